This is an optimization exercise on Yosys and OpenROAD, whose aim is small area, a short achievable clock period and few clock cycles per item, not a production implementation.
Where RTL was checked, it was by simulation tests only, not by an equivalence proof against the original.
Runs are listed by start time; runs that overlapped did not see each other's results, and the first one shown may already differ from the original design.
The series may have gaps, and a smaller design here may also do less where the tests do not look.
The RTL of runs 1 to 7, 11 to 13, 17, 20, 21, 24 and 25 was laid out without a check of its function.
Power is estimated from default activity; no workload was simulated.

==> design/flow/design.v <==
module fa_padd #(parameter W = 8)
  (input [W-1:0] x, input [W-1:0] y, input ci, output [W-1:0] s, output co);
   localparam L = $clog2(W);
   wire [W-1:0] p0 = x ^ y;
   reg  [W-1:0] g, p;
   integer      l, i;
   always @* begin
      g = x & y;
      p = p0;
      g[0] = g[0] | (p[0] & ci);
      for (l = 0; l < L; l = l + 1)
        for (i = 0; i < W; i = i + 1)
          if (i[l]) begin
             g[i] = g[i] | (p[i] & g[((i >> l) << l) - 1]);
             p[i] = p[i] & p[((i >> l) << l) - 1];
          end
   end
   assign s  = p0 ^ {g[W-2:0], ci};
   assign co = g[W-1];
endmodule
module float_add_module
  (
   input         clk,
   input         rstn,
   input  [31:0] a,
   input  [31:0] b,
   output [31:0] result,
   input         start_sig,
   output [3:0]  done_sig
   );
   wire        sa = a[31];
   wire        sb = b[31];
   wire [7:0]  ea = a[30:23];
   wire [7:0]  eb = b[30:23];
   wire [22:0] fa = a[22:0];
   wire [22:0] fb = b[22:0];
   wire [7:0]  dab, dba;
   wire        cab, cba;
   fa_padd #(8) u_dab (.x(ea), .y(~eb), .ci(1'b1), .s(dab), .co(cab));
   fa_padd #(8) u_dba (.x(eb), .y(~ea), .ci(1'b1), .s(dba), .co(cba));
   wire        swe  = ~cab;                 
   wire        eeq  = cab & cba;            
   wire [7:0]  d    = swe ? dba : dab;
   wire [22:0] fdum;
   wire        cf;
   fa_padd #(23) u_fc (.x(fa), .y(~fb), .ci(1'b1), .s(fdum), .co(cf));
   wire        swap = swe | (eeq & ~cf);
   wire        sx = swap ? sb : sa;
   wire        sy = swap ? sa : sb;
   wire [22:0] fx = swap ? fb : fa;
   wire [22:0] fy = swap ? fa : fb;
   wire [7:0]  ex = swe ? eb : ea;
   wire [23:0] sigy = {1'b1, fy};
   wire        dbig = |d[7:5];
   wire [25:0] s0 = {sigy, 2'b00};
   wire [25:0] s1 = d[0] ? {1'b0,  s0[25:1]}  : s0;
   wire [25:0] s2 = d[1] ? {2'b0,  s1[25:2]}  : s1;
   wire [25:0] s3 = d[2] ? {4'b0,  s2[25:4]}  : s2;
   wire [25:0] s4 = d[3] ? {8'b0,  s3[25:8]}  : s3;
   wire [25:0] s5 = d[4] ? {16'b0, s4[25:16]} : s4;
   wire [25:0] yw = dbig ? 26'd0 : s5;
   reg         sticky;
   integer     j;
   always @* begin
      sticky = 1'b0;
      for (j = 0; j < 24; j = j + 1)
        if (sigy[j] && ({1'b0, d} >= j + 3) && ({1'b0, d} <= j + 23))
          sticky = 1'b1;
   end
   wire        quirk = sy & (d >= 8'd47);
   wire        op = sx ^ sy;
   wire [26:0] xw = {2'b01, fx, 2'b00};
   wire [26:0] xa = quirk ? 27'd0 : xw;
   wire [26:0] yv = ({1'b0, yw} ^ {27{op & ~quirk}}) | ({27{quirk}} & ~xw);
   wire [26:0] m;
   wire        mco;
   fa_padd #(27) u_add (.x(xa), .y(yv), .ci((op & ~sticky) | quirk), .s(m), .co(mco));
   reg  [26:0] rm;
   reg  [7:0]  rex;
   reg         rs;
   reg         busy;
   always @(posedge clk) begin
      rm  <= m;
      rex <= ex;
      rs  <= sx ^ quirk;
   end
   always @(posedge clk)
     if (!rstn)
       busy <= 1'b0;
     else
       busy <= start_sig & ~busy;
   wire [31:0] mz  = {rm, 5'b11111};
   wire        z16 = ~|mz[31:16];
   wire [15:0] q16 = z16 ? mz[15:0] : mz[31:16];
   wire        z8  = ~|q16[15:8];
   wire [7:0]  q8  = z8 ? q16[7:0] : q16[15:8];
   wire        z4  = ~|q8[7:4];
   wire [3:0]  q4  = z4 ? q8[3:0] : q8[7:4];
   wire        z2  = ~|q4[3:2];
   wire [1:0]  q2  = z2 ? q4[1:0] : q4[3:2];
   wire        z1  = ~q2[1];
   wire [4:0]  lz  = {z16, z8, z4, z2, z1};
   wire [26:0] n4 = z16 ? {rm[10:0], 16'd0} : rm;
   wire [26:0] n3 = z8  ? {n4[18:0], 8'd0} : n4;
   wire [26:0] n2 = z4  ? {n3[22:0], 4'd0} : n3;
   wire [26:0] n1 = z2  ? {n2[24:0], 2'd0} : n2;
   wire [26:0] n0 = z1  ? {n1[25:0], 1'b0} : n1;
   wire [8:0]  eq1   = {1'b0, rex} + 9'd1;
   wire        mzero = ~|rm[26:2];          
   wire [9:0]  en;
   wire        enc;
   fa_padd #(10) u_en (.x({1'b0, eq1}), .y(~{5'd0, lz}), .ci(1'b1), .s(en), .co(enc));  
   wire [22:0] frac;
   wire        fco;
   fa_padd #(23) u_rnd (.x(n0[25:3]), .y(23'd0), .ci(n0[2]), .s(frac), .co(fco));
   wire over  = ~mzero & (en[9:8] == 2'b01);
   wire under = ~mzero & (en[9:8] == 2'b11);
   wire zero  = mzero;
   assign result   = (over | under | zero) ? 32'h3F800000 : {rs, en[7:0], frac};
   assign done_sig = {over, under, zero, busy};
endmodule
==> design/flow/run.sh <==
#!/bin/bash
# synth_recipe.tcl (not shown) runs the flow's synth.tcl, then flattens the netlist and writes it again
# the make line also repeats each setting of config.mk as NAME=value (left out here)
make -C /OpenROAD-flow-scripts/flow DESIGN_CONFIG=/design/flow/config.mk WORK_HOME=/design/flow/orfs CLKGATE_MAP_FILE= SYNTH_SCRIPT=/design/flow/synth_recipe.tcl finish
==> design/flow/config.mk <==
export PLATFORM = sky130hd
export DESIGN_NAME = float_add_module
export DESIGN_NICKNAME = float_add_module
export VERILOG_FILES = /design/flow/design.v
export SDC_FILE = /design/flow/constraint.sdc
export NUM_CORES = 4
export LEC_CHECK = 0
export ABC_AREA = 1
export CAP_MARGIN = 20
export CORE_MARGIN = 2
export CORE_UTILIZATION = 40
export SLEW_MARGIN = 20
==> design/flow/constraint.sdc <==
create_clock -name core_clock -period 10.0 [get_ports {clk}]
set_input_delay 2.0000 -clock core_clock [delete_from_list [all_inputs] [get_ports {clk}]]
set_output_delay 2.0000 -clock core_clock [all_outputs]
set_load 0.01 [all_outputs]
==> results of run 1 <==
state kept, by name (all words and copies together) (netlist names):
signal	flops
rm	27
rex	8
busy	1
rs	1
final cells by class:
cell class	instances	share of cell area [%]
multi-input cells	1351	68.5
repair buffers	125	11.3
inverters	226	8.08
flip-flops and latches	37	7.03
well taps	285	3.39
clock buffers	5	1.19
clock inverters	3	0.439
through the flow:
step	hold WS [ns]	total power, mW	instance area (um^2)
detailed placement	0.406	2.69	10400
floorplan	0.391	1.93	9220
global route	0.435	3.20	10500
global placement	0.397	2.70	10400
CTS	0.418	2.89	10500
finish	0.414	2.89	10500
layout by cell type (no fill, tap or decap), types with 3 or more instances in the layout:
cell type and instances:
nor2_4 7, nand2_4 5, a21o_1 3, clkdlybuf4s50_1 102, nand3_2 4, o31ai_1 5, nand4_1 18, dfxtp_1 37
nand2_1 523, nor2_1 107, o21bai_1 5, nand2_2 11, ha_1 75, fa_1 13, a21oi_1 67, a31oi_1 4
o211ai_1 8, or2_2 11, o2111ai_1 4, clkbuf_16 5, nand3_1 266, inv_1 222, o21ai_0 116, o21ai_2 4
nor3_1 16, xnor2_1 15, nor2_2 8, o21ai_1 12, xor2_1 26, buf_4 23
cell families after synthesis:
logic type | Yosys count | share of synthesized area, %
mux | 1 | 0.109
xor+xnor | 41 | 3.89
compound gates | 239 | 14.4
fa+ha+maj | 88 | 13.0
flops | 37 | 8.03
buf+inv | 303 | 13.8
simple gates | 982 | 46.8
metal layers:
| metal | global-route usage [%] | vias up |
|---|---|---|
| met4 | 10.3 | 0 |
| met3 | 2.08 | 79 |
| met2 | 51.5 | 404 |
| met5 | 0 | - |
| li1 | - | 5597 |
| met1 | 34.6 | 4933 |
where the power goes:
part           internal (mW)  leakage [nW]  switching [mW]  total [mW]
logic                  0.907          5.33            1.54        2.45
clock network          0.118        0.0800          0.0692       0.187
registers              0.218         0.312          0.0373       0.255
total                   1.24          5.72            1.65        2.89
final timing paths:
kind,startpoint,endpoint,slack [ns],cells after the start
max,rm[14],result[28],1.40,33
min,busy,busy,0.41,1
min reg2reg,busy,busy,0.41,1
max reg2reg,busy,busy,9.53,1
==> summary.txt, run 1 <==
===========================================================================================
Leakage power summed over all cells                                                 5.72 nW
Cell mode on critical path                                                            inv_1
Total I/O pin count                                                                     103
Total routing usage reported by global routing                                        28.2%
Clock slew at the register clock pins of the worst setup and hold paths             0.06 ns
Largest net degree at the start of global routing                                        48
Power per unit of standard cell area                                            275 nW/um^2
Bufs and invs on worst path                                                              10
First-pass GRT wire length                                                         54300 um
Final count of pins violating max slew                                                    0
Initial antenna violation count                                                           1
Post-Synthesis Cell Area                                                          9220 um^2
Fraction of synthesized cell area taken by the top area cell type                     21.3%
Number of setup buffers added after CTS                                                   0
Worst Path Class, Setup                                                        flip-flop to output pin
Maximum buffer depth of the clock tree                                                    2
Worst-path fanout max                                                                    36
Fmax achieved                                                                       116 MHz
Metal1 wirelength                                                                  14500 um
Min Tclk post-route                                                                 8.60 ns
Via count of the first global-routing pass                                            10300
Endpoint type of the worst setup path                                            output pin
GP Congestion                                                                          1.02
Number of hold buffers added after cts                                                    0
Antenna diode count                                                                       0
Final routed wirelength across all metal layers                                    34500 um
Wire length on met2                                                                16900 um
Leading register cell type out of synthesis                                         dfxtp_1
Transition time at the pin with the least slew margin                              0.860 ns
Top routing layer in use                                                               met4
Area occupied by multi-input gates                                                7220 um^2
Top-count cell post-synth                                                           nand2_1
HPWL Detailed                                                                      28900 um
TritonCTS clock tree                                                                    yes
CP peak stage delay                                                                 0.57 ns
TritonRoute pass-1 iters                                                                  6
Layout cells sized above 1                                                            5.15%
Antenna Nets Post-Route                                                                   0
Number of nets in the synthesized netlist                                              1846
Number of endpoints with negative hold slack in the final report                          0
Total clock sinks                                                                        37
Number of buffers added by the clock tree synthesis step                                  5
Required time of the critical path                                                  8.00 ns
Met3 WL post-DR                                                                     1830 um
Number of instances in the synthesized netlist                                         1691
Core ar.                                                                         22600 um^2
Cell with the biggest individual delay on the critical path                    clkdlybuf4s50_1
Cell type contributing the most total cell area after synthesis                     nand2_1
Post-Synthesis Mean Instance Area                                                 5.45 um^2
Number of core rows                                                                      55
Gr ovfl total                                                                             0
Worst-case setup slack after placement                                              1.20 ns
Number of gates resized after cts                                                         0
Leading post-synthesis cells by instance count                                 524 x nand2_1, 266 x nand3_1, 222 x inv_1
Synth top area cells                                                           nand2_1 21%, nand3_1 14%, ha_1 10%
Worst ir drop on vdd                                                             0.000198 V
Overall die area                                                                 24300 um^2
Count of cell types in the netlist                                                       50
Ratio of routed vias to standard cells                                                 5.42
Filler cell count                                                                      2512
Post-Route Utilization                                                                46.5%
Drt wl/cell                                                                         17.0 um
Sum of negative setup slack                                                            0 ns
Count of yosys warnings during synthesis                                                  5
Cell at the root of the clock tree                                                clkbuf_16
Placed Cells                                                                           2024
Later-pin clock latency in the skew report                                          0.29 ns
Hold Crit Class                                                                flip-flop to flip-flop
Relative area change from synthesis to final layout                                   14.2%
Vias                                                                                  11000
Count of buffers from port buffering                                                    102
Relative slew margins                                                                 42.1%
Status                                                                         finished clean
Number of design-rule violations left by the first detailed-router iteration            971
EDFF count, synth                                                                         0
Final clock period utilization by the worst path                                      86.0%
NumNets Final                                                                          1901
Arrival @ worst endpoint                                                            6.60 ns
Fraction of registers with async set or reset after synthesis                            0%
Sequential standard cell area                                                      741 um^2
Proportion of synthesized chip area in sequential cells                               8.03%
Die height                                                                           156 um
Setup repair after global routing missed its margin                                      no
#FFs+latches synth                                                                       37
Horizontal die dimension                                                             156 um
Fin cells                                                                              2032
Starting density of the core                                                          40.7%
Worst path top cell family by delay                                            buffers and inverters
# H-tree levels                                                                           2
Clock tree skew after final layout                                                     0 ns
Number of max-capacitance violations reported                                             0
Element type at the critical path start                                           flip-flop
Number of remaining DRC errors                                                            0
Count of endpoints failing setup in the final report                                      0
Worst Setup Slack, final                                                            1.40 ns
===========================================================================================
==> run 2, diff against run 1 <==
--- a/design/flow/config.mk
+++ b/design/flow/config.mk
@@ -8,5 +8,5 @@
 export ABC_AREA = 1
 export CAP_MARGIN = 20
 export CORE_MARGIN = 2
-export CORE_UTILIZATION = 40
+export CORE_UTILIZATION = 65
 export SLEW_MARGIN = 20
==> run 2 against run 1 <==
Total power down 1.1%. Still clean. Routed wire length is 8.6% lower. Die area down 38%. Critical endpoint is now rm[25]. Largest cell class unchanged. First-iteration DRC count grew 58%. Non-clock buffer count shrank 6.
==> summary.txt, run 2 <==
===========================================================================================
Worst-path fanout max                                                                    20   -44%
Number of setup buffers added after CTS                                                   0   unchanged
Total clock sinks                                                                        37   unchanged
Via count of the first global-routing pass                                            10100   -1.9%
Power per unit of standard cell area                                            276 nW/um^2   +0.60%
Count of buffers from port buffering                                                    102   unchanged
Cell with the biggest individual delay on the critical path                           inv_1
Relative area change from synthesis to final layout                                   12.3%
Total routing usage reported by global routing                                        41.1%   +13 points
Required time of the critical path                                                 10.21 ns   +2.21 ns
Leakage power summed over all cells                                                 5.70 nW   -0.43%
Hold_ws                                                                            0.409 ns   -0.00568 ns
Starting density of the core                                                          66.5%   +26 points
Count of cell types in the netlist                                                       50   unchanged
GP Congestion                                                                          1.17   +14%
NumNets Final                                                                          1895   -0.32%
Area occupied by multi-input gates                                                7220 um^2   unchanged
Number of hold buffers added after cts                                                    0   unchanged
TritonCTS clock tree                                                                    yes
Min Tclk post-route                                                                 9.15 ns   +0.552 ns
Layout cells sized above 1                                                            4.82%   -0.33 points
Post-Route Utilization                                                                74.6%   +28 points
Relative slew margins                                                                 41.3%   -0.81 points
Element type at the critical path start                                        primary input
Number of instances in the synthesized netlist                                         1691   unchanged
Proportion of synthesized chip area in sequential cells                               8.03%   unchanged
Total power draw                                                                    2.86 mW   -1.1%
Leading register cell type out of synthesis                                         dfxtp_1
Status                                                                         finished clean
Number of design-rule violations left by the first detailed-router iteration           1531   +58%
TritonRoute pass-1 iters                                                                  9   +3
Top-count cell post-synth                                                           nand2_1
Later-pin clock latency in the skew report                                          0.29 ns   about the same
HPWL Detailed                                                                      25500 um   -12%
Leading cell type in the layout, fill and taps excluded                             nand2_1
Number of nets in the synthesized netlist                                              1846   unchanged
Placed Cells                                                                           1913   -5.5%
Overall die area                                                                 15200 um^2   -38%
Post-route standard cell area excluding fillers                                  10400 um^2   -1.7%
Clock slew at the register clock pins of the worst setup and hold paths             0.06 ns   about the same
Vias                                                                                  11500   +4.7%
Total I/O pin count                                                                     103   unchanged
Final clock period utilization by the worst path                                      91.5%   +5.5 points
Setup repair after global routing missed its margin                                      no
Clock tree skew after final layout                                                     0 ns   unchanged
EDFF count, synth                                                                         0   unchanged
Number of buffers added by the clock tree synthesis step                                  5   unchanged
Arrival @ worst endpoint                                                            9.35 ns   +2.75 ns
Worst-case setup slack after placement                                             0.881 ns   -0.323 ns
Sum of negative setup slack                                                            0 ns   unchanged
Initial antenna violation count                                                           0   -1
CP peak stage delay                                                                 0.47 ns   -0.10 ns
Horizontal die dimension                                                             123 um   -21%
Count of endpoints failing setup in the final report                                      0   unchanged
Synth top area cells                                                           nand2_1 21%, nand3_1 14%, ha_1 10%
Leading post-synthesis cells by instance count                                 524 x nand2_1, 266 x nand3_1, 222 x inv_1
Die height                                                                           123 um   -21%
Antenna diode count                                                                       0   unchanged
Highest-count cells in the layout ignoring fill and taps                       523 x nand2_1, 266 x nand3_1, 222 x inv_1
Fraction of registers with async set or reset after synthesis                            0%   unchanged
Drt wl/cell                                                                         16.4 um   -3.3%
Registers with the most flip-flops                                             rm: 27 flops, rex: 8 flops
Cell at the root of the clock tree                                                clkbuf_16
Number of max-capacitance violations reported                                             0   unchanged
Worst Path Class, Setup                                                        primary input to flip-flop
Worst Setup Slack, final                                                           0.852 ns   -0.552 ns
Final routed wirelength across all metal layers                                    31500 um   -8.6%
Post-Synthesis Cell Area                                                          9220 um^2   unchanged
Number of remaining DRC errors                                                            0   unchanged
Worst ir drop on vdd                                                             0.000219 V   +11%
Core ar.                                                                         13900 um^2   -39%
First-pass GRT wire length                                                         49300 um   -9.2%
Fraction of synthesized cell area taken by the top area cell type                     21.3%   unchanged
# H-tree levels                                                                           2   unchanged
Hold Crit Class                                                                flip-flop to flip-flop
Number of endpoints with negative hold slack in the final report                          0   unchanged
Final count of pins violating max slew                                                    0   unchanged
#FFs+latches synth                                                                       37   unchanged
Total placed instance area                                                       10200 um^2   -1.7%
Ratio of routed vias to standard cells                                                 6.00   +11%
Largest net degree at the start of global routing                                        48   unchanged
Max reg flops                                                                            27   unchanged
Gr ovfl total                                                                             0   unchanged
Cell mode on critical path                                                          nand2_1
Filler cell count                                                                      1262   -50%
Endpoint type of the worst setup path                                             flip-flop
Count of yosys warnings during synthesis                                                  5   unchanged
Sequential standard cell area                                                      741 um^2   unchanged
Transition time at the pin with the least slew margin                              0.880 ns   +0.0202 ns
Cell type contributing the most total cell area after synthesis                     nand2_1
Post-Synthesis Mean Instance Area                                                 5.45 um^2   unchanged
Maximum buffer depth of the clock tree                                                    2   unchanged
Fmax achieved                                                                       109 MHz   -6.0%
Antenna Nets Post-Route                                                                   0   unchanged
Number of core rows                                                                      43   -22%
Register bank with the most flops                                                        rm
Number of gates resized after cts                                                         0   unchanged
Fin cells                                                                              1921   -5.5%
===========================================================================================
[run 2: changes by cell type in the layout (fill, tap and decap cells not counted)]
| cell | delta |
|---|---|
| clkinvlp_4 | -1 |
| inv_6 | +1 |
| clkinv_2 | +1 |
| buf_4 | -6 |
| clkinv_4 | -1 |
[run 2: kinds of logic after synthesis]
group | synth area share, %
buffers and inverters | 13.8
multiplexers | 0.109
flip-flops | 8.03
adder cells (fa/ha/maj) | 13.0
AO/OA/AOI/OAI | 14.4
XOR/XNOR | 3.89
AND/OR/NAND/NOR | 46.8
[run 2: power breakdown]
group | leakage, nW | internal, mW | switching [mW]
Sequential | 0.312 | 0.218 | 0.0346
Clock | 0.0842 | 0.118 | 0.0668
Combinational | 5.30 | 0.900 | 1.53
[run 2: final cells by class]
cell class	instances	share of cell area (%)
inverters	226	8.22
repair buffers	119	11.1
multi-input cells	1351	69.7
clock inverters	3	0.423
clock buffers	5	1.21
well taps	180	2.17
flip-flops and latches	37	7.15
[run 2: path summary, 6_finish.rpt]
kind                            start      to  slack, ns  depth (start not counted)
worst min register to register   busy    busy       0.41                          1
worst max register to register   busy    busy       9.53                          1
worst max-delay path            a[23]  rm[25]       0.85                         43
worst min-delay path             busy    busy       0.41                          1
[run 2: critical path, delay by kind of cell]
| kind | cells | cell delay [ns] |
|---|---|---|
| XOR/XNOR | 1 | 0.17 |
| buffers and inverters | 8 | 1.96 |
| AND/OR/NAND/NOR | 24 | 2.88 |
| adder cells (fa/ha/maj) | 3 | 0.76 |
| AO/OA/AOI/OAI | 7 | 1.59 |
[run 2: metal layers]
layer | vias up | track usage [%] | wire length (um) | part of all wire [%]
met4 | 0 | 20.9 | 1680 | 5.3
met3 | 141 | 11.8 | 3720 | 12
met2 | 719 | 65.2 | 14100 | 45
li1 | 5584 | - | - | -
met5 | - | 0 | 0 | 0
met1 | 5088 | 50.6 | 12000 | 38
==> run 3, diff against run 2 <==
==> design/flow/flow/run.sh (new file) <==
#!/bin/bash
# The standard layout, except that the port buffers are plain buffers
# (sky130_fd_sc_hd__buf_2) instead of the delay cells buffer_ports picks by
# default; the sizing steps of the flow then resize them as usual.
set -euo pipefail
cd "$(dirname "$0")/.."
bash standard.sh "BUFFER_PORTS_ARGS=-buffer_cell sky130_fd_sc_hd__buf_2" finish > flow_make.log 2>&1
==> design/flow/standard.sh (new file) <==
#!/bin/bash
# synth_recipe.tcl (not shown) runs the flow's synth.tcl, then flattens the netlist and writes it again
# the make line also repeats each setting of config.mk as NAME=value (left out here)
make -C /OpenROAD-flow-scripts/flow DESIGN_CONFIG=/design/flow/config.mk WORK_HOME=/design/flow/orfs CLKGATE_MAP_FILE= SYNTH_SCRIPT=/design/flow/synth_recipe.tcl "${@:-finish}"
--- a/design/flow/config.mk
+++ b/design/flow/config.mk
@@ -8,5 +8,5 @@
 export ABC_AREA = 1
 export CAP_MARGIN = 20
 export CORE_MARGIN = 2
-export CORE_UTILIZATION = 65
+export CORE_UTILIZATION = 40
 export SLEW_MARGIN = 20
removed: design/flow/run.sh
==> run 3 against run 2 <==
Still clean. Total power down 4.5%. Routed wire length is 7.1% higher. First-iteration DRC count down 48%. Global-route usage is 13 points lower. Critical endpoint unchanged. Largest power group unchanged.
==> summary.txt, run 3 <==
===========================================================================================
First-pass GRT wire length                                                         53600 um   +8.7%
Final clock period utilization by the worst path                                      85.8%   -5.7 points
Synth top area cells                                                           nand2_1 21%, nand3_1 14%, ha_1 10%
Total routing usage reported by global routing                                        27.7%   -13 points
Net switching power                                                                 1.63 mW   about the same
Cell mode on critical path                                                          nand2_1
Fin cells                                                                              2027   +5.5%
Min Tclk post-route                                                                 8.58 ns   -0.569 ns
Number of max-capacitance violations reported                                             0   unchanged
Fraction of synthesized cell area taken by the top area cell type                     21.3%   unchanged
Number of core rows                                                                      55   +28%
Post-route standard cell area excluding fillers                                  10000 um^2   -3.3%
Endpoint type of the worst setup path                                             flip-flop
#FFs+latches synth                                                                       37   unchanged
Transition time at the pin with the least slew margin                               1.03 ns   +0.147 ns
Antenna Nets Post-Route                                                                   0   unchanged
Arrival @ worst endpoint                                                            8.76 ns   -0.59 ns
Clock tree skew after final layout                                                     0 ns   unchanged
Required time of the critical path                                                 10.18 ns   -0.03 ns
CP peak stage delay                                                                 0.60 ns   +0.13 ns
Highest-count cells in the layout ignoring fill and taps                       523 x nand2_1, 266 x nand3_1, 222 x inv_1
Clock share of power                                                                   7.6%   +1.1 points
Leading cell type in the layout, fill and taps excluded                             nand2_1
Number of buffers added by the clock tree synthesis step                                  5   unchanged
Combinational share of power                                                          83.2%   -1.5 points
Worst path top cell family by delay                                            compound AO/OA/AOI/OAI gates
EDFF count, synth                                                                         0   unchanged
Bufs and invs on worst path                                                               6   -2
Initial antenna violation count                                                           1   +1
Count of endpoints failing setup in the final report                                      0   unchanged
Number of setup buffers added after CTS                                                   0   unchanged
Sum of negative setup slack                                                            0 ns   unchanged
Worst-path fanout max                                                                    18   -10%
Hold Crit Class                                                                flip-flop to flip-flop
Clock slew at the register clock pins of the worst setup and hold paths             0.06 ns   about the same
TritonCTS clock tree                                                                    yes
Fmax achieved                                                                       117 MHz   +6.6%
Sequential fraction of design power                                                    9.2%   +0.4 points
Vias                                                                                  11000   -4.6%
Proportion of synthesized chip area in sequential cells                               8.03%   unchanged
Antenna diode count                                                                       0   unchanged
Crit Reg-Reg Startpoint                                                                busy
Core ar.                                                                         22600 um^2   +63%
Post-Synthesis Cell Area                                                          9220 um^2   unchanged
Count of cell types in the netlist                                                       50   unchanged
Later-pin clock latency in the skew report                                          0.29 ns   about the same
Launching instance or port of the critical path                                       a[23]
Worst Setup Slack, final                                                            1.42 ns   +0.569 ns
Layout cells sized above 1                                                            10.7%   +5.9 points
Number of design-rule violations left by the first detailed-router iteration            796   -48%
Number of endpoints with negative hold slack in the final report                          0   unchanged
Placed Cells                                                                           2019   +5.5%
Drt wl/cell                                                                         16.6 um   +1.5%
Filler cell count                                                                      2534   +100%
Horizontal die dimension                                                             156 um   +27%
Critical Path Stages                                                                     43   unchanged
Registers with the most flip-flops                                             rm: 27 flops, rex: 8 flops
Cell type contributing the most total cell area after synthesis                     nand2_1
Number of nets in the synthesized netlist                                              1846   unchanged
Register bank with the most flops                                                        rm
Worst Path Class, Setup                                                        primary input to flip-flop
Internal Pwr Total                                                                  1.11 mW   -11%
Number of remaining DRC errors                                                            0   unchanged
Post-Synthesis Mean Instance Area                                                 5.45 um^2   unchanged
Worst R2R Setup Slack                                                               9.53 ns   about the same
Final routed wirelength across all metal layers                                    33700 um   +7.1%
Total power draw                                                                    2.73 mW   -4.5%
Leading post-synthesis cells by instance count                                 524 x nand2_1, 266 x nand3_1, 222 x inv_1
Number of instances in the synthesized netlist                                         1691   unchanged
Power per unit of standard cell area                                            273 nW/um^2   -1.2%
Relative area change from synthesis to final layout                                   8.50%
Final count of pins violating max slew                                                    0   unchanged
Worst reg2reg path endpoint                                                            busy
Starting density of the core                                                          40.7%   -26 points
Leakage power summed over all cells                                                 5.72 nW   +0.51%
Via count of the first global-routing pass                                            10200   +0.71%
Number of hold buffers added after cts                                                    0   unchanged
Fraction of registers with async set or reset after synthesis                            0%   unchanged
Switch share                                                                          59.6%   +2.7 points
Worst-case setup slack after placement                                              1.23 ns   +0.354 ns
Die height                                                                           156 um   +27%
Relative slew margins                                                                 31.5%   -9.8 points
Total placed instance area                                                        9810 um^2   -3.6%
Count of yosys warnings during synthesis                                                  5   unchanged
Total I/O pin count                                                                     103   unchanged
Number of gates resized after cts                                                         0   unchanged
Cell at the root of the clock tree                                                clkbuf_16
GP Congestion                                                                          1.01   -13%
Worst setup path endpoint                                                            rm[25]
Ratio of routed vias to standard cells                                                 5.43   -9.6%
Count of buffers from port buffering                                                    102   unchanged
Status                                                                         finished clean
HPWL Detailed                                                                      28100 um   +10%
NumNets Final                                                                          1896   +0.053%
TritonRoute pass-1 iters                                                                  8   -1
Overall die area                                                                 24300 um^2   +60%
Total clock sinks                                                                        37   unchanged
Top-count cell post-synth                                                           nand2_1
Cell with the biggest individual delay on the critical path                         o21ai_2
Worst ir drop on vdd                                                             0.000147 V   -33%
Maximum buffer depth of the clock tree                                                    2   unchanged
Element type at the critical path start                                        primary input
Largest net degree at the start of global routing                                        52   +8.3%
# H-tree levels                                                                           2   unchanged
Gr ovfl total                                                                             0   unchanged
Leading register cell type out of synthesis                                         dfxtp_1
Max reg flops                                                                            27   unchanged
Setup repair after global routing missed its margin                                      no
Number of cells traversed by the worst register-to-register path                          1   unchanged
===========================================================================================
run 3: cell counts after synthesis:
Identical to the previous run, type by type.
run 3: worst min-delay path by stage:
stage	start	endpoint	slack [ns]	depth (start not counted)
final	busy	busy	0.41	1
after global placement	busy	busy	0.40	1
after detailed placement	busy	busy	0.40	1
after global routing	busy	busy	0.43	1
after floorplan	busy	busy	0.39	1
after CTS	busy	busy	0.41	1
run 3: metrics by stage:
step | hold slack [ns] | util (%)
final | 0.406 | 44.2
after global routing | 0.427 | 44.2
after CTS | 0.414 | 44.2
after detailed placement | 0.405 | 43.3
after global placement | 0.396 | 43.3
after floorplan | 0.391 | -
run 3: routing by layer:
layer | wire length, um | vias to the layer above | GRT usage, % | share of wire [%]
met5 | 0 | - | 0 | 0
met4 | 920 | 0 | 8.52 | 2.7
met3 | 1540 | 48 | 1.58 | 4.6
met2 | 16600 | 350 | 49.6 | 49
met1 | 14700 | 5025 | 35.6 | 43
li1 | - | 5574 | - | -
run 3: layout make-up:
type / instances / area, um^2 / area share (%)
flip-flops and latches: 37 / 741 / 7.40
well taps: 285 / 357 / 3.56
inverters: 226 / 851 / 8.50
clock buffers: 5 / 125 / 1.25
clock inverters: 3 / 68.8 / 0.688
repair buffers: 120 / 646 / 6.45
multi-input cells: 1351 / 7220 / 72.1
run 3: cells by family (layout without fill, tap and decap cells):
logic type | count (synthesis) | count (layout) | synth area share, %
fa+ha+maj | 88 | 88 | 13.0
compound gates | 239 | 239 | 14.4
simple gates | 982 | 982 | 46.8
mux | 1 | 1 | 0.109
xor+xnor | 41 | 41 | 3.89
flops | 37 | 37 | 8.03
buf+inv | 303 | 354 | 13.8
run 3: power groups by stage:
stage                     Sequential [mW]  Combinational [mW]  Clock [mW]
final                               0.251                2.27       0.208
after CTS                           0.252                2.27       0.212
after floorplan                     0.242                1.68           0
after global placement              0.255                2.25           0
after detailed placement            0.255                2.26           0
after global routing                0.257                2.56       0.218
==> run 4, diff against run 3 <==
==> design/flow/run.sh (new file) <==
#!/bin/bash
# synth_recipe.tcl (not shown) runs the flow's synth.tcl, then flattens the netlist and writes it again
# the make line also repeats each setting of config.mk as NAME=value (left out here)
make -C /OpenROAD-flow-scripts/flow DESIGN_CONFIG=/design/flow/config.mk WORK_HOME=/design/flow/orfs CLKGATE_MAP_FILE= SYNTH_SCRIPT=/design/flow/synth_recipe.tcl finish
--- a/design/flow/config.mk
+++ b/design/flow/config.mk
@@ -9,4 +9,5 @@
 export CAP_MARGIN = 20
 export CORE_MARGIN = 2
 export CORE_UTILIZATION = 40
+export SETUP_SLACK_MARGIN = 2
 export SLEW_MARGIN = 20
removed: design/flow/flow/run.sh
removed: design/flow/standard.sh
==> run 4 against run 3 <==
Still clean. Register-to-register slack hardly changed. Non-clock buffer count is 35 higher. Core utilization is 6.2 points higher. Setup slack better by 0.93 ns. Synthesized cell count stayed put. Design area is 14% higher. Sequential cell count stayed put. Critical path type unchanged. Critical endpoint unchanged.
==> summary.txt, run 4 <==
===========================================================================================
Total clock sinks                                                                        37   unchanged
Fraction of synthesized cell area taken by the top area cell type                     21.3%   unchanged
EDFF count, synth                                                                         0   unchanged
Required time of the critical path                                                 10.22 ns   +0.04 ns
Largest net degree at the start of global routing                                        48   -7.7%
TritonRoute pass-1 iters                                                                  6   -2
Clock tree skew after final layout                                                     0 ns   unchanged
#FFs+latches synth                                                                       37   unchanged
Leading post-synthesis cells by instance count                                 524 x nand2_1, 266 x nand3_1, 222 x inv_1
Max reg flops                                                                            27   unchanged
Vias                                                                                  11400   +3.7%
Antenna Nets Post-Route                                                                   0   unchanged
Worst ir drop on vdd                                                             0.000199 V   +35%
Ratio of routed vias to standard cells                                                 5.51   +1.6%
Number of instances in the synthesized netlist                                         1691   unchanged
Clock slew at the register clock pins of the worst setup and hold paths             0.06 ns   about the same
Core ar.                                                                         22600 um^2   unchanged
Cell mode on critical path                                                          nand2_1
Fraction of registers with async set or reset after synthesis                            0%   unchanged
Min Tclk post-route                                                                 7.65 ns   -0.932 ns
Transition time at the pin with the least slew margin                              0.888 ns   -0.139 ns
Total I/O pin count                                                                     103   unchanged
GP Congestion                                                                          1.02   +0.65%
Cell type contributing the most total cell area after synthesis                     nand2_1
Number of endpoints with negative hold slack in the final report                          0   unchanged
Hold_ws                                                                            0.413 ns   +0.00785 ns
NumNets Final                                                                          1938   +2.2%
Leakage power summed over all cells                                                 6.01 nW   +5.0%
Drt wl/cell                                                                         17.7 um   +6.2%
Layout cells sized above 1                                                            10.9%   +0.14 points
Highest-count cells in the layout ignoring fill and taps                       501 x nand2_1, 259 x nand3_1, 212 x inv_1
Arrival @ worst endpoint                                                            7.86 ns   -0.90 ns
Relative area change from synthesis to final layout                                   23.8%
Count of endpoints failing setup in the final report                                      0   unchanged
Later-pin clock latency in the skew report                                          0.29 ns   about the same
Leading register cell type out of synthesis                                         dfxtp_1
Number of remaining DRC errors                                                            0   unchanged
Number of design-rule violations left by the first detailed-router iteration           1017   +28%
Setup repair after global routing missed its margin                                     yes
Overall die area                                                                 24300 um^2   unchanged
Hold Crit Class                                                                flip-flop to flip-flop
Element type at the critical path start                                        primary input
Final clock period utilization by the worst path                                      76.5%   -9.3 points
Number of core rows                                                                      55   unchanged
# H-tree levels                                                                           2   unchanged
Worst-path fanout max                                                                    20   +2
Endpoint type of the worst setup path                                             flip-flop
Horizontal die dimension                                                             156 um   unchanged
Post-Route Utilization                                                                50.5%   +6.2 points
Post-Synthesis Cell Area                                                          9220 um^2   unchanged
Leading cell type in the layout, fill and taps excluded                             nand2_1
Synth top area cells                                                           nand2_1 21%, nand3_1 14%, ha_1 10%
Starting density of the core                                                          40.7%   unchanged
Cell with the biggest individual delay on the critical path                    clkdlybuf4s50_1
Number of nets in the synthesized netlist                                              1846   unchanged
CP peak stage delay                                                                 0.44 ns   -0.16 ns
HPWL Detailed                                                                      28900 um   +2.7%
TritonCTS clock tree                                                                    yes
Cell at the root of the clock tree                                                clkbuf_16
Maximum buffer depth of the clock tree                                                    2   unchanged
Final count of pins violating max slew                                                    0   unchanged
Number of max-capacitance violations reported                                             0   unchanged
Post-Synthesis Mean Instance Area                                                 5.45 um^2   unchanged
Total power draw                                                                    3.07 mW   +12%
Power per unit of standard cell area                                            269 nW/um^2   -1.4%
Count of buffers from port buffering                                                    102   unchanged
Final routed wirelength across all metal layers                                    36600 um   +8.4%
Status                                                                         finished clean
Total routing usage reported by global routing                                        28.6%   +0.90 points
Initial antenna violation count                                                           1   unchanged
Relative slew margins                                                                 40.2%   +8.6 points
Proportion of synthesized chip area in sequential cells                               8.03%   unchanged
Worst Path Class, Setup                                                        primary input to flip-flop
Registers with the most flip-flops                                             rm: 27 flops, rex: 8 flops
Register bank with the most flops                                                        rm
Count of yosys warnings during synthesis                                                  5   unchanged
Gr ovfl total                                                                             0   unchanged
Via count of the first global-routing pass                                            10400   +2.1%
Top-count cell post-synth                                                           nand2_1
Die height                                                                           156 um   unchanged
Fmax achieved                                                                       131 MHz   +12%
Number of buffers added by the clock tree synthesis step                                  5   unchanged
Sum of negative setup slack                                                            0 ns   unchanged
First-pass GRT wire length                                                         55100 um   +2.7%
Count of cell types in the netlist                                                       50   unchanged
===========================================================================================
==> run 4: through the flow <==
stage	cell area (um^2)	setup WS [ns]	instances
floorplan	9220	3.07	1691
CTS	10600	2.01	2037
global placement	10400	1.19	2024
detailed placement	10400	1.20	2024
finish	11400	2.35	2070
global route	11400	1.88	2070
==> run 4: worst paths after layout <==
check             startpoint     end  slack (ns)  cells past startpoint
setup / recovery       a[23]  rm[25]        2.35                     45
hold / removal          busy    busy        0.41                      1
setup reg to reg        busy    busy        9.53                      1
hold reg to reg         busy    busy        0.41                      1
==> run 4: layer usage <==
layer / vias up / routed length (um) / GRT usage, %
met4: 0 / 1340 / 10.4
met1: 5182 / 15100 / 35.1
met3: 84 / 1990 / 1.78
met2: 469 / 18100 / 52.4
met5: - / 0 / 0
li1: 5674 / - / -
==> run 4: where the power goes <==
part	switching, mW	internal, mW
Sequential	0.0378	0.219
Clock	0.0677	0.118
Combinational	1.63	1.00
Total	1.73	1.34
==> run 4: repair_timing <==
item / in CTS / in global routing
endpoints found under the hold margin: 0 / 0
hold buffers: 0 / 0
setup buffers: 2 / 23
gates cloned: 3 / 9
gates resized for setup: 24 / 112
endpoints found under the setup margin: 36 / 50
pin swaps: 2 / 14
==> run 4: final cells by class <==
class                      instances  area, um^2
antenna                            1        2.50
clock buffer                       5         125
fill                            2429       11200
timing repair inverter             5        32.5
clock inverter                     3        46.3
multi-input combinational       1353        7590
inverter                         226         870
sequential                        37         743
timing repair buffer             155        1660
tap                              285         357
==> run 4: critical path: cells and delay by family <==
family | cells | cell delay, ns
buffers and inverters | 8 | 1.27
adders and majority gates | 4 | 0.93
and+or+nand+nor | 22 | 1.92
AOI/OAI and AO/OA | 10 | 1.60
xor gates and xnor gates | 1 | 0.12
==> run 4: logic make-up after synthesis <==
group / Yosys count / synth area share (%)
flops: 37 / 8.03
compound gates: 239 / 14.4
fa+ha+maj: 88 / 13.0
xor+xnor: 41 / 3.89
mux: 1 / 0.109
simple gates: 982 / 46.8
buf+inv: 303 / 13.8
==> run 5, diff against run 4 <==
--- a/design/flow/design.v
+++ b/design/flow/design.v
@@ -41,10 +41,7 @@
    wire        swe  = ~cab;                 
    wire        eeq  = cab & cba;            
    wire [7:0]  d    = swe ? dba : dab;
-   wire [22:0] fdum;
-   wire        cf;
-   fa_padd #(23) u_fc (.x(fa), .y(~fb), .ci(1'b1), .s(fdum), .co(cf));
-   wire        swap = swe | (eeq & ~cf);
+   wire        swap = swe | (eeq & (fa < fb));
    wire        sx = swap ? sb : sa;
    wire        sy = swap ? sa : sb;
    wire [22:0] fx = swap ? fb : fa;
@@ -59,22 +56,20 @@
    wire [25:0] s4 = d[3] ? {8'b0,  s3[25:8]}  : s3;
    wire [25:0] s5 = d[4] ? {16'b0, s4[25:16]} : s4;
    wire [25:0] yw = dbig ? 26'd0 : s5;
-   reg         sticky;
-   integer     j;
-   always @* begin
-      sticky = 1'b0;
-      for (j = 0; j < 24; j = j + 1)
-        if (sigy[j] && ({1'b0, d} >= j + 3) && ({1'b0, d} <= j + 23))
-          sticky = 1'b1;
-   end
+   wire [4:0]  dm2   = d[4:0] - 5'd2;
+   wire [22:0] smask = (d[4:0] < 5'd3) ? 23'd0 : ~(23'h7fffff << dm2);
+   wire [22:0] sfy   = fy & smask & {21'h1fffff, ~(d[4:0] == 5'd25), ~(d[4:0] >= 5'd24)};
+   wire        dlo   = (d[7:5] == 3'd0) & (d[4:0] <= 5'd25);
+   wire        dmid  = ~dlo & (d <= 8'd46);
+   wire        sticky = dmid | (dlo & |sfy);
    wire        quirk = sy & (d >= 8'd47);
    wire        op = sx ^ sy;
-   wire [26:0] xw = {2'b01, fx, 2'b00};
-   wire [26:0] xa = quirk ? 27'd0 : xw;
-   wire [26:0] yv = ({1'b0, yw} ^ {27{op & ~quirk}}) | ({27{quirk}} & ~xw);
+   wire        opy = op & ~quirk;
+   wire [26:0] xw = {2'b01, fx, 2'b00} ^ {27{quirk}};
+   wire [26:0] yv = {1'b0, yw} ^ {27{opy}};
    wire [26:0] m;
    wire        mco;
-   fa_padd #(27) u_add (.x(xa), .y(yv), .ci((op & ~sticky) | quirk), .s(m), .co(mco));
+   fa_padd #(27) u_add (.x(xw), .y(yv), .ci((opy & ~sticky) | quirk), .s(m), .co(mco));
    reg  [26:0] rm;
    reg  [7:0]  rex;
    reg         rs;
==> design/flow/flow/run.sh (new file) <==
#!/bin/bash
# The standard layout (standard.sh), with two changes:
#  * ADDER_MAP_FILE is empty, so synthesis does not extract full and half
#    adder cells; ABC maps the adders' prefix networks as ordinary logic
#  * the port buffers are plain buffers (sky130_fd_sc_hd__buf_2) instead of
#    the delay cells buffer_ports picks by default
# All of make's output goes to flow_make.log here; ORFS keeps its own
# per-step logs under orfs/logs.
set -euo pipefail
cd "$(dirname "$0")/.."
bash standard.sh "ADDER_MAP_FILE=" \
  "BUFFER_PORTS_ARGS=-buffer_cell sky130_fd_sc_hd__buf_2" finish > flow_make.log 2>&1
==> design/flow/standard.sh (new file) <==
#!/bin/bash
# synth_recipe.tcl (not shown) runs the flow's synth.tcl, then flattens the netlist and writes it again
# the make line also repeats each setting of config.mk as NAME=value (left out here)
make -C /OpenROAD-flow-scripts/flow DESIGN_CONFIG=/design/flow/config.mk WORK_HOME=/design/flow/orfs CLKGATE_MAP_FILE= SYNTH_SCRIPT=/design/flow/synth_recipe.tcl "${@:-finish}"
--- a/design/flow/config.mk
+++ b/design/flow/config.mk
@@ -9,5 +9,4 @@
 export CAP_MARGIN = 20
 export CORE_MARGIN = 2
 export CORE_UTILIZATION = 40
-export SETUP_SLACK_MARGIN = 2
 export SLEW_MARGIN = 20
removed: design/flow/run.sh
==> run 5 against run 4 <==
Still clean on timing, DRC and antenna. Synthesized area is 0.64% lower. Global-route usage is 5.8 points lower. Clock skew stayed put. Sequential power is 3% lower. Core utilization is 7.2 points lower. Register-to-register slack hardly changed. Via count is 4.5% lower. Cell count is 2.8% higher. Design area is 15% lower. Synthesized cell count is 6.4% higher. Largest cell class unchanged. Largest power group unchanged.
==> summary.txt, run 5 <==
===========================================================================================
Sum of negative setup slack                                                            0 ns   unchanged
HPWL Detailed                                                                      22900 um   -21%
Crit Reg-Reg Startpoint                                                                busy
Max reg flops                                                                            27   unchanged
Worst-path fanout max                                                                    38   +90%
Leading post-synthesis cells by instance count                                 644 x nand2_1, 254 x nand3_1, 197 x inv_1
Cell with the biggest individual delay on the critical path                         a21oi_4
Core ar.                                                                         22600 um^2   -0.30%
Worst R2R Setup Slack                                                               9.54 ns   about the same
Transition time at the pin with the least slew margin                              0.862 ns   -0.0264 ns
Top-count cell post-synth                                                           nand2_1
Leading register cell type out of synthesis                                         dfxtp_1
Proportion of synthesized chip area in sequential cells                               8.08%   +0.052 points
Number of gates resized after cts                                                         0   -100%
Global-route layer with the greatest usage                                             met2
Clock tree skew after final layout                                                     0 ns   unchanged
Via count of the first global-routing pass                                             9922   -4.7%
Post-route standard cell area excluding fillers                                   9750 um^2   -15%
Number of instances in the synthesized netlist                                         1800   +6.4%
Hold Crit Class                                                                flip-flop to flip-flop
Later-pin clock latency in the skew report                                          0.28 ns   about the same
Initial antenna violation count                                                           0   -1
NumNets Final                                                                          1908   -1.5%
Count of cell types in the netlist                                                       51   +2.0%
Count of endpoints failing setup in the final report                                      0   unchanged
Antenna diode count                                                                       0   -1
Maximum buffer depth of the clock tree                                                    2   unchanged
Die height                                                                           155 um   -0.31%
Count of buffers from port buffering                                                    102   unchanged
Number of remaining DRC errors                                                            0   unchanged
Number of max-capacitance violations reported                                             0   unchanged
Bufs and invs on worst path                                                               6   -2
Hold path start                                                                        busy
Hold_ws                                                                            0.400 ns   -0.0129 ns
GP Congestion                                                                         0.962   -5.8%
Drt wl/cell                                                                         12.9 um   -27%
Launching instance or port of the critical path                                      rm[23]
Post-Synthesis Cell Area                                                          9170 um^2   -0.64%
Fraction of registers with async set or reset after synthesis                            0%   unchanged
Ratio of routed vias to standard cells                                                 5.12   -7.1%
Total routing usage reported by global routing                                        22.7%   -5.8 points
Relative slew margins                                                                 42.0%   +1.9 points
Register bank with the most flops                                                        rm
Cell type contributing the most total cell area after synthesis                     nand2_1
Endpoint type of the worst setup path                                            output pin
Post-Synthesis Mean Instance Area                                                 5.09 um^2   -6.7%
Count of yosys warnings during synthesis                                                  5   unchanged
Largest net degree at the start of global routing                                        79   +65%
Total clock sinks                                                                        37   unchanged
Total placed instance area                                                        9560 um^2   -7.7%
First-pass GRT wire length                                                         46300 um   -16%
TritonCTS clock tree                                                                    yes
Registers with the most flip-flops                                             rm: 27 flops, rex: 8 flops
Number of setup buffers added after CTS                                                   0   -2
Status                                                                         finished clean
Gr ovfl total                                                                             0   unchanged
Leakage power summed over all cells                                                 5.51 nW   -8.2%
Synth top area cells                                                           nand2_1 26%, nand3_1 14%, dfxtp_1 8.1%
CP peak stage delay                                                                 0.48 ns   +0.04 ns
Number of hold buffers added after cts                                                    0   unchanged
Worst Setup Slack, final                                                            2.61 ns   +0.253 ns
Relative area change from synthesis to final layout                                   6.40%
Arrival @ worst endpoint                                                            5.39 ns   -2.47 ns
Global-route met3 utilization                                                         1.31%   -0.47 points
Number of nets in the synthesized netlist                                              1867   +1.1%
# H-tree levels                                                                           2   unchanged
Leading cell type in the layout, fill and taps excluded                             nand2_1
Starting density of the core                                                          40.6%   -0.14 points
Number of endpoints with negative hold slack in the final report                          0   unchanged
Number of buffers added by the clock tree synthesis step                                  5   unchanged
Hold Path Cell Cnt                                                                        1   unchanged
Final routed wirelength across all metal layers                                    27400 um   -25%
Required time of the critical path                                                  8.00 ns   -2.22 ns
Setup repair after global routing missed its margin                                      no
Worst Path Class, Setup                                                        flip-flop to output pin
Layout cells sized above 1                                                            13.8%   +3.0 points
Worst path top cell family by delay                                            simple AND/OR/NAND/NOR gates
Met2 track utilization from global routing                                            41.5%   -11 points
Filler cell count                                                                      2609   +7.4%
Final count of pins violating max slew                                                    0   unchanged
Worst ir drop on vdd                                                             0.000136 V   -31%
Vias                                                                                  10900   -4.5%
Antenna Nets Post-Route                                                                   0   unchanged
Highest-count cells in the layout ignoring fill and taps                       644 x nand2_1, 254 x nand3_1, 197 x inv_1
EDFF count, synth                                                                         0   unchanged
Horizontal die dimension                                                             155 um   -0.31%
Power per unit of standard cell area                                            270 nW/um^2   +0.12%
Total I/O pin count                                                                     103   unchanged
Fraction of synthesized cell area taken by the top area cell type                     26.4%   +5.1 points
Cell mode on critical path                                                          nand2_1
#FFs+latches synth                                                                       37   unchanged
Element type at the critical path start                                           flip-flop
Clock slew at the register clock pins of the worst setup and hold paths             0.06 ns   about the same
Final clock period utilization by the worst path                                      73.9%   -2.5 points
TritonRoute pass-1 iters                                                                  7   +1
Critical Path Stages                                                                     30   -33%
Number of core rows                                                                      55   unchanged
Overall die area                                                                 24100 um^2   -0.62%
Number of design-rule violations left by the first detailed-router iteration            697   -31%
Min Tclk post-route                                                                 7.39 ns   -0.253 ns
Number of cells traversed by the worst register-to-register path                          1   unchanged
Met1 usage                                                                            28.0%   -7.1 points
Worst-case setup slack after placement                                              2.91 ns   +1.71 ns
Fmax achieved                                                                       135 MHz   +3.4%
Cell at the root of the clock tree                                                clkbuf_16
===========================================================================================
-- run 5: cell count changes in the layout (fill, tap and decap cells not counted), moves of 19 or more --
| cell | delta |
|---|---|
| a21oi_1 | -30 |
| buf_2 | +101 |
| buf_4 | -27 |
| clkdlybuf4s50_1 | -99 |
| ha_1 | -74 |
| inv_2 | +29 |
| nand2_1 | +143 |
| nand2_2 | +19 |
| nor2_1 | +46 |
| xor2_1 | +23 |
-- run 5: cells by family (layout without fill, tap and decap cells) --
| family | count (synthesis) | after routing | synth area share (%) |
|---|---|---|---|
| xor+xnor | 68 | 68 | 6.58 |
| flops | 37 | 37 | 8.08 |
| compound gates | 190 | 190 | 11.9 |
| buf+inv | 308 | 350 | 15.1 |
| simple gates | 1197 | 1197 | 58.4 |
-- run 5: area by class of cell --
cell class	count	area, um^2	area share, %
Multi-Input combinational cell	1455	7040	72.2
Inverter	236	888	9.11
Timing Repair Buffer	106	548	5.62
Clock buffer	6	139	1.42
Sequential cell	37	741	7.60
Tap cell	285	357	3.66
Clock inverter	2	37.5	0.385
-- run 5: where the power goes --
group          switching, mW  internal [mW]
sequential            0.0347          0.215
combinational           1.47          0.729
clock                 0.0555          0.124
total                   1.56           1.07
-- run 5: layer usage --
layer  vias to the layer above  wire length, um  share of wire [%]
li1                       5773                -                  -
met4                         0             1010                3.7
met1                      4730            12100                 44
met3                        72             1190                4.3
met5                         -                0                  0
met2                       315            13100                 48
-- run 5: final timing paths --
kind / end
worst max-delay path: result[17]
worst min-delay path: busy
worst max register to register: busy
worst min register to register: busy
-- run 5: metrics by stage --
stage	power, mW	utilization [%]	cells
after global placement	2.43	42.4	2118
after global routing	2.97	43.2	2127
after CTS	2.63	43.1	2126
after floorplan	1.98	-	1800
final	2.63	43.2	2127
after detailed placement	2.45	42.4	2118
==> run 6, diff against run 5 <==
--- a/design/flow/config.mk
+++ b/design/flow/config.mk
@@ -8,5 +8,5 @@
 export ABC_AREA = 1
 export CAP_MARGIN = 20
 export CORE_MARGIN = 2
-export CORE_UTILIZATION = 40
+export CORE_UTILIZATION = 55
 export SLEW_MARGIN = 20
==> run 6 against run 5 <==
Synthesized cell count is the same. Die area shrank 27%. Still clean. Clock skew is the same. Core utilization grew 15 points. Critical path type unchanged. Highest routed layer unchanged. Design area shrank 1.3%.
==> summary.txt, run 6 <==
===========================================================================================
NumNets Final                                                                          1908   unchanged
Registers with the most flip-flops                                             rm: 27 flops, rex: 8 flops
Cell with the biggest individual delay on the critical path                          nor2_4
Area occupied by multi-input gates                                                7040 um^2   unchanged
Count of buffers from port buffering                                                    102   unchanged
Filler cell count                                                                      1772   -32%
Power per unit of standard cell area                                            268 nW/um^2   -0.48%
Total power draw                                                                    2.58 mW   -1.8%
Hold Crit Class                                                                flip-flop to flip-flop
Post-Synthesis Mean Instance Area                                                 5.09 um^2   unchanged
Max reg flops                                                                            27   unchanged
Status                                                                         finished clean
CP peak stage delay                                                                 0.48 ns   about the same
Setup repair after global routing missed its margin                                      no
Vias                                                                                  10800   -0.55%
Global-route layer with the greatest usage                                             met2
Count of yosys warnings during synthesis                                                  5   unchanged
Arrival @ worst endpoint                                                            5.41 ns   +0.02 ns
Number of setup buffers added after CTS                                                   0   unchanged
Clock slew at the register clock pins of the worst setup and hold paths             0.05 ns   about the same
Final routed wirelength across all metal layers                                    26300 um   -4.1%
GP Congestion                                                                          1.01   +5.5%
#FFs+latches synth                                                                       37   unchanged
Hold Path Cell Cnt                                                                        1   unchanged
Total clock sinks                                                                        37   unchanged
Final count of pins violating max slew                                                    0   unchanged
Number of gates resized after cts                                                         0   unchanged
Required time of the critical path                                                  8.00 ns   about the same
Die height                                                                           133 um   -14%
Number of instances in the synthesized netlist                                         1800   unchanged
Cell at the root of the clock tree                                                clkbuf_16
Element type at the critical path start                                           flip-flop
Leading cell type in the layout, fill and taps excluded                             nand2_1
Synth top area cells                                                           nand2_1 26%, nand3_1 14%, dfxtp_1 8.1%
Met2 track utilization from global routing                                            53.5%   +12 points
Ratio of routed vias to standard cells                                                 5.25   +2.6%
Count of cell types in the netlist                                                       51   unchanged
Number of cells traversed by the worst register-to-register path                          1   unchanged
Post-route standard cell area excluding fillers                                   9620 um^2   -1.3%
Number of design-rule violations left by the first detailed-router iteration            750   +7.6%
Clock tree skew after final layout                                                     0 ns   unchanged
Later-pin clock latency in the skew report                                          0.28 ns   about the same
Leakage power summed over all cells                                                 5.49 nW   -0.37%
Final clock period utilization by the worst path                                      74.1%   +0.19 points
Drt wl/cell                                                                         12.8 um   -1.1%
Leading post-synthesis cells by instance count                                 644 x nand2_1, 254 x nand3_1, 197 x inv_1
Number of buffers added by the clock tree synthesis step                                  5   unchanged
Maximum buffer depth of the clock tree                                                    2   unchanged
Worst-case setup slack after placement                                              2.88 ns   -0.0353 ns
HPWL Detailed                                                                      21800 um   -4.7%
Via count of the first global-routing pass                                             9456   -4.7%
Count of endpoints failing setup in the final report                                      0   unchanged
Total routing usage reported by global routing                                        29.2%   +6.5 points
Layout cells sized above 1                                                            13.7%   -0.16 points
Top-count cell post-synth                                                           nand2_1
Placed Cells                                                                           2054   -3.0%
Worst-path fanout max                                                                    38   unchanged
Global-route met3 utilization                                                         1.99%   +0.68 points
Number of max-capacitance violations reported                                             0   unchanged
Sequential standard cell area                                                      741 um^2   unchanged
EDFF count, synth                                                                         0   unchanged
Fmax achieved                                                                       135 MHz   -0.25%
TritonRoute pass-1 iters                                                                  6   -1
Cell mode on critical path                                                          nand2_1
Number of remaining DRC errors                                                            0   unchanged
# H-tree levels                                                                           2   unchanged
Fraction of registers with async set or reset after synthesis                            0%   unchanged
Proportion of synthesized chip area in sequential cells                               8.08%   unchanged
Overall die area                                                                 17700 um^2   -27%
Antenna Nets Post-Route                                                                   0   unchanged
Number of nets in the synthesized netlist                                              1867   unchanged
Core ar.                                                                         16400 um^2   -27%
Fraction of synthesized cell area taken by the top area cell type                     26.4%   unchanged
Number of endpoints with negative hold slack in the final report                          0   unchanged
Cell type contributing the most total cell area after synthesis                     nand2_1
Min Tclk post-route                                                                 7.41 ns   +0.0186 ns
Highest-count cells in the layout ignoring fill and taps                       644 x nand2_1, 254 x nand3_1, 197 x inv_1
Number of core rows                                                                      47   -15%
Total placed instance area                                                        9490 um^2   -0.77%
Met1 usage                                                                            35.3%   +7.3 points
TritonCTS clock tree                                                                    yes
Largest net degree at the start of global routing                                        79   unchanged
Fin cells                                                                              2062   -3.1%
Horizontal die dimension                                                             133 um   -14%
Sum of negative setup slack                                                            0 ns   unchanged
Worst Setup Slack, final                                                            2.59 ns   -0.0186 ns
Gr ovfl total                                                                             0   unchanged
Worst Path Class, Setup                                                        flip-flop to output pin
Worst ir drop on vdd                                                             0.000163 V   +19%
Relative area change from synthesis to final layout                                   5.00%
Post-Synthesis Cell Area                                                          9170 um^2   unchanged
Endpoint type of the worst setup path                                            output pin
Number of hold buffers added after cts                                                    0   unchanged
Initial antenna violation count                                                           0   unchanged
Critical Path Stages                                                                     31   +3.3%
Relative slew margins                                                                 36.0%   -6.0 points
Bufs and invs on worst path                                                               7   +1
Post-Route Utilization                                                                58.7%   +15 points
Antenna diode count                                                                       0   unchanged
Transition time at the pin with the least slew margin                              0.951 ns   +0.0887 ns
Starting density of the core                                                          55.9%   +15 points
Hold_ws                                                                            0.399 ns   -0.00131 ns
Total I/O pin count                                                                     103   unchanged
Worst path top cell family by delay                                            simple AND/OR/NAND/NOR gates
Register bank with the most flops                                                        rm
First-pass GRT wire length                                                         43400 um   -6.4%
Leading register cell type out of synthesis                                         dfxtp_1
===========================================================================================
## run 6: cell counts after synthesis
No cell type changed its count.
## run 6: cell type report
cell class / count / area share [%]
tap: 220 / 2.86
inverter: 236 / 9.23
multi-input combinational: 1455 / 73.2
timing repair buffer: 106 / 5.62
clock buffer: 8 / 1.42
sequential: 37 / 7.70
## run 6: per-layer routing
layer  vias to the layer above  wire [um]
li1                       5794          -
met1                      4672      11400
met2                       296      12600
met3                        68       1200
met4                         0       1050
met5                         -          0
## run 6: kinds of logic (layout without fill, tap and decap cells)
group,Yosys count,after routing,share of synthesized area [%]
flops,37,37,8.08
simple gates,1197,1197,58.4
compound gates,190,190,11.9
buf+inv,308,350,15.1
xor+xnor,68,68,6.58
## run 6: path summary, 6_finish.rpt
kind                            startpoint          to  slack [ns]
worst min-delay path                  busy        busy        0.40
worst min register to register        busy        busy        0.40
worst max-delay path                rm[23]  result[29]        2.59
worst max register to register        busy        busy        9.54
## run 6: power by group
group | total, mW | switching [mW] | internal [mW]
Sequential | 0.250 | 0.0349 | 0.215
Clock | 0.146 | 0.0538 | 0.0925
Combinational | 2.18 | 1.46 | 0.729
==> run 7, diff against run 6 <==
--- a/design/flow/config.mk
+++ b/design/flow/config.mk
@@ -8,5 +8,6 @@
 export ABC_AREA = 1
 export CAP_MARGIN = 20
 export CORE_MARGIN = 2
-export CORE_UTILIZATION = 55
+export CORE_UTILIZATION = 40
+export SETUP_SLACK_MARGIN = 1.5
 export SLEW_MARGIN = 20
==> run 7 against run 6 <==
Design area increased by 1.3%. Register-to-register slack about the same. Count of clock-buffer cells in the layout shrank 2. First-iteration DRC count shrank 7.1%. Via count rose by 0.55%. Sequential share of layout area decreased by 0.10 points. Largest cell class unchanged. Core utilization shrank 15 points. Setup slack gained 0.019 ns. Global-route usage down 6.5 points. Synthesized cell count unchanged. Sequential cell count is the same. Highest routed layer unchanged.
==> summary.txt, run 7 <==
===========================================================================================
Endpoint type of the worst setup path                                            output pin
Later-pin clock latency in the skew report                                          0.28 ns   about the same
Antenna Nets Post-Route                                                                   0   unchanged
EDFF count, synth                                                                         0   unchanged
CP peak stage delay                                                                 0.48 ns   about the same
Registers with the most flip-flops                                             rm: 27 flops, rex: 8 flops
Leading post-synthesis cells by instance count                                 644 x nand2_1, 254 x nand3_1, 197 x inv_1
Total routing usage reported by global routing                                        22.7%   -6.5 points
First-pass GRT wire length                                                         46300 um   +6.8%
Number of instances in the synthesized netlist                                         1800   unchanged
Count of yosys warnings during synthesis                                                  5   unchanged
Status                                                                         finished clean
Arrival @ worst endpoint                                                            5.39 ns   -0.02 ns
Number of gates resized after cts                                                         0   unchanged
Total power draw                                                                    2.63 mW   +1.8%
Transition time at the pin with the least slew margin                              0.862 ns   -0.0887 ns
Cell mode on critical path                                                          nand2_1
TritonRoute pass-1 iters                                                                  7   +1
Count of buffers from port buffering                                                    102   unchanged
Fraction of synthesized cell area taken by the top area cell type                     26.4%   unchanged
Cell with the biggest individual delay on the critical path                         a21oi_4
Cell type contributing the most total cell area after synthesis                     nand2_1
Initial antenna violation count                                                           0   unchanged
Relative slew margins                                                                 42.0%   +6.0 points
GP Congestion                                                                         0.962   -5.2%
Relative area change from synthesis to final layout                                   6.40%
Post-Synthesis Cell Area                                                          9170 um^2   unchanged
Highest-count cells in the layout ignoring fill and taps                       644 x nand2_1, 254 x nand3_1, 197 x inv_1
Via count of the first global-routing pass                                             9922   +4.9%
Post-Route Utilization                                                                43.2%   -15 points
Cell at the root of the clock tree                                                clkbuf_16
Filler cell count                                                                      2609   +47%
Leakage power summed over all cells                                                 5.51 nW   +0.37%
Post-Synthesis Mean Instance Area                                                 5.09 um^2   unchanged
Fmax achieved                                                                       135 MHz   +0.25%
Final routed wirelength across all metal layers                                    27400 um   +4.3%
Synth top area cells                                                           nand2_1 26%, nand3_1 14%, dfxtp_1 8.1%
Min Tclk post-route                                                                 7.39 ns   -0.0186 ns
Drt wl/cell                                                                         12.9 um   +1.1%
HPWL Detailed                                                                      22900 um   +4.9%
Horizontal die dimension                                                             155 um   +17%
Number of design-rule violations left by the first detailed-router iteration            697   -7.1%
Power per unit of standard cell area                                            270 nW/um^2   +0.48%
Number of cells traversed by the worst register-to-register path                          1   unchanged
Element type at the critical path start                                           flip-flop
Clock slew at the register clock pins of the worst setup and hold paths             0.06 ns   about the same
Worst-case setup slack after placement                                              2.91 ns   +0.0353 ns
TritonCTS clock tree                                                                    yes
Starting density of the core                                                          40.6%   -15 points
Total clock sinks                                                                        37   unchanged
Maximum buffer depth of the clock tree                                                    2   unchanged
Worst-path fanout max                                                                    38   unchanged
Max reg flops                                                                            27   unchanged
Core ar.                                                                         22600 um^2   +38%
NumNets Final                                                                          1908   unchanged
Top-count cell post-synth                                                           nand2_1
Required time of the critical path                                                  8.00 ns   about the same
Final clock period utilization by the worst path                                      73.9%   -0.19 points
Setup repair after global routing missed its margin                                      no
Proportion of synthesized chip area in sequential cells                               8.08%   unchanged
Vias                                                                                  10900   +0.55%
Overall die area                                                                 24100 um^2   +36%
Number of setup buffers added after CTS                                                   0   unchanged
Largest net degree at the start of global routing                                        79   unchanged
Gr ovfl total                                                                             0   unchanged
Register bank with the most flops                                                        rm
Number of core rows                                                                      55   +17%
Fraction of registers with async set or reset after synthesis                            0%   unchanged
Sum of negative setup slack                                                            0 ns   unchanged
Leading cell type in the layout, fill and taps excluded                             nand2_1
Count of cell types in the netlist                                                       51   unchanged
#FFs+latches synth                                                                       37   unchanged
Final count of pins violating max slew                                                    0   unchanged
Die height                                                                           155 um   +17%
Number of endpoints with negative hold slack in the final report                          0   unchanged
Worst ir drop on vdd                                                             0.000136 V   -16%
Number of remaining DRC errors                                                            0   unchanged
Worst Setup Slack, final                                                            2.61 ns   +0.0186 ns
Hold Crit Class                                                                flip-flop to flip-flop
Hold Path Cell Cnt                                                                        1   unchanged
Worst Path Class, Setup                                                        flip-flop to output pin
# H-tree levels                                                                           2   unchanged
Antenna diode count                                                                       0   unchanged
Number of nets in the synthesized netlist                                              1867   unchanged
Number of max-capacitance violations reported                                             0   unchanged
Leading register cell type out of synthesis                                         dfxtp_1
Layout cells sized above 1                                                            13.8%   +0.16 points
Total I/O pin count                                                                     103   unchanged
Number of hold buffers added after cts                                                    0   unchanged
Hold_ws                                                                            0.400 ns   +0.00131 ns
Count of endpoints failing setup in the final report                                      0   unchanged
Number of buffers added by the clock tree synthesis step                                  5   unchanged
Clock tree skew after final layout                                                     0 ns   unchanged
Ratio of routed vias to standard cells                                                 5.12   -2.5%
===========================================================================================
run 7: cell types whose count changed in the layout (fill, tap and decap cells not counted), sizes merged:
cell	previous run	this run
clkinvlp	0	1
clkbuf	8	6
bufinv	0	1
run 7: per-layer routing:
metal	part of all wire, %	routed length, um	up-vias	GRT usage [%]
met5	0	0	-	0
met4	3.7	1010	0	8.69
met3	4.3	1190	72	1.31
met2	48	13100	315	41.5
met1	44	12100	4730	28.0
li1	-	-	5773	-
run 7: critical path, delay by kind of cell, from the launching register on:
kind            cells  cell delay, ns
compound gates      3            0.83
flops               1            0.36
buf+inv             6            1.26
simple gates       21            2.63
run 7: cells by family (layout without fill, tap and decap cells):
group                     after synthesis  in the layout  synth area share (%)
and+or+nand+nor                      1197           1197                  58.4
xor gates and xnor gates               68             68                  6.58
DFF                                    37             37                  8.08
buffers and inverters                 308            350                  15.1
AOI/OAI and AO/OA                     190            190                  11.9
run 7: power breakdown:
group | switching (mW) | internal [mW] | total, mW
sequential | 0.0347 | 0.215 | 0.250
clock | 0.0555 | 0.124 | 0.180
combinational | 1.47 | 0.729 | 2.20
run 7: layout make-up:
type | count | area (um^2) | share of cell area [%]
Multi-Input combinational cell | 1455 | 7040 | 72.2
Inverter | 236 | 888 | 9.11
Sequential cell | 37 | 741 | 7.60
Timing Repair Buffer | 106 | 548 | 5.62
Tap cell | 285 | 357 | 3.66
Clock buffer | 6 | 139 | 1.42
Clock inverter | 2 | 37.5 | 0.385
run 7: final timing paths:
kind / slack [ns] / start / endpoint
setup reg to reg: 9.54 / busy / busy
hold / removal: 0.40 / busy / busy
setup / recovery: 2.61 / rm[23] / result[17]
hold reg to reg: 0.40 / busy / busy
run 7: metrics by stage:
step / area (um^2) / cells
final: 9750 / 2127
after global routing: 9750 / 2127
after CTS: 9740 / 2126
after detailed placement: 9560 / 2118
after global placement: 9560 / 2118
after floorplan: 9170 / 1800
==> run 8, diff against run 7 <==
--- a/design/flow/design.v
+++ b/design/flow/design.v
@@ -1,6 +1,5 @@
 module fa_padd #(parameter W = 8)
   (input [W-1:0] x, input [W-1:0] y, input ci, output [W-1:0] s, output co);
-   localparam L = $clog2(W);
    wire [W-1:0] p0 = x ^ y;
    reg  [W-1:0] g, p;
    integer      l, i;
@@ -8,7 +7,7 @@
       g = x & y;
       p = p0;
       g[0] = g[0] | (p[0] & ci);
-      for (l = 0; l < L; l = l + 1)
+      for (l = 0; (1 << l) < W; l = l + 1)
         for (i = 0; i < W; i = i + 1)
           if (i[l]) begin
              g[i] = g[i] | (p[i] & g[((i >> l) << l) - 1]);
--- a/design/flow/config.mk
+++ b/design/flow/config.mk
@@ -9,5 +9,4 @@
 export CAP_MARGIN = 20
 export CORE_MARGIN = 2
 export CORE_UTILIZATION = 40
-export SETUP_SLACK_MARGIN = 1.5
 export SLEW_MARGIN = 20
==> run 8 against run 7 <==
Combinational power is essentially flat. Design area is the same. Sequential share of layout area is the same. Critical endpoint unchanged. Largest power group unchanged. Sequential cell count is the same. Total power is the same. Hold slack is the same. Register-to-register slack is essentially flat. Non-clock buffer count is the same. Setup slack is the same. Largest cell class unchanged. Clock power is essentially flat. Still clean on timing, DRC and antenna. First-iteration DRC count is the same.
==> summary.txt, run 8 <==
===========================================================================================
Fmax achieved                                                                       135 MHz   unchanged
Count of cell types in the netlist                                                       51   unchanged
Via count of the first global-routing pass                                             9922   unchanged
Antenna diode count                                                                       0   unchanged
# H-tree levels                                                                           2   unchanged
Total routing usage reported by global routing                                        22.7%   unchanged
Die height                                                                           155 um   unchanged
Post-Synthesis Mean Instance Area                                                 5.09 um^2   unchanged
Worst path top cell family by delay                                            simple AND/OR/NAND/NOR gates
Number of buffers added by the clock tree synthesis step                                  5   unchanged
Max reg flops                                                                            27   unchanged
Internal Pwr Total                                                                  1.07 mW   unchanged
Number of max-capacitance violations reported                                             0   unchanged
Fraction of synthesized cell area taken by the top area cell type                     26.4%   unchanged
Overall die area                                                                 24100 um^2   unchanged
Core ar.                                                                         22600 um^2   unchanged
Final clock period utilization by the worst path                                      73.9%   unchanged
Switch share                                                                          59.3%   unchanged
Fraction of registers with async set or reset after synthesis                            0%   unchanged
First-pass GRT wire length                                                         46300 um   unchanged
Number of setup buffers added after CTS                                                   0   unchanged
Later-pin clock latency in the skew report                                          0.28 ns   about the same
Total clock sinks                                                                        37   unchanged
Count of endpoints failing setup in the final report                                      0   unchanged
Top-count cell post-synth                                                           nand2_1
Antenna Nets Post-Route                                                                   0   unchanged
Number of nets in the synthesized netlist                                              1867   unchanged
EDFF count, synth                                                                         0   unchanged
Starting density of the core                                                          40.6%   unchanged
Worst ir drop on vdd                                                             0.000136 V   unchanged
Worst-path fanout max                                                                    38   unchanged
Gr ovfl total                                                                             0   unchanged
Registers with the most flip-flops                                             rm: 27 flops, rex: 8 flops
Number of remaining DRC errors                                                            0   unchanged
Vias                                                                                  10900   unchanged
Sum of negative setup slack                                                            0 ns   unchanged
HPWL Detailed                                                                      22900 um   unchanged
Worst Path Class, Setup                                                        flip-flop to output pin
Ratio of routed vias to standard cells                                                 5.12   unchanged
CP peak stage delay                                                                 0.48 ns   about the same
Synth top area cells                                                           nand2_1 26%, nand3_1 14%, dfxtp_1 8.1%
Final routed wirelength across all metal layers                                    27400 um   unchanged
Hold Crit Class                                                                flip-flop to flip-flop
Number of hold buffers added after cts                                                    0   unchanged
Bufs and invs on worst path                                                               6   unchanged
Hold_ws                                                                            0.400 ns   unchanged
#FFs+latches synth                                                                       37   unchanged
Count of buffers from port buffering                                                    102   unchanged
Horizontal die dimension                                                             155 um   unchanged
Highest-count cells in the layout ignoring fill and taps                       644 x nand2_1, 254 x nand3_1, 197 x inv_1
Clock tree skew after final layout                                                     0 ns   unchanged
Initial antenna violation count                                                           0   unchanged
Relative slew margins                                                                 42.0%   unchanged
Register bank with the most flops                                                        rm
Largest net degree at the start of global routing                                        79   unchanged
Cell at the root of the clock tree                                                clkbuf_16
Leading register cell type out of synthesis                                         dfxtp_1
TritonRoute pass-1 iters                                                                  7   unchanged
Count of yosys warnings during synthesis                                                  5   unchanged
Number of design-rule violations left by the first detailed-router iteration            697   unchanged
Power per unit of standard cell area                                            270 nW/um^2   unchanged
Maximum buffer depth of the clock tree                                                    2   unchanged
Leading post-synthesis cells by instance count                                 644 x nand2_1, 254 x nand3_1, 197 x inv_1
Cell mode on critical path                                                          nand2_1
Net switching power                                                                 1.56 mW   unchanged
Element type at the critical path start                                           flip-flop
Layout cells sized above 1                                                            13.8%   unchanged
Clock share of power                                                                   6.8%   about the same
Number of instances in the synthesized netlist                                         1800   unchanged
Combinational share of power                                                          83.7%   about the same
Setup repair after global routing missed its margin                                      no
NumNets Final                                                                          1908   unchanged
Clock slew at the register clock pins of the worst setup and hold paths             0.06 ns   about the same
Leading cell type in the layout, fill and taps excluded                             nand2_1
Status                                                                         finished clean
Post-Synthesis Cell Area                                                          9170 um^2   unchanged
Endpoint type of the worst setup path                                            output pin
Arrival @ worst endpoint                                                            5.39 ns   about the same
TritonCTS clock tree                                                                    yes
Total power draw                                                                    2.63 mW   unchanged
Cell with the biggest individual delay on the critical path                         a21oi_4
Leakage power summed over all cells                                                 5.51 nW   unchanged
Drt wl/cell                                                                         12.9 um   unchanged
Cell type contributing the most total cell area after synthesis                     nand2_1
Relative area change from synthesis to final layout                                   6.40%   unchanged
Proportion of synthesized chip area in sequential cells                               8.08%   unchanged
Total I/O pin count                                                                     103   unchanged
Final count of pins violating max slew                                                    0   unchanged
Min Tclk post-route                                                                 7.39 ns   unchanged
Number of gates resized after cts                                                         0   unchanged
Sequential fraction of design power                                                    9.5%   about the same
Transition time at the pin with the least slew margin                              0.862 ns   unchanged
GP Congestion                                                                         0.962   unchanged
Required time of the critical path                                                  8.00 ns   about the same
Number of endpoints with negative hold slack in the final report                          0   unchanged
Number of core rows                                                                      55   unchanged
===========================================================================================
==> run 8: cell counts after synthesis <==
No cell type changed its count.
==> run 8: power by group through the flow <==
stage | clock network [mW] | registers (mW) | logic (mW)
after global placement | 0 | 0.251 | 2.17
after global routing | 0.188 | 0.257 | 2.53
after detailed placement | 0 | 0.254 | 2.19
after CTS | 0.183 | 0.251 | 2.20
after floorplan | 0 | 0.238 | 1.74
final | 0.180 | 0.250 | 2.20
==> run 8: worst paths after layout <==
path / start / endpoint / slack [ns] / cells after the start
worst max-delay path: rm[23] / result[17] / 2.61 / 30
worst min register to register: busy / busy / 0.40 / 1
worst max register to register: busy / busy / 9.54 / 1
worst min-delay path: busy / busy / 0.40 / 1
==> run 8: cell families (layout without fill, tap and decap cells) <==
kind of cell / count (synthesis) / count (layout) / share of synthesized area, %
buffers and inverters: 308 / 350 / 15.1
XOR/XNOR: 68 / 68 / 6.58
AO/OA/AOI/OAI: 190 / 190 / 11.9
AND/OR/NAND/NOR: 1197 / 1197 / 58.4
flip-flops: 37 / 37 / 8.08
==> run 8: per-stage QoR <==
step,area (um^2),cells,utilization (%),setup slack (ns)
floorplan,9170,1800,-,4.79
global placement,9560,2118,42.4,3.03
detailed placement,9560,2118,42.4,2.91
CTS,9740,2126,43.1,2.61
global route,9750,2127,43.2,1.89
finish,9750,2127,43.2,2.61
==> run 8: metal layers <==
metal	global-route usage (%)	up-vias	wire length [um]
met3	1.31	72	1190
met4	8.69	0	1010
met1	28.0	4730	12100
met5	0	-	0
li1	-	5773	-
met2	41.5	315	13100
==> run 8: cell type report <==
cell class / count / area [um^2]
flip-flops and latches: 37 / 741
clock buffers: 6 / 139
multi-input cells: 1455 / 7040
well taps: 285 / 357
clock inverters: 2 / 37.5
fillers: 2609 / 12800
inverters: 236 / 888
repair buffers: 106 / 548
Testbench counts for the RTL of run 8, summed over its fixed seeds: cycles 4,096, items 2,048.
==> run 9, diff against run 8 <==
--- a/design/flow/config.mk
+++ b/design/flow/config.mk
@@ -9,4 +9,5 @@
 export CAP_MARGIN = 20
 export CORE_MARGIN = 2
 export CORE_UTILIZATION = 40
+export SETUP_SLACK_MARGIN = 4
 export SLEW_MARGIN = 20
==> run 9 against run 8 <==
Clock power is essentially flat. Critical endpoint is now result[10]. Sequential power grew 5%. Total power grew 29%. Non-clock buffer count grew 87. Die area is the same. Routed wire length grew 19%. Critical path type unchanged. Critical path depth grew 2.
==> summary.txt, run 9 <==
===========================================================================================
Sequential fraction of design power                                                    7.7%   -1.8 points
Count of endpoints failing setup in the final report                                      0   unchanged
Status                                                                         finished clean
Transition time at the pin with the least slew margin                              0.954 ns   +0.0926 ns
Later-pin clock latency in the skew report                                          0.28 ns   about the same
Synthesized-area fraction occupied by and/or/nand/nor cells                           58.4%   unchanged
Final clock period utilization by the worst path                                      61.0%   -13 points
Cell mode on critical path                                                          nand2_2
Register bank with the most flops                                                        rm
Post-Synthesis Mean Instance Area                                                 5.09 um^2   unchanged
Worst ir drop on vdd                                                             0.000186 V   +36%
Relative area change from synthesis to final layout                                   27.1%
Total routing usage reported by global routing                                        25.3%   +2.5 points
Final count of pins violating max slew                                                    0   unchanged
Leading cell type in the layout, fill and taps excluded                             nand2_1
Hold path start                                                                        busy
Number of hold buffers added after cts                                                    0   unchanged
Gr ovfl total                                                                             0   unchanged
Endpoint type of the worst setup path                                            output pin
Setup repair after global routing missed its margin                                     yes
CP peak stage delay                                                                 0.35 ns   -0.13 ns
Post-Synthesis Cell Area                                                          9170 um^2   unchanged
Vias                                                                                  11900   +9.1%
HPWL Detailed                                                                      22900 um   unchanged
Total placed instance area                                                        9560 um^2   unchanged
Leading register cell type out of synthesis                                         dfxtp_1
# H-tree levels                                                                           2   unchanged
Number of remaining DRC errors                                                            0   unchanged
Max reg flops                                                                            27   unchanged
Net switching power                                                                 1.91 mW   +23%
Sum of negative setup slack                                                            0 ns   unchanged
Adder and majority gate portion of the synthesized area                                  0%   unchanged
Post-route standard cell area excluding fillers                                  11700 um^2   +19%
Crit Reg-Reg Startpoint                                                                busy
XOR/XNOR share of the synthesized area                                                6.58%   unchanged
Number of max-capacitance violations reported                                             0   unchanged
Cell at the root of the clock tree                                                clkbuf_16
#FFs+latches synth                                                                       37   unchanged
Count of yosys warnings during synthesis                                                  5   unchanged
Required time of the critical path                                                  8.00 ns   about the same
Drt wl/cell                                                                         14.6 um   +13%
Combinational share of power                                                          87.0%   +3.3 points
Antenna Nets Post-Route                                                                   0   unchanged
Die height                                                                           155 um   unchanged
Sequential standard cell area                                                      757 um^2   +2.2%
Total I/O pin count                                                                     103   unchanged
Synth top area cells                                                           nand2_1 26%, nand3_1 14%, dfxtp_1 8.1%
Number of buffers added by the clock tree synthesis step                                  5   unchanged
Total clock sinks                                                                        37   unchanged
Fraction of synthesized cell area taken by the top area cell type                     26.4%   unchanged
Arrival @ worst endpoint                                                            4.10 ns   -1.29 ns
GP Congestion                                                                         0.962   unchanged
Initial antenna violation count                                                           0   unchanged
Core ar.                                                                         22600 um^2   unchanged
Internal Pwr Total                                                                  1.48 mW   +39%
Overall die area                                                                 24100 um^2   unchanged
Worst Path Class, Setup                                                        flip-flop to output pin
Largest net degree at the start of global routing                                        40   -49%
Total power draw                                                                    3.39 mW   +29%
Number of design-rule violations left by the first detailed-router iteration            923   +32%
Number of instances in the synthesized netlist                                         1800   unchanged
Clock slew at the register clock pins of the worst setup and hold paths             0.05 ns   about the same
Count of cell types in the netlist                                                       51   unchanged
Bufs and invs on worst path                                                               9   +3
Registers with the most flip-flops                                             rm: 27 flops, rex: 8 flops
Worst-case setup slack after placement                                              2.91 ns   unchanged
Element type at the critical path start                                           flip-flop
Number of core rows                                                                      55   unchanged
Hold Crit Class                                                                flip-flop to flip-flop
Worst Setup Slack, final                                                            3.90 ns   +1.29 ns
Ratio of routed vias to standard cells                                                 5.32   +3.9%
Proportion of synthesized chip area in sequential cells                               8.08%   unchanged
Area occupied by multi-input gates                                                7870 um^2   +12%
Clock tree skew after final layout                                                     0 ns   unchanged
Final routed wirelength across all metal layers                                    32700 um   +19%
Min Tclk post-route                                                                 6.10 ns   -1.29 ns
Count of buffers from port buffering                                                    102   unchanged
Cell with the biggest individual delay on the critical path                         dfxtp_4
Switch share                                                                          56.3%   -3.0 points
First-pass GRT wire length                                                         51000 um   +10%
Number of endpoints with negative hold slack in the final report                          0   unchanged
Area fraction in compound gates after synthesis                                       11.9%   unchanged
TritonRoute pass-1 iters                                                                  6   -1
Cell type contributing the most total cell area after synthesis                     nand2_1
Number of nets in the synthesized netlist                                              1867   unchanged
EDFF count, synth                                                                         0   unchanged
Hold_ws                                                                            0.400 ns   -0.000220 ns
Horizontal die dimension                                                             155 um   unchanged
Fraction of registers with async set or reset after synthesis                            0%   unchanged
Highest-count cells in the layout ignoring fill and taps                       611 x nand2_1, 247 x nand3_1, 193 x inv_1
Filler cell count                                                                      2336   -10%
Clock share of power                                                                   5.3%   -1.5 points
Starting density of the core                                                          40.6%   unchanged
Via count of the first global-routing pass                                            10800   +9.1%
Leakage power summed over all cells                                                 6.32 nW   +15%
Relative slew margins                                                                 35.8%   -6.2 points
Power per unit of standard cell area                                            291 nW/um^2   +8.0%
Worst path top cell family by delay                                            simple AND/OR/NAND/NOR gates
Launching instance or port of the critical path                                      rm[23]
NumNets Final                                                                          2014   +5.6%
Maximum buffer depth of the clock tree                                                    2   unchanged
Worst-path fanout max                                                                     6   -84%
Antenna diode count                                                                       0   unchanged
Layout cells sized above 1                                                            24.1%   +10 points
Fraction of synthesized area in multiplexers                                             0%   unchanged
Leading post-synthesis cells by instance count                                 644 x nand2_1, 254 x nand3_1, 197 x inv_1
TritonCTS clock tree                                                                    yes
Fmax achieved                                                                       164 MHz   +21%
Top-count cell post-synth                                                           nand2_1
Main combinational cell family by area after synthesis                         simple AND/OR/NAND/NOR gates
===========================================================================================
run 9: cell counts after synthesis:
Identical to the previous run, type by type.
run 9: layer usage:
layer / track usage (%) / vias up / share of wire (%) / routed length (um)
met5: 0 / - / 0 / 0
met4: 12.8 / 0 / 5.8 / 1900
met3: 1.25 / 127 / 5.1 / 1670
met2: 46.4 / 474 / 50 / 16200
met1: 29.8 / 5251 / 40 / 12900
li1: - / 6026 / - / -
run 9: power groups by stage:
stage / Combinational, mW / Clock [mW] / Sequential [mW]
final: 2.95 / 0.179 / 0.262
after global routing: 3.27 / 0.188 / 0.270
after CTS: 2.62 / 0.183 / 0.256
after detailed placement: 2.19 / 0 / 0.254
after global placement: 2.17 / 0 / 0.251
after floorplan: 1.74 / 0 / 0.238
run 9: cells by family after synthesis:
family,count (synthesis)
simple gates,1197
buf+inv,308
compound gates,190
xor+xnor,68
flops,37
run 9: final timing paths:
path / endpoint / slack [ns] / cells past startpoint
min: busy / 0.40 / 1
max reg2reg: busy / 9.54 / 1
min reg2reg: busy / 0.40 / 1
max: result[10] / 3.90 / 32
run 9: timing repair:
action                     4_1_cts  5_1_grt
pin swaps                       27       50
buffers inserted                55       29
setup endpoints to repair       53       52
gates cloned                    15        8
gates resized for setup        130      131
run 9: final cells by class:
cell class	count	area share, %
Multi-Input combinational cell	1472	67.5
Sequential cell	37	6.50
Timing Repair Buffer	193	12.7
Tap cell	285	3.06
Timing Repair inverter	2	0.129
Inverter	236	8.55
Clock inverter	2	0.322
Clock buffer	6	1.19
run 9: metrics by stage:
stage               std cells  utilization (%)
floorplan                1800                -
global placement         2118             42.4
detailed placement       2118             42.4
CTS                      2196             48.3
global route             2233             51.6
finish                   2233             51.6
==> run 10, diff against run 9 <==
--- a/design/flow/design.v
+++ b/design/flow/design.v
@@ -7,11 +7,16 @@
       g = x & y;
       p = p0;
       g[0] = g[0] | (p[0] & ci);
-      for (l = 0; (1 << l) < W; l = l + 1)
-        for (i = 0; i < W; i = i + 1)
-          if (i[l]) begin
-             g[i] = g[i] | (p[i] & g[((i >> l) << l) - 1]);
-             p[i] = p[i] & p[((i >> l) << l) - 1];
+      for (l = 1; (1 << (l - 1)) < W; l = l + 1)
+        for (i = (1 << l) - 1; i < W; i = i + (1 << l)) begin
+           g[i] = g[i] | (p[i] & g[i - (1 << (l - 1))]);
+           p[i] = p[i] & p[i - (1 << (l - 1))];
+        end
+      for (l = 8; l > 0; l = l - 1)
+        if ((1 << l) <= 2 * W)
+          for (i = (1 << l) + (1 << (l - 1)) - 1; i < W; i = i + (1 << l)) begin
+             g[i] = g[i] | (p[i] & g[i - (1 << (l - 1))]);
+             p[i] = p[i] & p[i - (1 << (l - 1))];
           end
    end
    assign s  = p0 ^ {g[W-2:0], ci};
--- a/design/flow/config.mk
+++ b/design/flow/config.mk
@@ -9,5 +9,4 @@
 export CAP_MARGIN = 20
 export CORE_MARGIN = 2
 export CORE_UTILIZATION = 40
-export SETUP_SLACK_MARGIN = 4
 export SLEW_MARGIN = 20
==> run 10 against run 9 <==
Highest routed layer unchanged. Still clean. Synthesized area decreased by 4.4%. Die area decreased by 4.3%. Sequential share of layout area is 1.4 points higher. Cell count shrank 9.6%. Largest cell class unchanged. Hold slack improved by 0.0017 ns. Global-route usage down 3.3 points.
==> summary.txt, run 10 <==
===========================================================================================
Proportion of synthesized chip area in sequential cells                               8.46%   +0.38 points
GP Congestion                                                                         0.959   -0.24%
Clock tree skew after final layout                                                     0 ns   unchanged
Worst Path Class, Setup                                                        flip-flop to output pin
CP peak stage delay                                                                 0.32 ns   -0.03 ns
Final count of pins violating max slew                                                    0   unchanged
EDFF count, synth                                                                         0   unchanged
Antenna diode count                                                                       0   unchanged
Worst ir drop on vdd                                                             0.000101 V   -46%
Core ar.                                                                         21700 um^2   -3.9%
Starting density of the core                                                          40.4%   -0.22 points
Hold_ws                                                                            0.402 ns   +0.00166 ns
Post-route standard cell area excluding fillers                                   9410 um^2   -19%
Sequential fraction of design power                                                    9.8%   +2.1 points
Hold Crit Class                                                                flip-flop to flip-flop
Clock slew at the register clock pins of the worst setup and hold paths             0.05 ns   about the same
Cell type contributing the most total cell area after synthesis                     nand2_1
Number of remaining DRC errors                                                            0   unchanged
Adder and majority gate portion of the synthesized area                                  0%   unchanged
Clock share of power                                                                   7.6%   +2.3 points
Worst path top cell family by delay                                            simple AND/OR/NAND/NOR gates
TritonRoute pass-1 iters                                                                  5   -1
Max reg flops                                                                            27   unchanged
Leading cell type in the layout, fill and taps excluded                             nand2_1
Number of max-capacitance violations reported                                             0   unchanged
Power per unit of standard cell area                                            277 nW/um^2   -4.7%
Total power draw                                                                    2.61 mW   -23%
Internal Pwr Total                                                                  1.11 mW   -25%
Number of gates resized after cts                                                         0   -100%
XOR/XNOR share of the synthesized area                                                8.27%   +1.7 points
Fmax achieved                                                                       140 MHz   -15%
Antenna Nets Post-Route                                                                   0   unchanged
Count of cell types in the netlist                                                       53   +3.9%
Leading post-synthesis cells by instance count                                 600 x nand2_1, 214 x nand3_1, 172 x inv_1
Largest net degree at the start of global routing                                        78   +95%
Number of instances in the synthesized netlist                                         1690   -6.1%
Element type at the critical path start                                           flip-flop
Total routing usage reported by global routing                                        22.0%   -3.3 points
Number of buffers added by the clock tree synthesis step                                  5   unchanged
Highest-count cells in the layout ignoring fill and taps                       600 x nand2_1, 214 x nand3_1, 172 x inv_1
Final clock period utilization by the worst path                                      71.6%   +11 points
Count of endpoints failing setup in the final report                                      0   unchanged
Synth top area cells                                                           nand2_1 26%, nand3_1 12%, dfxtp_1 8.5%
Status                                                                         finished clean
Cell with the biggest individual delay on the critical path                         nand2_2
Arrival @ worst endpoint                                                            5.16 ns   +1.06 ns
Relative area change from synthesis to final layout                                   7.44%
Switch share                                                                          57.5%   +1.2 points
Register bank with the most flops                                                        rm
NumNets Final                                                                          1805   -10%
Cell at the root of the clock tree                                                clkbuf_16
Number of design-rule violations left by the first detailed-router iteration            574   -38%
Sum of negative setup slack                                                            0 ns   unchanged
Synthesized-area fraction occupied by and/or/nand/nor cells                           56.6%   -1.7 points
Horizontal die dimension                                                             152 um   -2.2%
Fraction of synthesized area in multiplexers                                             0%   unchanged
Total I/O pin count                                                                     103   unchanged
Combinational share of power                                                          82.6%   -4.4 points
Drt wl/cell                                                                         13.0 um   -11%
Bufs and invs on worst path                                                               4   -5
Post-Synthesis Cell Area                                                          8760 um^2   -4.4%
Main combinational cell family by area after synthesis                         simple AND/OR/NAND/NOR gates
Worst-path fanout max                                                                    35   +29
Post-Route Utilization                                                                43.4%   -8.2 points
Top-count cell post-synth                                                           nand2_1
Overall die area                                                                 23100 um^2   -4.3%
Leading register cell type out of synthesis                                         dfxtp_1
Area fraction in compound gates after synthesis                                       12.7%   +0.78 points
Fraction of synthesized cell area taken by the top area cell type                     25.7%   -0.66 points
Initial antenna violation count                                                           0   unchanged
First-pass GRT wire length                                                         43200 um   -15%
Required time of the critical path                                                  8.00 ns   about the same
Count of buffers from port buffering                                                    102   unchanged
Count of yosys warnings during synthesis                                                  5   unchanged
HPWL Detailed                                                                      22100 um   -3.3%
Total placed instance area                                                        9220 um^2   -3.6%
Post-Synthesis Mean Instance Area                                                 5.18 um^2   +1.8%
Registers with the most flip-flops                                             rm: 27 flops, rex: 8 flops
Die height                                                                           152 um   -2.2%
Gr ovfl total                                                                             0   unchanged
#FFs+latches synth                                                                       37   unchanged
Number of hold buffers added after cts                                                    0   unchanged
Number of setup buffers added after CTS                                                   0   -100%
Via count of the first global-routing pass                                             8980   -17%
Fraction of registers with async set or reset after synthesis                            0%   unchanged
Final routed wirelength across all metal layers                                    26200 um   -20%
Min Tclk post-route                                                                 7.16 ns   +1.06 ns
Setup repair after global routing missed its margin                                      no
Vias                                                                                  10100   -15%
# H-tree levels                                                                           2   unchanged
Ratio of routed vias to standard cells                                                 5.03   -5.5%
Net switching power                                                                 1.50 mW   -21%
Total clock sinks                                                                        37   unchanged
Transition time at the pin with the least slew margin                              0.721 ns   -0.234 ns
Endpoint type of the worst setup path                                            output pin
Number of core rows                                                                      54   -1.8%
TritonCTS clock tree                                                                    yes
Number of endpoints with negative hold slack in the final report                          0   unchanged
Number of nets in the synthesized netlist                                              1757   -5.9%
Later-pin clock latency in the skew report                                          0.28 ns   about the same
Layout cells sized above 1                                                            14.5%   -9.6 points
Relative slew margins                                                                 51.9%   +16 points
Maximum buffer depth of the clock tree                                                    2   unchanged
Leakage power summed over all cells                                                 5.35 nW   -15%
===========================================================================================
[run 10: cell count changes after synthesis, moves of 11 or more]
cell / before / now
nand3_2: 15 / 4
o21ai_1: 17 / 46
nand2_1: 644 / 600
inv_1: 197 / 172
nand3_1: 254 / 214
nand2_2: 45 / 26
[run 10: metal layers]
| layer | vias up | part of all wire [%] | track usage [%] |
|---|---|---|---|
| li1 | 5452 | - | - |
| met1 | 4383 | 46 | 28.6 |
| met2 | 257 | 47 | 38.2 |
| met3 | 54 | 2.9 | 0.456 |
| met4 | 0 | 3.6 | 9.26 |
| met5 | - | 0 | 0 |
[run 10: worst paths after layout]
path | from | slack, ns | endpoint | cells after the start
setup / recovery | rm[23] | 2.84 | result[21] | 25
hold / removal | busy | 0.40 | busy | 1
setup reg to reg | busy | 9.54 | busy | 1
hold reg to reg | busy | 0.40 | busy | 1
[run 10: power by group through the flow]
stage | Combinational, mW | Clock, mW | Sequential, mW
6_report | 2.16 | 0.199 | 0.255
5_1_grt | 2.45 | 0.212 | 0.262
4_1_cts | 2.16 | 0.204 | 0.255
3_5_place_dp | 2.16 | 0 | 0.259
3_3_place_gp | 2.15 | 0 | 0.257
2_1_floorplan | 1.71 | 0 | 0.246
[run 10: area by class of cell]
class / instances / area [um^2]
Timing Repair Buffer: 103 / 518
Inverter: 214 / 811
Tap cell: 280 / 350
Clock inverter: 3 / 68.8
Multi-Input combinational cell: 1377 / 6800
Clock buffer: 5 / 125
Fill cell: 2450 / 12300
Sequential cell: 37 / 741
[run 10: kinds of logic (layout without fill, tap and decap cells)]
kind of cell / after synthesis / count (layout)
DFF: 37 / 37
and+or+nand+nor: 1097 / 1097
buffers and inverters: 276 / 325
AOI/OAI and AO/OA: 199 / 199
xor gates and xnor gates: 81 / 81
[run 10: per-stage QoR]
step           instances  worst slack, ns
2_1_floorplan       1690             4.71
3_5_place_dp        2011             3.09
6_report            2019             2.84
4_1_cts             2019             2.78
3_3_place_gp        2011             3.25
5_1_grt             2019             2.23
Testbench counts for the RTL of run 10, summed over its fixed seeds: cycles 4,096, items 2,048.
==> run 11, diff against run 10 <==
--- a/design/flow/design.v
+++ b/design/flow/design.v
@@ -74,38 +74,36 @@
    wire [26:0] m;
    wire        mco;
    fa_padd #(27) u_add (.x(xw), .y(yv), .ci((opy & ~sticky) | quirk), .s(m), .co(mco));
+   wire        mz16 = ~|m[26:11];
+   wire [26:0] m16  = mz16 ? {m[10:0], 16'd0} : m;
    reg  [26:0] rm;
+   reg         rz16;
    reg  [7:0]  rex;
    reg         rs;
    reg         busy;
    always @(posedge clk) begin
-      rm  <= m;
-      rex <= ex;
-      rs  <= sx ^ quirk;
+      rm   <= m16;
+      rz16 <= mz16;
+      rex  <= ex;
+      rs   <= sx ^ quirk;
    end
    always @(posedge clk)
      if (!rstn)
        busy <= 1'b0;
      else
        busy <= start_sig & ~busy;
-   wire [31:0] mz  = {rm, 5'b11111};
-   wire        z16 = ~|mz[31:16];
-   wire [15:0] q16 = z16 ? mz[15:0] : mz[31:16];
-   wire        z8  = ~|q16[15:8];
-   wire [7:0]  q8  = z8 ? q16[7:0] : q16[15:8];
-   wire        z4  = ~|q8[7:4];
-   wire [3:0]  q4  = z4 ? q8[3:0] : q8[7:4];
-   wire        z2  = ~|q4[3:2];
-   wire [1:0]  q2  = z2 ? q4[1:0] : q4[3:2];
-   wire        z1  = ~q2[1];
+   wire        z16 = rz16;
+   wire        z8  = ~|rm[26:19];
+   wire [26:0] n3  = z8 ? {rm[18:0], 8'd0} : rm;
+   wire        z4  = ~|n3[26:23];
+   wire [26:0] n2  = z4 ? {n3[22:0], 4'd0} : n3;
+   wire        z2  = ~|n2[26:25];
+   wire [26:0] n1  = z2 ? {n2[24:0], 2'd0} : n2;
+   wire        z1  = ~n1[26];
+   wire [26:0] n0  = z1 ? {n1[25:0], 1'b0} : n1;
    wire [4:0]  lz  = {z16, z8, z4, z2, z1};
-   wire [26:0] n4 = z16 ? {rm[10:0], 16'd0} : rm;
-   wire [26:0] n3 = z8  ? {n4[18:0], 8'd0} : n4;
-   wire [26:0] n2 = z4  ? {n3[22:0], 4'd0} : n3;
-   wire [26:0] n1 = z2  ? {n2[24:0], 2'd0} : n2;
-   wire [26:0] n0 = z1  ? {n1[25:0], 1'b0} : n1;
    wire [8:0]  eq1   = {1'b0, rex} + 9'd1;
-   wire        mzero = ~|rm[26:2];          
+   wire        mzero = rz16 ? ~|rm[26:18] : 1'b0;    
    wire [9:0]  en;
    wire        enc;
    fa_padd #(10) u_en (.x({1'b0, eq1}), .y(~{5'd0, lz}), .ci(1'b1), .s(en), .co(enc));  
==> run 11 against run 10 <==
Largest power group unchanged. Highest routed layer unchanged. Critical path depth rose by 4. Total power shrank 6.8%. Sequential power barely moved. Non-clock buffer count increased by 3.
==> summary.txt, run 11 <==
===========================================================================================
Overall die area                                                                 23500 um^2   +1.8%
Number of design-rule violations left by the first detailed-router iteration            837   +46%
Arrival @ worst endpoint                                                            6.01 ns   +0.85 ns
Worst-case setup slack after placement                                              1.98 ns   -1.12 ns
Min Tclk post-route                                                                 8.01 ns   +0.847 ns
Leading post-synthesis cells by instance count                                 629 x nand2_1, 254 x nand3_1, 205 x inv_1
Antenna Nets Post-Route                                                                   0   unchanged
Count of buffers from port buffering                                                    102   unchanged
Leakage power summed over all cells                                                 5.48 nW   +2.4%
Worst ir drop on vdd                                                             0.000101 V   -0.29%
HPWL Detailed                                                                      22700 um   +2.5%
Relative area change from synthesis to final layout                                   7.03%
Worst-path fanout max                                                                    34   -2.9%
Hold Path Cell Cnt                                                                        1   unchanged
Leading register cell type out of synthesis                                         dfxtp_1
#FFs+latches synth                                                                       38   +2.7%
Relative slew margins                                                                 32.4%   -20 points
Number of buffers added by the clock tree synthesis step                                  5   unchanged
Via count of the first global-routing pass                                             9459   +5.3%
Largest net degree at the start of global routing                                        54   -31%
TritonRoute pass-1 iters                                                                  8   +3
Number of gates resized after cts                                                         0   unchanged
Die height                                                                           153 um   +0.89%
Filler cell count                                                                      2498   +2.0%
Number of instances in the synthesized netlist                                         1749   +3.5%
Number of cells traversed by the worst register-to-register path                          1   unchanged
Gr ovfl total                                                                             0   unchanged
Later-pin clock latency in the skew report                                          0.28 ns   about the same
Register bank with the most flops                                                        rm
Number of core rows                                                                      54   unchanged
Status                                                                         finished clean
First-pass GRT wire length                                                         45700 um   +5.6%
Maximum buffer depth of the clock tree                                                    2   unchanged
Number of max-capacitance violations reported                                             0   unchanged
Count of yosys warnings during synthesis                                                  5   unchanged
Number of setup buffers added after CTS                                                   0   unchanged
TritonCTS clock tree                                                                    yes
Max reg flops                                                                            27   unchanged
Fmax achieved                                                                       125 MHz   -11%
CP peak stage delay                                                                 0.63 ns   +0.31 ns
Synth top area cells                                                           nand2_1 26%, nand3_1 14%, inv_1 8.6%
Setup repair after global routing missed its margin                                      no
Drt wl/cell                                                                         13.2 um   +1.9%
Proportion of synthesized chip area in sequential cells                               8.53%   +0.071 points
Endpoint type of the worst setup path                                            output pin
Highest-count cells in the layout ignoring fill and taps                       629 x nand2_1, 254 x nand3_1, 205 x inv_1
Hold Crit Class                                                                flip-flop to flip-flop
Total power draw                                                                    2.43 mW   -6.8%
Number of hold buffers added after cts                                                    0   unchanged
Count of endpoints failing setup in the final report                                      0   unchanged
Cell at the root of the clock tree                                                clkbuf_16
Final routed wirelength across all metal layers                                    27500 um   +4.7%
Layout cells sized above 1                                                            12.5%   -2.0 points
GP Congestion                                                                         0.952   -0.77%
Power per unit of standard cell area                                            255 nW/um^2   -8.2%
Core ar.                                                                         21800 um^2   +0.62%
Cell mode on critical path                                                          nand2_2
Sum of negative setup slack                                                            0 ns   unchanged
Count of cell types in the netlist                                                       55   +3.8%
Transition time at the pin with the least slew margin                               1.01 ns   +0.292 ns
Worst path top cell family by delay                                            simple AND/OR/NAND/NOR gates
NumNets Final                                                                          1860   +3.0%
Starting density of the core                                                          40.9%   +0.49 points
Number of remaining DRC errors                                                            0   unchanged
Final clock period utilization by the worst path                                      80.1%   +8.5 points
Element type at the critical path start                                           flip-flop
Top-count cell post-synth                                                           nand2_1
Post-Synthesis Mean Instance Area                                                 5.10 um^2   -1.6%
Required time of the critical path                                                  8.00 ns   about the same
Vias                                                                                  10600   +4.8%
Initial antenna violation count                                                           0   unchanged
Post-Synthesis Cell Area                                                          8920 um^2   +1.8%
Fraction of synthesized cell area taken by the top area cell type                     26.5%   +0.76 points
Cell type contributing the most total cell area after synthesis                     nand2_1
Ratio of routed vias to standard cells                                                 5.13   +2.1%
Antenna diode count                                                                       0   unchanged
EDFF count, synth                                                                         0   unchanged
Critical Path Stages                                                                     29   +16%
Total I/O pin count                                                                     103   unchanged
Registers with the most flip-flops                                             rm: 27 flops, rex: 8 flops
Worst Setup Slack, final                                                            1.99 ns   -0.847 ns
Bufs and invs on worst path                                                               4   unchanged
Cell with the biggest individual delay on the critical path                         nand2_1
Number of nets in the synthesized netlist                                              1816   +3.4%
Number of endpoints with negative hold slack in the final report                          0   unchanged
Leading cell type in the layout, fill and taps excluded                             nand2_1
Clock tree skew after final layout                                                     0 ns   unchanged
Horizontal die dimension                                                             153 um   +0.89%
Worst Path Class, Setup                                                        flip-flop to output pin
Clock slew at the register clock pins of the worst setup and hold paths             0.06 ns   about the same
Fraction of registers with async set or reset after synthesis                            0%   unchanged
# H-tree levels                                                                           2   unchanged
Total clock sinks                                                                        38   +2.7%
Final count of pins violating max slew                                                    0   unchanged
Total routing usage reported by global routing                                        23.0%   +1.1 points
===========================================================================================
[run 11: cell count changes after synthesis, moves of 7 or more]
cell and delta:
a21oi_1 +9, clkbuf_1 +9, inv_1 +33, inv_2 -24
nand2_1 +29, nand2_2 +8, nand2_4 -7, nand3_1 +40
nor2_1 -19, o21ai_0 +33, o21ai_1 -33, xnor2_1 -13
xor2_1 -9
[run 11: kinds of logic (layout without fill, tap and decap cells)]
kind of cell | count (synthesis) | in the layout | share of synthesized area [%]
simple gates | 1150 | 1150 | 57.8
buf+inv | 293 | 338 | 14.7
compound gates | 204 | 204 | 12.5
xor+xnor | 59 | 59 | 5.96
flops | 38 | 38 | 8.53
mux | 5 | 5 | 0.561
[run 11: path summary, 6_finish.rpt]
kind	start	endpoint	slack [ns]
max	rm[19]	result[19]	1.99
min	busy	busy	0.40
max reg2reg	busy	busy	9.54
min reg2reg	busy	busy	0.40
[run 11: final cells by class]
class	instances	area [um^2]	share of cell area, %
multi-input cells	1418	6860	71.8
inverters	224	846	8.86
clock buffers	5	125	1.31
clock inverters	3	68.8	0.721
flip-flops and latches	38	761	7.97
well taps	280	350	3.67
repair buffers	106	541	5.66
[run 11: stage by stage]
stage / cells / utilization, % / hold WS (ns) / cell area (um^2)
floorplan: 1749 / - / 0.391 / 8920
global placement: 2066 / 42.9 / 0.393 / 9350
finish: 2074 / 43.7 / 0.405 / 9550
global route: 2074 / 43.7 / 0.439 / 9550
detailed placement: 2066 / 42.9 / 0.402 / 9350
CTS: 2074 / 43.7 / 0.410 / 9550
[run 11: per-layer routing]
| layer | share of wire (%) | global-route usage (%) |
|---|---|---|
| met1 | 46 | 30.8 |
| met2 | 45 | 38.9 |
| met3 | 5.7 | 1.50 |
| met4 | 3.9 | 8.56 |
| met5 | 0 | 0 |
[run 11: power breakdown]
| group | switching, mW | internal [mW] |
|---|---|---|
| Combinational | 1.33 | 0.648 |
| Sequential | 0.0346 | 0.221 |
| Clock | 0.0590 | 0.143 |
| Total | 1.42 | 1.01 |
==> run 12, diff against run 11 <==
--- a/design/flow/design.v
+++ b/design/flow/design.v
@@ -74,42 +74,57 @@
    wire [26:0] m;
    wire        mco;
    fa_padd #(27) u_add (.x(xw), .y(yv), .ci((opy & ~sticky) | quirk), .s(m), .co(mco));
-   wire        mz16 = ~|m[26:11];
-   wire [26:0] m16  = mz16 ? {m[10:0], 16'd0} : m;
    reg  [26:0] rm;
-   reg         rz16;
    reg  [7:0]  rex;
    reg         rs;
    reg         busy;
    always @(posedge clk) begin
-      rm   <= m16;
-      rz16 <= mz16;
-      rex  <= ex;
-      rs   <= sx ^ quirk;
+      rm  <= m;
+      rex <= ex;
+      rs  <= sx ^ quirk;
    end
    always @(posedge clk)
      if (!rstn)
        busy <= 1'b0;
      else
        busy <= start_sig & ~busy;
-   wire        z16 = rz16;
-   wire        z8  = ~|rm[26:19];
-   wire [26:0] n3  = z8 ? {rm[18:0], 8'd0} : rm;
-   wire        z4  = ~|n3[26:23];
-   wire [26:0] n2  = z4 ? {n3[22:0], 4'd0} : n3;
-   wire        z2  = ~|n2[26:25];
-   wire [26:0] n1  = z2 ? {n2[24:0], 2'd0} : n2;
-   wire        z1  = ~n1[26];
-   wire [26:0] n0  = z1 ? {n1[25:0], 1'b0} : n1;
-   wire [4:0]  lz  = {z16, z8, z4, z2, z1};
+   wire        lbig = ~|rm[26:24];          
+   wire [23:0] fr  = rm[26] ? rm[25:2] : rm[25] ? rm[24:1] : rm[23:0];
+   wire [22:0] frnd;
+   wire        fco;
+   fa_padd #(23) u_rnd (.x(fr[23:1]), .y(23'd0), .ci(fr[0]), .s(frnd), .co(fco));
+   wire [31:0] mz  = {rm[23:0], 8'hff};
+   wire [15:0] o2;                           
+   genvar      gi;
+   generate
+      for (gi = 0; gi < 16; gi = gi + 1) begin : g_o2
+         assign o2[gi] = mz[2*gi+1] | mz[2*gi];
+      end
+   endgenerate
+   wire [7:0]  o4 = {o2[15] | o2[14], o2[13] | o2[12], o2[11] | o2[10], o2[9] | o2[8],
+                     o2[7] | o2[6], o2[5] | o2[4], o2[3] | o2[2], o2[1] | o2[0]};
+   wire [3:0]  o8 = {o4[7] | o4[6], o4[5] | o4[4], o4[3] | o4[2], o4[1] | o4[0]};
+   wire        z16 = ~(o8[3] | o8[2]);
+   wire        z8  = z16 ? ~o8[1] : ~o8[3];
+   wire [1:0]  i4  = {z16, z8};
+   wire        z4  = ~o4[{~i4, 1'b1}];
+   wire [2:0]  i2  = {z16, z8, z4};
+   wire        z2  = ~o2[{~i2, 1'b1}];
+   wire [3:0]  i1  = {z16, z8, z4, z2};
+   wire        z1  = ~mz[{~i1, 1'b1}];
+   wire [4:0]  lzn = {z16, z8, z4, z2, z1};   
+   wire [23:0] n4 = z16 ? {rm[7:0], 16'd0} : rm[23:0];
+   wire [23:0] n3 = z8  ? {n4[15:0], 8'd0} : n4;
+   wire [23:0] n2 = z4  ? {n3[19:0], 4'd0} : n3;
+   wire [23:0] n1 = z2  ? {n2[21:0], 2'd0} : n2;
+   wire [22:0] n0 = z1  ? n1[21:0] << 1 : n1[22:0];
+   wire [22:0] frac = lbig ? n0 : frnd;
+   wire [4:0]  lz   = lbig ? lzn + 5'd3 : {3'd0, ~rm[26] & ~rm[25], ~rm[26] & rm[25]};
    wire [8:0]  eq1   = {1'b0, rex} + 9'd1;
-   wire        mzero = rz16 ? ~|rm[26:18] : 1'b0;    
+   wire        mzero = ~|rm[26:2];          
    wire [9:0]  en;
    wire        enc;
    fa_padd #(10) u_en (.x({1'b0, eq1}), .y(~{5'd0, lz}), .ci(1'b1), .s(en), .co(enc));  
-   wire [22:0] frac;
-   wire        fco;
-   fa_padd #(23) u_rnd (.x(n0[25:3]), .y(23'd0), .ci(n0[2]), .s(frac), .co(fco));
    wire over  = ~mzero & (en[9:8] == 2'b01);
    wire under = ~mzero & (en[9:8] == 2'b11);
    wire zero  = mzero;
==> run 12 against run 11 <==
Count of clock-buffer cells in the layout up 1. Core utilization grew 0.23 points. Maximum frequency is 0.93% higher. Synthesized area up 0.38%. Via count increased by 1.5%. Global-route usage grew 1.4 points. Total power up 6.8%. Sequential power increased by 21%. Sequential cell count decreased by 1. Critical path type unchanged. Setup slack better by 0.074 ns. Routed wire length is 8.1% higher.
==> summary.txt, run 12 <==
===========================================================================================
Power per unit of standard cell area                                            270 nW/um^2   +5.9%
Fraction of synthesized cell area taken by the top area cell type                     25.6%   -0.90 points
Worst setup path endpoint                                                        result[22]
Count of endpoints failing setup in the final report                                      0   unchanged
Hold path start                                                                        busy
Ratio of routed vias to standard cells                                                 5.14   +0.28%
Launching instance or port of the critical path                                      rm[23]
Fraction of synthesized area in multiplexers                                         0.447%   -0.11 points
Number of gates resized after cts                                                         0   unchanged
Cell at the root of the clock tree                                                clkbuf_16
Top routing layer in use                                                               met4
Worst Path Class, Setup                                                        flip-flop to output pin
Hold Crit Class                                                                flip-flop to flip-flop
Relative slew margins                                                                 41.1%   +8.8 points
Number of max-capacitance violations reported                                             0   unchanged
Layout cells sized above 1                                                            11.2%   -1.3 points
Overall die area                                                                 23600 um^2   +0.37%
Count of yosys warnings during synthesis                                                  5   unchanged
TritonCTS clock tree                                                                    yes
Final routed wirelength across all metal layers                                    29700 um   +8.1%
Hold_ws                                                                            0.404 ns   -0.000615 ns
Sum of negative setup slack                                                            0 ns   unchanged
Max reg flops                                                                            27   unchanged
Fraction of registers with async set or reset after synthesis                            0%   unchanged
Main combinational cell family by area after synthesis                         simple AND/OR/NAND/NOR gates
Antenna Nets Post-Route                                                                   0   unchanged
Core ar.                                                                         21900 um^2   +0.31%
Total clock sinks                                                                        37   -2.6%
Drt wl/cell                                                                         14.1 um   +6.8%
Horizontal die dimension                                                             154 um   +0.18%
Area fraction in compound gates after synthesis                                       16.2%   +3.7 points
Register bank with the most flops                                                        rm
Total I/O pin count                                                                     103   unchanged
Metal1 wirelength                                                                  13500 um   +7.5%
GP Congestion                                                                         0.941   -1.2%
Initial antenna violation count                                                           0   unchanged
Number of design-rule violations left by the first detailed-router iteration            701   -16%
Final count of pins violating max slew                                                    0   unchanged
Proportion of synthesized chip area in sequential cells                               8.27%   -0.26 points
Number of cells traversed by the worst register-to-register path                          1   unchanged
Post-Synthesis Mean Instance Area                                                 5.04 um^2   -1.1%
Number of core rows                                                                      54   unchanged
Final clock period utilization by the worst path                                      79.4%   -0.74 points
Synthesized-area fraction occupied by and/or/nand/nor cells                           53.7%   -4.1 points
Later-pin clock latency in the skew report                                          0.28 ns   about the same
Worst reg2reg path endpoint                                                            busy
Leading post-synthesis cells by instance count                                 610 x nand2_1, 229 x nand3_1, 190 x inv_1, 190 x nor2_1, 117 x o21ai_0
Post-route standard cell area excluding fillers                                   9630 um^2   +0.83%
Clock tree skew after final layout                                                     0 ns   unchanged
Setup repair after global routing missed its margin                                      no
Starting density of the core                                                          40.9%   about the same
Top-count cell post-synth                                                           nand2_1
Leakage power summed over all cells                                                 5.27 nW   -3.8%
Highest-count cells in the layout ignoring fill and taps                       610 x nand2_1, 229 x nand3_1, 190 x inv_1, 190 x nor2_1, 117 x o21ai_0
Gr ovfl total                                                                             0   unchanged
Vias                                                                                  10800   +1.5%
Cell type contributing the most total cell area after synthesis                     nand2_1
Wire length on met2                                                                13900 um   +14%
Worst ir drop on vdd                                                             0.000110 V   +8.9%
Clock slew at the register clock pins of the worst setup and hold paths             0.05 ns   about the same
Worst R2R Setup Slack                                                               9.54 ns   about the same
Number of buffers added by the clock tree synthesis step                                  5   unchanged
Count of buffers from port buffering                                                    102   unchanged
Total power draw                                                                    2.60 mW   +6.8%
Leading cell type in the layout, fill and taps excluded                             nand2_1
HPWL Detailed                                                                      24600 um   +8.3%
Fmax achieved                                                                       126 MHz   +0.93%
Cell with the biggest individual delay on the critical path                          nor2_1
TritonRoute pass-1 iters                                                                  6   -2
Element type at the critical path start                                           flip-flop
Antenna diode count                                                                       0   unchanged
NumNets Final                                                                          1886   +1.4%
Met3 WL post-DR                                                                      999 um   -36%
Transition time at the pin with the least slew margin                              0.882 ns   -0.131 ns
Min Tclk post-route                                                                 7.94 ns   -0.0738 ns
Via count of the first global-routing pass                                             9700   +2.5%
Status                                                                         finished clean
First-pass GRT wire length                                                         48300 um   +5.8%
Crit Reg-Reg Startpoint                                                                busy
Total placed instance area                                                        9450 um^2   +1.0%
Number of hold buffers added after cts                                                    0   unchanged
CP peak stage delay                                                                 0.69 ns   +0.06 ns
Required time of the critical path                                                  8.00 ns   about the same
Count of cell types in the netlist                                                       48   -13%
Number of setup buffers added after CTS                                                   0   unchanged
Synth top area cells                                                           nand2_1 26%, nand3_1 13%, dfxtp_1 8.3%
Number of nets in the synthesized netlist                                              1843   +1.5%
Die height                                                                           154 um   +0.18%
# H-tree levels                                                                           2   unchanged
Worst-path fanout max                                                                    32   -5.9%
Leading register cell type out of synthesis                                         dfxtp_1
Largest net degree at the start of global routing                                        78   +44%
Number of remaining DRC errors                                                            0   unchanged
Arrival @ worst endpoint                                                            5.94 ns   -0.07 ns
XOR/XNOR share of the synthesized area                                                7.91%   +1.9 points
Endpoint type of the worst setup path                                            output pin
Total routing usage reported by global routing                                        24.4%   +1.4 points
Cell mode on critical path                                                          nand2_1
Number of endpoints with negative hold slack in the final report                          0   unchanged
#FFs+latches synth                                                                       37   -2.6%
Adder and majority gate portion of the synthesized area                                  0%   unchanged
Number of instances in the synthesized netlist                                         1776   +1.5%
EDFF count, synth                                                                         0   unchanged
Post-Synthesis Cell Area                                                          8950 um^2   +0.38%
Relative area change from synthesis to final layout                                   7.50%
Registers with the most flip-flops                                             rm: 27 flops, rex: 8 flops
Maximum buffer depth of the clock tree                                                    2   unchanged
===========================================================================================
==> run 12: how the worst min path moves through the flow <==
stage / to / cells after the start
detailed placement: busy / 1
floorplan: busy / 1
finish: busy / 1
global placement: busy / 1
global route: busy / 1
CTS: busy / 1
==> run 12: final cells by class <==
type                            instances  area (um^2)
Timing Repair Buffer                  108          556
Tap cell                              280          350
Clock buffer                            6          139
Fill cell                            2539        12300
Sequential cell                        37          741
Clock inverter                          2         37.5
Inverter                              212          796
Multi-Input combinational cell       1455         7010
==> run 12: worst max-delay path: cells and delay by family, from the launching register on <==
kind	cells	cell delay, ns
buf+inv	5	1.20
simple gates	22	3.78
flops	1	0.33
compound gates	2	0.31
==> run 12: logic make-up (layout without fill, tap and decap cells) <==
kind of cell,count (synthesis),in the layout
flops,37,37
mux,4,4
xor+xnor,80,80
buf+inv,284,328
simple gates,1120,1120
compound gates,251,251
==> run 12: routing by layer <==
layer  up-vias  GRT usage (%)
li1       5775              -
met1      4664           31.6
met2       289           42.5
met3        73           1.07
met4         0           9.87
met5         -              0
==> run 12: stage by stage <==
step | instances | setup slack (ns) | util [%]
4_1_cts | 2100 | 2.11 | 44.0
3_3_place_gp | 2092 | 2.55 | 43.2
6_report | 2100 | 2.06 | 44.0
3_5_place_dp | 2092 | 2.41 | 43.2
5_1_grt | 2100 | 1.44 | 44.0
2_1_floorplan | 1776 | 4.62 | -
==> run 12: where the power goes <==
| group | internal (mW) | total [mW] | switching, mW |
|---|---|---|---|
| combinational | 0.732 | 2.11 | 1.38 |
| clock | 0.124 | 0.180 | 0.0559 |
| sequential | 0.220 | 0.308 | 0.0879 |
| total | 1.08 | 2.60 | 1.52 |
==> run 13, diff against run 12 <==
--- a/design/flow/design.v
+++ b/design/flow/design.v
@@ -122,11 +122,10 @@
    wire [4:0]  lz   = lbig ? lzn + 5'd3 : {3'd0, ~rm[26] & ~rm[25], ~rm[26] & rm[25]};
    wire [8:0]  eq1   = {1'b0, rex} + 9'd1;
    wire        mzero = ~|rm[26:2];          
-   wire [9:0]  en;
-   wire        enc;
-   fa_padd #(10) u_en (.x({1'b0, eq1}), .y(~{5'd0, lz}), .ci(1'b1), .s(en), .co(enc));  
-   wire over  = ~mzero & (en[9:8] == 2'b01);
-   wire under = ~mzero & (en[9:8] == 2'b11);
+   wire [7:0]  en    = eq1[7:0] - {3'd0, lz};                    
+   wire [22:0] umask = ~(23'h7fffff >> (rex[4:0] + 5'd1));     
+   wire over  = rm[26] & (&rex);
+   wire under = ~mzero & ~rm[26] & (rex < 8'd23) & ~|(rm[25:3] & umask);
    wire zero  = mzero;
    assign result   = (over | under | zero) ? 32'h3F800000 : {rs, en[7:0], frac};
    assign done_sig = {over, under, zero, busy};
==> run 13 against run 12 <==
Synthesized area rose by 3.2%. First-iteration DRC count rose by 55%. Non-clock buffer count is 2 higher. Combinational power grew 4%. Routed wire length up 11%. Clock power about the same. Global-route usage increased by 2.5 points. Design area rose by 3.6%. Critical endpoint is now result[27]. Largest cell class unchanged.
==> summary.txt, run 13 <==
===========================================================================================
# H-tree levels                                                                           2   unchanged
Endpoint type of the worst setup path                                            output pin
Worst-path fanout max                                                                    36   +13%
Post-route standard cell area excluding fillers                                   9970 um^2   +3.6%
Number of max-capacitance violations reported                                             0   unchanged
Number of design-rule violations left by the first detailed-router iteration           1089   +55%
Switch share                                                                          60.2%   +1.6 points
Hold Crit Class                                                                flip-flop to flip-flop
Post-Synthesis Cell Area                                                          9240 um^2   +3.2%
Final routed wirelength across all metal layers                                    32900 um   +11%
Total clock sinks                                                                        37   unchanged
Post-Synthesis Mean Instance Area                                                 5.09 um^2   +1.1%
Count of buffers from port buffering                                                    102   unchanged
Number of setup buffers added after CTS                                                   0   unchanged
Number of buffers added by the clock tree synthesis step                                  5   unchanged
Top-count cell post-synth                                                           nand2_1
Registers with the most flip-flops                                             rm: 27 flops, rex: 8 flops
Fraction of registers with async set or reset after synthesis                            0%   unchanged
EDFF count, synth                                                                         0   unchanged
Antenna Nets Post-Route                                                                   0   unchanged
Gr ovfl total                                                                             0   unchanged
Relative slew margins                                                                 36.0%   -5.2 points
Count of cell types in the netlist                                                       58   +21%
Starting density of the core                                                          40.8%   -0.10 points
Clock tree skew after final layout                                                     0 ns   unchanged
Overall die area                                                                 24300 um^2   +3.1%
Final count of pins violating max slew                                                    0   unchanged
Layout cells sized above 1                                                            11.7%   +0.56 points
Sum of negative setup slack                                                            0 ns   unchanged
Status                                                                         finished clean
TritonCTS clock tree                                                                    yes
HPWL Detailed                                                                      26900 um   +9.6%
Core ar.                                                                         22600 um^2   +3.4%
Antenna diode count                                                                       0   unchanged
Number of remaining DRC errors                                                            0   unchanged
Highest-count cells in the layout ignoring fill and taps                       565 x nand2_1, 229 x nand3_1, 208 x inv_1
Number of instances in the synthesized netlist                                         1813   +2.1%
Drt wl/cell                                                                         15.3 um   +8.4%
Internal Pwr Total                                                                  1.07 mW   -0.83%
Cell at the root of the clock tree                                                clkbuf_16
Number of core rows                                                                      55   +1.9%
TritonRoute pass-1 iters                                                                  6   unchanged
Total routing usage reported by global routing                                        26.8%   +2.5 points
Min Tclk post-route                                                                 8.02 ns   +0.0802 ns
Worst Setup Slack, final                                                            1.98 ns   -0.0802 ns
Clock slew at the register clock pins of the worst setup and hold paths             0.06 ns   about the same
Die height                                                                           156 um   +1.5%
Maximum buffer depth of the clock tree                                                    2   unchanged
Count of yosys warnings during synthesis                                                  4   -1
Number of nets in the synthesized netlist                                              1880   +2.0%
Combinational share of power                                                          81.5%   +0.3 points
Number of endpoints with negative hold slack in the final report                          0   unchanged
Number of hold buffers added after cts                                                    0   unchanged
Leading post-synthesis cells by instance count                                 565 x nand2_1, 229 x nand3_1, 208 x inv_1
Element type at the critical path start                                           flip-flop
CP peak stage delay                                                                 0.60 ns   -0.09 ns
Vias                                                                                  11700   +8.6%
Later-pin clock latency in the skew report                                          0.29 ns   about the same
Number of gates resized after cts                                                         0   unchanged
Sequential fraction of design power                                                   11.7%   about the same
Arrival @ worst endpoint                                                            6.02 ns   +0.08 ns
Largest net degree at the start of global routing                                        80   +2.6%
Via count of the first global-routing pass                                            10500   +8.6%
Total I/O pin count                                                                     103   unchanged
Register bank with the most flops                                                        rm
Total placed instance area                                                        9800 um^2   +3.7%
Synth top area cells                                                           nand2_1 23%, nand3_1 12%, inv_1 8.5%
Initial antenna violation count                                                           0   unchanged
Horizontal die dimension                                                             156 um   +1.5%
Fmax achieved                                                                       125 MHz   -1.0%
Ratio of routed vias to standard cells                                                 5.46   +6.2%
#FFs+latches synth                                                                       37   unchanged
Required time of the critical path                                                  8.00 ns   about the same
Transition time at the pin with the least slew margin                              0.957 ns   +0.0753 ns
Cell with the biggest individual delay on the critical path                         nand2_1
Proportion of synthesized chip area in sequential cells                               8.02%   -0.25 points
Power per unit of standard cell area                                            269 nW/um^2   -0.35%
Max reg flops                                                                            27   unchanged
Worst-case setup slack after placement                                              2.42 ns   +0.0109 ns
Fraction of synthesized cell area taken by the top area cell type                     23.0%   -2.6 points
Cell type contributing the most total cell area after synthesis                     nand2_1
First-pass GRT wire length                                                         53500 um   +11%
NumNets Final                                                                          1927   +2.2%
Cell mode on critical path                                                          nand2_1
Setup repair after global routing missed its margin                                      no
Relative area change from synthesis to final layout                                   7.94%
Leading cell type in the layout, fill and taps excluded                             nand2_1
Leakage power summed over all cells                                                 5.36 nW   +1.6%
Final clock period utilization by the worst path                                      80.2%   +0.80 points
Worst ir drop on vdd                                                             0.000102 V   -6.9%
Net switching power                                                                 1.61 mW   +6.1%
Clock share of power                                                                   6.8%   about the same
Count of endpoints failing setup in the final report                                      0   unchanged
Leading register cell type out of synthesis                                         dfxtp_1
Worst Path Class, Setup                                                        flip-flop to output pin
GP Congestion                                                                         0.986   +4.8%
===========================================================================================
[run 13: cell types whose count changed after synthesis, sizes merged, moves of 8 or more]
cell   before  now
nor3        2   27
a21oi      56   87
nor2      207  186
inv       211  237
xnor2      27   18
buf        39   31
nand2     640  594
o22ai      13   24
[run 13: through the flow]
stage / utilization, % / hold WS [ns] / std cells / total power [mW]
after global placement: 43.3 / 0.391 / 2138 / 2.48
after CTS: 44.0 / 0.405 / 2146 / 2.66
after global routing: 44.0 / 0.421 / 2146 / 2.96
after floorplan: - / 0.391 / 1813 / 1.89
final: 44.0 / 0.403 / 2146 / 2.68
after detailed placement: 43.3 / 0.396 / 2138 / 2.47
[run 13: final cells by class]
| class | count | area (um^2) |
|---|---|---|
| Tap cell | 285 | 357 |
| Sequential cell | 37 | 741 |
| Fill cell | 2589 | 12700 |
| Timing Repair Buffer | 110 | 571 |
| Multi-Input combinational cell | 1469 | 7240 |
| Clock buffer | 6 | 129 |
| Inverter | 237 | 895 |
| Clock inverter | 2 | 38.8 |
[run 13: cells by family (layout without fill, tap and decap cells)]
| group | after synthesis | after routing | share of synthesized area, % |
|---|---|---|---|
| AOI/OAI and AO/OA | 298 | 298 | 18.5 |
| xor gates and xnor gates | 72 | 72 | 6.99 |
| buffers and inverters | 307 | 355 | 13.7 |
| DFF | 37 | 37 | 8.02 |
| muxes | 11 | 11 | 1.19 |
| and+or+nand+nor | 1088 | 1088 | 51.6 |
[run 13: worst max-delay path: cells and delay by family, from the launching register on]
| family | cells | cell delay, ns |
|---|---|---|
| buffers and inverters | 6 | 1.49 |
| xor gates and xnor gates | 1 | 0.14 |
| AOI/OAI and AO/OA | 2 | 0.39 |
| DFF | 1 | 0.35 |
| and+or+nand+nor | 22 | 3.30 |
[run 13: final timing paths]
path / slack (ns) / cells after the start / end / from
worst min register to register: 0.40 / 1 / busy / busy
worst max-delay path: 1.98 / 31 / result[27] / rm[7]
worst min-delay path: 0.40 / 1 / busy / busy
worst max register to register: 9.54 / 1 / busy / busy
[run 13: power by group through the flow]
stage	Clock [mW]	Sequential [mW]	Combinational, mW
after floorplan	0	0.272	1.62
after global placement	0	0.313	2.17
after detailed placement	0	0.313	2.16
after CTS	0.184	0.310	2.17
after global routing	0.190	0.321	2.45
final	0.181	0.314	2.19
[run 13: layer usage]
| metal | wire length, um | part of all wire [%] | global-route usage (%) | vias to the layer above |
|---|---|---|---|---|
| met4 | 1180 | 3.6 | 9.04 | 0 |
| met2 | 15300 | 47 | 47.0 | 435 |
| met5 | 0 | 0 | 0 | - |
| met1 | 14600 | 44 | 35.0 | 5223 |
| li1 | - | - | - | 5992 |
| met3 | 1810 | 5.5 | 1.69 | 75 |
==> run 14, diff against run 13 <==
==> design/flow/design.v: back to that of run 10 <==
==> design/flow/flow/run.sh (replaced) <==
#!/bin/bash
# The standard layout (standard.sh), with three changes:
#  * synthesis runs flow/synth_abc.tcl: the standard flow's own synthesis script, except
#    that ABC maps with flow/abc.script (delay-targeted mapping with area
#    recovery) instead of ORFS's abc_area.script
#  * ADDER_MAP_FILE is empty, so synthesis does not extract full and half
#    adder cells; ABC maps the adders' prefix networks as ordinary logic
#  * the port buffers are plain buffers (sky130_fd_sc_hd__buf_2) instead of
#    the delay cells buffer_ports picks by default
# All of make's output goes to flow_make.log here; ORFS keeps its own
# per-step logs under orfs/logs.
set -euo pipefail
cd "$(dirname "$0")/.."
W=$(pwd)
export MY_ABC_SCRIPT="$W/flow/abc.script"
export FLOW_SYNTH_TCL="$W/synth_recipe.tcl"
bash standard.sh "ADDER_MAP_FILE=" \
  "BUFFER_PORTS_ARGS=-buffer_cell sky130_fd_sc_hd__buf_2" \
  "SYNTH_SCRIPT=$W/flow/synth_abc.tcl" finish > flow_make.log 2>&1
==> design/flow/flow/abc.script (new file) <==
strash
dch
map -D 3500
topo
stime -c
buffer -c
upsize -c
dnsize -c
==> design/flow/flow/synth_abc.tcl (new file) <==
# The standard flow's synthesis script (synth_recipe.tcl, which runs ORFS's synth.tcl) with
# one change: ABC maps the logic with flow/abc.script, a delay-targeted
# mapping with area recovery, instead of ORFS's own abc_area.script.
# Registers are not touched by ABC (no -dff), so they keep their names.
proc abc {args} {
  set i [lsearch -exact $args -script]
  if {$i >= 0} { lset args [expr {$i + 1}] $::env(MY_ABC_SCRIPT) }
  yosys abc {*}$args
}
source $::env(FLOW_SYNTH_TCL)
==> run 14 against run 13 <==
Total power shrank 3.9%. Non-clock buffer count increased by 1. Hold slack got worse by 0.00084 ns. Combinational power shrank 4%. Cell count is 22% lower. Core utilization up 0.73 points. Maximum frequency is 6.6% lower. Largest cell class unchanged. Highest routed layer unchanged.
==> summary.txt, run 14 <==
===========================================================================================
Antenna Nets Post-Route                                                                   0   unchanged
Clock tree skew after final layout                                                     0 ns   unchanged
First-pass GRT wire length                                                         38000 um   -29%
Proportion of synthesized chip area in sequential cells                               9.71%   +1.7 points
Number of buffers added by the clock tree synthesis step                                  5   unchanged
Cell at the root of the clock tree                                                clkbuf_16
Largest net degree at the start of global routing                                        47   -41%
Maximum buffer depth of the clock tree                                                    2   unchanged
Endpoint type of the worst setup path                                            output pin
Gr ovfl total                                                                             0   unchanged
Antenna diode count                                                                       0   unchanged
Leakage power summed over all cells                                                 4.03 nW   -25%
Number of max-capacitance violations reported                                             0   unchanged
Final routed wirelength across all metal layers                                    23300 um   -29%
Clock slew at the register clock pins of the worst setup and hold paths             0.06 ns   about the same
Drt wl/cell                                                                         13.9 um   -9.0%
Hold Crit Class                                                                flip-flop to flip-flop
Worst Setup Slack, final                                                            1.42 ns   -0.564 ns
Die height                                                                           142 um   -8.9%
Setup repair after global routing missed its margin                                      no
Overall die area                                                                 20200 um^2   -17%
Worst Path Class, Setup                                                        flip-flop to output pin
Highest-count cells in the layout ignoring fill and taps                       304 x nand2_1, 195 x nor2_1, 177 x inv_1
Core ar.                                                                         18700 um^2   -17%
Leading cell type in the layout, fill and taps excluded                             nand2_1
Leading post-synthesis cells by instance count                                 304 x nand2_1, 195 x nor2_1, 177 x inv_1
Relative area change from synthesis to final layout                                   9.79%
TritonCTS clock tree                                                                    yes
Register bank with the most flops                                                        rm
Number of hold buffers added after cts                                                    0   unchanged
NumNets Final                                                                          1504   -22%
CP peak stage delay                                                                 0.69 ns   +0.09 ns
GP Congestion                                                                         0.947   -3.9%
Number of setup buffers added after CTS                                                   0   unchanged
Later-pin clock latency in the skew report                                          0.28 ns   about the same
Cell with the biggest individual delay on the critical path                          nor2_2
Worst-case setup slack after placement                                              1.74 ns   -0.684 ns
Worst ir drop on vdd                                                             0.000111 V   +8.8%
Fraction of registers with async set or reset after synthesis                            0%   unchanged
Synth top area cells                                                           nand2_1 15%, o21ai_0 10%, dfxtp_1 9.7%
Fmax achieved                                                                       117 MHz   -6.6%
Ratio of routed vias to standard cells                                                 5.20   -4.8%
Layout cells sized above 1                                                            14.5%   +2.8 points
Power per unit of standard cell area                                            308 nW/um^2   +14%
Count of endpoints failing setup in the final report                                      0   unchanged
Count of cell types in the netlist                                                       76   +31%
Transition time at the pin with the least slew margin                              0.995 ns   +0.0379 ns
Number of remaining DRC errors                                                            0   unchanged
Number of design-rule violations left by the first detailed-router iteration            786   -28%
Post-Synthesis Cell Area                                                          7630 um^2   -17%
Starting density of the core                                                          40.8%   about the same
Max reg flops                                                                            27   unchanged
TritonRoute pass-1 iters                                                                  6   unchanged
Number of nets in the synthesized netlist                                              1439   -23%
Sum of negative setup slack                                                            0 ns   unchanged
Top-count cell post-synth                                                           nand2_1
Fraction of synthesized cell area taken by the top area cell type                     15.0%   -8.0 points
Total I/O pin count                                                                     103   unchanged
Status                                                                         finished clean
Count of buffers from port buffering                                                    102   unchanged
Number of core rows                                                                      50   -9.1%
Worst-path fanout max                                                                    33   -8.3%
Leading register cell type out of synthesis                                         dfxtp_1
Min Tclk post-route                                                                 8.58 ns   +0.564 ns
Number of gates resized after cts                                                         0   unchanged
Relative slew margins                                                                 33.5%   -2.5 points
Cell mode on critical path                                                          nand2_1
Total clock sinks                                                                        37   unchanged
Initial antenna violation count                                                           0   unchanged
HPWL Detailed                                                                      19400 um   -28%
Final clock period utilization by the worst path                                      85.8%   +5.6 points
Vias                                                                                   8693   -26%
Total routing usage reported by global routing                                        22.9%   -4.0 points
#FFs+latches synth                                                                       37   unchanged
EDFF count, synth                                                                         0   unchanged
Arrival @ worst endpoint                                                            6.58 ns   +0.56 ns
Horizontal die dimension                                                             142 um   -8.9%
Element type at the critical path start                                           flip-flop
Registers with the most flip-flops                                             rm: 27 flops, rex: 8 flops
Required time of the critical path                                                  8.00 ns   about the same
Post-Synthesis Mean Instance Area                                                 5.56 um^2   +9.1%
Number of endpoints with negative hold slack in the final report                          0   unchanged
Via count of the first global-routing pass                                             7833   -26%
Final count of pins violating max slew                                                    0   unchanged
# H-tree levels                                                                           2   unchanged
Cell type contributing the most total cell area after synthesis                     nand2_1
Count of yosys warnings during synthesis                                                  5   +1
Number of instances in the synthesized netlist                                         1372   -24%
===========================================================================================
## run 14: cell count changes after synthesis, moves of 20 or more
cell / before / now
nand2_1: 565 / 304
nand3_1: 229 / 23
o21ai_0: 116 / 155
inv_1: 208 / 177
xnor2_1: 18 / 46
nor2_1: 171 / 195
nand4_1: 26 / 6
## run 14: final timing paths
kind                             start   endpoint  slack, ns  depth (start not counted)
worst max-delay path            rm[13]  result[7]       1.42                         31
worst min-delay path              busy       busy       0.40                          1
worst max register to register    busy       busy       9.54                          1
worst min register to register    busy       busy       0.40                          1
## run 14: layout make-up
cell class	count	area, um^2
inverters	188	706
well taps	234	293
fillers	2057	10300
repair buffers	111	578
flip-flops and latches	37	741
clock buffers	5	125
clock inverters	3	68.8
multi-input cells	1094	5860
## run 14: kinds of logic (layout without fill, tap and decap cells)
group,Yosys count,count (layout),share of synthesized area [%]
xor+xnor,88,88,10.4
flops,37,37,9.71
simple gates,637,637,36.8
mux,10,10,1.31
buf+inv,241,307,13.4
compound gates,359,359,28.4
## run 14: per-stage QoR
stage,std cells,power [mW],hold slack (ns),cell area (um^2),util (%)
5_1_grt,1672,2.87,0.436,8370,44.8
2_1_floorplan,1372,1.87,0.391,7630,-
3_3_place_gp,1664,2.35,0.394,8180,43.7
6_report,1672,2.58,0.402,8370,44.8
3_5_place_dp,1664,2.36,0.397,8180,43.7
4_1_cts,1672,2.57,0.405,8370,44.8
## run 14: power by group
group	internal, mW	switching [mW]
Sequential	0.223	0.0474
Clock	0.144	0.0599
Combinational	0.763	1.34
## run 14: per-layer routing
metal	GRT usage, %	vias up	part of all wire (%)	wire length (um)
met4	5.42	0	1.8	420
met3	1.14	32	4.4	1040
li1	-	4596	-	-
met2	40.2	269	46	10800
met5	0	-	0	0
met1	30.8	3796	48	11100
## run 14: critical path, delay by kind of cell (launching register included)
kind | cells | cell delay [ns]
simple gates | 17 | 3.30
buf+inv | 6 | 1.30
flops | 1 | 0.33
compound gates | 8 | 1.35
Testbench counts for the RTL of run 14, summed over its fixed seeds: cycles 4,096, items 2,048.
==> run 15, diff against run 14 <==
--- a/design/flow/config.mk
+++ b/design/flow/config.mk
@@ -9,4 +9,5 @@
 export CAP_MARGIN = 20
 export CORE_MARGIN = 2
 export CORE_UTILIZATION = 40
+export SETUP_SLACK_MARGIN = 3.5
 export SLEW_MARGIN = 20
==> run 15 against run 14 <==
Sequential cell count stayed put. Die area unchanged. Hold slack about the same. Total power up 42%. Routed wire length is 30% higher. Sequential share of layout area fell by 2.6 points. Via count rose by 17%. First-iteration DRC count up 30%. Global-route usage is 3.7 points higher. Maximum frequency is 19% higher. Register-to-register slack about the same. Highest routed layer unchanged.
==> summary.txt, run 15 <==
===========================================================================================
Transition time at the pin with the least slew margin                              0.996 ns   +0.000724 ns
Endpoint type of the worst setup path                                            output pin
Largest net degree at the start of global routing                                        29   -38%
NumNets Final                                                                          1719   +14%
Fmax achieved                                                                       139 MHz   +19%
Leading register cell type out of synthesis                                         dfxtp_1
Antenna Nets Post-Route                                                                   0   unchanged
Count of yosys warnings during synthesis                                                  5   unchanged
Required time of the critical path                                                  8.00 ns   about the same
Number of nets in the synthesized netlist                                              1439   unchanged
Maximum buffer depth of the clock tree                                                    2   unchanged
Top-count cell post-synth                                                           nand2_1
Hold_ws                                                                            0.402 ns   +0.000303 ns
Number of max-capacitance violations reported                                             0   unchanged
Number of hold buffers added after cts                                                    0   unchanged
Combinational share of power                                                          86.6%   +5.0 points
Die height                                                                           142 um   unchanged
TritonRoute pass-1 iters                                                                  5   -1
EDFF count, synth                                                                         0   unchanged
Initial antenna violation count                                                           0   unchanged
Main combinational cell family by area after synthesis                         simple AND/OR/NAND/NOR gates
Area fraction in compound gates after synthesis                                       28.4%   unchanged
Number of instances in the synthesized netlist                                         1372   unchanged
Number of core rows                                                                      50   unchanged
Total routing usage reported by global routing                                        26.6%   +3.7 points
Min Tclk post-route                                                                 7.18 ns   -1.40 ns
Final routed wirelength across all metal layers                                    30300 um   +30%
Internal Pwr Total                                                                  1.73 mW   +53%
Cell at the root of the clock tree                                                clkbuf_16
Layout cells sized above 1                                                            40.4%   +26 points
Status                                                                         finished clean
Fraction of synthesized area in multiplexers                                          1.31%   unchanged
HPWL Detailed                                                                      19400 um   unchanged
Post-Route Utilization                                                                63.8%   +19 points
Via count of the first global-routing pass                                             8916   +14%
Cell type contributing the most total cell area after synthesis                     nand2_1
Highest-count cells in the layout ignoring fill and taps                       272 x nand2_1, 160 x inv_1, 158 x buf_4
Proportion of synthesized chip area in sequential cells                               9.71%   unchanged
Synth top area cells                                                           nand2_1 15%, o21ai_0 10%, dfxtp_1 9.7%
Fraction of synthesized cell area taken by the top area cell type                     15.0%   unchanged
Bufs and invs on worst path                                                               5   -1
Relative slew margins                                                                 33.5%   about the same
Total clock sinks                                                                        37   unchanged
Post-Synthesis Mean Instance Area                                                 5.56 um^2   unchanged
Horizontal die dimension                                                             142 um   unchanged
Count of endpoints failing setup in the final report                                      0   unchanged
# H-tree levels                                                                           2   unchanged
Later-pin clock latency in the skew report                                          0.28 ns   about the same
Number of endpoints with negative hold slack in the final report                          0   unchanged
Post-route standard cell area excluding fillers                                  11900 um^2   +43%
Register bank with the most flops                                                        rm
GP Congestion                                                                         0.947   unchanged
Leading post-synthesis cells by instance count                                 304 x nand2_1, 195 x nor2_1, 177 x inv_1
Ratio of routed vias to standard cells                                                 5.41   +4.0%
Max reg flops                                                                            27   unchanged
Clock share of power                                                                   5.6%   -2.3 points
CP peak stage delay                                                                 0.32 ns   -0.37 ns
Number of design-rule violations left by the first detailed-router iteration           1021   +30%
Adder and majority gate portion of the synthesized area                                  0%   unchanged
Number of remaining DRC errors                                                            0   unchanged
First-pass GRT wire length                                                         43800 um   +15%
#FFs+latches synth                                                                       37   unchanged
Leakage power summed over all cells                                                 5.50 nW   +37%
Setup repair after global routing missed its margin                                     yes
Leading cell type in the layout, fill and taps excluded                             nand2_1
Worst-path fanout max                                                                     6   -82%
Clock slew at the register clock pins of the worst setup and hold paths             0.06 ns   about the same
Relative area change from synthesis to final layout                                   56.6%
Vias                                                                                  10200   +17%
Count of buffers from port buffering                                                    102   unchanged
Worst path top cell family by delay                                            simple AND/OR/NAND/NOR gates
XOR/XNOR share of the synthesized area                                                10.4%   unchanged
Count of cell types in the netlist                                                       76   unchanged
Hold Crit Class                                                                flip-flop to flip-flop
Number of buffers added by the clock tree synthesis step                                  5   unchanged
Fraction of registers with async set or reset after synthesis                            0%   unchanged
Worst Path Class, Setup                                                        flip-flop to output pin
Sum of negative setup slack                                                            0 ns   unchanged
Starting density of the core                                                          40.8%   unchanged
Net switching power                                                                 1.93 mW   +33%
Total placed instance area                                                        8180 um^2   unchanged
Drt wl/cell                                                                         16.1 um   +15%
Core ar.                                                                         18700 um^2   unchanged
Synthesized-area fraction occupied by and/or/nand/nor cells                           36.8%   unchanged
Gr ovfl total                                                                             0   unchanged
Final count of pins violating max slew                                                    0   unchanged
Sequential fraction of design power                                                    7.8%   -2.7 points
Arrival @ worst endpoint                                                            5.18 ns   -1.40 ns
Antenna diode count                                                                       0   unchanged
Power per unit of standard cell area                                            306 nW/um^2   -0.58%
Post-Synthesis Cell Area                                                          7630 um^2   unchanged
Cell with the biggest individual delay on the critical path                         dfxtp_2
Worst ir drop on vdd                                                             0.000139 V   +25%
Final clock period utilization by the worst path                                      71.8%   -14 points
Overall die area                                                                 20200 um^2   unchanged
Registers with the most flip-flops                                             rm: 27 flops, rex: 8 flops
Element type at the critical path start                                           flip-flop
Clock tree skew after final layout                                                     0 ns   unchanged
TritonCTS clock tree                                                                    yes
Total I/O pin count                                                                     103   unchanged
Switch share                                                                          52.8%   -3.4 points
Cell mode on critical path                                                           nor2_4
===========================================================================================
-- run 15: cell counts after synthesis --
Identical to the previous run, type by type.
-- run 15: repair_timing --
item,CTS,global route
resized for setup,185,296
endpoints found under the setup margin,60,54
pin swaps,70,143
cloned,12,7
setup buffers,91,105
-- run 15: area by class of cell --
cell class | instances | area (um^2)
repair buffers | 316 | 2640
fillers | 1650 | 6760
well taps | 234 | 293
multi-input cells | 1103 | 7310
clock inverters | 3 | 68.8
clock buffers | 5 | 125
inverters | 188 | 751
flip-flops and latches | 37 | 747
repair inverters | 1 | 7.51
-- run 15: worst paths after layout --
path	depth (start not counted)	startpoint	to	slack, ns
max	31	rm[19]	result[22]	2.82
min	1	busy	busy	0.40
max reg2reg	1	busy	busy	9.54
min reg2reg	1	busy	busy	0.40
-- run 15: routing by layer --
metal	global-route usage (%)	wire (um)	vias up
met4	9.68	1290	0
met3	1.78	1680	106
met1	33.8	12500	4614
met5	0	0	-
li1	-	-	5042
met2	47.2	14900	444
-- run 15: power by group through the flow --
stage               logic, mW  clock network [mW]  registers [mW]
detailed placement       2.09                   0           0.273
floorplan                1.62                   0           0.252
global route             3.43               0.214           0.290
CTS                      2.54               0.207           0.274
global placement         2.08                   0           0.273
finish                   3.16               0.206           0.285
-- run 15: cell families (layout without fill, tap and decap cells) --
family	count (synthesis)	count (layout)
AOI/OAI and AO/OA	359	364
buffers and inverters	241	513
muxes	10	10
and+or+nand+nor	637	641
DFF	37	37
xor gates and xnor gates	88	88
-- run 15: through the flow --
stage	setup slack (ns)	cells	power [mW]
global placement	1.85	1664	2.35
floorplan	3.75	1372	1.87
CTS	2.81	1775	3.02
global route	2.53	1887	3.94
finish	2.82	1887	3.65
detailed placement	1.74	1664	2.36
==> run 16, diff against run 15 <==
==> design/flow/flow/run.sh (replaced) <==
#!/bin/bash
# The standard layout (standard.sh), with two changes:
#  * ADDER_MAP_FILE is empty, so synthesis does not extract full and half
#    adder cells; ABC maps the adders' prefix networks as ordinary logic
#  * the port buffers are plain buffers (sky130_fd_sc_hd__buf_2) instead of
#    the delay cells buffer_ports picks by default
# All of make's output goes to flow_make.log here; ORFS keeps its own
# per-step logs under orfs/logs.
set -euo pipefail
cd "$(dirname "$0")/.."
bash standard.sh "ADDER_MAP_FILE=" \
  "BUFFER_PORTS_ARGS=-buffer_cell sky130_fd_sc_hd__buf_2" finish > flow_make.log 2>&1
--- a/design/flow/config.mk
+++ b/design/flow/config.mk
@@ -9,5 +9,5 @@
 export CAP_MARGIN = 20
 export CORE_MARGIN = 2
 export CORE_UTILIZATION = 40
-export SETUP_SLACK_MARGIN = 3.5
+export SETUP_SLACK_MARGIN = 3.0
 export SLEW_MARGIN = 20
removed: design/flow/flow/abc.script
removed: design/flow/flow/synth_abc.tcl
==> run 16 against run 15 <==
Still clean. Sequential share of layout area increased by 1.4 points. Register-to-register slack about the same. Critical path depth decreased by 5. First-iteration DRC count decreased by 38%. Critical endpoint is now result[20]. Largest power group unchanged.
==> summary.txt, run 16 <==
===========================================================================================
Fraction of registers with async set or reset after synthesis                            0%   unchanged
Setup repair after global routing missed its margin                                      no
Number of max-capacitance violations reported                                             0   unchanged
HPWL Detailed                                                                      22100 um   +14%
Worst R2R Setup Slack                                                               9.54 ns   about the same
Worst ir drop on vdd                                                             0.000101 V   -27%
Sequential fraction of design power                                                    9.5%   +1.7 points
Cell type contributing the most total cell area after synthesis                     nand2_1
TritonCTS clock tree                                                                    yes
NumNets Final                                                                          1821   +5.9%
Leading post-synthesis cells by instance count                                 600 x nand2_1, 214 x nand3_1, 172 x inv_1
Met3 WL post-DR                                                                      863 um   -49%
Vias                                                                                  10300   +1.2%
Fraction of synthesized cell area taken by the top area cell type                     25.7%   +11 points
Combinational share of power                                                          83.1%   -3.5 points
Number of instances in the synthesized netlist                                         1690   +23%
Leading register cell type out of synthesis                                         dfxtp_1
Number of endpoints with negative hold slack in the final report                          0   unchanged
Leading cell type in the layout, fill and taps excluded                             nand2_1
Count of endpoints failing setup in the final report                                      0   unchanged
Clock share of power                                                                   7.4%   +1.8 points
Hold Path Cell Cnt                                                                        1   unchanged
Largest net degree at the start of global routing                                        78   +170%
TritonRoute pass-1 iters                                                                  7   +2
Clock slew at the register clock pins of the worst setup and hold paths             0.05 ns   about the same
Switch share                                                                          57.6%   +4.8 points
Top-count cell post-synth                                                           nand2_1
Number of remaining DRC errors                                                            0   unchanged
Ratio of routed vias to standard cells                                                 5.07   -6.2%
GP Congestion                                                                         0.959   +1.3%
Max reg flops                                                                            27   unchanged
Total routing usage reported by global routing                                        22.0%   -4.6 points
Wire length on met2                                                                13200 um   -11%
Total I/O pin count                                                                     103   unchanged
Overall die area                                                                 23100 um^2   +14%
Net switching power                                                                 1.55 mW   -19%
Starting density of the core                                                          40.4%   -0.39 points
Leakage power summed over all cells                                                 5.46 nW   -0.83%
Status                                                                         finished clean
Hold path start                                                                        busy
Required time of the critical path                                                  8.00 ns   about the same
Total clock sinks                                                                        37   unchanged
Worst-case hold path end point                                                         busy
Transition time at the pin with the least slew margin                              0.763 ns   -0.233 ns
Initial antenna violation count                                                           0   unchanged
Proportion of synthesized chip area in sequential cells                               8.46%   -1.3 points
Count of cell types in the netlist                                                       53   -30%
Top routing layer in use                                                               met4
Number of cells traversed by the worst register-to-register path                          1   unchanged
Later-pin clock latency in the skew report                                          0.28 ns   about the same
Element type at the critical path start                                           flip-flop
Antenna diode count                                                                       0   unchanged
Number of design-rule violations left by the first detailed-router iteration            632   -38%
Worst Path Class, Setup                                                        flip-flop to output pin
Internal Pwr Total                                                                  1.14 mW   -34%
Cell at the root of the clock tree                                                clkbuf_16
Crit Reg-Reg Startpoint                                                                busy
Core ar.                                                                         21700 um^2   +16%
Via count of the first global-routing pass                                             8995   +0.89%
Power per unit of standard cell area                                            280 nW/um^2   -8.4%
Layout cells sized above 1                                                            15.4%   -25 points
Register bank with the most flops                                                        rm
Post-Synthesis Mean Instance Area                                                 5.18 um^2   -6.8%
Maximum buffer depth of the clock tree                                                    2   unchanged
Filler cell count                                                                      2441   +48%
Final clock period utilization by the worst path                                      66.0%   -5.9 points
Count of yosys warnings during synthesis                                                  5   unchanged
Hold Crit Class                                                                flip-flop to flip-flop
Clock tree skew after final layout                                                     0 ns   unchanged
Synth top area cells                                                           nand2_1 26%, nand3_1 12%, dfxtp_1 8.5%
Sum of negative setup slack                                                            0 ns   unchanged
Number of buffers added by the clock tree synthesis step                                  5   unchanged
Worst-path fanout max                                                                    18   +12
Highest-count cells in the layout ignoring fill and taps                       601 x nand2_1, 214 x nand3_1, 172 x inv_1
Post-Synthesis Cell Area                                                          8760 um^2   +15%
Arrival @ worst endpoint                                                            4.60 ns   -0.58 ns
Relative slew margins                                                                 49.0%   +15 points
Final count of pins violating max slew                                                    0   unchanged
First-pass GRT wire length                                                         43300 um   -1.2%
#FFs+latches synth                                                                       37   unchanged
Endpoint type of the worst setup path                                            output pin
Horizontal die dimension                                                             152 um   +7.0%
Count of buffers from port buffering                                                    102   unchanged
Fmax achieved                                                                       152 MHz   +8.9%
EDFF count, synth                                                                         0   unchanged
Drt wl/cell                                                                         13.4 um   -16%
Sequential standard cell area                                                      741 um^2   -0.84%
Worst reg2reg path endpoint                                                            busy
Registers with the most flip-flops                                             rm: 27 flops, rex: 8 flops
Antenna Nets Post-Route                                                                   0   unchanged
Hold_ws                                                                            0.402 ns   -0.000301 ns
Area occupied by multi-input gates                                                6930 um^2   -5.2%
Number of nets in the synthesized netlist                                              1757   +22%
Die height                                                                           152 um   +7.0%
Relative area change from synthesis to final layout                                   9.80%
Final routed wirelength across all metal layers                                    27300 um   -9.9%
Min Tclk post-route                                                                 6.60 ns   -0.588 ns
# H-tree levels                                                                           2   unchanged
Metal1 wirelength                                                                  12300 um   -1.6%
Number of core rows                                                                      54   +8.0%
Gr ovfl total                                                                             0   unchanged
===========================================================================================
-- run 16: cell types whose count changed in the layout (fill, tap and decap cells not counted), sizes merged, moves of 12 or more --
cell	delta
a21oi	-40
o22ai	-14
buf	-198
xor2	+16
nand4	+22
nor2	-48
nor3	-24
or2	-12
nand2	+331
xnor2	-23
o21ai	-53
inv	+31
nand3	+199
-- run 16: repair_timing --
action / in CTS / in global routing
buffers inserted: 2 / 7
gates resized for setup: 2 / 16
hold buffers: 0 / 0
gates cloned: 0 / 7
pin swaps: 1 / 10
endpoints found under the setup margin: 25 / 32
-- run 16: worst max-delay path by stage --
| stage | start | to | slack (ns) |
|---|---|---|---|
| 3_3_place_gp | rm[14] | result[22] | 3.25 |
| 6_report | rm[21] | result[20] | 3.40 |
| 4_1_cts | rm[23] | result[21] | 3.11 |
| 2_1_floorplan | rm[23] | result[10] | 4.71 |
| 5_1_grt | rm[21] | result[20] | 2.96 |
| 3_5_place_dp | rm[14] | result[22] | 3.09 |
-- run 16: power groups by stage --
stage	clock network (mW)	registers [mW]	logic, mW
finish	0.199	0.257	2.24
global placement	0	0.257	2.15
detailed placement	0	0.259	2.16
global route	0.212	0.264	2.53
CTS	0.204	0.255	2.17
floorplan	0	0.246	1.71
-- run 16: cell families (layout without fill, tap and decap cells) --
family	after synthesis	in the layout	synth area share, %
AOI/OAI and AO/OA	199	199	12.7
buffers and inverters	276	334	14.0
xor gates and xnor gates	81	81	8.27
DFF	37	37	8.46
and+or+nand+nor	1097	1104	56.6
-- run 16: through the flow --
stage | instance area (um^2) | setup slack (ns) | total power, mW | std cells | utilization [%]
final | 9620 | 3.40 | 2.69 | 2035 | 44.3
after global routing | 9620 | 2.96 | 3.00 | 2035 | 44.3
after CTS | 9430 | 3.11 | 2.63 | 2021 | 43.5
after detailed placement | 9220 | 3.09 | 2.42 | 2011 | 42.5
after global placement | 9220 | 3.25 | 2.40 | 2011 | 42.5
after floorplan | 8760 | 4.71 | 1.95 | 1690 | -
-- run 16: routing by layer --
layer  GRT usage [%]  up-vias
met5               0        -
met4            9.03        0
met1            28.6     4486
met3           0.456       58
met2            38.4      276
li1                -     5505
-- run 16: cell type report --
| cell class | count | area share (%) |
|---|---|---|
| Timing Repair Buffer | 112 | 6.06 |
| Clock buffer | 5 | 1.30 |
| Sequential cell | 37 | 7.70 |
| Tap cell | 280 | 3.64 |
| Multi-Input combinational cell | 1384 | 72.1 |
| Clock inverter | 3 | 0.716 |
| Inverter | 214 | 8.51 |
-- run 16: worst max-delay path, cell delays in order, from the launching register on --
cell,delay [ns]
dfxtp_1,0.29
inv_1,0.08
nand4_1,0.17
nor4_4,0.28
nand2_1,0.20
o21ai_1,0.28
nor4_4,0.11
nand2_4,0.20
o21ai_1,0.12
nor2_2,0.24
nand2_4,0.17
o21bai_1,0.22
nand2_1,0.21
nand3_4,0.21
buf_4,0.18
o211ai_1,0.10
o21ai_2,0.12
nand2_1,0.09
nor3_2,0.12
nand2_2,0.13
nor2_4,0.17
clkbuf_2,0.19
nand2_1,0.08
nand2_1,0.07
nand2_1,0.05
nor2_1,0.09
buf_2,0.14
==> run 17, diff against run 16 <==
==> design/flow/design.v: back to that of run 13 <==
--- a/design/flow/config.mk
+++ b/design/flow/config.mk
@@ -9,5 +9,5 @@
 export CAP_MARGIN = 20
 export CORE_MARGIN = 2
 export CORE_UTILIZATION = 40
-export SETUP_SLACK_MARGIN = 3.0
+export SETUP_SLACK_MARGIN = 3.5
 export SLEW_MARGIN = 20
==> run 17 against run 16 <==
Still clean. Die area rose by 5.3%. Synthesized cell count is 7.3% higher. Sequential power up 29%. Total power increased by 11%. Register-to-register slack about the same. Maximum frequency is 4.7% higher. Critical endpoint is now result[29]. Largest cell class unchanged.
==> summary.txt, run 17 <==
===========================================================================================
Synthesized-area fraction occupied by and/or/nand/nor cells                           51.6%   -5.0 points
Count of buffers from port buffering                                                    102   unchanged
Starting density of the core                                                          40.8%   +0.41 points
Main combinational cell family by area after synthesis                         simple AND/OR/NAND/NOR gates
Post-Synthesis Cell Area                                                          9240 um^2   +5.5%
Required time of the critical path                                                  8.00 ns   about the same
Relative area change from synthesis to final layout                                   19.7%
Cell mode on critical path                                                          nand2_1
Worst-path fanout max                                                                    13   -5
Final routed wirelength across all metal layers                                    35700 um   +30%
EDFF count, synth                                                                         0   unchanged
Number of buffers added by the clock tree synthesis step                                  5   unchanged
Worst Path Class, Setup                                                        flip-flop to output pin
Cell with the biggest individual delay on the critical path                         dfxtp_1
CP peak stage delay                                                                 0.33 ns   +0.04 ns
Count of cell types in the netlist                                                       58   +9.4%
Number of max-capacitance violations reported                                             0   unchanged
Cell at the root of the clock tree                                                clkbuf_16
Core ar.                                                                         22600 um^2   +4.4%
Die height                                                                           156 um   +2.6%
Filler cell count                                                                      2485   +1.8%
Post-Synthesis Mean Instance Area                                                 5.09 um^2   -1.7%
Count of yosys warnings during synthesis                                                  4   -1
Adder and majority gate portion of the synthesized area                                  0%   unchanged
Maximum buffer depth of the clock tree                                                    2   unchanged
Area occupied by multi-input gates                                                7710 um^2   +11%
Fraction of synthesized cell area taken by the top area cell type                     23.0%   -2.8 points
Hold Crit Class                                                                flip-flop to flip-flop
Final clock period utilization by the worst path                                      63.0%   -3.0 points
HPWL Detailed                                                                      26900 um   +22%
Number of instances in the synthesized netlist                                         1813   +7.3%
Power per unit of standard cell area                                            271 nW/um^2   -3.3%
Worst ir drop on vdd                                                             0.000102 V   +0.88%
Leading post-synthesis cells by instance count                                 565 x nand2_1, 229 x nand3_1, 208 x inv_1
Top-count cell post-synth                                                           nand2_1
Initial antenna violation count                                                           0   unchanged
Count of endpoints failing setup in the final report                                      0   unchanged
Number of design-rule violations left by the first detailed-router iteration           1173   +86%
Final count of pins violating max slew                                                    0   unchanged
GP Congestion                                                                         0.986   +2.7%
#FFs+latches synth                                                                       37   unchanged
Number of hold buffers added after cts                                                    0   unchanged
Cell type contributing the most total cell area after synthesis                     nand2_1
Proportion of synthesized chip area in sequential cells                               8.02%   -0.44 points
Gr ovfl total                                                                             0   unchanged
Horizontal die dimension                                                             156 um   +2.6%
Sequential standard cell area                                                      756 um^2   +2.0%
Setup repair after global routing missed its margin                                      no
Overall die area                                                                 24300 um^2   +5.3%
Clock tree skew after final layout                                                     0 ns   unchanged
# H-tree levels                                                                           2   unchanged
Leakage power summed over all cells                                                 5.81 nW   +6.4%
Fraction of synthesized area in multiplexers                                          1.19%   +1.2 points
Max reg flops                                                                            27   unchanged
Fmax achieved                                                                       159 MHz   +4.7%
Drt wl/cell                                                                         16.1 um   +20%
Highest-count cells in the layout ignoring fill and taps                       547 x nand2_1, 224 x nand3_1, 197 x inv_1
TritonCTS clock tree                                                                    yes
Arrival @ worst endpoint                                                            4.30 ns   -0.30 ns
Leading register cell type out of synthesis                                         dfxtp_1
Element type at the critical path start                                           flip-flop
Relative slew margins                                                                 59.7%   +11 points
Layout cells sized above 1                                                            18.6%   +3.2 points
Fin cells                                                                              2220   +9.1%
Antenna Nets Post-Route                                                                   0   unchanged
Fraction of registers with async set or reset after synthesis                            0%   unchanged
Transition time at the pin with the least slew margin                              0.605 ns   -0.158 ns
First-pass GRT wire length                                                         54500 um   +26%
XOR/XNOR share of the synthesized area                                                6.99%   -1.3 points
Registers with the most flip-flops                                             rm: 27 flops, rex: 8 flops
TritonRoute pass-1 iters                                                                  6   -1
Largest net degree at the start of global routing                                        80   +2.6%
Total routing usage reported by global routing                                        27.4%   +5.5 points
Number of remaining DRC errors                                                            0   unchanged
Status                                                                         finished clean
Number of endpoints with negative hold slack in the final report                          0   unchanged
Register bank with the most flops                                                        rm
Clock slew at the register clock pins of the worst setup and hold paths             0.06 ns   about the same
Area fraction in compound gates after synthesis                                       18.5%   +5.9 points
Total clock sinks                                                                        37   unchanged
Number of core rows                                                                      55   +1.9%
Sum of negative setup slack                                                            0 ns   unchanged
Via count of the first global-routing pass                                            10800   +20%
Endpoint type of the worst setup path                                            output pin
Vias                                                                                  12300   +19%
Leading cell type in the layout, fill and taps excluded                             nand2_1
NumNets Final                                                                          2001   +9.9%
Synth top area cells                                                           nand2_1 23%, nand3_1 12%, inv_1 8.5%
Antenna diode count                                                                       0   unchanged
Total I/O pin count                                                                     103   unchanged
Min Tclk post-route                                                                 6.30 ns   -0.296 ns
Later-pin clock latency in the skew report                                          0.29 ns   about the same
Ratio of routed vias to standard cells                                                 5.53   +9.1%
Number of nets in the synthesized netlist                                              1880   +7.0%
Placed Cells                                                                           2138   +6.3%
===========================================================================================
[run 17: cell count changes after synthesis, moves of 22 or more]
cell      previous run  this run
inv_1              172       208
nor2_1             149       171
a21oi_1             33        84
clkbuf_1            11        39
o21ai_1             46        10
o22ai_1              1        24
nand2_1            600       565
o21ai_0             85       116
[run 17: where the power goes]
group / leakage (nW) / total, mW / internal, mW / switching (mW)
registers: 0.312 / 0.332 / 0.224 / 0.108
logic: 5.41 / 2.48 / 0.889 / 1.59
clock network: 0.0810 / 0.181 / 0.118 / 0.0629
total: 5.81 / 2.99 / 1.23 / 1.76
[run 17: kinds of logic (layout without fill, tap and decap cells)]
family                 Yosys count  count (layout)
AO/OA/AOI/OAI                  298             298
XOR/XNOR                        72              72
buffers and inverters          307             421
flip-flops                      37              37
multiplexers                    11              11
AND/OR/NAND/NOR               1088            1096
[run 17: routing by layer]
layer | track usage, % | part of all wire [%] | vias up
met5 | 0 | 0 | -
met2 | 48.0 | 47 | 516
met1 | 35.2 | 42 | 5509
met4 | 9.92 | 4.4 | 0
li1 | - | - | 6157
met3 | 2.42 | 6.5 | 103
[run 17: worst paths after layout]
| kind | start | endpoint | slack [ns] | depth (start not counted) |
|---|---|---|---|---|
| worst min register to register | busy | busy | 0.40 | 1 |
| worst min-delay path | busy | busy | 0.40 | 1 |
| worst max-delay path | rm[8] | result[29] | 3.70 | 32 |
| worst max register to register | busy | busy | 9.54 | 1 |
[run 17: critical path, delay by kind of cell (launching register included)]
family / cells / cell delay, ns
simple gates: 22 / 2.40
buf+inv: 9 / 1.17
flops: 1 / 0.33
compound gates: 1 / 0.08
[run 17: what timing repair did]
item,CTS,global route
resized for setup,31,107
setup endpoints to repair,43,45
hold endpoints to repair,0,0
pin swaps,7,42
gates cloned,3,8
setup buffers,17,46
[run 17: per-stage QoR]
step / hold WS, ns / util, % / total power, mW / setup WS, ns / area [um^2]
finish: 0.403 / 48.8 / 2.99 / 3.70 / 11100
global route: 0.421 / 48.8 / 3.27 / 3.46 / 11100
CTS: 0.405 / 45.3 / 2.75 / 3.49 / 10300
detailed placement: 0.396 / 43.3 / 2.47 / 2.42 / 9800
global placement: 0.391 / 43.3 / 2.48 / 2.31 / 9800
floorplan: 0.391 / - / 1.89 / 4.59 / 9240
[run 17: cell type report]
type | instances | share of cell area, %
clock buffers | 6 | 1.17
repair inverters | 2 | 0.147
well taps | 285 | 3.23
repair buffers | 174 | 10.0
inverters | 237 | 8.51
multi-input cells | 1477 | 69.7
clock inverters | 2 | 0.351
flip-flops and latches | 37 | 6.84
==> run 18, diff against run 17 <==
==> design/flow/design.v: back to that of run 10 <==
==> run 18 against run 17 <==
Die area fell by 5.0%. Critical path depth fell by 6. Largest cell class unchanged. Clock power rose by 9.9%. Count of clock-buffer cells in the layout fell by 1. Via count fell by 14%. Total power fell by 5.1%. Combinational power fell by 4%. Design area fell by 8.6%. Highest routed layer unchanged. First-iteration DRC count fell by 46%.
==> summary.txt, run 18 <==
===========================================================================================
Max reg flops                                                                            27   unchanged
Hold Crit Class                                                                flip-flop to flip-flop
TritonCTS clock tree                                                                    yes
Main combinational cell family by area after synthesis                         simple AND/OR/NAND/NOR gates
Count of yosys warnings during synthesis                                                  5   +1
Fraction of registers with async set or reset after synthesis                            0%   unchanged
Registers with the most flip-flops                                             rm: 27 flops, rex: 8 flops
HPWL Detailed                                                                      22100 um   -18%
Core ar.                                                                         21700 um^2   -4.2%
Fmax achieved                                                                       161 MHz   +1.7%
XOR/XNOR share of the synthesized area                                                8.27%   +1.3 points
Sequential standard cell area                                                      742 um^2   -1.8%
Proportion of synthesized chip area in sequential cells                               8.46%   +0.44 points
Number of remaining DRC errors                                                            0   unchanged
Initial antenna violation count                                                           0   unchanged
Final routed wirelength across all metal layers                                    28500 um   -20%
Leading cell type in the layout, fill and taps excluded                             nand2_1
Number of endpoints with negative hold slack in the final report                          0   unchanged
EDFF count, synth                                                                         0   unchanged
Number of instances in the synthesized netlist                                         1690   -6.8%
Number of max-capacitance violations reported                                             0   unchanged
Leading post-synthesis cells by instance count                                 600 x nand2_1, 214 x nand3_1, 172 x inv_1
Worst ir drop on vdd                                                             0.000105 V   +2.2%
Count of cell types in the netlist                                                       53   -8.6%
Horizontal die dimension                                                             152 um   -2.6%
Leading register cell type out of synthesis                                         dfxtp_1
Bufs and invs on worst path                                                               8   -1
Number of nets in the synthesized netlist                                              1757   -6.5%
Antenna diode count                                                                       0   unchanged
Via count of the first global-routing pass                                             9179   -15%
Synthesized-area fraction occupied by and/or/nand/nor cells                           56.6%   +5.0 points
Count of buffers from port buffering                                                    102   unchanged
Worst Path Class, Setup                                                        flip-flop to output pin
Starting density of the core                                                          40.4%   -0.41 points
Filler cell count                                                                      2384   -4.1%
Drt wl/cell                                                                         13.8 um   -14%
Total routing usage reported by global routing                                        22.8%   -4.6 points
Status                                                                         finished clean
Element type at the critical path start                                           flip-flop
Area occupied by multi-input gates                                                7180 um^2   -6.8%
Leakage power summed over all cells                                                 5.69 nW   -2.0%
TritonRoute pass-1 iters                                                                  5   -1
Post-Synthesis Mean Instance Area                                                 5.18 um^2   +1.7%
Fraction of synthesized area in multiplexers                                             0%   -1.2 points
Later-pin clock latency in the skew report                                          0.28 ns   about the same
Clock tree skew after final layout                                                     0 ns   unchanged
Cell mode on critical path                                                          nand2_1
Die height                                                                           152 um   -2.6%
Required time of the critical path                                                  8.00 ns   about the same
Number of design-rule violations left by the first detailed-router iteration            629   -46%
Number of hold buffers added after cts                                                    0   unchanged
Transition time at the pin with the least slew margin                              0.856 ns   +0.251 ns
Arrival @ worst endpoint                                                            4.20 ns   -0.10 ns
Count of endpoints failing setup in the final report                                      0   unchanged
Layout cells sized above 1                                                            18.1%   -0.46 points
Largest net degree at the start of global routing                                        78   -2.5%
First-pass GRT wire length                                                         44700 um   -18%
Fraction of synthesized cell area taken by the top area cell type                     25.7%   +2.8 points
#FFs+latches synth                                                                       37   unchanged
Relative area change from synthesis to final layout                                   15.4%
Top-count cell post-synth                                                           nand2_1
Endpoint type of the worst setup path                                            output pin
Highest-count cells in the layout ignoring fill and taps                       596 x nand2_1, 213 x nand3_1, 172 x inv_1
Number of buffers added by the clock tree synthesis step                                  5   unchanged
Maximum buffer depth of the clock tree                                                    2   unchanged
NumNets Final                                                                          1852   -7.4%
Total clock sinks                                                                        37   unchanged
Antenna Nets Post-Route                                                                   0   unchanged
Final clock period utilization by the worst path                                      62.0%   -1.0 points
Overall die area                                                                 23100 um^2   -5.0%
Vias                                                                                  10500   -14%
Worst-path fanout max                                                                    10   -3
Number of core rows                                                                      54   -1.8%
Sum of negative setup slack                                                            0 ns   unchanged
Gr ovfl total                                                                             0   unchanged
Cell with the biggest individual delay on the critical path                         dfxtp_1
# H-tree levels                                                                           2   unchanged
Power per unit of standard cell area                                            281 nW/um^2   +3.8%
Relative slew margins                                                                 42.8%   -17 points
GP Congestion                                                                         0.959   -2.7%
Fin cells                                                                              2066   -6.9%
Synth top area cells                                                           nand2_1 26%, nand3_1 12%, dfxtp_1 8.5%
Total I/O pin count                                                                     103   unchanged
Post-Synthesis Cell Area                                                          8760 um^2   -5.2%
Register bank with the most flops                                                        rm
Cell at the root of the clock tree                                                clkbuf_16
Setup repair after global routing missed its margin                                      no
CP peak stage delay                                                                 0.35 ns   +0.02 ns
Adder and majority gate portion of the synthesized area                                  0%   unchanged
Cell type contributing the most total cell area after synthesis                     nand2_1
Total power draw                                                                    2.84 mW   -5.1%
Final count of pins violating max slew                                                    0   unchanged
Clock slew at the register clock pins of the worst setup and hold paths             0.05 ns   about the same
Area fraction in compound gates after synthesis                                       12.7%   -5.9 points
Worst path top cell family by delay                                            simple AND/OR/NAND/NOR gates
Min Tclk post-route                                                                 6.20 ns   -0.104 ns
Placed Cells                                                                           2011   -5.9%
Ratio of routed vias to standard cells                                                 5.09   -8.0%
===========================================================================================
run 18: changes by cell type in the layout (fill, tap and decap cells not counted), moves of 11 or more:
cell	change
nand3_1	-11
nand2_1	+49
o21ai_0	-32
mux2i_1	-11
nor2_1	-14
o21ai_1	+31
inv_1	-25
o22ai_1	-23
buf_4	-33
nor3_1	-18
a21oi_1	-48
run 18: what timing repair did:
action	CTS	global route
cloned	7	6
endpoints found under the setup margin	34	49
resized for setup	14	62
buffers inserted	7	27
pin swaps	8	24
run 18: power breakdown:
part	switching [mW]	total (mW)	leakage (nW)	internal, mW
clock	0.0556	0.199	0.0944	0.143
combinational	1.54	2.39	5.29	0.848
sequential	0.0372	0.257	0.312	0.220
run 18: cells by family after synthesis:
kind of cell,Yosys count
XOR/XNOR,81
buffers and inverters,276
flip-flops,37
AO/OA/AOI/OAI,199
AND/OR/NAND/NOR,1097
run 18: metrics by stage:
step / area [um^2] / util (%) / hold slack, ns / setup WS, ns
floorplan: 8760 / - / 0.391 / 4.71
global route: 10100 / 46.6 / 0.438 / 3.46
finish: 10100 / 46.6 / 0.402 / 3.80
detailed placement: 9220 / 42.5 / 0.402 / 3.09
CTS: 9580 / 44.2 / 0.410 / 3.51
global placement: 9220 / 42.5 / 0.391 / 3.25
run 18: layer usage:
metal / vias to the layer above / track usage, % / part of all wire (%)
li1: 5577 / - / -
met5: - / 0 / 0
met2: 283 / 40.6 / 49
met3: 56 / 0.485 / 2.9
met4: 0 / 9.48 / 3.8
met1: 4604 / 29.1 / 44
run 18: final timing paths:
path / from / end / slack [ns] / depth (start not counted)
setup / recovery: rm[15] / result[22] / 3.80 / 26
hold / removal: busy / busy / 0.40 / 1
setup reg to reg: busy / busy / 9.54 / 1
hold reg to reg: busy / busy / 0.40 / 1
run 18: cell type report:
| type | instances | share of cell area (%) |
|---|---|---|
| clock buffer | 5 | 1.24 |
| clock inverter | 3 | 0.681 |
| inverter | 214 | 8.40 |
| multi-input combinational | 1390 | 71.1 |
| sequential | 37 | 7.34 |
| tap | 280 | 3.47 |
| timing repair buffer | 137 | 7.79 |
Testbench counts for the RTL of run 18, summed over its fixed seeds: cycles 4,096, items 2,048.
==> run 19, diff against run 18 <==
--- a/design/flow/config.mk
+++ b/design/flow/config.mk
@@ -8,6 +8,7 @@
 export ABC_AREA = 1
 export CAP_MARGIN = 20
 export CORE_MARGIN = 2
-export CORE_UTILIZATION = 40
+export CORE_UTILIZATION = 60
+export PLACE_DENSITY = 0.75
 export SETUP_SLACK_MARGIN = 3.5
 export SLEW_MARGIN = 20
==> run 19 against run 18 <==
Still clean. Design area is 1.4% lower. Synthesized cell count stayed put. First-iteration DRC count is 13% higher. Synthesized area stayed put. Hold slack better by 0.014 ns. Sequential power is 2% higher. Critical endpoint is now result[19]. Largest cell class unchanged.
==> summary.txt, run 19 <==
===========================================================================================
Status                                                                         finished clean
Count of yosys warnings during synthesis                                                  5   unchanged
Cell type contributing the most total cell area after synthesis                     nand2_1
Number of core rows                                                                      44   -19%
Number of buffers added by the clock tree synthesis step                                  5   unchanged
Antenna Nets Post-Route                                                                   0   unchanged
Gr ovfl total                                                                             0   unchanged
Sequential fraction of design power                                                    9.1%   about the same
Clock slew at the register clock pins of the worst setup and hold paths             0.06 ns   about the same
Final clock period utilization by the worst path                                      63.0%   +1.1 points
Net switching power                                                                 1.66 mW   +1.8%
Proportion of synthesized chip area in sequential cells                               8.46%   unchanged
Initial antenna violation count                                                           0   unchanged
HPWL Detailed                                                                      21000 um   -5.0%
Via count of the first global-routing pass                                             9385   +2.2%
EDFF count, synth                                                                         0   unchanged
Fraction of synthesized area in multiplexers                                             0%   unchanged
Synthesized-area fraction occupied by and/or/nand/nor cells                           56.6%   unchanged
Relative slew margins                                                                 41.8%   -1.0 points
Worst Setup Slack, final                                                            3.70 ns   -0.106 ns
Clock tree skew after final layout                                                     0 ns   unchanged
Drt wl/cell                                                                         13.9 um   +0.99%
# H-tree levels                                                                           2   unchanged
Worst setup path endpoint                                                        result[19]
First-pass GRT wire length                                                         43100 um   -3.5%
XOR/XNOR share of the synthesized area                                                8.27%   unchanged
Later-pin clock latency in the skew report                                          0.28 ns   about the same
Endpoint type of the worst setup path                                            output pin
Total clock sinks                                                                        37   unchanged
Horizontal die dimension                                                             125 um   -18%
Fmax achieved                                                                       159 MHz   -1.7%
Post-Synthesis Mean Instance Area                                                 5.18 um^2   unchanged
Worst ir drop on vdd                                                             0.000143 V   +36%
Fraction of registers with async set or reset after synthesis                            0%   unchanged
Total I/O pin count                                                                     103   unchanged
Synth top area cells                                                           nand2_1 26%, nand3_1 12%, dfxtp_1 8.5%
Number of cells traversed by the worst register-to-register path                          1   unchanged
Internal Pwr Total                                                                  1.21 mW   -0.32%
Final routed wirelength across all metal layers                                    27500 um   -3.6%
Post-Synthesis Cell Area                                                          8760 um^2   unchanged
TritonRoute pass-1 iters                                                                  8   +3
Leading post-synthesis cells by instance count                                 600 x nand2_1, 214 x nand3_1, 172 x inv_1
Overall die area                                                                 15600 um^2   -33%
Die height                                                                           125 um   -18%
Final count of pins violating max slew                                                    0   unchanged
Number of max-capacitance violations reported                                             0   unchanged
Crit Reg-Reg Startpoint                                                                busy
Number of instances in the synthesized netlist                                         1690   unchanged
Number of design-rule violations left by the first detailed-router iteration            713   +13%
Launching instance or port of the critical path                                      rm[14]
TritonCTS clock tree                                                                    yes
Main combinational cell family by area after synthesis                         simple AND/OR/NAND/NOR gates
Count of endpoints failing setup in the final report                                      0   unchanged
Leading cell type in the layout, fill and taps excluded                             nand2_1
Relative area change from synthesis to final layout                                   13.8%
Leading register cell type out of synthesis                                         dfxtp_1
Worst reg2reg path endpoint                                                            busy
Cell at the root of the clock tree                                                clkbuf_16
Count of cell types in the netlist                                                       53   unchanged
NumNets Final                                                                          1854   +0.11%
Worst-case setup slack after placement                                              3.10 ns   +0.00534 ns
Core ar.                                                                         14400 um^2   -33%
Max reg flops                                                                            27   unchanged
Worst-path fanout max                                                                     6   -4
Area fraction in compound gates after synthesis                                       12.7%   unchanged
Adder and majority gate portion of the synthesized area                                  0%   unchanged
Top-count cell post-synth                                                           nand2_1
Ratio of routed vias to standard cells                                                 5.51   +8.3%
Total routing usage reported by global routing                                        32.9%   +10 points
Switch share                                                                          57.9%   +0.52 points
Registers with the most flip-flops                                             rm: 27 flops, rex: 8 flops
Count of buffers from port buffering                                                    102   unchanged
Fraction of synthesized cell area taken by the top area cell type                     25.7%   unchanged
Maximum buffer depth of the clock tree                                                    2   unchanged
Highest-count cells in the layout ignoring fill and taps                       597 x nand2_1, 214 x nand3_1, 172 x inv_1
Power per unit of standard cell area                                            288 nW/um^2   +2.3%
Worst R2R Setup Slack                                                               9.52 ns   -0.02 ns
Starting density of the core                                                          60.7%   +20 points
Vias                                                                                  10900   +3.4%
Layout cells sized above 1                                                            17.8%   -0.30 points
Antenna diode count                                                                       0   unchanged
Hold Crit Class                                                                flip-flop to flip-flop
Worst Path Class, Setup                                                        flip-flop to output pin
Setup repair after global routing missed its margin                                      no
GP Congestion                                                                         0.985   +2.7%
Sum of negative setup slack                                                            0 ns   unchanged
#FFs+latches synth                                                                       37   unchanged
Clock share of power                                                                   6.3%   -0.7 points
Min Tclk post-route                                                                 6.30 ns   +0.106 ns
Arrival @ worst endpoint                                                            4.30 ns   +0.10 ns
Number of remaining DRC errors                                                            0   unchanged
Number of endpoints with negative hold slack in the final report                          0   unchanged
Required time of the critical path                                                  8.00 ns   about the same
Transition time at the pin with the least slew margin                              0.871 ns   +0.0152 ns
Combinational share of power                                                          84.6%   +0.6 points
Total power draw                                                                    2.87 mW   +0.91%
Element type at the critical path start                                           flip-flop
Leakage power summed over all cells                                                 5.67 nW   -0.33%
Number of nets in the synthesized netlist                                              1757   unchanged
Register bank with the most flops                                                        rm
Largest net degree at the start of global routing                                        78   unchanged
===========================================================================================
[run 19: cell count changes in the layout (fill, tap and decap cells not counted), moves of 3 or more]
cell,change
buf_4,+5
o21ai_2,-5
nand3_2,-3
nand2_4,-4
o21ai_4,+3
[run 19: logic make-up after synthesis]
kind of cell              Yosys count
xor gates and xnor gates           81
DFF                                37
AOI/OAI and AO/OA                 199
buffers and inverters             276
and+or+nand+nor                  1097
[run 19: power groups by stage]
stage / logic, mW / registers (mW) / clock network (mW)
2_1_floorplan: 1.71 / 0.246 / 0
4_1_cts: 2.21 / 0.257 / 0.184
3_5_place_dp: 2.14 / 0.260 / 0
5_1_grt: 2.68 / 0.269 / 0.190
6_report: 2.43 / 0.261 / 0.181
3_3_place_gp: 2.11 / 0.258 / 0
[run 19: critical path, stage by stage (launching register included)]
cell and delay (ns):
dfxtp_1 0.34, nor4_1 0.06, and2_1 0.20, nand2_4 0.16
nor2_1 0.07, nor2_2 0.14, nand2_1 0.11, nor3_4 0.28
nand2_4 0.17, o21ai_4 0.21, inv_1 0.07, o21ai_0 0.08
nand2_1 0.10, nand2_2 0.10, inv_4 0.08, nand2_4 0.11
nand3_4 0.16, buf_6 0.19, o21ai_4 0.18, nand2_2 0.12
nor3_4 0.30, nand3_4 0.14, nor2_4 0.16, nand3b_1 0.12
nand2_1 0.08, nand2_1 0.05, nor2_1 0.09, buf_2 0.14
[run 19: what timing repair did]
item                       CTS  global route
buffers inserted             7            30
cloned                       6             6
gates resized for setup     20            50
hold buffers                 0             0
pin swaps                    8            19
setup endpoints to repair   34            48
[run 19: metal layers]
layer	share of wire [%]	vias to the layer above	GRT usage (%)
met3	4.6	112	3.44
met5	0	-	0
met1	41	4789	37.8
met4	6.4	0	19.9
li1	-	5583	-
met2	48	389	58.7
[run 19: cell type report]
type                            count  area [um^2]
Clock inverter                      1         30.0
Multi-Input combinational cell   1389         7170
Inverter                          214          853
Timing Repair Buffer              140          800
Fill cell                        1416         4460
Clock buffer                        7          143
Sequential cell                    37          742
Tap cell                          184          230
[run 19: how the worst min path moves through the flow]
stage | startpoint | endpoint | slack [ns] | cells after the start
after floorplan | busy | busy | 0.39 | 1
after global placement | busy | busy | 0.39 | 1
after detailed placement | busy | busy | 0.40 | 1
after CTS | busy | busy | 0.41 | 1
after global routing | busy | busy | 0.42 | 1
final | busy | busy | 0.42 | 1
[run 19: stage by stage]
stage / cells / cell area, um^2 / utilization [%] / hold WS, ns
final: 1972 / 9960 / 69.1 / 0.416
after global routing: 1972 / 9960 / 69.1 / 0.417
after CTS: 1936 / 9470 / 65.6 / 0.412
after detailed placement: 1915 / 9100 / 63.1 / 0.402
after global placement: 1915 / 9100 / 63.1 / 0.392
after floorplan: 1690 / 8760 / - / 0.391
==> run 20, diff against run 19 <==
--- a/design/flow/design.v
+++ b/design/flow/design.v
@@ -75,13 +75,9 @@
    wire        mco;
    fa_padd #(27) u_add (.x(xw), .y(yv), .ci((opy & ~sticky) | quirk), .s(m), .co(mco));
    reg  [26:0] rm;
-   reg  [7:0]  rex;
-   reg         rs;
    reg         busy;
    always @(posedge clk) begin
       rm  <= m;
-      rex <= ex;
-      rs  <= sx ^ quirk;
    end
    always @(posedge clk)
      if (!rstn)
@@ -104,7 +100,7 @@
    wire [26:0] n2 = z4  ? {n3[22:0], 4'd0} : n3;
    wire [26:0] n1 = z2  ? {n2[24:0], 2'd0} : n2;
    wire [26:0] n0 = z1  ? {n1[25:0], 1'b0} : n1;
-   wire [8:0]  eq1   = {1'b0, rex} + 9'd1;
+   wire [8:0]  eq1   = {1'b0, ex} + 9'd1;       
    wire        mzero = ~|rm[26:2];          
    wire [9:0]  en;
    wire        enc;
@@ -115,6 +111,6 @@
    wire over  = ~mzero & (en[9:8] == 2'b01);
    wire under = ~mzero & (en[9:8] == 2'b11);
    wire zero  = mzero;
-   assign result   = (over | under | zero) ? 32'h3F800000 : {rs, en[7:0], frac};
+   assign result   = (over | under | zero) ? 32'h3F800000 : {sx ^ quirk, en[7:0], frac};
    assign done_sig = {over, under, zero, busy};
 endmodule
--- a/design/flow/config.mk
+++ b/design/flow/config.mk
@@ -8,7 +8,6 @@
 export ABC_AREA = 1
 export CAP_MARGIN = 20
 export CORE_MARGIN = 2
-export CORE_UTILIZATION = 60
-export PLACE_DENSITY = 0.75
+export CORE_UTILIZATION = 40
 export SETUP_SLACK_MARGIN = 3.5
 export SLEW_MARGIN = 20
==> run 20 against run 19 <==
Combinational power down 8%. Sequential share of layout area fell by 2.1 points. Maximum frequency fell by 7.9%. Synthesized cell count up 1.5%. Die area increased by 45%. Non-clock buffer count is 15 higher. Highest routed layer unchanged. Still clean. Routed wire length is 8.2% higher. Via count fell by 0.77%.
==> summary.txt, run 20 <==
===========================================================================================
Leakage power summed over all cells                                                 5.78 nW   +1.9%
CP peak stage delay                                                                 0.18 ns   -0.16 ns
Post-Synthesis Cell Area                                                          8590 um^2   -1.9%
HPWL Detailed                                                                      22400 um   +6.5%
Clock tree skew after final layout                                                     0 ns   unchanged
Later-pin clock latency in the skew report                                          0.26 ns   -0.02 ns
Number of buffers added by the clock tree synthesis step                                  3   -2
Min Tclk post-route                                                                 6.84 ns   +0.538 ns
Register bank with the most flops                                                        rm
Final routed wirelength across all metal layers                                    29800 um   +8.2%
Arrival @ worst endpoint                                                            4.84 ns   +0.54 ns
TritonCTS clock tree                                                                    yes
Number of design-rule violations left by the first detailed-router iteration            807   +13%
Post-Synthesis Mean Instance Area                                                 5.01 um^2   -3.4%
Hold Crit Class                                                                flip-flop to flip-flop
NumNets Final                                                                          1885   +1.7%
Hold_ws                                                                            0.402 ns   -0.0138 ns
Max reg flops                                                                            27   unchanged
Ratio of routed vias to standard cells                                                 5.16   -6.5%
Combinational share of power                                                          87.3%   +2.7 points
Leading register cell type out of synthesis                                         dfxtp_1
Number of endpoints with negative hold slack in the final report                          0   unchanged
Worst path top cell family by delay                                            simple AND/OR/NAND/NOR gates
GP Congestion                                                                         0.982   -0.30%
Fraction of registers with async set or reset after synthesis                            0%   unchanged
Bufs and invs on worst path                                                               9   +5
Leading cell type in the layout, fill and taps excluded                             nand2_1
Final count of pins violating max slew                                                    0   unchanged
Number of instances in the synthesized netlist                                         1715   +1.5%
Number of core rows                                                                      53   +20%
Net switching power                                                                 1.47 mW   -11%
Overall die area                                                                 22700 um^2   +45%
Number of max-capacitance violations reported                                             0   unchanged
# H-tree levels                                                                           1   -1
Total routing usage reported by global routing                                        25.2%   -7.7 points
Total clock sinks                                                                        28   -24%
Power per unit of standard cell area                                            246 nW/um^2   -14%
Transition time at the pin with the least slew margin                              0.724 ns   -0.146 ns
Fmax achieved                                                                       146 MHz   -7.9%
Drt wl/cell                                                                         14.2 um   +2.0%
Worst Path Class, Setup                                                        primary input to output pin
Total I/O pin count                                                                     103   unchanged
Count of endpoints failing setup in the final report                                      0   unchanged
Top-count cell post-synth                                                           nand2_1
Cell at the root of the clock tree                                                clkbuf_16
Internal Pwr Total                                                                  1.10 mW   -9.3%
Clock slew at the register clock pins of the worst setup and hold paths             0.07 ns   about the same
Number of nets in the synthesized netlist                                              1782   +1.4%
Registers with the most flip-flops                                             rm: 27 flops, busy: 1 flops
Count of cell types in the netlist                                                       53   unchanged
Antenna diode count                                                                       0   unchanged
Synth top area cells                                                           nand2_1 27%, nand3_1 12%, inv_1 8.8%
Sum of negative setup slack                                                            0 ns   unchanged
Highest-count cells in the layout ignoring fill and taps                       596 x nand2_1, 203 x nand3_1, 185 x inv_1
Horizontal die dimension                                                             151 um   +21%
Relative area change from synthesis to final layout                                   21.2%
Core ar.                                                                         21000 um^2   +46%
Cell mode on critical path                                                          nand2_2
Worst-path fanout max                                                                     6   unchanged
Worst ir drop on vdd                                                             0.000120 V   -16%
First-pass GRT wire length                                                         46800 um   +8.5%
Setup repair after global routing missed its margin                                     yes
Antenna Nets Post-Route                                                                   0   unchanged
Gr ovfl total                                                                             0   unchanged
Maximum buffer depth of the clock tree                                                    2   unchanged
Initial antenna violation count                                                           0   unchanged
Relative slew margins                                                                 51.2%   +9.4 points
TritonRoute pass-1 iters                                                                  5   -3
Count of buffers from port buffering                                                    102   unchanged
Leading post-synthesis cells by instance count                                 620 x nand2_1, 207 x nand3_1, 201 x inv_1
EDFF count, synth                                                                         0   unchanged
Clock share of power                                                                   4.6%   -1.7 points
Element type at the critical path start                                        primary input
Via count of the first global-routing pass                                             9695   +3.3%
Cell with the biggest individual delay on the critical path                          buf_12
Total power draw                                                                    2.57 mW   -11%
Sequential fraction of design power                                                    8.1%   -1.0 points
Fraction of synthesized cell area taken by the top area cell type                     27.1%   +1.4 points
Final clock period utilization by the worst path                                      68.4%   +5.4 points
Required time of the critical path                                                  8.00 ns   about the same
Count of yosys warnings during synthesis                                                  5   unchanged
#FFs+latches synth                                                                       28   -24%
Proportion of synthesized chip area in sequential cells                               6.53%   -1.9 points
Status                                                                         finished clean
Die height                                                                           151 um   +21%
Switch share                                                                          57.3%   -0.57 points
Endpoint type of the worst setup path                                            output pin
Starting density of the core                                                          40.9%   -20 points
Vias                                                                                  10800   -0.77%
Largest net degree at the start of global routing                                        40   -49%
Number of remaining DRC errors                                                            0   unchanged
Layout cells sized above 1                                                            19.7%   +1.9 points
Cell type contributing the most total cell area after synthesis                     nand2_1
===========================================================================================
==> run 20: worst paths after layout <==
path / cells after the start / from / slack [ns] / to
setup reg to reg: 1 / busy / 9.54 / busy
setup / recovery: 31 / a[23] / 3.16 / result[11]
hold reg to reg: 1 / busy / 0.40 / busy
hold / removal: 1 / busy / 0.40 / busy
==> run 20: layout make-up <==
class	count	area, um^2
clock buffer	3	75.1
tap	275	344
clock inverter	1	30.0
timing repair buffer	155	1170
fill	2279	10600
inverter	229	911
sequential	28	561
multi-input combinational	1401	7320
==> run 20: per-layer routing <==
layer  part of all wire [%]  global-route usage, %  up-vias
met5                      0                      0        -
met3                    5.9                   2.27       38
met4                    2.5                   6.18        0
li1                       -                      -     5615
met1                     45                   33.6     4809
met2                     46                   43.7      327
==> run 20: kinds of logic (layout without fill, tap and decap cells) <==
kind of cell	count (synthesis)	in the layout	share of synthesized area [%]
simple gates	1113	1120	57.1
buf+inv	294	388	15.2
compound gates	200	201	12.8
flops	28	28	6.53
mux	2	2	0.233
xor+xnor	78	78	8.13
==> run 20: what timing repair did <==
| action | in CTS | in global routing |
|---|---|---|
| endpoints found under the hold margin | 0 | 0 |
| endpoints found under the setup margin | 34 | 48 |
| pin swaps | 33 | 28 |
| buffers inserted | 24 | 26 |
| hold buffers | 0 | 0 |
| gates cloned | 8 | 1 |
| gates resized for setup | 93 | 52 |
==> run 20: power by group through the flow <==
| stage | Clock, mW | Combinational, mW | Sequential, mW |
|---|---|---|---|
| after floorplan | 0 | 1.55 | 0.196 |
| after global placement | 0 | 1.96 | 0.208 |
| after detailed placement | 0 | 1.96 | 0.210 |
| after CTS | 0.118 | 2.16 | 0.208 |
| after global routing | 0.122 | 2.50 | 0.214 |
| final | 0.117 | 2.24 | 0.208 |
==> run 20: through the flow <==
stage | std cells | setup slack (ns) | area [um^2] | util (%)
after global placement | 2029 | 1.99 | 9270 | 44.1
final | 2092 | 3.16 | 10400 | 49.5
after global routing | 2092 | 2.93 | 10400 | 49.5
after detailed placement | 2029 | 1.76 | 9270 | 44.1
after floorplan | 1715 | 3.22 | 8870 | -
after CTS | 2065 | 3.23 | 10000 | 47.7
==> run 21, diff against run 20 <==
--- a/design/flow/design.v
+++ b/design/flow/design.v
@@ -22,6 +22,32 @@
    assign s  = p0 ^ {g[W-2:0], ci};
    assign co = g[W-1];
 endmodule
+module fa_absdiff #(parameter W = 8)
+  (input [W-1:0] x, input [W-1:0] y, output [W-1:0] d, output lt, output eq);
+   wire [W-1:0] p0 = x ^ ~y;
+   reg  [W-1:0] g, p;
+   integer      l, i;
+   always @* begin
+      g = x & ~y;
+      p = p0;
+      for (l = 1; (1 << (l - 1)) < W; l = l + 1)
+        for (i = (1 << l) - 1; i < W; i = i + (1 << l)) begin
+           g[i] = g[i] | (p[i] & g[i - (1 << (l - 1))]);
+           p[i] = p[i] & p[i - (1 << (l - 1))];
+        end
+      for (l = 8; l > 0; l = l - 1)
+        if ((1 << l) <= 2 * W)
+          for (i = (1 << l) + (1 << (l - 1)) - 1; i < W; i = i + (1 << l)) begin
+             g[i] = g[i] | (p[i] & g[i - (1 << (l - 1))]);
+             p[i] = p[i] & p[i - (1 << (l - 1))];
+          end
+   end
+   wire [W-1:0] s0 = p0 ^ {g[W-2:0], 1'b0};              
+   wire [W-1:0] s1 = p0 ^ {g[W-2:0] | p[W-2:0], 1'b1};   
+   assign lt = ~(g[W-1] | p[W-1]);
+   assign eq = p[W-1];
+   assign d  = lt ? ~s0 : s1;
+endmodule
 module float_add_module
   (
    input         clk,
@@ -38,13 +64,10 @@
    wire [7:0]  eb = b[30:23];
    wire [22:0] fa = a[22:0];
    wire [22:0] fb = b[22:0];
-   wire [7:0]  dab, dba;
-   wire        cab, cba;
-   fa_padd #(8) u_dab (.x(ea), .y(~eb), .ci(1'b1), .s(dab), .co(cab));
-   fa_padd #(8) u_dba (.x(eb), .y(~ea), .ci(1'b1), .s(dba), .co(cba));
-   wire        swe  = ~cab;                 
-   wire        eeq  = cab & cba;            
-   wire [7:0]  d    = swe ? dba : dab;
+   wire [7:0]  d;
+   wire        swe;                         
+   wire        eeq;                         
+   fa_absdiff #(8) u_d (.x(ea), .y(eb), .d(d), .lt(swe), .eq(eeq));
    wire        swap = swe | (eeq & (fa < fb));
    wire        sx = swap ? sb : sa;
    wire        sy = swap ? sa : sb;
@@ -53,13 +76,13 @@
    wire [7:0]  ex = swe ? eb : ea;
    wire [23:0] sigy = {1'b1, fy};
    wire        dbig = |d[7:5];
+   wire [4:0]  ds = d[4:0] | {5{dbig}};     
    wire [25:0] s0 = {sigy, 2'b00};
-   wire [25:0] s1 = d[0] ? {1'b0,  s0[25:1]}  : s0;
-   wire [25:0] s2 = d[1] ? {2'b0,  s1[25:2]}  : s1;
-   wire [25:0] s3 = d[2] ? {4'b0,  s2[25:4]}  : s2;
-   wire [25:0] s4 = d[3] ? {8'b0,  s3[25:8]}  : s3;
-   wire [25:0] s5 = d[4] ? {16'b0, s4[25:16]} : s4;
-   wire [25:0] yw = dbig ? 26'd0 : s5;
+   wire [25:0] s1 = ds[0] ? {1'b0,  s0[25:1]}  : s0;
+   wire [25:0] s2 = ds[1] ? {2'b0,  s1[25:2]}  : s1;
+   wire [25:0] s3 = ds[2] ? {4'b0,  s2[25:4]}  : s2;
+   wire [25:0] s4 = ds[3] ? {8'b0,  s3[25:8]}  : s3;
+   wire [25:0] yw = ds[4] ? {16'b0, s4[25:16]} : s4;
    wire [4:0]  dm2   = d[4:0] - 5'd2;
    wire [22:0] smask = (d[4:0] < 5'd3) ? 23'd0 : ~(23'h7fffff << dm2);
    wire [22:0] sfy   = fy & smask & {21'h1fffff, ~(d[4:0] == 5'd25), ~(d[4:0] >= 5'd24)};
@@ -75,9 +98,13 @@
    wire        mco;
    fa_padd #(27) u_add (.x(xw), .y(yv), .ci((opy & ~sticky) | quirk), .s(m), .co(mco));
    reg  [26:0] rm;
+   reg  [7:0]  rex;
+   reg         rs;
    reg         busy;
    always @(posedge clk) begin
       rm  <= m;
+      rex <= ex;
+      rs  <= sx ^ quirk;
    end
    always @(posedge clk)
      if (!rstn)
@@ -100,7 +127,7 @@
    wire [26:0] n2 = z4  ? {n3[22:0], 4'd0} : n3;
    wire [26:0] n1 = z2  ? {n2[24:0], 2'd0} : n2;
    wire [26:0] n0 = z1  ? {n1[25:0], 1'b0} : n1;
-   wire [8:0]  eq1   = {1'b0, ex} + 9'd1;       
+   wire [8:0]  eq1   = {1'b0, rex} + 9'd1;
    wire        mzero = ~|rm[26:2];          
    wire [9:0]  en;
    wire        enc;
@@ -111,6 +138,6 @@
    wire over  = ~mzero & (en[9:8] == 2'b01);
    wire under = ~mzero & (en[9:8] == 2'b11);
    wire zero  = mzero;
-   assign result   = (over | under | zero) ? 32'h3F800000 : {sx ^ quirk, en[7:0], frac};
+   assign result   = (over | under | zero) ? 32'h3F800000 : {rs, en[7:0], frac};
    assign done_sig = {over, under, zero, busy};
 endmodule
==> run 21 against run 20 <==
Still clean. Cell count up 4.0%. Hold slack gained 0.0025 ns. Synthesized area increased by 2.4%. Clock power rose by 34%. Clock skew is the same. Non-clock buffer count up 31. Via count up 8.0%. Critical endpoint is now result[14].
==> summary.txt, run 21 <==
===========================================================================================
Horizontal die dimension                                                             152 um   +1.2%
Cell at the root of the clock tree                                                clkbuf_16
Vias                                                                                  11700   +8.0%
Number of remaining DRC errors                                                            0   unchanged
Synth top area cells                                                           nand2_1 27%, nand3_1 14%, dfxtp_1 8.4%
Top-count cell post-synth                                                           nand2_1
HPWL Detailed                                                                      23300 um   +3.9%
Power per unit of standard cell area                                            243 nW/um^2   -1.6%
Number of max-capacitance violations reported                                             0   unchanged
First-pass GRT wire length                                                         48400 um   +3.5%
Cell with the biggest individual delay on the critical path                         dfxtp_2
Gr ovfl total                                                                             0   unchanged
Leakage power summed over all cells                                                 5.89 nW   +1.8%
Hold Crit Class                                                                flip-flop to flip-flop
Cell mode on critical path                                                           nor2_4
Max reg flops                                                                            27   unchanged
Proportion of synthesized chip area in sequential cells                               8.42%   +1.9 points
Final routed wirelength across all metal layers                                    32200 um   +8.3%
Number of nets in the synthesized netlist                                              1817   +2.0%
Worst-path fanout max                                                                     6   unchanged
Number of core rows                                                                      54   +1.9%
Highest-count cells in the layout ignoring fill and taps                       612 x nand2_1, 231 x nand3_1, 181 x inv_1
Cell type contributing the most total cell area after synthesis                     nand2_1
TritonRoute pass-1 iters                                                                  6   +1
Min Tclk post-route                                                                 6.56 ns   -0.281 ns
Relative area change from synthesis to final layout                                   22.0%
Final clock period utilization by the worst path                                      65.6%   -2.8 points
Number of buffers added by the clock tree synthesis step                                  5   +2
Die height                                                                           152 um   +1.2%
Leading post-synthesis cells by instance count                                 625 x nand2_1, 238 x nand3_1, 189 x inv_1
Transition time at the pin with the least slew margin                              0.828 ns   +0.104 ns
Sum of negative setup slack                                                            0 ns   unchanged
Starting density of the core                                                          40.6%   -0.30 points
Total I/O pin count                                                                     103   unchanged
Required time of the critical path                                                  8.00 ns   about the same
Number of endpoints with negative hold slack in the final report                          0   unchanged
Overall die area                                                                 23200 um^2   +2.3%
Antenna Nets Post-Route                                                                   0   unchanged
Filler cell count                                                                      2347   +3.0%
Via count of the first global-routing pass                                             9931   +2.4%
Drt wl/cell                                                                         14.8 um   +4.2%
Endpoint type of the worst setup path                                            output pin
Ratio of routed vias to standard cells                                                 5.36   +3.9%
Registers with the most flip-flops                                             rm: 27 flops, rex: 8 flops
Post-Synthesis Cell Area                                                          8800 um^2   +2.4%
Leading register cell type out of synthesis                                         dfxtp_1
Count of yosys warnings during synthesis                                                  5   unchanged
Number of instances in the synthesized netlist                                         1750   +2.0%
EDFF count, synth                                                                         0   unchanged
Maximum buffer depth of the clock tree                                                    2   unchanged
CP peak stage delay                                                                 0.39 ns   +0.21 ns
Worst-case setup slack after placement                                              2.18 ns   +0.419 ns
Clock tree skew after final layout                                                     0 ns   unchanged
Antenna diode count                                                                       0   unchanged
TritonCTS clock tree                                                                    yes
Fraction of synthesized cell area taken by the top area cell type                     26.7%   -0.42 points
Fraction of registers with async set or reset after synthesis                            0%   unchanged
# H-tree levels                                                                           2   +1
Count of buffers from port buffering                                                    102   unchanged
Clock slew at the register clock pins of the worst setup and hold paths             0.05 ns   -0.02 ns
Post-Synthesis Mean Instance Area                                                 5.03 um^2   +0.36%
Final count of pins violating max slew                                                    0   unchanged
Core ar.                                                                         21700 um^2   +3.2%
NumNets Final                                                                          1961   +4.0%
Count of endpoints failing setup in the final report                                      0   unchanged
Arrival @ worst endpoint                                                            4.56 ns   -0.28 ns
Fmax achieved                                                                       152 MHz   +4.3%
Total routing usage reported by global routing                                        24.9%   -0.37 points
Status                                                                         finished clean
Count of cell types in the netlist                                                       48   -9.4%
Initial antenna violation count                                                           0   unchanged
Worst Setup Slack, final                                                            3.44 ns   +0.281 ns
Later-pin clock latency in the skew report                                          0.28 ns   +0.02 ns
Element type at the critical path start                                           flip-flop
Number of design-rule violations left by the first detailed-router iteration           1096   +36%
Layout cells sized above 1                                                            19.7%   +0.033 points
GP Congestion                                                                         0.936   -4.7%
Relative slew margins                                                                 44.5%   -6.8 points
Leading cell type in the layout, fill and taps excluded                             nand2_1
Largest net degree at the start of global routing                                        83   +110%
Worst ir drop on vdd                                                             0.000123 V   +2.5%
Total clock sinks                                                                        37   +32%
Register bank with the most flops                                                        rm
Worst Path Class, Setup                                                        flip-flop to output pin
#FFs+latches synth                                                                       37   +32%
Setup repair after global routing missed its margin                                     yes
===========================================================================================
[run 21: layout make-up]
type,instances,area (um^2),share of cell area [%]
Sequential cell,37,753,7.02
Clock buffer,6,139,1.29
Clock inverter,2,13.8,0.128
Timing Repair Buffer,186,1230,11.5
Timing Repair inverter,6,42.5,0.396
Inverter,218,897,8.36
Tap cell,280,350,3.26
Multi-Input combinational cell,1440,7310,68.1
[run 21: path summary, 6_finish.rpt]
path	cells past startpoint	from	to	slack [ns]
max	28	rm[19]	result[14]	3.44
min	1	busy	busy	0.40
max reg2reg	1	busy	busy	9.54
min reg2reg	1	busy	busy	0.40
[run 21: layer usage]
metal	vias to the layer above	part of all wire (%)	GRT usage, %
met2	534	45	41.7
met3	104	7.6	1.99
li1	5898	-	-
met1	5119	42	31.9
met5	-	0	0
met4	0	5.4	12.8
[run 21: power breakdown]
part	switching, mW	total (mW)	internal, mW
clock network	0.0577	0.157	0.0989
registers	0.0590	0.281	0.222
logic	1.38	2.17	0.782
total	1.50	2.60	1.10
[run 21: worst max-delay path, delay by kind of cell (launching register included)]
family          cells  cell delay, ns
compound gates      3            0.63
buf+inv             4            0.50
flops               1            0.39
mux                 1            0.23
simple gates       20            2.49
[run 21: repair_timing]
action	CTS	global route
setup buffers	15	66
endpoints found under the hold margin	0	0
pin swaps	11	36
endpoints found under the setup margin	57	54
gates resized for setup	41	103
gates cloned	9	12
hold buffers	0	0
[run 21: logic make-up (layout without fill, tap and decap cells)]
group           after synthesis  in the layout  synth area share [%]
compound gates              206            206                  12.8
xor+xnor                     71             71                  7.16
buf+inv                     287            418                  13.8
flops                        37             37                  8.42
mux                           7              7                 0.797
simple gates               1142           1156                  57.1
[run 21: metrics by stage]
stage                     cells  hold WS [ns]  instance area [um^2]  total power, mW  utilization [%]
final                      2175         0.404                 10700             2.60             49.5
after global routing       2175         0.432                 10700             2.87             49.5
after CTS                  2097         0.414                  9760             2.35             45.0
after detailed placement   2065         0.406                  9280             2.11             42.8
after global placement     2065         0.396                  9280             2.09             42.8
after floorplan            1750         0.391                  8800             1.66                -
==> run 22, diff against run 21 <==
==> design/flow/design.v: back to that of run 10 <==
--- a/design/flow/config.mk
+++ b/design/flow/config.mk
@@ -6,8 +6,8 @@
 export NUM_CORES = 4
 export LEC_CHECK = 0
 export ABC_AREA = 1
-export CAP_MARGIN = 20
+export CAP_MARGIN = 0
 export CORE_MARGIN = 2
 export CORE_UTILIZATION = 40
 export SETUP_SLACK_MARGIN = 3.5
-export SLEW_MARGIN = 20
+export SLEW_MARGIN = 0
==> run 22 against run 21 <==
Setup slack improved by 0.36 ns. Count of clock-buffer cells in the layout fell by 1. First-iteration DRC count fell by 43%. Clock skew did not move. Cell count fell by 5.0%. Design area fell by 5.9%. Critical path depth fell by 2.
==> summary.txt, run 22 <==
===========================================================================================
Count of buffers from port buffering                                                    102   unchanged
Number of endpoints with negative hold slack in the final report                          0   unchanged
Worst Path Class, Setup                                                        flip-flop to output pin
Worst Setup Slack, final                                                            3.80 ns   +0.363 ns
Total I/O pin count                                                                     103   unchanged
Worst-path fanout max                                                                    10   +4
Post-Synthesis Cell Area                                                          8760 um^2   -0.43%
Transition time at the pin with the least slew margin                              0.856 ns   +0.0275 ns
Sum of negative setup slack                                                            0 ns   unchanged
Element type at the critical path start                                           flip-flop
Ratio of routed vias to standard cells                                                 5.09   -5.0%
Later-pin clock latency in the skew report                                          0.28 ns   about the same
Post-route standard cell area excluding fillers                                  10100 um^2   -5.9%
EDFF count, synth                                                                         0   unchanged
Number of core rows                                                                      54   unchanged
Count of endpoints failing setup in the final report                                      0   unchanged
Total clock sinks                                                                        37   unchanged
Total routing usage reported by global routing                                        22.8%   -2.0 points
Global-route layer with the greatest usage                                             met2
Layout cells sized above 1                                                            18.1%   -1.6 points
Number of max-capacitance violations reported                                             0   unchanged
Final clock period utilization by the worst path                                      62.0%   -3.6 points
Cell type contributing the most total cell area after synthesis                     nand2_1
Leading register cell type out of synthesis                                         dfxtp_1
Synth top area cells                                                           nand2_1 26%, nand3_1 12%, dfxtp_1 8.5%
Placed Cells                                                                           2011   -2.6%
Largest net degree at the start of global routing                                        78   -6.0%
Number of design-rule violations left by the first detailed-router iteration            629   -43%
GP Congestion                                                                         0.959   +2.4%
Count of yosys warnings during synthesis                                                  5   unchanged
Leading cell type in the layout, fill and taps excluded                             nand2_1
Proportion of synthesized chip area in sequential cells                               8.46%   +0.036 points
Count of cell types in the netlist                                                       53   +10%
Number of nets in the synthesized netlist                                              1757   -3.3%
Total placed instance area                                                        9220 um^2   -0.71%
Initial antenna violation count                                                           0   unchanged
Relative area change from synthesis to final layout                                   15.4%
TritonCTS clock tree                                                                    yes
Met1 usage                                                                            29.1%   -2.8 points
HPWL Detailed                                                                      22100 um   -4.9%
Min Tclk post-route                                                                 6.20 ns   -0.363 ns
Drt wl/cell                                                                         13.8 um   -6.9%
Power per unit of standard cell area                                            281 nW/um^2   +16%
# H-tree levels                                                                           2   unchanged
Cell at the root of the clock tree                                                clkbuf_16
Highest-count cells in the layout ignoring fill and taps                       596 x nand2_1, 213 x nand3_1, 172 x inv_1
Antenna diode count                                                                       0   unchanged
Core ar.                                                                         21700 um^2   unchanged
Clock slew at the register clock pins of the worst setup and hold paths             0.05 ns   about the same
Worst-case setup slack after placement                                              3.09 ns   +0.915 ns
Antenna Nets Post-Route                                                                   0   unchanged
Worst ir drop on vdd                                                             0.000105 V   -15%
Clock tree skew after final layout                                                     0 ns   unchanged
Final count of pins violating max slew                                                    0   unchanged
Global-route met3 utilization                                                        0.485%   -1.5 points
Number of buffers added by the clock tree synthesis step                                  5   unchanged
Die height                                                                           152 um   -0.21%
Fraction of registers with async set or reset after synthesis                            0%   unchanged
Leading post-synthesis cells by instance count                                 600 x nand2_1, 214 x nand3_1, 172 x inv_1
Register bank with the most flops                                                        rm
Fin cells                                                                              2066   -5.0%
Relative slew margins                                                                 42.8%   -1.7 points
Maximum buffer depth of the clock tree                                                    2   unchanged
Met2 track utilization from global routing                                            40.6%   -1.1 points
Arrival @ worst endpoint                                                            4.20 ns   -0.36 ns
Leakage power summed over all cells                                                 5.69 nW   -3.3%
Fmax achieved                                                                       161 MHz   +5.9%
TritonRoute pass-1 iters                                                                  5   -1
Status                                                                         finished clean
Hold Crit Class                                                                flip-flop to flip-flop
NumNets Final                                                                          1852   -5.6%
Setup repair after global routing missed its margin                                      no
Max reg flops                                                                            27   unchanged
Fraction of synthesized cell area taken by the top area cell type                     25.7%   -0.96 points
Horizontal die dimension                                                             152 um   -0.21%
Number of instances in the synthesized netlist                                         1690   -3.4%
Required time of the critical path                                                  8.00 ns   about the same
Filler cell count                                                                      2384   +1.6%
Gr ovfl total                                                                             0   unchanged
Number of remaining DRC errors                                                            0   unchanged
Starting density of the core                                                          40.4%   -0.17 points
Registers with the most flip-flops                                             rm: 27 flops, rex: 8 flops
Overall die area                                                                 23100 um^2   -0.42%
Vias                                                                                  10500   -9.7%
First-pass GRT wire length                                                         44700 um   -7.7%
Endpoint type of the worst setup path                                            output pin
Via count of the first global-routing pass                                             9179   -7.6%
Final routed wirelength across all metal layers                                    28500 um   -12%
Top-count cell post-synth                                                           nand2_1
Post-Synthesis Mean Instance Area                                                 5.18 um^2   +3.1%
#FFs+latches synth                                                                       37   unchanged
===========================================================================================
run 22: cell types whose count changed after synthesis, moves of 7 or more:
cell,before,now
xor2_1,45,55
nand2_1,625,600
inv_2,27,39
nand2_4,6,16
nand3_1,238,214
inv_1,189,172
nand4_1,38,28
o21ai_0,130,85
mux2i_1,7,0
o21ai_1,12,46
clkbuf_1,22,11
nor2_1,157,149
run 22: logic make-up after synthesis:
| kind of cell | share of synthesized area, % |
|---|---|
| AO/OA/AOI/OAI | 12.7 |
| XOR/XNOR | 8.27 |
| buffers and inverters | 14.0 |
| flip-flops | 8.46 |
| AND/OR/NAND/NOR | 56.6 |
run 22: timing repair:
action,in CTS,in global routing
resized for setup,14,62
hold buffers,0,0
gates cloned,7,6
pin swaps,8,24
setup buffers,7,27
setup endpoints to repair,34,49
run 22: path summary, 6_finish.rpt:
check,cells after the start,startpoint,slack (ns),to
min reg2reg,1,busy,0.40,busy
min,1,busy,0.40,busy
max,26,rm[15],3.80,result[22]
max reg2reg,1,busy,9.54,busy
run 22: critical path, stage by stage, from the launching register on:
cell	delay [ns]
dfxtp_1	0.35
nor4_1	0.06
and2_1	0.18
nand2_4	0.15
clkinv_4	0.06
a21oi_2	0.17
nand2_2	0.08
nor3_4	0.22
nand2_4	0.12
clkbuf_2	0.18
buf_4	0.15
buf_4	0.13
inv_2	0.16
a31oi_1	0.19
o21ai_1	0.26
inv_1	0.07
nand2_1	0.07
o21ai_0	0.15
or2_2	0.31
o21ai_0	0.11
inv_1	0.09
nor2_1	0.14
nand3_1	0.09
nand2_1	0.07
nand2_1	0.09
nor2_4	0.10
buf_2	0.14
run 22: final cells by class:
type / count / area [um^2] / area share [%]
clock inverters: 3 / 68.8 / 0.681
clock buffers: 5 / 125 / 1.24
multi-input cells: 1390 / 7180 / 71.1
repair buffers: 137 / 787 / 7.79
well taps: 280 / 350 / 3.47
inverters: 214 / 848 / 8.40
flip-flops and latches: 37 / 742 / 7.34
run 22: stage by stage:
| stage | utilization [%] | hold slack (ns) | power, mW |
|---|---|---|---|
| finish | 46.6 | 0.402 | 2.84 |
| detailed placement | 42.5 | 0.402 | 2.42 |
| CTS | 44.2 | 0.410 | 2.68 |
| floorplan | - | 0.391 | 1.95 |
| global placement | 42.5 | 0.391 | 2.40 |
| global route | 46.6 | 0.438 | 3.15 |
run 22: per-layer routing:
layer | vias up | part of all wire (%)
li1 | 5577 | -
met3 | 56 | 2.9
met1 | 4604 | 44
met5 | - | 0
met4 | 0 | 3.8
met2 | 283 | 49
run 22: report_power, final:
| group | switching [mW] | total, mW | internal (mW) |
|---|---|---|---|
| Clock | 0.0556 | 0.199 | 0.143 |
| Combinational | 1.54 | 2.39 | 0.848 |
| Sequential | 0.0372 | 0.257 | 0.220 |
| Total | 1.63 | 2.84 | 1.21 |
Testbench counts for the RTL of run 22, summed over its fixed seeds: cycles 4,096, items 2,048.
==> run 23, diff against run 22 <==
--- a/design/flow/config.mk
+++ b/design/flow/config.mk
@@ -6,8 +6,10 @@
 export NUM_CORES = 4
 export LEC_CHECK = 0
 export ABC_AREA = 1
-export CAP_MARGIN = 0
+export CAP_MARGIN = 20
 export CORE_MARGIN = 2
 export CORE_UTILIZATION = 40
+export GPL_ROUTABILITY_DRIVEN = 0
+export GPL_TIMING_DRIVEN = 1
 export SETUP_SLACK_MARGIN = 3.5
-export SLEW_MARGIN = 0
+export SLEW_MARGIN = 20
==> run 23 against run 22 <==
Non-clock buffer count increased by 9. Design area up 1.3%. Core utilization increased by 0.62 points. Register-to-register slack about the same. Via count grew 0.73%. Total power grew 3.6%. Synthesized cell count unchanged. Synthesized area stayed put. Critical endpoint unchanged. Largest cell class unchanged.
==> summary.txt, run 23 <==
===========================================================================================
Status                                                                         finished clean
EDFF count, synth                                                                         0   unchanged
Clock tree skew after final layout                                                     0 ns   unchanged
Antenna diode count                                                                       0   unchanged
Hold Path Cell Cnt                                                                        1   unchanged
Clock share of power                                                                   6.7%   -0.3 points
Count of endpoints failing setup in the final report                                      0   unchanged
Number of cells traversed by the worst register-to-register path                          1   unchanged
Cell at the root of the clock tree                                                clkbuf_16
Fraction of registers with async set or reset after synthesis                            0%   unchanged
Cell type contributing the most total cell area after synthesis                     nand2_1
Fmax achieved                                                                       159 MHz   -1.8%
Core ar.                                                                         21700 um^2   unchanged
Max reg flops                                                                            27   unchanged
Highest-count cells in the layout ignoring fill and taps                       594 x nand2_1, 213 x nand3_1, 169 x inv_1
Transition time at the pin with the least slew margin                              0.917 ns   +0.0612 ns
Proportion of synthesized chip area in sequential cells                               8.46%   unchanged
Drt wl/cell                                                                         13.3 um   -3.7%
Worst Path Class, Setup                                                        flip-flop to output pin
Element type at the critical path start                                           flip-flop
Count of buffers from port buffering                                                    102   unchanged
Top-count cell post-synth                                                           nand2_1
Number of endpoints with negative hold slack in the final report                          0   unchanged
Clock slew at the register clock pins of the worst setup and hold paths             0.05 ns   about the same
Number of core rows                                                                      54   unchanged
Later-pin clock latency in the skew report                                          0.28 ns   about the same
Number of design-rule violations left by the first detailed-router iteration            669   +6.4%
Number of remaining DRC errors                                                            0   unchanged
Required time of the critical path                                                  8.00 ns   about the same
HPWL Detailed                                                                      21000 um   -5.2%
Internal Pwr Total                                                                  1.27 mW   +4.9%
Synth top area cells                                                           nand2_1 26%, nand3_1 12%, dfxtp_1 8.5%
Final clock period utilization by the worst path                                      63.1%   +1.1 points
Filler cell count                                                                      2398   +0.59%
Hold Crit Class                                                                flip-flop to flip-flop
TritonRoute pass-1 iters                                                                  6   +1
Initial antenna violation count                                                           0   unchanged
Sequential fraction of design power                                                    8.9%   about the same
Ratio of routed vias to standard cells                                                 5.11   +0.30%
Layout cells sized above 1                                                            18.9%   +0.80 points
Final routed wirelength across all metal layers                                    27600 um   -3.3%
Via count of the first global-routing pass                                             9180   +0.011%
Setup repair after global routing missed its margin                                      no
Total routing usage reported by global routing                                        21.7%   -1.1 points
Worst R2R Setup Slack                                                               9.54 ns   about the same
Worst ir drop on vdd                                                             0.000124 V   +19%
Starting density of the core                                                          40.4%   unchanged
Post-Synthesis Cell Area                                                          8760 um^2   unchanged
Count of cell types in the netlist                                                       53   unchanged
Gr ovfl total                                                                             0   unchanged
Fraction of synthesized cell area taken by the top area cell type                     25.7%   unchanged
Hold_ws                                                                            0.399 ns   -0.00257 ns
Leading register cell type out of synthesis                                         dfxtp_1
Relative area change from synthesis to final layout                                   16.9%
Leakage power summed over all cells                                                 5.70 nW   about the same
Endpoint type of the worst setup path                                            output pin
Count of yosys warnings during synthesis                                                  5   unchanged
Relative slew margins                                                                 38.7%   -4.1 points
TritonCTS clock tree                                                                    yes
Register bank with the most flops                                                        rm
Switch share                                                                          56.8%   -0.54 points
Registers with the most flip-flops                                             rm: 27 flops, rex: 8 flops
Power per unit of standard cell area                                            288 nW/um^2   +2.2%
Number of instances in the synthesized netlist                                         1690   unchanged
Total clock sinks                                                                        37   unchanged
First-pass GRT wire length                                                         43100 um   -3.5%
NumNets Final                                                                          1861   +0.49%
Cell with the biggest individual delay on the critical path                         o21ai_0
Die height                                                                           152 um   unchanged
Leading post-synthesis cells by instance count                                 600 x nand2_1, 214 x nand3_1, 172 x inv_1
Sum of negative setup slack                                                            0 ns   unchanged
Maximum buffer depth of the clock tree                                                    2   unchanged
Number of hold buffers added after cts                                                    0   unchanged
Number of max-capacitance violations reported                                             0   unchanged
Total I/O pin count                                                                     103   unchanged
Net switching power                                                                 1.67 mW   +2.6%
Horizontal die dimension                                                             152 um   unchanged
Post-Synthesis Mean Instance Area                                                 5.18 um^2   unchanged
Arrival @ worst endpoint                                                            4.31 ns   +0.11 ns
Largest net degree at the start of global routing                                        78   unchanged
# H-tree levels                                                                           2   unchanged
Number of buffers added by the clock tree synthesis step                                  5   unchanged
Antenna Nets Post-Route                                                                   0   unchanged
Min Tclk post-route                                                                 6.31 ns   +0.111 ns
Worst-path fanout max                                                                    15   +5
Overall die area                                                                 23100 um^2   unchanged
Combinational share of power                                                          84.4%   +0.4 points
Final count of pins violating max slew                                                    0   unchanged
#FFs+latches synth                                                                       37   unchanged
Vias                                                                                  10600   +0.73%
CP peak stage delay                                                                 0.33 ns   -0.02 ns
Leading cell type in the layout, fill and taps excluded                             nand2_1
Number of nets in the synthesized netlist                                              1757   unchanged
===========================================================================================
## run 23: cell count changes in the layout (fill, tap and decap cells not counted), moves of 3 or more
cell     before  now
inv_1       172  169
nand2_4      23   17
nor2_2       14   17
buf_4        32   39
nand2_2      26   30
nor2_1      143  139
nand2_8       7   10
## run 23: kinds of logic after synthesis
kind of cell | count (synthesis) | share of synthesized area [%]
compound gates | 199 | 12.7
xor+xnor | 81 | 8.27
buf+inv | 276 | 14.0
flops | 37 | 8.46
simple gates | 1097 | 56.6
## run 23: timing repair
item	CTS	global route
buffers inserted	6	37
endpoints found under the setup margin	34	47
pin swaps	5	24
resized for setup	16	73
cloned	5	8
## run 23: final cells by class
cell class | instances | area (um^2) | share of cell area (%)
Multi-Input combinational cell | 1389 | 7210 | 70.5
Clock buffer | 5 | 125 | 1.22
Clock inverter | 3 | 65.1 | 0.635
Timing Repair inverter | 1 | 8.76 | 0.0855
Tap cell | 280 | 350 | 3.42
Inverter | 214 | 850 | 8.30
Timing Repair Buffer | 146 | 886 | 8.65
Sequential cell | 37 | 741 | 7.23
## run 23: stage by stage
step | instances | worst slack [ns] | util (%) | power, mW | instance area (um^2)
after global routing | 2075 | 3.47 | 47.2 | 3.24 | 10200
final | 2075 | 3.69 | 47.2 | 2.94 | 10200
after global placement | 2011 | 3.35 | 42.5 | 2.38 | 9220
after floorplan | 1690 | 4.71 | - | 1.95 | 8760
after CTS | 2030 | 3.52 | 44.1 | 2.66 | 9560
after detailed placement | 2011 | 3.17 | 42.5 | 2.40 | 9220
## run 23: worst paths after layout
path	from	end
min reg2reg	busy	busy
max	rm[22]	result[22]
max reg2reg	busy	busy
min	busy	busy
## run 23: worst max-delay path: cells and delay by family, from the launching register on
kind                   cells  cell delay (ns)
buffers and inverters      7             0.89
AO/OA/AOI/OAI              4             0.70
flip-flops                 1             0.29
AND/OR/NAND/NOR           17             2.13
## run 23: power by group through the flow
stage	clock network (mW)	registers [mW]	logic [mW]
after global placement	0	0.258	2.12
final	0.196	0.263	2.49
after global routing	0.208	0.270	2.76
after CTS	0.200	0.258	2.20
after floorplan	0	0.246	1.71
after detailed placement	0	0.258	2.14
## run 23: layer usage
metal / vias up / GRT usage [%] / routed length, um
met5: - / 0 / 0
met4: 0 / 9.88 / 1240
met3: 89 / 1.11 / 1040
met2: 330 / 38.1 / 13000
met1: 4590 / 27.4 / 12300
li1: 5588 / - / -
==> run 24, diff against run 23 <==
--- a/design/flow/design.v
+++ b/design/flow/design.v
@@ -60,12 +60,20 @@
    wire [25:0] s4 = d[3] ? {8'b0,  s3[25:8]}  : s3;
    wire [25:0] s5 = d[4] ? {16'b0, s4[25:16]} : s4;
    wire [25:0] yw = dbig ? 26'd0 : s5;
-   wire [4:0]  dm2   = d[4:0] - 5'd2;
-   wire [22:0] smask = (d[4:0] < 5'd3) ? 23'd0 : ~(23'h7fffff << dm2);
-   wire [22:0] sfy   = fy & smask & {21'h1fffff, ~(d[4:0] == 5'd25), ~(d[4:0] >= 5'd24)};
+   reg  [22:0] sor;                         
+   integer     k2;
+   always @* begin
+      sor[0] = fy[0];
+      for (k2 = 1; k2 < 23; k2 = k2 + 1)
+        sor[k2] = sor[k2-1] | fy[k2];
+   end
+   wire [4:0]  dm3   = d[4:0] - 5'd3;
+   wire        slo   = (d[4:0] < 5'd3)   ? 1'b0 :
+                       (d[4:0] == 5'd24) ? |fy[21:1] :
+                       (d[4:0] == 5'd25) ? |fy[22:2] : sor[dm3];
    wire        dlo   = (d[7:5] == 3'd0) & (d[4:0] <= 5'd25);
    wire        dmid  = ~dlo & (d <= 8'd46);
-   wire        sticky = dmid | (dlo & |sfy);
+   wire        sticky = dmid | (dlo & slo);
    wire        quirk = sy & (d >= 8'd47);
    wire        op = sx ^ sy;
    wire        opy = op & ~quirk;
--- a/design/flow/config.mk
+++ b/design/flow/config.mk
@@ -9,7 +9,5 @@
 export CAP_MARGIN = 20
 export CORE_MARGIN = 2
 export CORE_UTILIZATION = 40
-export GPL_ROUTABILITY_DRIVEN = 0
-export GPL_TIMING_DRIVEN = 1
 export SETUP_SLACK_MARGIN = 3.5
 export SLEW_MARGIN = 20
==> run 24 against run 23 <==
Still clean. Register-to-register slack is essentially flat. Total power shrank 6.8%. Synthesized area shrank 4.3%. Combinational power shrank 8.0%. Die area shrank 4.2%. Global-route usage grew 1.0 points. Sequential cell count is the same. Critical path depth grew 7. Count of clock-buffer cells in the layout grew 1. Setup slack lost 0.17 ns. Critical path type unchanged. Critical endpoint is now result[27].
==> summary.txt, run 24 <==
===========================================================================================
Arrival @ worst endpoint                                                            4.47 ns   +0.16 ns
Leading post-synthesis cells by instance count                                 585 x nand2_1, 176 x inv_1, 155 x nor2_1
Filler cell count                                                                      2202   -8.2%
Number of remaining DRC errors                                                            0   unchanged
Setup repair after global routing missed its margin                                     yes
Leading cell type in the layout, fill and taps excluded                             nand2_1
Number of buffers added by the clock tree synthesis step                                  5   unchanged
Overall die area                                                                 22100 um^2   -4.2%
Initial antenna violation count                                                           0   unchanged
Count of yosys warnings during synthesis                                                  5   unchanged
Placed Cells                                                                           1911   -5.0%
Combinational share of power                                                          83.3%   -1.1 points
Clock tree skew after final layout                                                     0 ns   unchanged
First-pass GRT wire length                                                         41600 um   -3.5%
Required time of the critical path                                                  8.00 ns   about the same
Fmax achieved                                                                       155 MHz   -2.6%
Vias                                                                                  10000   -5.6%
Post-Synthesis Mean Instance Area                                                 5.26 um^2   +1.4%
GP Congestion                                                                         0.949
Number of endpoints with negative hold slack in the final report                          0   unchanged
Proportion of synthesized chip area in sequential cells                               8.84%   +0.38 points
Gr ovfl total                                                                             0   unchanged
Cell with the biggest individual delay on the critical path                         dfxtp_2
Power per unit of standard cell area                                            273 nW/um^2   -5.0%
Element type at the critical path start                                           flip-flop
Clock share of power                                                                   6.7%   about the same
Post-Synthesis Cell Area                                                          8380 um^2   -4.3%
Die height                                                                           149 um   -2.1%
Worst Path Class, Setup                                                        flip-flop to output pin
Cell at the root of the clock tree                                                clkbuf_16
Highest-count cells in the layout ignoring fill and taps                       578 x nand2_1, 168 x inv_1, 150 x nor2_1
Horizontal die dimension                                                             149 um   -2.1%
Antenna Nets Post-Route                                                                   0   unchanged
Leakage power summed over all cells                                                 5.43 nW   -4.6%
Relative slew margins                                                                 56.8%   +18 points
Sequential fraction of design power                                                   10.0%   +1.1 points
Top-count cell post-synth                                                           nand2_1
Transition time at the pin with the least slew margin                              0.648 ns   -0.269 ns
Max reg flops                                                                            27   unchanged
NumNets Final                                                                          1784   -4.1%
Synth top area cells                                                           nand2_1 26%, dfxtp_1 8.8%, inv_1 7.9%
Drt wl/cell                                                                         13.6 um   +1.9%
Min Tclk post-route                                                                 6.47 ns   +0.166 ns
Final clock period utilization by the worst path                                      64.7%   +1.7 points
Final routed wirelength across all metal layers                                    26900 um   -2.3%
Status                                                                         finished clean
Maximum buffer depth of the clock tree                                                    2   unchanged
Sum of negative setup slack                                                            0 ns   unchanged
Worst Setup Slack, final                                                            3.53 ns   -0.166 ns
Sequential standard cell area                                                      743 um^2   +0.34%
Largest net degree at the start of global routing                                        98   +26%
Registers with the most flip-flops                                             rm: 27 flops, rex: 8 flops
Hold Crit Class                                                                flip-flop to flip-flop
Number of instances in the synthesized netlist                                         1595   -5.6%
Total I/O pin count                                                                     103   unchanged
Cell type contributing the most total cell area after synthesis                     nand2_1
Count of cell types in the netlist                                                       58   +9.4%
Number of design-rule violations left by the first detailed-router iteration            668   -0.15%
EDFF count, synth                                                                         0   unchanged
Via count of the first global-routing pass                                             8636   -5.9%
Fraction of synthesized cell area taken by the top area cell type                     26.2%   +0.48 points
TritonCTS clock tree                                                                    yes
Net switching power                                                                 1.54 mW   -8.0%
Area occupied by multi-input gates                                                6930 um^2   -3.9%
Clock slew at the register clock pins of the worst setup and hold paths             0.06 ns   about the same
Internal Pwr Total                                                                  1.21 mW   -5.1%
Later-pin clock latency in the skew report                                          0.28 ns   about the same
Fraction of registers with async set or reset after synthesis                            0%   unchanged
TritonRoute pass-1 iters                                                                  5   -1
Core ar.                                                                         20400 um^2   -5.8%
Number of core rows                                                                      52   -3.7%
Total clock sinks                                                                        37   unchanged
Layout cells sized above 1                                                            22.1%   +3.2 points
Worst-path fanout max                                                                     7   -8
Count of endpoints failing setup in the final report                                      0   unchanged
Fin cells                                                                              1988   -4.2%
Relative area change from synthesis to final layout                                   19.9%
Antenna diode count                                                                       0   unchanged
# H-tree levels                                                                           2   unchanged
Register bank with the most flops                                                        rm
Final count of pins violating max slew                                                    0   unchanged
Starting density of the core                                                          41.0%   +0.64 points
Total power draw                                                                    2.74 mW   -6.8%
Ratio of routed vias to standard cells                                                 5.03   -1.4%
Worst-case setup slack after placement                                              2.15 ns   -1.02 ns
Number of max-capacitance violations reported                                             0   unchanged
Number of cells traversed by the worst register-to-register path                          1   unchanged
Endpoint type of the worst setup path                                            output pin
Hold Path Cell Cnt                                                                        1   unchanged
Worst ir drop on vdd                                                            0.0000993 V   -20%
CP peak stage delay                                                                 0.31 ns   -0.02 ns
Total routing usage reported by global routing                                        22.7%   +1.0 points
Count of buffers from port buffering                                                    102   unchanged
#FFs+latches synth                                                                       37   unchanged
HPWL Detailed                                                                      20400 um   -2.7%
Leading register cell type out of synthesis                                         dfxtp_1
Number of nets in the synthesized netlist                                              1662   -5.4%
Switch share                                                                          56.1%   -0.76 points
===========================================================================================
## run 24: cell types whose count changed in the layout (fill, tap and decap cells not counted), sizes merged, moves of 9 or more
cell / delta
o21ai: +55
nand3b: -9
nand3: -128
buf: +20
nand4: -16
nand2: -30
or2: +14
nor2: +11
## run 24: per-stage QoR
stage	hold slack (ns)	utilization, %	cell area (um^2)
2_1_floorplan	0.391	-	8380
3_3_place_gp	0.394	43.2	8820
3_5_place_dp	0.396	43.2	8820
4_1_cts	0.404	46.0	9400
5_1_grt	0.418	49.2	10000
6_report	0.399	49.2	10000
## run 24: worst max-delay path, delay by kind of cell (launching register included)
family,cells,cell delay (ns)
compound gates,4,0.56
buf+inv,8,0.98
simple gates,23,2.31
flops,1,0.31
## run 24: cell type report
type                       instances  area share, %
clock buffer                       6           1.38
clock inverter                     2          0.374
inverter                         208           8.15
multi-input combinational       1299           69.0
sequential                        37           7.40
tap                              270           3.36
timing repair buffer             166           10.4
## run 24: kinds of logic (layout without fill, tap and decap cells)
| family | Yosys count | after routing | share of synthesized area [%] |
|---|---|---|---|
| flip-flops | 37 | 37 | 8.84 |
| AO/OA/AOI/OAI | 256 | 256 | 17.0 |
| multiplexers | 7 | 7 | 0.836 |
| XOR/XNOR | 84 | 84 | 9.63 |
| AND/OR/NAND/NOR | 943 | 952 | 49.0 |
| buffers and inverters | 268 | 382 | 14.7 |
## run 24: path summary, 6_finish.rpt
path | from | endpoint | slack, ns
max | rm[24] | result[27] | 3.53
min | busy | busy | 0.40
max reg2reg | busy | busy | 9.54
min reg2reg | busy | busy | 0.40
## run 24: metal layers
metal / up-vias / routed length, um / track usage, %
met1: 4404 / 12000 / 29.6
met2: 291 / 12900 / 40.8
met5: - / 0 / 0
li1: 5256 / - / -
met4: 0 / 878 / 5.90
met3: 56 / 1150 / 1.53
## run 24: repair_timing
action                                  4_1_cts  5_1_grt
resized for setup                            45       90
setup buffers                                23       36
gates cloned                                  6        4
hold buffers                                  0        0
pin swaps                                    17       33
endpoints found under the setup margin       42       50
## run 24: power groups by stage
stage | sequential [mW] | combinational (mW) | clock, mW
floorplan | 0.247 | 1.53 | 0
global placement | 0.263 | 1.92 | 0
detailed placement | 0.265 | 1.93 | 0
CTS | 0.265 | 2.03 | 0.185
global route | 0.282 | 2.55 | 0.192
finish | 0.275 | 2.29 | 0.183
==> run 25, diff against run 24 <==
--- a/design/flow/config.mk
+++ b/design/flow/config.mk
@@ -9,5 +9,5 @@
 export CAP_MARGIN = 20
 export CORE_MARGIN = 2
 export CORE_UTILIZATION = 40
-export SETUP_SLACK_MARGIN = 3.5
+export SETUP_SLACK_MARGIN = 3.25
 export SLEW_MARGIN = 20
==> run 25 against run 24 <==
First-iteration DRC count is 3.1% lower. Count of clock-buffer cells in the layout stayed put. Sequential share of layout area is 0.20 points higher. Core utilization is 1.4 points lower. Via count is 2.1% lower. Die area stayed put. Critical path type unchanged. Still clean.
==> summary.txt, run 25 <==
===========================================================================================
Status                                                                         finished clean
Largest net degree at the start of global routing                                        98   unchanged
Number of nets in the synthesized netlist                                              1662   unchanged
Number of endpoints with negative hold slack in the final report                          0   unchanged
Leading post-synthesis cells by instance count                                 585 x nand2_1, 176 x inv_1, 155 x nor2_1
Post-Synthesis Cell Area                                                          8380 um^2   unchanged
Element type at the critical path start                                           flip-flop
Required time of the critical path                                                  8.00 ns   about the same
NumNets Final                                                                          1763   -1.2%
Maximum buffer depth of the clock tree                                                    2   unchanged
Proportion of synthesized chip area in sequential cells                               8.84%   unchanged
Min Tclk post-route                                                                 6.50 ns   +0.0321 ns
Total routing usage reported by global routing                                        22.1%   -0.67 points
Number of max-capacitance violations reported                                             0   unchanged
Registers with the most flip-flops                                             rm: 27 flops, rex: 8 flops
Setup repair after global routing missed its margin                                     yes
Count of buffers from port buffering                                                    102   unchanged
Sum of negative setup slack                                                            0 ns   unchanged
Final count of pins violating max slew                                                    0   unchanged
TritonCTS clock tree                                                                    yes
Clock tree skew after final layout                                                     0 ns   unchanged
Ratio of routed vias to standard cells                                                 4.98   -1.1%
Synth top area cells                                                           nand2_1 26%, dfxtp_1 8.8%, inv_1 7.9%
Leakage power summed over all cells                                                 5.30 nW   -2.5%
Worst Path Class, Setup                                                        flip-flop to output pin
Antenna Nets Post-Route                                                                   0   unchanged
First-pass GRT wire length                                                         40400 um   -3.0%
Post-Synthesis Mean Instance Area                                                 5.26 um^2   unchanged
# H-tree levels                                                                           2   unchanged
EDFF count, synth                                                                         0   unchanged
Fraction of registers with async set or reset after synthesis                            0%   unchanged
Max reg flops                                                                            27   unchanged
Starting density of the core                                                          41.0%   unchanged
Number of design-rule violations left by the first detailed-router iteration            647   -3.1%
Worst-path fanout max                                                                     8   +1
Arrival @ worst endpoint                                                            4.50 ns   +0.03 ns
Sequential standard cell area                                                      742 um^2   -0.17%
Overall die area                                                                 22100 um^2   unchanged
TritonRoute pass-1 iters                                                                  5   unchanged
Total clock sinks                                                                        37   unchanged
Initial antenna violation count                                                           0   unchanged
Cell mode on critical path                                                          nand2_4
Number of core rows                                                                      52   unchanged
Vias                                                                                   9795   -2.1%
Fmax achieved                                                                       154 MHz   -0.49%
Core ar.                                                                         20400 um^2   unchanged
Final clock period utilization by the worst path                                      65.0%   +0.32 points
Count of yosys warnings during synthesis                                                  5   unchanged
Leading register cell type out of synthesis                                         dfxtp_1
Area occupied by multi-input gates                                                6780 um^2   -2.1%
Power per unit of standard cell area                                            271 nW/um^2   -0.88%
#FFs+latches synth                                                                       37   unchanged
Die height                                                                           149 um   unchanged
Hold_ws                                                                            0.399 ns   +0.0000320 ns
GP Congestion                                                                         0.949   unchanged
Total I/O pin count                                                                     103   unchanged
Final routed wirelength across all metal layers                                    26100 um   -2.9%
Clock slew at the register clock pins of the worst setup and hold paths             0.06 ns   about the same
Gr ovfl total                                                                             0   unchanged
CP peak stage delay                                                                 0.39 ns   +0.08 ns
Number of hold buffers added after cts                                                    0   unchanged
Endpoint type of the worst setup path                                            output pin
Relative slew margins                                                                 47.4%   -9.3 points
Cell type contributing the most total cell area after synthesis                     nand2_1
Hold Crit Class                                                                flip-flop to flip-flop
Transition time at the pin with the least slew margin                              0.788 ns   +0.140 ns
Number of buffers added by the clock tree synthesis step                                  5   unchanged
Count of cell types in the netlist                                                       58   unchanged
Via count of the first global-routing pass                                             8385   -2.9%
Count of endpoints failing setup in the final report                                      0   unchanged
Post-Route Utilization                                                                47.8%   -1.4 points
Antenna diode count                                                                       0   unchanged
Total placed instance area                                                        8820 um^2   unchanged
Register bank with the most flops                                                        rm
Worst ir drop on vdd                                                            0.0000991 V   -0.26%
Number of remaining DRC errors                                                            0   unchanged
Leading cell type in the layout, fill and taps excluded                             nand2_1
Cell with the biggest individual delay on the critical path                         dfxtp_1
Top-count cell post-synth                                                           nand2_1
Drt wl/cell                                                                         13.3 um   -1.9%
Highest-count cells in the layout ignoring fill and taps                       580 x nand2_1, 171 x inv_1, 150 x nor2_1
Later-pin clock latency in the skew report                                          0.28 ns   about the same
Layout cells sized above 1                                                            19.9%   -2.2 points
Number of instances in the synthesized netlist                                         1595   unchanged
Post-route standard cell area excluding fillers                                   9760 um^2   -2.8%
Fraction of synthesized cell area taken by the top area cell type                     26.2%   unchanged
Filler cell count                                                                      2238   +1.6%
Cell at the root of the clock tree                                                clkbuf_16
Relative area change from synthesis to final layout                                   16.5%
HPWL Detailed                                                                      20400 um   unchanged
Horizontal die dimension                                                             149 um   unchanged
===========================================================================================
[run 25: cell counts after synthesis]
No cell type changed its count.
[run 25: what timing repair did]
item	CTS	global route
cloned	3	4
resized for setup	29	62
buffers inserted	8	33
pin swaps	4	24
endpoints found under the setup margin	34	50
[run 25: logic make-up after synthesis]
family / synth area share (%)
xor+xnor: 9.63
mux: 0.836
buf+inv: 14.7
flops: 8.84
simple gates: 49.0
compound gates: 17.0
[run 25: area by class of cell]
type | instances | share of cell area, %
Clock inverter | 2 | 0.385
Multi-Input combinational cell | 1296 | 69.5
Tap cell | 270 | 3.46
Clock buffer | 6 | 1.42
Timing Repair Buffer | 148 | 9.41
Inverter | 208 | 8.23
Sequential cell | 37 | 7.60
[run 25: worst paths after layout]
check	from	end	slack [ns]	cells after the start
max	rm[14]	result[22]	3.50	27
min	busy	busy	0.40	1
max reg2reg	busy	busy	9.54	1
min reg2reg	busy	busy	0.40	1
[run 25: through the flow]
step | power [mW] | std cells | worst slack, ns
floorplan | 1.78 | 1595 | 4.47
global route | 2.93 | 1967 | 3.09
CTS | 2.43 | 1930 | 3.25
global placement | 2.18 | 1911 | 2.42
detailed placement | 2.19 | 1911 | 2.15
finish | 2.64 | 1967 | 3.50
[run 25: critical path, delay by kind of cell, from the launching register on]
kind | cells | cell delay [ns]
AND/OR/NAND/NOR | 16 | 2.17
AO/OA/AOI/OAI | 5 | 0.81
buffers and inverters | 5 | 0.68
flip-flops | 1 | 0.39
XOR/XNOR | 1 | 0.15
[run 25: power breakdown]
| part | internal, mW | leakage [nW] | switching (mW) |
|---|---|---|---|
| Sequential | 0.221 | 0.312 | 0.0489 |
| Combinational | 0.810 | 4.90 | 1.38 |
| Clock | 0.124 | 0.0831 | 0.0581 |
| Total | 1.15 | 5.30 | 1.49 |
[run 25: layer usage]
layer	track usage, %	wire length, um	vias to the layer above
met5	0	0	-
met3	1.47	1240	50
met4	5.57	856	0
met1	29.1	11700	4246
met2	39.1	12300	302
li1	-	-	5197

[static timing again, ports no longer ideal]
Ports are ideal in the flow. The routed layouts listed here were re-timed in OpenROAD.
Step 1 (the two cells are an assumption about what drives the block):
set clk [get_ports {clk}]
set_driving_cell -lib_cell sky130_fd_sc_hd__clkbuf_16 $clk
set_driving_cell -lib_cell sky130_fd_sc_hd__buf_2 [delete_from_list [all_inputs] $clk]
Step 2 adds t to the input delays and takes it off the output delays; t is the mean of the earliest and latest rising clock arrival at the registers after step 1. Input paths then give back, and output paths get back, about the clock's delay inside the block.
Slacks: ideal / step 1 / step 2; pairs: ideal / step 1.
run	t, ns	slack for setup (ns)	pins driven straight from the clock port
run 1	0.325	1.404 / 1.364 / 1.152	1
run 2	0.326	0.852 / 0.872 / 0.547	1
run 3	0.324	1.422 / 1.443 / 1.119	1
run 4	0.326	2.353 / 2.334 / 2.042	1
run 5	0.311	2.606 / 2.570 / 2.882	1
run 6	0.314	2.588 / 2.552 / 2.866	1
run 7	0.311	2.606 / 2.570 / 2.882	1
run 8	0.311	2.606 / 2.570 / 2.882	1
run 9	0.310	3.897 / 3.860 / 4.028	1
run 10	0.314	2.835 / 2.798 / 3.112	1
run 11	0.314	1.988 / 1.951 / 1.821	1
run 12	0.310	2.062 / 2.029 / 2.339	1
run 13	0.327	1.982 / 1.940 / 2.266	1
run 14	0.314	1.417 / 1.380 / 1.694	1
run 15	0.314	2.816 / 2.779 / 3.092	1
run 16	0.314	3.404 / 3.367 / 3.269	1
run 17	0.326	3.700 / 3.658 / 3.519	1
run 18	0.313	3.804 / 3.768 / 3.586	1
run 19	0.322	3.698 / 3.657 / 3.575	1
run 20	0.295	3.160 / 3.104 / 3.104	1
run 21	0.317	3.441 / 3.402 / 3.466	1
run 22	0.313	3.804 / 3.768 / 3.586	1
run 23	0.310	3.693 / 3.657 / 3.705	1
run 24	0.312	3.528 / 3.489 / 3.615	1
run 25	0.311	3.496 / 3.457 / 3.418	1
After both steps every run listed still meets setup and hold. For run 4, which loses most, drivers alone change the setup slack by -0.019 ns; drivers and shift together by -0.311 ns.
